This design comes from an exercise in tuning for small area, a short achievable clock period and few clock cycles on the open sky130 flow, not from production work.
RTL that was checked went through simulation tests only; none was proved equivalent to the original.
Order is by start time. A run may have started before the one above it ended, and the first run may already hold edits.
Some runs may be left out. An edit can pass the tests and still lose a function that they never use.
For runs 3 to 5, 12 and 13, only the layout was checked, not whether the RTL still works.

<file path="flow/run.sh">
#!/bin/bash
# synth_recipe.tcl (not shown) runs the flow's synth.tcl, then flattens the netlist and writes it again
# the make line also repeats each setting of config.mk as NAME=value (left out here)
make -C /OpenROAD-flow-scripts/flow DESIGN_CONFIG=/design/flow/config.mk WORK_HOME=/design/flow/orfs CLKGATE_MAP_FILE= SYNTH_SCRIPT=/design/flow/synth_recipe.tcl finish
</file>
<file path="flow/config.mk">
export PLATFORM = sky130hd
export DESIGN_NAME = xoodoo
export DESIGN_NICKNAME = xoodoo
export VERILOG_FILES = /design/flow/design.v
export SDC_FILE = /design/flow/constraint.sdc
export NUM_CORES = 4
export LEC_CHECK = 0
export CAP_MARGIN = 20
export CORE_MARGIN = 2
export CORE_UTILIZATION = 35
export SLEW_MARGIN = 20
</file>
<file path="flow/constraint.sdc">
create_clock -name core_clock -period 6.5 [get_ports {clk_i}]
set_input_delay 1.3000 -clock core_clock [delete_from_list [all_inputs] [get_ports {clk_i}]]
set_output_delay 1.3000 -clock core_clock [all_outputs]
set_load 0.01 [all_outputs]
</file>
<file path="flow/design.v">
module xoodoo_rc(
    state_in,
    state_out,
    rc
);
    input  [5:0] state_in;
    output [5:0] state_out;
    output [31:0] rc;
    wire [2:0] si;
    wire [3:0] temp_new_si;
    wire [2:0] new_si;
    wire [2:0] qi;
    wire [2:0] new_qi;
    wire [3:0] qi_plus_t3;
    assign si = state_in[2:0];
    assign temp_new_si = {1'b0, si} + {si[1:0], si[2]};
    assign new_si = temp_new_si[2:0] + {2'b0, temp_new_si[3]};
    assign state_out[2:0] = new_si;
    assign qi = state_in[5:3];
    assign new_qi[0] = qi[2];
    assign new_qi[1] = qi[0] ^ qi[2];
    assign new_qi[2] = qi[1];
    assign state_out[5:3] = new_qi;
    assign qi_plus_t3 = {1'b1, qi};
    assign rc[31:10] = 22'h0;
    assign rc[9:0] = (si == 3'b001) ? {5'b0, qi_plus_t3[3], qi_plus_t3[2], qi_plus_t3[1], qi_plus_t3[0], 1'b0} :
                     (si == 3'b010) ? {4'b0, qi_plus_t3[3], qi_plus_t3[2], qi_plus_t3[1], qi_plus_t3[0], 2'b0} :
                     (si == 3'b011) ? {3'b0, qi_plus_t3[3], qi_plus_t3[2], qi_plus_t3[1], qi_plus_t3[0], 3'b0} :
                     (si == 3'b100) ? {2'b0, qi_plus_t3[3], qi_plus_t3[2], qi_plus_t3[1], qi_plus_t3[0], 4'b0} :
                     (si == 3'b101) ? {1'b0, qi_plus_t3[3], qi_plus_t3[2], qi_plus_t3[1], qi_plus_t3[0], 5'b0} :
                     (si == 3'b110) ? {qi_plus_t3[3], qi_plus_t3[2], qi_plus_t3[1], qi_plus_t3[0], 6'b0} :
                     10'b0;
endmodule
module xoodoo_round(
    state_in,
    rc,
    state_out
);
    input  [383:0] state_in;
    input  [31:0]  rc;
    output [383:0] state_out;
    reg  [31:0] state_array [0:2][0:3];
    reg  [31:0] theta_out [0:2][0:3];
    reg  [31:0] rho_w_out [0:2][0:3];
    reg  [31:0] iota_out [0:2][0:3];
    reg  [31:0] chi_out [0:2][0:3];
    reg  [31:0] rho_e_out [0:2][0:3];
    reg  [31:0] P [0:3];
    reg  [31:0] E [0:3];
    integer x, y;
    always @(*) begin
        for (y = 0; y < 3; y = y + 1)
            for (x = 0; x < 4; x = x + 1)
                state_array[y][x] = state_in[128*y + 32*x +: 32];
    end
    always @(*) begin
        for (x = 0; x < 4; x = x + 1)
            P[x] = state_array[0][x] ^ state_array[1][x] ^ state_array[2][x];
    end
    function [31:0] rotl32;
        input [31:0] val;
        input [4:0]  shift;
        begin
            rotl32 = (val << shift) | (val >> (32 - shift));
        end
    endfunction
    always @(*) begin
        for (x = 0; x < 4; x = x + 1) begin
            E[x] = rotl32(P[(x+3) % 4], 5) ^ rotl32(P[(x+3) % 4], 14);
        end
    end
    always @(*) begin
            for (y = 0; y < 3; y = y + 1)
            for (x = 0; x < 4; x = x + 1)
                theta_out[y][x] = state_array[y][x] ^ E[x];
    end
    always @(*) begin
            for (x = 0; x < 4; x = x + 1) begin
            rho_w_out[0][x] = theta_out[0][x];
            rho_w_out[1][x] = theta_out[1][(x+3) % 4];
            rho_w_out[2][x] = rotl32(theta_out[2][x], 11);
        end
    end
    always @(*) begin
        for (y = 0; y < 3; y = y + 1)
            for (x = 0; x < 4; x = x + 1)
                if (y == 0 && x == 0)
                    iota_out[y][x] = rho_w_out[y][x] ^ rc;
                else
                    iota_out[y][x] = rho_w_out[y][x];
    end
    reg [31:0] B0, B1, B2;
    always @(*) begin
        for (x = 0; x < 4; x = x + 1) begin
            B0 = (~iota_out[1][x]) & iota_out[2][x];
            B1 = (~iota_out[2][x]) & iota_out[0][x];
            B2 = (~iota_out[0][x]) & iota_out[1][x];
            chi_out[0][x] = iota_out[0][x] ^ B0;
            chi_out[1][x] = iota_out[1][x] ^ B1;
            chi_out[2][x] = iota_out[2][x] ^ B2;
        end
    end
    always @(*) begin
        for (x = 0; x < 4; x = x + 1) begin
            rho_e_out[0][x] = chi_out[0][x];
            rho_e_out[1][x] = rotl32(chi_out[1][x], 1);
            rho_e_out[2][x] = rotl32(chi_out[2][(x+2) % 4], 8);
        end
    end
    reg [383:0] state_out_reg;
    always @(*) begin
        for (y = 0; y < 3; y = y + 1)
            for (x = 0; x < 4; x = x + 1)
                state_out_reg[128*y + 32*x +: 32] = rho_e_out[y][x];
    end
    assign state_out = state_out_reg;
endmodule
module xoodoo_n_rounds(
    state_in,
    state_out,
    rc_state_in,
    rc_state_out
);
    parameter roundPerCycle = 2;
    input  [383:0] state_in;
    output [383:0] state_out;
    input  [5:0]   rc_state_in;
    output [5:0]   rc_state_out;
    wire [383:0] round_outputs [0:roundPerCycle-1];
    wire [31:0]  round_rc_values [0:roundPerCycle-1];
    wire [5:0]   round_rc_outputs [0:roundPerCycle-1];
    genvar r;
    generate
        for (r = 0; r < roundPerCycle; r = r + 1) begin : gen_rounds
            xoodoo_rc rc_inst(
                .state_in(r == 0 ? rc_state_in : round_rc_outputs[r-1]),
                .state_out(round_rc_outputs[r]),
                .rc(round_rc_values[r])
            );
            xoodoo_round round_inst(
                .state_in(r == 0 ? state_in : round_outputs[r-1]),
                .rc(round_rc_values[r]),
                .state_out(round_outputs[r])
            );
        end
    endgenerate
    assign state_out = round_outputs[roundPerCycle-1];
    assign rc_state_out = round_rc_outputs[roundPerCycle-1];
endmodule
module xoodoo(
    clk_i,
    rst_i,
    start_i,
    state_valid_o,
    init_reg,
    word_in,
    word_index_in,
    word_enable_in,
    domain_i,
    domain_enable_i,
    word_out
);
    input               clk_i;
    input               rst_i;
    input               start_i;
    output              state_valid_o;
    input               init_reg;
    input      [31:0]   word_in;
    input      [3:0]    word_index_in;   
    input               word_enable_in;
    input      [31:0]   domain_i;
    input               domain_enable_i;
    output     [31:0]   word_out;
    parameter roundPerCycle = 2;
    parameter active_rst = 1'b1;
    reg  [383:0] reg_value;
    wire [383:0] round_in_state;
    wire [383:0] round_out_state;
    reg  [5:0]  rc_state_in;
    wire [5:0]  rc_state_out;
    reg         done;
    reg         running;
    xoodoo_n_rounds #(.roundPerCycle(roundPerCycle)) rounds_inst(
        .state_in(reg_value),
        .state_out(round_out_state),
        .rc_state_in(rc_state_in),
        .rc_state_out(rc_state_out)
    );
    always @(posedge clk_i) begin
        if (rst_i == active_rst) begin
            reg_value <= 384'h0;
        end else begin
            if (init_reg == 1'b1) begin
                reg_value <= 384'h0;
            end else if (running == 1'b1 || start_i == 1'b1) begin
                reg_value <= round_out_state;
            end else begin
                if (domain_enable_i == 1'b1) begin
                    reg_value[383:352] <= reg_value[383:352] ^ domain_i;
                end
                if (word_enable_in == 1'b1) begin
                    reg_value[word_index_in*32 +: 32] <= 
                        reg_value[word_index_in*32 +: 32] ^ word_in;
                end
            end
        end
    end
    assign word_out = (word_index_in < 4'd12) ? reg_value[word_index_in*32 +: 32] : 32'h0;
    always @(posedge clk_i) begin
        if (rst_i == active_rst) begin
            done <= 1'b0;
            running <= 1'b0;
            rc_state_in <= 6'b011011;   
        end else begin
            if (start_i == 1'b1) begin
                done <= 1'b0;
                running <= 1'b1;
                rc_state_in <= rc_state_out;
            end else if (running == 1'b1) begin
                done <= 1'b0;
                running <= 1'b1;
                rc_state_in <= rc_state_out;
            end
            if (rc_state_out == 6'b010011) begin
                done <= 1'b1;
                running <= 1'b0;
                rc_state_in <= 6'b011011;   
            end
        end
    end
    assign state_valid_o = done;
endmodule
</file>
==> results.py, run 1 <==
metrics = {
    "outcome": {
        "outcome": "finished clean",
    },
    "synthesis": {
        "synth_edf_count": 0,
        "yosys.area_share.simple": 0.111,
        "ys.flop_type": "dfxtp_1",
        "synthXorXnorAreaFrac": 0.558,
        "synth_top_family_by_area": "XOR/XNOR gates",
        "yosysWarnings": 11,
        "synthCells": 4980,
        "syn-cell-area_um2": 50400,
        "ys_types": 57,
        "async_flop_share": 0,
        "yosysTopAreaCell": "xnor3_1",
        "synthAdderAreaFrac": 0.00338,
        "netlist.area_leader.share": 0.222,
        "synth_mux_area_frac": 0.0608,
        "synth-seq-cells": 392,
        "yosys-top-cells-area": "xnor3_1 (22%), dfxtp_1 (16%), xnor2_1 (14%)",
        "synth_area_per_cell_um2": 10.1,
        "yosysSeqAreaShare": 0.156,
        "synth_compound_area_frac": 0.0923,
    },
    "route": {
        "route.antenna.remaining_nets": 0,
        "routed_wl_um": 376000,
        "drt_pass1_iterations": 6,
        "wl_per_cell_um": 51.8,
        "route.detailed.drc": 0,
        "via_per_inst": 6.32,
        "vias": 45900,
        "detailedRoute.firstIterationViolations": 8547,
    },
    "cts": {
        "cts_tree": "built",
        "numCtsBuffers": 60,
        "clk_pin_slew_ns": 0.06,
        "insertion_delay_ns": 0.75,
        "post-cts-setup-buffer-count": 0,
        "cts.path.max_buffers": 3,
        "cts_resized": 0,
        "h-tree-depth": 2,
        "cts_root_buf": "clkbuf_16",
        "hold_buffers": 0,
        "cts.sinks": 392,
    },
    "floorplanning": {
        "die_y_um": 383,
        "die_w_um": 383,
        "fp-row-count": 139,
        "ios": 107,
        "dieArea_um2": 147000,
        "core-area_um2": 143000,
        "start_util": 0.352,
    },
    "cells_and_area": {
        "layout_common_cells": "xnor2_1 (818), nor2_1 (554), xnor3_1 (497), xor2_1 (461), dfxtp_1 (392)",
        "area_growth_pct": 15.8,
        "final_common_cell": "xnor2_1",
        "nets": 5381,
        "multi_input_area_um2": 41800,
        "utilization": 0.407,
        "regArea_um2": 7850,
        "layout-drive-gt1-share": 0.153,
        "final_cells": 7256,
        "fill_cells": 14200,
    },
    "sta": {
        "worst_slack_ns": 0.431,
        "fin_crit_sh": 0.934,
        "hold_violations": 0,
        "tns_ns": 0,
        "finalSetupViolCount": 0,
        "fin_skew_ns": 0.0493,
        "rsz0062_at_grt": "false",
        "relSlewSlack": 0.101,
        "min_period_ns": 6.07,
        "tightest_slew_ns": 1.34,
        "clock.fmax_mhz": 165,
        "drv_slew": 0,
    },
    "critical_path": {
        "critPathSlowestCell": "o21ai_0",
        "worstSetupPathType": "in2out",
        "cp.required_ns": 5.20,
        "crit_buf_inv": 5,
        "slowest_delay_ns": 0.75,
        "critPathCaptureType": "primary output",
        "cp_top_family": "buffers and inverters",
        "cp_max_fo": 13,
        "cp_cell_sequence": "clkdlybuf4s50_1 > inv_2 > buf_4 > mux2i_1 > o21ai_0 > buf_4 > clkdlybuf4s50_1",
        "startpoint_type": "input pin",
        "arrival_ns": 4.77,
    },
    "global_routing": {
        "grt.total_usage": 0.499,
        "antenna_found_initial": 23,
        "grt_pass1_vias": 40200,
        "grt_max_degree": 137,
        "overflow": 0,
        "grt_pass1_wl_um": 463000,
    },
    "place": {
        "numPortBuffers": 106,
        "gp_congestion": 1.17,
        "post-place-ws_ns": 0.667,
        "hpwl_um": 313000,
        "dp.cells": 7134,
    },
    "worst_hold_path": {
        "hold_class": "reg2reg",
    },
    "flow_run": {
        "max_cap_violations": 0,
    },
}
## final timing paths
check | to | start | slack, ns | cells past startpoint
setup reg to reg | reg_value[374] | reg_value[219] | 0.59 | 11
hold reg to reg | done | done | 0.50 | 2
hold / removal | done | done | 0.50 | 2
setup / recovery | word_out[25] | word_index_in[3] | 0.43 | 7
## cells in the mapped netlist (5+ instances only)
cell	count
xor3_1	78
buf_1	19
inv_1	13
nor2_1	555
a22oi_1	6
xnor2_1	831
nand3b_1	5
o22ai_1	345
clkbuf_1	223
xnor3_1	497
o21ai_0	99
nand2_1	362
nor2b_1	181
xor2_1	462
dfxtp_1	392
o21ai_1	7
xnor3_2	48
a21o_1	6
a21oi_1	353
nand3_1	12
mux2i_1	79
mux2_2	10
ha_1	12
xnor2_2	72
nand2b_1	111
and2_1	7
xor2_2	6
xor3_2	50
mux4_2	96
## stage by stage
step	instance area, um^2	hold slack (ns)
after floorplan	50400	0.460
after global placement	56100	0.474
after detailed placement	56200	0.484
after CTS	58300	0.504
after global routing	58300	0.554
final	58300	0.501
## cell families (layout without fill, tap and decap cells)
kind of cell	after synthesis	in the layout
other	0	9
multiplexers	185	185
AND/OR/NAND/NOR	1256	1256
flip-flops	392	392
buffers and inverters	259	623
AO/OA/AOI/OAI	829	829
adder cells (fa/ha/maj)	13	13
XOR/XNOR	2046	2046
## registers in the layout (all words and copies together), names as in the netlist
register	cells
running	1
reg_value	384
done	1
rc_state_in	6
## routing by layer
layer | share of wire | vias to the layer above | track usage
met5 | 0.00018 | - | 0
met4 | 0.099 | 8 | 0.392
met3 | 0.14 | 969 | 0.201
met2 | 0.38 | 3974 | 0.664
met1 | 0.38 | 23100 | 0.634
li1 | - | 17800 | -
## tightest hold or removal path: cells and delay by family, from the launching register on
kind | cells | cell delay, ns
flip-flops | 1 | 0.33
AND/OR/NAND/NOR | 1 | 0.07
AO/OA/AOI/OAI | 1 | 0.06
## cell type report
class / count / area share
Inverter: 13 / 0.000837
Antenna cell: 9 / 0.000386
Multi-Input combinational cell: 4329 / 0.716
Tap cell: 1903 / 0.0408
Clock buffer: 84 / 0.0301
Clock inverter: 28 / 0.00641
Sequential cell: 392 / 0.135
Timing Repair Buffer: 498 / 0.0707
Testbench counts, summed over its fixed seeds: cycles 15,110.
Power of run 1 is left out: the tool's default activity adds up to more than one toggle a clock period on the data nets, which glitch-free logic cannot reach.
==> run 2, diff against run 1 <==
==> flow/design.v (replaced) <==
module xoodoo_rc(
    round_i,
    rc
);
    input  [3:0] round_i;
    output reg [9:0] rc;
    always @(*) begin
        case (round_i)
            4'd0:  rc = 10'h058;
            4'd1:  rc = 10'h038;
            4'd2:  rc = 10'h3C0;
            4'd3:  rc = 10'h0D0;
            4'd4:  rc = 10'h120;
            4'd5:  rc = 10'h014;
            4'd6:  rc = 10'h060;
            4'd7:  rc = 10'h02C;
            4'd8:  rc = 10'h380;
            4'd9:  rc = 10'h0F0;
            4'd10: rc = 10'h1A0;
            4'd11: rc = 10'h012;
            default: rc = 10'h000;
        endcase
    end
endmodule
module xoodoo_xor2(a, b, y);
    input a, b;
    output y;
    assign y = a ^ b;
endmodule
module xoodoo_xnor2(a, b, y);
    input a, b;
    output y;
    assign y = ~(a ^ b);
endmodule
module xoodoo_ornb(a, b, y);
    input a, b;
    output y;
    assign y = a | ~b;
endmodule
module xoodoo_chi(b0, b1, b2, y);
    input b0, b1, b2;
    output y;
    wire n;
    xoodoo_ornb u_n(.a(b1), .b(b2), .y(n));
    xoodoo_xnor2 u_x(.a(b0), .b(n), .y(y));
endmodule
module xoodoo_round(
    state_in,
    rc,
    state_out
);
    parameter [9:0] RC_MASK = 10'h3FF;
    input  [383:0] state_in;
    input  [9:0]   rc;
    output [383:0] state_out;
    function integer rot;    
        input integer z;
        input integer n;
        begin
            rot = (z + 32 - n) % 32;
        end
    endfunction
    wire [31:0] a  [0:2][0:3];
    wire [31:0] p1 [0:3];
    wire [31:0] p  [0:3];
    wire [31:0] e  [0:3];
    wire [31:0] t  [0:2][0:3];
    wire [31:0] b  [0:2][0:3];
    wire [31:0] c  [0:2][0:3];
    genvar x, y, z;
    generate
        for (y = 0; y < 3; y = y + 1) begin : g_unpack
            for (x = 0; x < 4; x = x + 1) begin : g_x
                assign a[y][x] = state_in[128*y + 32*x +: 32];
            end
        end
        for (x = 0; x < 4; x = x + 1) begin : g_theta
            for (z = 0; z < 32; z = z + 1) begin : g_z
                xoodoo_xor2 u_p1(.a(a[0][x][z]), .b(a[1][x][z]), .y(p1[x][z]));
                xoodoo_xor2 u_p (.a(p1[x][z]),   .b(a[2][x][z]), .y(p[x][z]));
                xoodoo_xor2 u_e (.a(p[(x+3)%4][rot(z,5)]), .b(p[(x+3)%4][rot(z,14)]), .y(e[x][z]));
                xoodoo_xor2 u_t0(.a(a[0][x][z]), .b(e[x][z]), .y(t[0][x][z]));
                xoodoo_xor2 u_t1(.a(a[1][x][z]), .b(e[x][z]), .y(t[1][x][z]));
                xoodoo_xor2 u_t2(.a(a[2][x][z]), .b(e[x][z]), .y(t[2][x][z]));
            end
        end
        for (x = 0; x < 4; x = x + 1) begin : g_rhow
            for (z = 0; z < 32; z = z + 1) begin : g_z
                if (x == 0 && z < 10 && RC_MASK[z]) begin : g_iota
                    xoodoo_xor2 u_i(.a(t[0][0][z]), .b(rc[z]), .y(b[0][0][z]));
                end else begin : g_noiota
                    assign b[0][x][z] = t[0][x][z];
                end
                assign b[1][x][z] = t[1][(x+3)%4][z];
                assign b[2][x][z] = t[2][x][rot(z,11)];
            end
        end
        for (x = 0; x < 4; x = x + 1) begin : g_chi
            for (z = 0; z < 32; z = z + 1) begin : g_z
                xoodoo_chi u_c0(.b0(b[0][x][z]), .b1(b[1][x][z]), .b2(b[2][x][z]), .y(c[0][x][z]));
                xoodoo_chi u_c1(.b0(b[1][x][z]), .b1(b[2][x][z]), .b2(b[0][x][z]), .y(c[1][x][z]));
                xoodoo_chi u_c2(.b0(b[2][x][z]), .b1(b[0][x][z]), .b2(b[1][x][z]), .y(c[2][x][z]));
            end
        end
        for (x = 0; x < 4; x = x + 1) begin : g_rhoe
            for (z = 0; z < 32; z = z + 1) begin : g_z
                assign state_out[  0 + 32*x + z] = c[0][x][z];
                assign state_out[128 + 32*x + z] = c[1][x][rot(z,1)];
                assign state_out[256 + 32*x + z] = c[2][(x+2)%4][rot(z,8)];
            end
        end
    endgenerate
endmodule
module xoodoo_n_rounds(
    state_in,
    state_out,
    step_i
);
    parameter roundPerCycle = 2;
    input  [383:0] state_in;
    output [383:0] state_out;
    input  [3:0]   step_i;
    function [9:0] rc_mask;
        input integer slot;
        integer k;
        reg [9:0] m;
        begin
            m = 10'h0;
            for (k = slot; k < 12; k = k + roundPerCycle)
                case (k)
                    0: m = m | 10'h058;  1: m = m | 10'h038;  2: m = m | 10'h3C0;
                    3: m = m | 10'h0D0;  4: m = m | 10'h120;  5: m = m | 10'h014;
                    6: m = m | 10'h060;  7: m = m | 10'h02C;  8: m = m | 10'h380;
                    9: m = m | 10'h0F0; 10: m = m | 10'h1A0; 11: m = m | 10'h012;
                    default: m = m;
                endcase
            rc_mask = m;
        end
    endfunction
    wire [383:0] st [0:roundPerCycle];
    assign st[0] = state_in;
    genvar r;
    generate
        for (r = 0; r < roundPerCycle; r = r + 1) begin : gen_rounds
            wire [9:0] rc;
            wire [3:0] idx = step_i * roundPerCycle + r;
            xoodoo_rc rc_inst(
                .round_i(idx),
                .rc(rc)
            );
            xoodoo_round #(.RC_MASK(rc_mask(r))) round_inst(
                .state_in(st[r]),
                .rc(rc),
                .state_out(st[r+1])
            );
        end
    endgenerate
    assign state_out = st[roundPerCycle];
endmodule
module xoodoo_aoi222(a1, a2, b1, b2, c1, c2, y);
    input a1, a2, b1, b2, c1, c2;
    output y;
    assign y = ~((a1 & a2) | (b1 & b2) | (c1 & c2));
endmodule
module xoodoo_nand4(a, b, c, d, y);
    input a, b, c, d;
    output y;
    assign y = ~(a & b & c & d);
endmodule
module xoodoo_rd(sel, v, y);
    input [11:0] sel;
    input [11:0] v;
    output y;
    wire [3:0] g;
    genvar j;
    generate
        for (j = 0; j < 4; j = j + 1) begin : g_g
            xoodoo_aoi222 u_g(.a1(sel[3*j]),   .a2(v[3*j]),
                              .b1(sel[3*j+1]), .b2(v[3*j+1]),
                              .c1(sel[3*j+2]), .c2(v[3*j+2]), .y(g[j]));
        end
    endgenerate
    xoodoo_nand4 u_o(.a(g[0]), .b(g[1]), .c(g[2]), .d(g[3]), .y(y));
endmodule
module xoodoo(
    clk_i,
    rst_i,
    start_i,
    state_valid_o,
    init_reg,
    word_in,
    word_index_in,
    word_enable_in,
    domain_i,
    domain_enable_i,
    word_out
);
    input               clk_i;
    input               rst_i;
    input               start_i;
    output              state_valid_o;
    input               init_reg;
    input      [31:0]   word_in;
    input      [3:0]    word_index_in;   
    input               word_enable_in;
    input      [31:0]   domain_i;
    input               domain_enable_i;
    output     [31:0]   word_out;
    parameter roundPerCycle = 2;
    localparam STEPS = 12 / roundPerCycle;
    reg  [383:0] state_n;        
    wire [383:0] state = ~state_n;
    wire [383:0] round_out_state;
    reg  [3:0]  step;
    reg         running;
    reg         done;
    wire        perm = running | start_i;
    wire        clr  = rst_i | init_reg;
    xoodoo_n_rounds #(.roundPerCycle(roundPerCycle)) rounds_inst(
        .state_in(state),
        .state_out(round_out_state),
        .step_i(running ? step : 4'd0)
    );
    wire [11:0] sel;
    wire [11:0] ps, pn;
    wire        pr = perm & ~clr;
    genvar i, k;
    generate
        for (i = 0; i < 12; i = i + 1) begin : g_sel
            assign sel[i] = (word_index_in == i);
            assign pn[i]  = ~perm & ~clr & word_enable_in & sel[i];
            assign ps[i]  = ~perm & ~clr & ~(word_enable_in & sel[i]);
        end
    endgenerate
    wire [31:0] new_word = word_out ^ word_in;
    wire [31:0] dom = domain_enable_i ? domain_i : 32'h0;
    generate
        for (k = 0; k < 32; k = k + 1) begin : g_rd
            wire [11:0] v;
            for (i = 0; i < 12; i = i + 1) begin : g_v
                assign v[i] = state[32*i + k];
            end
            xoodoo_rd u_rd(.sel(sel), .v(v), .y(word_out[k]));
        end
    endgenerate
    wire [383:0] d;
    generate
        for (i = 0; i < 12; i = i + 1) begin : g_w
            for (k = 0; k < 32; k = k + 1) begin : g_b
                wire nv, hv;
                if (i == 11) begin : g_dom
                    assign nv = new_word[k] ^ dom[k];
                    assign hv = state[32*i + k] ^ dom[k];
                end else begin : g_plain
                    assign nv = new_word[k];
                    assign hv = state[32*i + k];
                end
                xoodoo_aoi222 u_upd(.a1(pr), .a2(round_out_state[32*i + k]),
                                    .b1(pn[i]), .b2(nv), .c1(ps[i]), .c2(hv),
                                    .y(d[32*i + k]));
            end
        end
    endgenerate
    always @(posedge clk_i)
        state_n <= d;
    wire last = running ? (step == STEPS - 1) : (STEPS == 1);
    always @(posedge clk_i) begin
        if (rst_i) begin
            done    <= 1'b0;
            running <= 1'b0;
            step    <= 4'd0;
        end else if (perm) begin
            if (last) begin
                done    <= 1'b1;
                running <= 1'b0;
                step    <= 4'd0;
            end else begin
                done    <= 1'b0;
                running <= 1'b1;
                step    <= (running ? step : 4'd0) + 4'd1;
            end
        end
    end
    assign state_valid_o = done;
endmodule
--- a/flow/config.mk
+++ b/flow/config.mk
@@ -9,3 +9,4 @@
 export CORE_MARGIN = 2
 export CORE_UTILIZATION = 35
 export SLEW_MARGIN = 20
+export SYNTH_HIERARCHICAL = 1
==> run 2 against run 1 <==
Compared with the run above: global-route usage grew 1.0 points; critical path depth stayed put; register-to-register slack better by 0.04 ns; design area is 8.7% lower; synthesized cell count fell by 5.8%; via count shrank 3.2%; setup slack gained 0.095 ns; fmax increased by 1.6%; flip-flop and latch count down 2; first-iteration DRC count is 26% higher; non-clock buffer count increased by 431.
==> results.py, run 2 <==
metrics = {
    "worst_hold_path": {
        "min_from": "step[3]",
        "hold_class": "reg2reg",
        "worstHoldEndpoint": "step[3]",
        "min_path_cells": 2,
    },
    "floorplanning": {
        "die_w_um": 349,
        "ios": 107,
        "dieArea_um2": 122000,
        "fp-row-count": 126,
        "die_y_um": 349,
        "core-area_um2": 118000,
        "start_util": 0.353,
    },
    "cells_and_area": {
        "layout-drive-gt1-share": 0.168,
        "layout_common_cells": "xor2_1 (1581), xnor2_1 (832), buf_4 (806), nand2b_1 (773), a222oi_1 (512)",
        "regMostFlops": "state_n",
        "final_common_cell": "xor2_1",
        "fill_cells": 12000,
        "area_growth_pct": 28.0,
        "final_cells": 7256,
        "reg.largest.list": "state_n (384), step (4)",
        "utilization": 0.452,
        "regArea_um2": 7810,
        "largest_register_ffs": 384,
        "multi_input_area_um2": 32600,
        "nets": 5762,
    },
    "route": {
        "drt_pass1_iterations": 11,
        "via_per_inst": 6.12,
        "route.antenna.remaining_nets": 0,
        "vias": 44400,
        "detailedRoute.firstIterationViolations": 10800,
        "wl_per_cell_um": 44.2,
        "route.detailed.drc": 0,
        "routed_wl_um": 321000,
    },
    "sta": {
        "finalSetupViolCount": 0,
        "tightest_slew_ns": 1.19,
        "hold_ws_ns": 0.494,
        "rsz0062_at_grt": "false",
        "drv_slew": 0,
        "worst_slack_ns": 0.526,
        "fin_crit_sh": 0.919,
        "hold_violations": 0,
        "relSlewSlack": 0.209,
        "fin_skew_ns": 0.0269,
        "clock.fmax_mhz": 167,
        "min_period_ns": 5.97,
    },
    "place": {
        "hpwl_um": 262000,
        "numPortBuffers": 106,
        "post-place-ws_ns": 0.648,
        "gp_congestion": 1.13,
        "dp.cells": 7153,
    },
    "critical_path": {
        "cp.required_ns": 5.20,
        "ff2ff_path_depth": 19,
        "worstSetupPathType": "in2out",
        "critPathSlowestCell": "a222oi_1",
        "cp_cell_sequence": "clkdlybuf4s50_1 > nand2b_1 > nor2_4 > buf_12 > a222oi_1 > nand4_1 > clkdlybuf4s50_1",
        "cpMostUsedCell": "clkdlybuf4s50_1",
        "reg2reg_slack_ns": 0.63,
        "arrival_ns": 4.67,
        "r2r_end": "state_n[336]",
        "slowest_delay_ns": 0.78,
        "startpoint_type": "input pin",
        "r2r_start": "state_n[41]",
        "cp_max_fo": 32,
        "critPathCaptureType": "primary output",
    },
    "cts": {
        "post-cts-setup-buffer-count": 0,
        "clk_pin_slew_ns": 0.06,
        "cts.path.max_buffers": 3,
        "hold_buffers": 0,
        "cts.sinks": 390,
        "numCtsBuffers": 54,
        "h-tree-depth": 2,
        "cts_resized": 0,
        "insertion_delay_ns": 0.68,
        "cts_tree": "built",
        "cts_root_buf": "clkbuf_16",
    },
    "flow_run": {
        "max_cap_violations": 0,
    },
    "synthesis": {
        "yosysWarnings": 11,
        "synth_area_per_cell_um2": 8.86,
        "synthCells": 4692,
        "syn-cell-area_um2": 41600,
    },
    "global_routing": {
        "grt_pass1_wl_um": 405000,
        "grt.total_usage": 0.509,
        "grt_pass1_vias": 40600,
        "overflow": 0,
        "grt_max_degree": 174,
        "antenna_found_initial": 6,
    },
    "outcome": {
        "outcome": "finished clean",
    },
}
[run 2: final cells by class]
cell class / count / share of cell area
Antenna cell: 2 / 0.0000940
Inverter: 398 / 0.0281
Timing Repair Buffer: 929 / 0.140
Multi-Input combinational cell: 3900 / 0.612
Sequential cell: 390 / 0.147
Clock buffer: 75 / 0.0299
Clock inverter: 26 / 0.00756
Tap cell: 1536 / 0.0361
[run 2: how the worst max path moves through the flow]
stage / from / to / slack [ns] / depth (start not counted)
2_1_floorplan: rst_i / state_n[0] / -1.94 / 3
3_3_place_gp: word_index_in[1] / word_out[27] / 0.66 / 7
3_5_place_dp: word_index_in[1] / word_out[27] / 0.65 / 7
4_1_cts: word_index_in[1] / word_out[27] / 0.65 / 7
5_1_grt: word_index_in[1] / word_out[27] / 0.51 / 7
6_report: word_index_in[1] / word_out[27] / 0.53 / 7
[run 2: critical path, delay by kind of cell]
kind,cells,cell delay (ns)
simple gates,3,0.97
compound gates,1,0.78
buf+inv,3,1.57
[run 2: metal layers]
layer,vias to the layer above,GRT usage,wire length (um)
met5,-,0,29
met4,4,0.388,30600
met3,905,0.144,41000
met2,3628,0.723,127000
met1,22000,0.647,122000
li1,17900,-,-
[run 2: through the flow]
step / TNS (ns) / area [um^2]
6_report: 0 / 53300
5_1_grt: 0 / 53300
4_1_cts: 0 / 53300
3_5_place_dp: 0 / 51300
3_3_place_gp: 0 / 51200
2_1_floorplan: -743.55 / 41600
Testbench counts for the RTL of run 2, summed over its fixed seeds: cycles 15,110.
Power of run 2 is left out for the same reason.
==> run 3, diff against run 2 <==
--- a/flow/design.v
+++ b/flow/design.v
@@ -116,7 +116,7 @@
     state_out,
     step_i
 );
-    parameter roundPerCycle = 2;
+    parameter roundPerCycle = 1;
     input  [383:0] state_in;
     output [383:0] state_out;
     input  [3:0]   step_i;
@@ -206,7 +206,7 @@
     input      [31:0]   domain_i;
     input               domain_enable_i;
     output     [31:0]   word_out;
-    parameter roundPerCycle = 2;
+    parameter roundPerCycle = 1;
     localparam STEPS = 12 / roundPerCycle;
     reg  [383:0] state_n;        
     wire [383:0] state = ~state_n;
--- a/flow/config.mk
+++ b/flow/config.mk
@@ -8,5 +8,6 @@
 export CAP_MARGIN = 20
 export CORE_MARGIN = 2
 export CORE_UTILIZATION = 35
+export SETUP_SLACK_MARGIN = 2.5
 export SLEW_MARGIN = 20
 export SYNTH_HIERARCHICAL = 1
==> run 3 against run 2 <==
Compared with the run above: clock skew decreased by 0.0059 ns; non-clock buffer count decreased by 672; design area decreased by 34%; still clean; critical endpoint is now word_out[21].
==> results.py, run 3 <==
metrics = {
    "outcome": {
        "outcome": "finished clean",
    },
    "critical_path": {
        "crit_buf_inv": 4,
        "cp.required_ns": 5.20,
        "arrival_ns": 2.88,
        "cpMostUsedCell": "buf_12",
        "slowest_delay_ns": 0.36,
        "cp_cell_sequence": "buf_12 > or2_4 > nor3_4 > buf_12 > buf_16 > a222oi_1 > nand4_1 > buf_2",
        "cp_top_family": "buffers and inverters",
        "reg2reg_slack_ns": 2.68,
        "startpoint_type": "input pin",
        "worstSetupPathType": "in2out",
        "cp_max_fo": 8,
        "critPathCaptureType": "primary output",
        "critPathSlowestCell": "a222oi_1",
    },
    "place": {
        "dpl_cell_area_um2": 32300,
        "gp_congestion": 1.07,
        "hpwl_um": 113000,
        "numPortBuffers": 106,
    },
    "cts": {
        "cts.path.max_buffers": 3,
        "cts.sinks": 390,
        "clk_pin_slew_ns": 0.05,
        "cts_tree": "built",
        "hold_buffers": 0,
        "h-tree-depth": 2,
        "numCtsBuffers": 50,
        "cts_root_buf": "clkbuf_16",
        "insertion_delay_ns": 0.63,
    },
    "cells_and_area": {
        "nets": 3501,
        "regMostFlops": "state_n",
        "area_growth_pct": 21.1,
        "layout-drive-gt1-share": 0.0920,
        "reg.largest.list": "state_n (384), step (4)",
        "fin_area_um2": 34900,
        "final_common_cell": "xor2_1",
        "layout_common_cells": "xor2_1 (810), a222oi_1 (512), xnor2_1 (448), inv_1 (391), dfxtp_1 (390)",
        "largest_register_ffs": 384,
        "utilization": 0.427,
    },
    "floorplanning": {
        "dieArea_um2": 84700,
        "fp-row-count": 105,
        "die_y_um": 291,
        "start_util": 0.352,
        "core-area_um2": 81800,
        "ios": 107,
        "die_w_um": 291,
    },
    "route": {
        "via_per_inst": 6.39,
        "route.antenna.remaining_nets": 0,
        "routed_wl_um": 157000,
        "detailedRoute.firstIterationViolations": 7279,
        "wl_per_cell_um": 34.6,
        "drt_pass1_iterations": 15,
        "route.detailed.drc": 0,
        "vias": 28900,
    },
    "global_routing": {
        "overflow": 0,
        "grt_max_degree": 189,
        "antenna_found_initial": 6,
        "grt_pass1_vias": 26000,
        "grt.total_usage": 0.351,
        "grt_pass1_wl_um": 211000,
    },
    "flow_run": {
        "max_cap_violations": 0,
    },
    "sta": {
        "relSlewSlack": 0.186,
        "hold_violations": 0,
        "rsz0062_at_grt": "true",
        "fin_skew_ns": 0.0211,
        "clock.fmax_mhz": 239,
        "min_period_ns": 4.18,
        "tightest_slew_ns": 1.22,
        "drv_slew": 0,
        "fin_crit_sh": 0.644,
        "tns_ns": 0,
        "finalSetupViolCount": 0,
    },
    "worst_hold_path": {
        "hold_class": "reg2reg",
    },
    "synthesis": {
        "syn-cell-area_um2": 28900,
        "synthCells": 3121,
        "synth_area_per_cell_um2": 9.24,
        "yosysWarnings": 10,
    },
}
run 3: layer usage:
metal / track usage / up-vias / wire [um]
met5: 0 / - / 65
met4: 0.241 / 10 / 13300
met3: 0.0914 / 590 / 21900
met2: 0.507 / 2472 / 63300
met1: 0.456 / 14000 / 58200
li1: - / 11800 / -
run 3: worst register-to-register path: cells and delay by family (launching register included):
kind	cells	cell delay, ns
AND/OR/NAND/NOR	1	0.11
flip-flops	1	0.30
XOR/XNOR	5	2.83
AO/OA/AOI/OAI	1	0.25
buffers and inverters	1	0.15
run 3: what timing repair did:
item,in CTS,in global routing
pin swaps,93,57
endpoints found under the setup margin,130,65
resized for setup,232,5
hold endpoints to repair,0,0
gates cloned,4,2
buffers inserted,52,9
run 3: final cells by class:
type	instances	area (um^2)
diodes	1	2.50
clock inverters	19	248
flip-flops and latches	390	7810
well taps	1070	1340
multi-input cells	2329	19900
repair buffers	257	2670
inverters	391	1470
clock buffers	72	1490
fillers	8139	46900
run 3: worst paths after layout:
kind | to | cells after the start | from
setup reg to reg | state_n[331] | 8 | state_n[94]
setup / recovery | word_out[21] | 8 | word_index_in[0]
hold reg to reg | done | 2 | done
hold / removal | done | 2 | done
run 3: metrics by stage:
stage,setup slack [ns],hold WS [ns],std cells
6_report,2.32,0.475,4529
5_1_grt,2.29,0.510,4528
4_1_cts,2.38,0.478,4517
3_5_place_dp,0.654,0.460,4370
3_3_place_gp,0.693,0.465,4369
2_1_floorplan,-1.94,0.461,3121
Power of run 3 is not shown: the default activity estimate is doubtful for this run.
==> run 4, diff against run 3 <==
--- a/flow/config.mk
+++ b/flow/config.mk
@@ -7,7 +7,8 @@
 export LEC_CHECK = 0
 export CAP_MARGIN = 20
 export CORE_MARGIN = 2
-export CORE_UTILIZATION = 35
+export CORE_UTILIZATION = 50
+export GPL_TIMING_DRIVEN = 0
 export SETUP_SLACK_MARGIN = 2.5
 export SLEW_MARGIN = 20
 export SYNTH_HIERARCHICAL = 1
==> run 4 against run 3 <==
Compared with the run above: flip-flop and latch count did not move; wire length rose by 3.8%; worst hold slack got worse by 0.014 ns; fmax fell by 5.5%; synthesized cell count did not move; count of clock-buffer cells in the layout fell by 8; clock skew rose by 0.0070 ns.
==> results.py, run 4 <==
metrics = {
    "outcome": {
        "outcome": "finished clean",
    },
    "worst_hold_path": {
        "hold_class": "reg2reg",
        "min_path_cells": 2,
    },
    "cells_and_area": {
        "largest_register_ffs": 384,
        "nets": 3580,
        "multi_input_area_um2": 20100,
        "layout-drive-gt1-share": 0.119,
        "utilization": 0.634,
        "regArea_um2": 7810,
        "reg.largest.list": "state_n (384), step (4)",
        "fill_cells": 4809,
        "area_growth_pct": 26.1,
        "final_common_cell": "xor2_1",
        "regMostFlops": "state_n",
        "layout_common_cells": "xor2_1 (782), a222oi_1 (512), xnor2_1 (447), inv_1 (391), dfxtp_1 (390)",
    },
    "sta": {
        "hold_violations": 0,
        "finalSetupViolCount": 0,
        "hold_ws_ns": 0.461,
        "fin_crit_sh": 0.681,
        "rsz0062_at_grt": "true",
        "tns_ns": 0,
        "drv_slew": 0,
        "tightest_slew_ns": 1.25,
        "relSlewSlack": 0.162,
        "clock.fmax_mhz": 226,
        "min_period_ns": 4.43,
        "fin_skew_ns": 0.0281,
    },
    "critical_path": {
        "arrival_ns": 3.13,
        "cp_cell_sequence": "clkbuf_16 > or2_4 > clkbuf_16 > nor3_4 > buf_16 > buf_12 > buf_8 > a222oi_1 > nand4_1 > buf_2",
        "cp_max_fo": 6,
        "worst-path-stages": 10,
        "slowest_delay_ns": 0.34,
        "cp_top_family": "buffers and inverters",
        "startpoint_type": "input pin",
        "critPathSlowestCell": "nand4_1",
        "critPathCaptureType": "primary output",
        "cp.required_ns": 5.20,
        "worstSetupPathType": "in2out",
        "ff2ff_path_depth": 8,
        "crit_buf_inv": 6,
        "cpMostUsedCell": "clkbuf_16",
    },
    "cts": {
        "numCtsBuffers": 47,
        "h-tree-depth": 2,
        "clk_pin_slew_ns": 0.07,
        "cts.path.max_buffers": 3,
        "insertion_delay_ns": 0.62,
        "cts_tree": "built",
        "cts.sinks": 390,
        "cts_root_buf": "clkbuf_16",
    },
    "flow_run": {
        "max_cap_violations": 0,
    },
    "global_routing": {
        "grt.total_usage": 0.523,
        "grt_pass1_vias": 28500,
        "overflow": 0,
        "grt_pass1_wl_um": 219000,
        "antenna_found_initial": 1,
        "grt_max_degree": 22,
    },
    "synthesis": {
        "synthCells": 3121,
        "syn-cell-area_um2": 28900,
        "yosysWarnings": 10,
        "synth_area_per_cell_um2": 9.24,
    },
    "floorplanning": {
        "die_w_um": 244,
        "fp-row-count": 88,
        "ios": 107,
        "start_util": 0.503,
        "die_y_um": 244,
        "core-area_um2": 57400,
        "dieArea_um2": 59600,
    },
    "route": {
        "via_per_inst": 7.10,
        "vias": 30500,
        "detailedRoute.firstIterationViolations": 7678,
        "drt_pass1_iterations": 15,
        "routed_wl_um": 163000,
        "route.antenna.remaining_nets": 0,
        "route.detailed.drc": 0,
        "wl_per_cell_um": 37.9,
    },
    "place": {
        "hpwl_um": 122000,
        "numPortBuffers": 103,
        "gp_congestion": 1.06,
    },
}
-- run 4: changes by cell type in the layout (fill, tap and decap cells not counted), sizes merged --
cell / before / now
buf: 186 / 258
clkdlybuf4s15: 0 / 2
bufbuf: 0 / 1
bufinv: 6 / 5
clkinvlp: 1 / 0
diode: 1 / 2
nor2: 32 / 31
-- run 4: path summary, 6_finish.rpt --
kind	start	to	slack [ns]
setup / recovery	word_index_in[0]	word_out[2]	2.07
hold / removal	done	done	0.46
setup reg to reg	state_n[172]	state_n[313]	2.53
hold reg to reg	done	done	0.46
-- run 4: tightest hold or removal path: cells and delay by family (launching register included) --
| family | cells | cell delay (ns) |
|---|---|---|
| AO/OA/AOI/OAI | 1 | 0.05 |
| flip-flops | 1 | 0.31 |
| AND/OR/NAND/NOR | 1 | 0.05 |
-- run 4: what timing repair did --
| item | 4_1_cts | 5_1_grt |
|---|---|---|
| pin swaps | 76 | 35 |
| endpoints found under the setup margin | 360 | 33 |
| gates cloned | 2 | 1 |
| hold buffers | 0 | 0 |
| resized for setup | 184 | 8 |
| buffers inserted | 89 | 21 |
-- run 4: area by class of cell --
| type | instances | share of cell area |
|---|---|---|
| Multi-Input combinational cell | 2328 | 0.553 |
| Sequential cell | 390 | 0.215 |
| Timing Repair Buffer | 328 | 0.119 |
| Inverter | 391 | 0.0403 |
| Clock buffer | 64 | 0.0366 |
| Tap cell | 765 | 0.0263 |
| Clock inverter | 17 | 0.00598 |
| Buffer | 12 | 0.00368 |
| Antenna cell | 2 | 0.000138 |
-- run 4: routing by layer --
| metal | GRT usage | vias up | routed length [um] |
|---|---|---|---|
| met5 | 0 | - | 13 |
| met3 | 0.197 | 864 | 26600 |
| met2 | 0.743 | 3015 | 64400 |
| met4 | 0.408 | 2 | 16100 |
| li1 | - | 12000 | - |
| met1 | 0.633 | 14600 | 55600 |
-- run 4: per-stage QoR --
stage	setup WS (ns)	cell area [um^2]	cells
detailed placement	0.660	33700	4101
floorplan	-1.94	29000	3121
CTS	2.21	36100	4273
global route	2.06	36400	4295
global placement	-7.81	31000	3989
finish	2.07	36400	4297
Power of run 4 is not shown: the default activity estimate is doubtful for this run.
==> run 5, diff against run 4 <==
--- a/flow/design.v
+++ b/flow/design.v
@@ -249,7 +249,7 @@
             for (k = 0; k < 32; k = k + 1) begin : g_b
                 wire nv, hv;
                 if (i == 11) begin : g_dom
-                    assign nv = new_word[k] ^ dom[k];
+                    assign nv = new_word[k];
                     assign hv = state[32*i + k] ^ dom[k];
                 end else begin : g_plain
                     assign nv = new_word[k];
==> flow/flow/run.sh (new file) <==
#!/bin/bash
# Standard ORFS layout (standard.sh) with plain buffers on the ports
# instead of the delay cells buffer_ports picks by default.
set -euo pipefail
export BUFFER_PORTS_ARGS="-buffer_cell sky130_fd_sc_hd__buf_1"
bash standard.sh > orfs_flow.log 2>&1
==> flow/standard.sh (new file) <==
#!/bin/bash
# synth_recipe.tcl (not shown) runs the flow's synth.tcl, then flattens the netlist and writes it again
# the make line also repeats each setting of config.mk as NAME=value (left out here)
make -C /OpenROAD-flow-scripts/flow DESIGN_CONFIG=/design/flow/config.mk WORK_HOME=/design/flow/orfs CLKGATE_MAP_FILE= SYNTH_SCRIPT=/design/flow/synth_recipe.tcl "${@:-finish}"
--- a/flow/config.mk
+++ b/flow/config.mk
@@ -7,8 +7,8 @@
 export LEC_CHECK = 0
 export CAP_MARGIN = 20
 export CORE_MARGIN = 2
-export CORE_UTILIZATION = 50
-export GPL_TIMING_DRIVEN = 0
+export CORE_UTILIZATION = 35
+export CTS_BUF_LIST = sky130_fd_sc_hd__clkbuf_4 sky130_fd_sc_hd__clkbuf_8
 export SETUP_SLACK_MARGIN = 2.5
 export SLEW_MARGIN = 20
 export SYNTH_HIERARCHICAL = 1
removed: flow/run.sh
==> run 5 against run 4 <==
Compared with the run above: wire length down 2.7%; clock skew grew 0.023 ns; highest routed layer is now met4; fmax rose by 4.4%; flip-flop and latch count unchanged; first-iteration DRC count rose by 3.1%; global-route usage fell by 16 points; worst hold slack about the same; cell count up 5.9%; register-to-register slack got worse by 0.11 ns; die area increased by 41%; via count shrank 4.8%.
==> results.py, run 5 <==
metrics = {
    "outcome": {
        "outcome": "finished clean",
    },
    "synthesis": {
        "synth_area_per_cell_um2": 9.25,
        "yosysWarnings": 10,
        "syn-cell-area_um2": 28600,
        "synthCells": 3089,
    },
    "critical_path": {
        "arrival_ns": 2.94,
        "cp_max_fo": 16,
        "startpoint_type": "input pin",
        "cp_cell_sequence": "buf_12 > nand2b_4 > buf_4 > nor2_4 > clkbuf_16 > a222oi_1 > nand4_1 > buf_4 > buf_1",
        "worstSetupPathType": "in2out",
        "cp.required_ns": 5.20,
        "slowest_delay_ns": 0.33,
        "startpoint": "word_index_in[1]",
        "critPathSlowestCell": "nor2_4",
        "reg2reg_slack_ns": 2.42,
        "cpMostUsedCell": "buf_4",
        "critPathCaptureType": "primary output",
        "r2r_start": "state_n[247]",
    },
    "floorplanning": {
        "fp-row-count": 104,
        "ios": 107,
        "dieArea_um2": 83900,
        "die_w_um": 290,
        "die_y_um": 290,
        "core-area_um2": 80700,
        "start_util": 0.354,
    },
    "cells_and_area": {
        "layout_common_cells": "xor2_1 (807), a222oi_1 (512), xnor2_1 (416), inv_1 (391), dfxtp_1 (390)",
        "area_growth_pct": 19.6,
        "nets": 3508,
        "largest_register_ffs": 384,
        "final_common_cell": "xor2_1",
        "regMostFlops": "state_n",
        "layout-drive-gt1-share": 0.109,
        "reg.largest.list": "state_n (384), step (4)",
    },
    "global_routing": {
        "grt_pass1_vias": 26700,
        "grt_max_degree": 192,
        "grt_pass1_wl_um": 211000,
        "antenna_found_initial": 7,
        "grt.total_usage": 0.358,
        "overflow": 0,
    },
    "sta": {
        "drv_slew": 0,
        "fin_crit_sh": 0.653,
        "hold_violations": 0,
        "rsz0062_at_grt": "true",
        "finalSetupViolCount": 0,
        "relSlewSlack": 0.0607,
        "tightest_slew_ns": 1.40,
        "tns_ns": 0,
        "min_period_ns": 4.24,
        "clock.fmax_mhz": 236,
        "fin_skew_ns": 0.0507,
    },
    "route": {
        "wl_per_cell_um": 34.8,
        "drt_pass1_iterations": 15,
        "vias": 29000,
        "route.antenna.remaining_nets": 0,
        "routed_wl_um": 158000,
        "detailedRoute.firstIterationViolations": 7919,
        "via_per_inst": 6.37,
        "route.detailed.drc": 0,
    },
    "worst_hold_path": {
        "min_from": "done",
        "hold_class": "reg2reg",
    },
    "place": {
        "hpwl_um": 111000,
        "gp_congestion": 1.07,
        "numPortBuffers": 106,
    },
    "cts": {
        "insertion_delay_ns": 0.73,
        "cts_root_buf": "clkbuf_8",
        "cts_tree": "built",
        "cts.sinks": 390,
        "h-tree-depth": 3,
        "clk_pin_slew_ns": 0.05,
        "numCtsBuffers": 76,
        "cts.path.max_buffers": 3,
        "hold_buffers": 0,
    },
    "flow_run": {
        "max_cap_violations": 0,
    },
}
run 5: metrics by stage:
stage / cell area (um^2) / setup WS (ns) / util / cells / hold slack [ns]
final: 34200 / 2.26 / 0.424 / 4552 / 0.462
after global routing: 34200 / 2.29 / 0.423 / 4547 / 0.493
after CTS: 33700 / 2.37 / 0.418 / 4523 / 0.470
after detailed placement: 31300 / 1.22 / 0.387 / 4320 / 0.456
after global placement: 31300 / 1.25 / 0.387 / 4320 / 0.451
after floorplan: 28700 / -1.94 / - / 3089 / 0.461
run 5: worst paths after layout:
| kind | cells past startpoint | to |
|---|---|---|
| worst min register to register | 2 | done |
| worst max-delay path | 9 | word_out[12] |
| worst min-delay path | 2 | done |
| worst max register to register | 8 | state_n[365] |
run 5: per-layer routing:
metal,vias to the layer above,track usage,part of all wire
met5,-,0,0
met2,2544,0.524,0.40
li1,11800,-,-
met1,14000,0.458,0.36
met3,619,0.109,0.15
met4,0,0.224,0.084
run 5: cell type report:
cell class              count  area, um^2
diodes                      6        15.0
clock buffers             115        1480
clock inverters            23         153
fillers                  8154       46500
inverters                 391        1470
multi-input cells        2297       19700
flip-flops and latches    390        7810
well taps                1060        1330
repair buffers            270        2250
run 5: worst max-delay path, delay by kind of cell:
kind	cells	cell delay [ns]
buffers and inverters	5	0.91
AND/OR/NAND/NOR	3	0.60
AO/OA/AOI/OAI	1	0.11
run 5: what timing repair did:
action,in CTS,in global routing
buffers inserted,63,14
gates resized for setup,69,31
endpoints found under the setup margin,32,44
pin swaps,63,29
cloned,2,9
Power of run 5 is not shown: the default activity estimate is doubtful for this run.
==> run 6, diff against run 5 <==
--- a/flow/design.v
+++ b/flow/design.v
@@ -162,25 +162,30 @@
     output y;
     assign y = ~((a1 & a2) | (b1 & b2) | (c1 & c2));
 endmodule
-module xoodoo_nand4(a, b, c, d, y);
-    input a, b, c, d;
-    output y;
-    assign y = ~(a & b & c & d);
-endmodule
-module xoodoo_rd(sel, v, y);
-    input [11:0] sel;
+module xoodoo_mux4(s, d, y);
+    input [1:0] s;
+    input [3:0] d;
+    output y;
+    assign y = d[s];
+endmodule
+module xoodoo_sel3(s, a, b, c, y);
+    input [1:0] s;
+    input a, b, c;
+    output y;
+    assign y = s[1] ? (~s[0] & c) : (s[0] ? b : a);
+endmodule
+module xoodoo_rd(idx, v, y);
+    input [3:0] idx;
     input [11:0] v;
     output y;
-    wire [3:0] g;
+    wire [2:0] m;
     genvar j;
     generate
-        for (j = 0; j < 4; j = j + 1) begin : g_g
-            xoodoo_aoi222 u_g(.a1(sel[3*j]),   .a2(v[3*j]),
-                              .b1(sel[3*j+1]), .b2(v[3*j+1]),
-                              .c1(sel[3*j+2]), .c2(v[3*j+2]), .y(g[j]));
-        end
-    endgenerate
-    xoodoo_nand4 u_o(.a(g[0]), .b(g[1]), .c(g[2]), .d(g[3]), .y(y));
+        for (j = 0; j < 3; j = j + 1) begin : g_m
+            xoodoo_mux4 u_m(.s(idx[1:0]), .d(v[4*j +: 4]), .y(m[j]));
+        end
+    endgenerate
+    xoodoo_sel3 u_o(.s(idx[3:2]), .a(m[0]), .b(m[1]), .c(m[2]), .y(y));
 endmodule
 module xoodoo(
     clk_i,
@@ -240,7 +245,7 @@
             for (i = 0; i < 12; i = i + 1) begin : g_v
                 assign v[i] = state[32*i + k];
             end
-            xoodoo_rd u_rd(.sel(sel), .v(v), .y(word_out[k]));
+            xoodoo_rd u_rd(.idx(word_index_in), .v(v), .y(word_out[k]));
         end
     endgenerate
     wire [383:0] d;
==> run 6 against run 5 <==
Compared with the run above: largest cell class unchanged; highest routed layer is now met5; fmax up 5.1%; critical endpoint is now word_out[5]; cell count up 0.35%; design area is 1.8% higher; wire length decreased by 5.1%; count of clock-buffer cells in the layout increased by 10.
==> results.py, run 6 <==
metrics = {
    "outcome": {
        "outcome": "finished clean",
    },
    "cells_and_area": {
        "reg.largest.list": "state_n (384), step (4)",
        "layout_common_cells": "xor2_1 (801), xnor2_1 (416), inv_1 (390), dfxtp_1 (390), nand2b_1 (385)",
        "area_growth_pct": 16.7,
        "final_cells": 4568,
        "regMostFlops": "state_n",
        "fill_cells": 8584,
        "fin_area_um2": 34800,
        "final_common_cell": "xor2_1",
        "nets": 3442,
        "layout-drive-gt1-share": 0.115,
        "largest_register_ffs": 384,
    },
    "cts": {
        "numCtsBuffers": 78,
        "cts_root_buf": "clkbuf_8",
        "cts.path.max_buffers": 3,
        "cts_tree": "built",
        "cts.sinks": 390,
        "clk_pin_slew_ns": 0.06,
        "insertion_delay_ns": 0.70,
        "h-tree-depth": 3,
    },
    "place": {
        "post-place-ws_ns": 1.61,
        "dp.cells": 4405,
        "hpwl_um": 108000,
        "dpl_cell_area_um2": 32400,
        "gp_congestion": 1.06,
        "numPortBuffers": 106,
    },
    "global_routing": {
        "grt_pass1_wl_um": 203000,
        "grt_max_degree": 213,
        "grt_pass1_vias": 25700,
        "antenna_found_initial": 5,
        "grt.total_usage": 0.333,
        "overflow": 0,
    },
    "floorplanning": {
        "start_util": 0.351,
        "core-area_um2": 84900,
        "die_y_um": 296,
        "ios": 107,
        "die_w_um": 296,
        "dieArea_um2": 87600,
        "fp-row-count": 107,
    },
    "route": {
        "route.detailed.drc": 0,
        "vias": 28100,
        "routed_wl_um": 150000,
        "detailedRoute.firstIterationViolations": 6490,
        "via_per_inst": 6.14,
        "wl_per_cell_um": 32.9,
        "drt_pass1_iterations": 12,
        "route.antenna.remaining_nets": 0,
    },
    "sta": {
        "fin_skew_ns": 0.0303,
        "hold_violations": 0,
        "hold_ws_ns": 0.462,
        "finalSetupViolCount": 0,
        "worst_slack_ns": 2.46,
        "relSlewSlack": 0.137,
        "min_period_ns": 4.04,
        "rsz0062_at_grt": "true",
        "drv_slew": 0,
        "fin_crit_sh": 0.621,
        "clock.fmax_mhz": 248,
        "tightest_slew_ns": 1.29,
    },
    "critical_path": {
        "cp_cell_sequence": "clkbuf_8 > buf_12 > mux2i_1 > o22ai_2 > buf_1",
        "cp_max_fo": 30,
        "cp.required_ns": 5.20,
        "worstSetupPathType": "in2out",
        "critPathSlowestCell": "o22ai_2",
        "critPathCaptureType": "primary output",
        "startpoint_type": "input pin",
        "arrival_ns": 2.74,
        "slowest_delay_ns": 0.36,
    },
    "synthesis": {
        "synthCells": 3104,
        "syn-cell-area_um2": 29800,
        "synth_area_per_cell_um2": 9.61,
        "yosysWarnings": 10,
    },
    "worst_hold_path": {
        "hold_class": "reg2reg",
    },
    "flow_run": {
        "max_cap_violations": 0,
    },
}
-- run 6: final cells by class --
cell class | count | area [um^2] | share of cell area
well taps | 1144 | 1430 | 0.0411
repair buffers | 184 | 1410 | 0.0404
diodes | 2 | 5.00 | 0.000144
clock inverters | 17 | 151 | 0.00435
flip-flops and latches | 390 | 7810 | 0.224
inverters | 390 | 1460 | 0.0421
multi-input cells | 2316 | 21000 | 0.602
clock buffers | 125 | 1570 | 0.0451
-- run 6: critical path, delay by kind of cell --
family | cells | cell delay [ns]
buf+inv | 3 | 0.82
compound gates | 1 | 0.36
mux | 1 | 0.18
-- run 6: routing by layer --
metal / vias up / track usage / part of all wire
met3: 530 / 0.0953 / 0.15
li1: 11500 / - / -
met2: 2313 / 0.485 / 0.41
met5: - / 0 / 0.00014
met1: 13700 / 0.430 / 0.37
met4: 6 / 0.211 / 0.077
-- run 6: path summary, 6_finish.rpt --
check | startpoint | to | slack [ns] | cells past startpoint
worst max-delay path | word_index_in[3] | word_out[5] | 2.46 | 5
worst max register to register | state_n[224] | state_n[333] | 2.83 | 9
worst min register to register | done | done | 0.46 | 2
worst min-delay path | done | done | 0.46 | 2
-- run 6: timing repair --
| item | in CTS | in global routing |
|---|---|---|
| gates resized for setup | 40 | 29 |
| hold buffers | 0 | 0 |
| cloned | 9 | 1 |
| setup endpoints to repair | 61 | 28 |
| setup buffers | 4 | 4 |
| pin swaps | 0 | 3 |
-- run 6: metrics by stage --
stage	TNS, ns	utilization
after global routing	0	0.410
after detailed placement	0	0.382
final	0	0.410
after CTS	0	0.407
after floorplan	-751.67	-
after global placement	0	0.382
Testbench counts for the RTL of run 6, summed over its fixed seeds: cycles 22,310.
Power of run 6 is not shown: the default activity estimate is doubtful for this run.
==> run 7, diff against run 6 <==
--- a/flow/config.mk
+++ b/flow/config.mk
@@ -9,6 +9,6 @@
 export CORE_MARGIN = 2
 export CORE_UTILIZATION = 35
 export CTS_BUF_LIST = sky130_fd_sc_hd__clkbuf_4 sky130_fd_sc_hd__clkbuf_8
-export SETUP_SLACK_MARGIN = 2.5
+export SETUP_SLACK_MARGIN = 2.8
 export SLEW_MARGIN = 20
 export SYNTH_HIERARCHICAL = 1
==> run 7 against run 6 <==
Compared with the run above: still clean; clock skew barely moved; wire length rose by 1.0%; count of clock-buffer cells in the layout did not move; sequential share of layout area fell by 0.23 points; cell count rose by 0.44%; first-iteration DRC count fell by 0.80%; setup slack improved by 0.037 ns; via count rose by 1.1%; design area rose by 1.0%; critical path depth rose by 1; non-clock buffer count rose by 19; highest routed layer unchanged.
==> results.py, run 7 <==
metrics = {
    "outcome": {
        "outcome": "finished clean",
    },
    "critical_path": {
        "critPathCapture": "word_out[29]",
        "critPathSlowestCell": "mux4_2",
        "r2r_start": "state_n[224]",
        "cp_cell_sequence": "clkbuf_16 > clkbuf_16 > mux4_2 > mux2i_1 > o22ai_2 > clkbuf_2",
        "cp_max_fo": 7,
        "startpoint": "word_index_in[0]",
        "ff2ff_path_depth": 9,
        "startpoint_type": "input pin",
        "critPathCaptureType": "primary output",
        "slowest_delay_ns": 0.50,
        "reg2reg_slack_ns": 2.83,
        "r2r_end": "state_n[333]",
        "arrival_ns": 2.70,
        "cp.required_ns": 5.20,
        "cpMostUsedCell": "clkbuf_16",
        "worstSetupPathType": "in2out",
    },
    "global_routing": {
        "grt.total_usage": 0.334,
        "overflow": 0,
        "grt_pass1_wl_um": 204000,
        "grt_max_degree": 213,
        "grt_pass1_vias": 25800,
        "antenna_found_initial": 5,
    },
    "route": {
        "wl_met1_um": 56300,
        "via_per_inst": 6.18,
        "drt_pass1_iterations": 11,
        "top_layer_used": "met5",
        "route.detailed.drc": 0,
        "dr_wl_met3_um": 21800,
        "wl_per_cell_um": 33.1,
        "route.antenna.remaining_nets": 0,
        "wl_met2_um": 62300,
        "routed_wl_um": 152000,
        "vias": 28400,
        "detailedRoute.firstIterationViolations": 6438,
    },
    "sta": {
        "hold_violations": 0,
        "relSlewSlack": 0.160,
        "drv_slew": 0,
        "tightest_slew_ns": 1.26,
        "rsz0062_at_grt": "true",
        "finalSetupViolCount": 0,
        "fin_skew_ns": 0.0302,
        "clock.fmax_mhz": 250,
        "fin_crit_sh": 0.616,
        "min_period_ns": 4.00,
    },
    "cts": {
        "numCtsBuffers": 78,
        "cts_root_buf": "clkbuf_8",
        "h-tree-depth": 3,
        "cts.path.max_buffers": 3,
        "cts.sinks": 390,
        "cts_tree": "built",
        "insertion_delay_ns": 0.71,
        "clk_pin_slew_ns": 0.06,
    },
    "cells_and_area": {
        "final_common_cell": "xor2_1",
        "regMostFlops": "state_n",
        "utilization": 0.414,
        "layout_common_cells": "xor2_1 (801), xnor2_1 (416), inv_1 (390), dfxtp_1 (390), nand2b_1 (385)",
        "nets": 3461,
        "largest_register_ffs": 384,
        "layout-drive-gt1-share": 0.126,
        "area_growth_pct": 17.9,
        "fill_cells": 8555,
        "reg.largest.list": "state_n (384), step (4)",
    },
    "worst_hold_path": {
        "hold_class": "reg2reg",
    },
    "place": {
        "numPortBuffers": 106,
        "hpwl_um": 108000,
        "gp_congestion": 1.06,
    },
    "floorplanning": {
        "dieArea_um2": 87600,
        "fp-row-count": 107,
        "ios": 107,
        "core-area_um2": 84900,
        "start_util": 0.351,
        "die_w_um": 296,
        "die_y_um": 296,
    },
    "synthesis": {
        "synth_area_per_cell_um2": 9.61,
        "synthCells": 3104,
        "yosysWarnings": 10,
        "syn-cell-area_um2": 29800,
    },
    "flow_run": {
        "max_cap_violations": 0,
    },
}
==> run 7: layout make-up <==
type	instances	area, um^2	share of cell area
diodes	3	7.51	0.000213
clock buffers	125	1570	0.0447
clock inverters	17	151	0.00431
inverters	390	1460	0.0416
multi-input cells	2316	21000	0.597
flip-flops and latches	390	7810	0.222
well taps	1144	1430	0.0407
repair buffers	203	1730	0.0492
==> run 7: stage by stage <==
| stage | setup TNS (ns) | setup slack (ns) | hold WS [ns] | std cells | area, um^2 |
|---|---|---|---|---|---|
| finish | 0 | 2.50 | 0.461 | 4588 | 35200 |
| global route | 0 | 2.46 | 0.483 | 4586 | 35200 |
| CTS | 0 | 2.49 | 0.464 | 4565 | 34700 |
| detailed placement | 0 | 1.61 | 0.454 | 4405 | 32400 |
| global placement | 0 | 1.63 | 0.449 | 4404 | 32400 |
| floorplan | -751.67 | -1.96 | 0.462 | 3104 | 29900 |
==> run 7: repair_timing <==
| action | in CTS | in global routing |
|---|---|---|
| pin swaps | 2 | 8 |
| hold buffers | 0 | 0 |
| buffers inserted | 7 | 15 |
| resized for setup | 49 | 57 |
| setup endpoints to repair | 212 | 60 |
| gates cloned | 11 | 4 |
==> run 7: worst min-delay path by stage <==
stage | slack [ns] | from | depth (start not counted) | to
6_report | 0.46 | done | 2 | done
5_1_grt | 0.48 | done | 2 | done
3_5_place_dp | 0.45 | done | 2 | done
3_3_place_gp | 0.45 | done | 2 | done
2_1_floorplan | 0.46 | step[1] | 2 | step[1]
4_1_cts | 0.46 | done | 2 | done
==> run 7: worst max-delay path, delay by kind of cell <==
| family | cells | cell delay [ns] |
|---|---|---|
| compound gates | 1 | 0.14 |
| buf+inv | 3 | 0.56 |
| mux | 2 | 0.68 |
==> run 7: metal layers <==
metal | vias to the layer above | global-route usage
met5 | - | 0
met1 | 13900 | 0.436
met3 | 527 | 0.0880
met4 | 4 | 0.205
li1 | 11500 | -
met2 | 2356 | 0.489
Power of run 7 is not shown: the default activity estimate is doubtful for this run.
==> run 8, diff against run 7 <==
==> flow/flow/run.sh (replaced) <==
#!/bin/bash
# Standard ORFS layout (standard.sh) with two changes:
# - plain buffers on the ports instead of the delay cells buffer_ports
#   picks by default;
# - the word_index_in and word_out pins grouped on one edge (flow/io.tcl).
set -euo pipefail
export BUFFER_PORTS_ARGS="-buffer_cell sky130_fd_sc_hd__buf_1"
export IO_CONSTRAINTS="$PWD/flow/io.tcl"
bash standard.sh > orfs_flow.log 2>&1
==> flow/flow/io.tcl (new file) <==
# Keep the read path's ports together: word_out is combinational from
# word_index_in, so their pins sit side by side on one edge.
set_io_pin_constraint -group -order -region bottom:* -pin_names {word_out[0] word_out[1] word_out[2] word_out[3] word_out[4] word_out[5] word_out[6] word_out[7] word_out[8] word_out[9] word_out[10] word_out[11] word_out[12] word_out[13] word_out[14] word_out[15] word_index_in[0] word_index_in[1] word_index_in[2] word_index_in[3] word_out[16] word_out[17] word_out[18] word_out[19] word_out[20] word_out[21] word_out[22] word_out[23] word_out[24] word_out[25] word_out[26] word_out[27] word_out[28] word_out[29] word_out[30] word_out[31]}
--- a/flow/config.mk
+++ b/flow/config.mk
@@ -9,6 +9,6 @@
 export CORE_MARGIN = 2
 export CORE_UTILIZATION = 35
 export CTS_BUF_LIST = sky130_fd_sc_hd__clkbuf_4 sky130_fd_sc_hd__clkbuf_8
-export SETUP_SLACK_MARGIN = 2.8
+export SETUP_SLACK_MARGIN = 2.5
 export SLEW_MARGIN = 20
 export SYNTH_HIERARCHICAL = 1
==> run 8 against run 7 <==
Compared with the run above: still clean on timing, DRC and antenna; worst hold slack improved by 0.00081 ns; via count increased by 0.63%; critical path depth increased by 1; flip-flop and latch count unchanged; largest cell class unchanged.
==> results.py, run 8 <==
metrics = {
    "cts": {
        "cts.sinks": 390,
        "cts_tree": "built",
        "h-tree-depth": 3,
        "numCtsBuffers": 76,
        "insertion_delay_ns": 0.70,
        "clk_pin_slew_ns": 0.06,
        "cts_root_buf": "clkbuf_8",
        "cts.path.max_buffers": 3,
    },
    "cells_and_area": {
        "fin_area_um2": 35100,
        "layout-drive-gt1-share": 0.124,
        "regMostFlops": "state_n",
        "final_common_cell": "xor2_1",
        "utilization": 0.414,
        "nets": 3456,
        "area_growth_pct": 17.7,
        "reg.largest.list": "state_n (384), step (4)",
        "layout_common_cells": "xor2_1 (800), xnor2_1 (416), inv_1 (390), dfxtp_1 (390), nand2b_1 (385)",
        "largest_register_ffs": 384,
        "fill_cells": 8624,
    },
    "synthesis": {
        "syn-cell-area_um2": 29800,
        "synth_area_per_cell_um2": 9.61,
        "yosysWarnings": 10,
        "synthCells": 3104,
    },
    "floorplanning": {
        "ios": 107,
        "die_w_um": 296,
        "core-area_um2": 84900,
        "die_y_um": 296,
        "dieArea_um2": 87600,
        "fp-row-count": 107,
        "start_util": 0.351,
    },
    "critical_path": {
        "ff2ff_path_depth": 8,
        "crit_buf_inv": 4,
        "r2r_end": "state_n[319]",
        "critPathSlowestCell": "mux4_2",
        "cp_max_fo": 5,
        "startpoint_type": "input pin",
        "cp_top_family": "multiplexers",
        "cp.required_ns": 5.20,
        "r2r_start": "state_n[201]",
        "worstSetupPathType": "in2out",
        "arrival_ns": 2.82,
        "cp_cell_sequence": "clkbuf_16 > buf_12 > buf_12 > mux4_2 > mux2i_2 > o22ai_4 > buf_1",
        "reg2reg_slack_ns": 2.85,
        "critPathCaptureType": "primary output",
        "slowest_delay_ns": 0.50,
        "cpMostUsedCell": "buf_12",
    },
    "route": {
        "route.antenna.remaining_nets": 0,
        "drt_pass1_iterations": 14,
        "detailedRoute.firstIterationViolations": 7610,
        "routed_wl_um": 156000,
        "vias": 28500,
        "route.detailed.drc": 0,
        "wl_per_cell_um": 34.1,
        "via_per_inst": 6.23,
    },
    "worst_hold_path": {
        "min_path_cells": 2,
        "hold_class": "reg2reg",
        "worstHoldEndpoint": "done",
        "min_from": "done",
    },
    "outcome": {
        "outcome": "finished clean",
    },
    "global_routing": {
        "grt_max_degree": 209,
        "grt.total_usage": 0.342,
        "antenna_found_initial": 7,
        "grt_pass1_vias": 25600,
        "overflow": 0,
        "grt_pass1_wl_um": 207000,
    },
    "sta": {
        "tightest_slew_ns": 1.25,
        "hold_ws_ns": 0.462,
        "fin_crit_sh": 0.633,
        "finalSetupViolCount": 0,
        "min_period_ns": 4.12,
        "relSlewSlack": 0.165,
        "clock.fmax_mhz": 243,
        "fin_skew_ns": 0.0355,
        "tns_ns": 0,
        "drv_slew": 0,
        "hold_violations": 0,
        "rsz0062_at_grt": "true",
    },
    "place": {
        "hpwl_um": 112000,
        "dpl_cell_area_um2": 32400,
        "gp_congestion": 1.04,
        "numPortBuffers": 106,
    },
    "flow_run": {
        "max_cap_violations": 0,
    },
}
## run 8: worst max-delay path by stage
stage	from	endpoint	slack (ns)	depth (start not counted)
2_1_floorplan	rst_i	state_n[0]	-1.96	3
3_3_place_gp	word_index_in[1]	word_out[0]	1.66	6
3_5_place_dp	word_index_in[1]	word_out[13]	1.65	6
4_1_cts	word_index_in[1]	word_out[7]	2.39	6
5_1_grt	word_index_in[0]	word_out[3]	2.39	7
6_report	word_index_in[0]	word_out[3]	2.38	7
## run 8: repair_timing
action,4_1_cts,5_1_grt
endpoints found under the setup margin,32,29
pin swaps,4,13
hold buffers,0,0
cloned,6,6
hold endpoints to repair,0,0
resized for setup,79,36
buffers inserted,12,13
## run 8: metrics by stage
step,setup slack (ns),cells
floorplan,-1.96,3104
global placement,1.66,4403
detailed placement,1.65,4403
CTS,2.39,4555
global route,2.39,4575
finish,2.38,4580
## run 8: worst reg2reg max path: cells and delay by family (launching register included)
kind,cells,cell delay (ns)
DFF,1,0.29
xor gates and xnor gates,5,2.53
AOI/OAI and AO/OA,1,0.22
and+or+nand+nor,1,0.23
buffers and inverters,1,0.17
## run 8: layer usage
metal | vias to the layer above | wire length (um) | GRT usage | share of wire
li1 | 11500 | - | - | -
met5 | - | 23 | 0 | 0.00015
met2 | 2495 | 63400 | 0.495 | 0.41
met3 | 588 | 23500 | 0.105 | 0.15
met4 | 4 | 12600 | 0.221 | 0.081
met1 | 13900 | 56500 | 0.439 | 0.36
## run 8: area by class of cell
type	instances	area [um^2]	share of cell area
diodes	6	15.0	0.000428
clock buffers	121	1550	0.0442
clock inverters	13	165	0.00470
inverters	390	1460	0.0417
multi-input cells	2316	21100	0.601
flip-flops and latches	390	7810	0.222
well taps	1144	1430	0.0408
repair buffers	200	1580	0.0449
Power of run 8 is not shown: the default activity estimate is doubtful for this run.
==> run 9, diff against run 8 <==
--- a/flow/design.v
+++ b/flow/design.v
@@ -45,12 +45,12 @@
     xoodoo_xnor2 u_x(.a(b0), .b(n), .y(y));
 endmodule
 module xoodoo_round(
-    state_in,
+    state_n_in,
     rc,
     state_out
 );
     parameter [9:0] RC_MASK = 10'h3FF;
-    input  [383:0] state_in;
+    input  [383:0] state_n_in;
     input  [9:0]   rc;
     output [383:0] state_out;
     function integer rot;    
@@ -60,9 +60,10 @@
             rot = (z + 32 - n) % 32;
         end
     endfunction
-    wire [31:0] a  [0:2][0:3];
+    wire [31:0] an [0:2][0:3];    
+    wire [31:0] ai [0:2][0:3];    
     wire [31:0] p1 [0:3];
-    wire [31:0] p  [0:3];
+    wire [31:0] p  [0:3];         
     wire [31:0] e  [0:3];
     wire [31:0] t  [0:2][0:3];
     wire [31:0] b  [0:2][0:3];
@@ -71,26 +72,29 @@
     generate
         for (y = 0; y < 3; y = y + 1) begin : g_unpack
             for (x = 0; x < 4; x = x + 1) begin : g_x
-                assign a[y][x] = state_in[128*y + 32*x +: 32];
+                assign an[y][x] = state_n_in[128*y + 32*x +: 32];
+                for (z = 0; z < 32; z = z + 1) begin : g_z
+                    if (y == 0 && x == 0 && z < 10 && RC_MASK[z]) begin : g_iota
+                        xoodoo_xor2 u_i(.a(an[0][0][z]), .b(rc[z]), .y(ai[0][0][z]));
+                    end else begin : g_noiota
+                        assign ai[y][x][z] = an[y][x][z];
+                    end
+                end
             end
         end
         for (x = 0; x < 4; x = x + 1) begin : g_theta
             for (z = 0; z < 32; z = z + 1) begin : g_z
-                xoodoo_xor2 u_p1(.a(a[0][x][z]), .b(a[1][x][z]), .y(p1[x][z]));
-                xoodoo_xor2 u_p (.a(p1[x][z]),   .b(a[2][x][z]), .y(p[x][z]));
+                xoodoo_xor2 u_p1(.a(an[0][x][z]), .b(an[1][x][z]), .y(p1[x][z]));
+                xoodoo_xor2 u_p (.a(p1[x][z]),    .b(an[2][x][z]), .y(p[x][z]));
                 xoodoo_xor2 u_e (.a(p[(x+3)%4][rot(z,5)]), .b(p[(x+3)%4][rot(z,14)]), .y(e[x][z]));
-                xoodoo_xor2 u_t0(.a(a[0][x][z]), .b(e[x][z]), .y(t[0][x][z]));
-                xoodoo_xor2 u_t1(.a(a[1][x][z]), .b(e[x][z]), .y(t[1][x][z]));
-                xoodoo_xor2 u_t2(.a(a[2][x][z]), .b(e[x][z]), .y(t[2][x][z]));
+                xoodoo_xnor2 u_t0(.a(ai[0][x][z]), .b(e[x][z]), .y(t[0][x][z]));
+                xoodoo_xnor2 u_t1(.a(ai[1][x][z]), .b(e[x][z]), .y(t[1][x][z]));
+                xoodoo_xnor2 u_t2(.a(ai[2][x][z]), .b(e[x][z]), .y(t[2][x][z]));
             end
         end
         for (x = 0; x < 4; x = x + 1) begin : g_rhow
             for (z = 0; z < 32; z = z + 1) begin : g_z
-                if (x == 0 && z < 10 && RC_MASK[z]) begin : g_iota
-                    xoodoo_xor2 u_i(.a(t[0][0][z]), .b(rc[z]), .y(b[0][0][z]));
-                end else begin : g_noiota
-                    assign b[0][x][z] = t[0][x][z];
-                end
+                assign b[0][x][z] = t[0][x][z];
                 assign b[1][x][z] = t[1][(x+3)%4][z];
                 assign b[2][x][z] = t[2][x][rot(z,11)];
             end
@@ -112,12 +116,12 @@
     endgenerate
 endmodule
 module xoodoo_n_rounds(
-    state_in,
+    state_n_in,
     state_out,
     step_i
 );
     parameter roundPerCycle = 1;
-    input  [383:0] state_in;
+    input  [383:0] state_n_in;     
     output [383:0] state_out;
     input  [3:0]   step_i;
     function [9:0] rc_mask;
@@ -138,7 +142,7 @@
         end
     endfunction
     wire [383:0] st [0:roundPerCycle];
-    assign st[0] = state_in;
+    assign st[0] = ~state_n_in;
     genvar r;
     generate
         for (r = 0; r < roundPerCycle; r = r + 1) begin : gen_rounds
@@ -149,7 +153,7 @@
                 .rc(rc)
             );
             xoodoo_round #(.RC_MASK(rc_mask(r))) round_inst(
-                .state_in(st[r]),
+                .state_n_in(r == 0 ? state_n_in : ~st[r]),
                 .rc(rc),
                 .state_out(st[r+1])
             );
@@ -222,7 +226,7 @@
     wire        perm = running | start_i;
     wire        clr  = rst_i | init_reg;
     xoodoo_n_rounds #(.roundPerCycle(roundPerCycle)) rounds_inst(
-        .state_in(state),
+        .state_n_in(state_n),
         .state_out(round_out_state),
         .step_i(running ? step : 4'd0)
     );
==> flow/flow/run.sh (replaced) <==
#!/bin/bash
# Standard ORFS layout (standard.sh) with two changes:
# - plain buffers on the ports instead of the delay cells buffer_ports
#   picks by default;
# - clock tree: larger sink clusters and no dummy load cells.
set -euo pipefail
export BUFFER_PORTS_ARGS="-buffer_cell sky130_fd_sc_hd__buf_1"
export CTS_ARGS="-sink_clustering_enable -repair_clock_nets -dont_use_dummy_load -sink_clustering_size 24 -sink_clustering_max_diameter 80 -buf_list {sky130_fd_sc_hd__clkbuf_8 sky130_fd_sc_hd__clkbuf_16}"
bash standard.sh > orfs_flow.log 2>&1
==> flow/config.mk (replaced) <==
export PLATFORM = sky130hd
export DESIGN_NAME = xoodoo
export DESIGN_NICKNAME = xoodoo
export VERILOG_FILES = /design/flow/design.v
export SDC_FILE = /design/flow/constraint.sdc
export NUM_CORES = 4
export LEC_CHECK = 0
export CAP_MARGIN = 5
export CORE_MARGIN = 2
export CORE_UTILIZATION = 35
export SETUP_SLACK_MARGIN = 2.5
export SLEW_MARGIN = 5
export SYNTH_HIERARCHICAL = 1
removed: flow/flow/io.tcl
==> run 9 against run 8 <==
Compared with the run above: critical path depth stayed put; cell count is 2.9% lower; synthesized cell count stayed put; still clean on timing, DRC and antenna; largest cell class unchanged; via count is 2.4% lower; clock skew is 0.049 ns higher; sequential share of layout area is 1.0 points higher; wire length is 2.1% lower; die area stayed put.
==> results.py, run 9 <==
metrics = {
    "critical_path": {
        "critPathCaptureType": "primary output",
        "startpoint_type": "input pin",
        "arrival_ns": 2.81,
        "ff2ff_path_depth": 7,
        "worstSetupPathType": "in2out",
        "cp.required_ns": 5.20,
        "r2r_start": "state_n[192]",
        "critPathCapture": "word_out[10]",
        "cp_max_fo": 8,
        "r2r_end": "state_n[310]",
        "startpoint": "word_index_in[0]",
        "reg2reg_slack_ns": 2.66,
    },
    "route": {
        "route.antenna.remaining_nets": 0,
        "via_per_inst": 6.27,
        "vias": 27900,
        "route.detailed.drc": 0,
        "routed_wl_um": 153000,
        "wl_per_cell_um": 34.3,
        "drt_pass1_iterations": 15,
        "detailedRoute.firstIterationViolations": 6077,
    },
    "sta": {
        "fin_skew_ns": 0.0841,
        "rsz0062_at_grt": "true",
        "hold_ws_ns": 0.470,
        "clock.fmax_mhz": 244,
        "min_period_ns": 4.11,
        "tightest_slew_ns": 1.32,
        "hold_violations": 0,
        "relSlewSlack": 0.120,
        "drv_slew": 0,
        "finalSetupViolCount": 0,
        "fin_crit_sh": 0.632,
    },
    "cts": {
        "cts_tree": "built",
        "insertion_delay_ns": 0.68,
        "cts_root_buf": "clkbuf_16",
        "numCtsBuffers": 30,
        "cts.sinks": 390,
        "cts.path.max_buffers": 3,
        "clk_pin_slew_ns": 0.06,
        "h-tree-depth": 1,
    },
    "cells_and_area": {
        "layout_common_cells": "xnor2_1 (800), xor2_1 (426), inv_1 (390), dfxtp_1 (390), nand2b_1 (385)",
        "final_common_cell": "xnor2_1",
        "reg.largest.list": "state_n (384), step (4)",
        "utilization": 0.396,
        "regArea_um2": 7810,
        "regMostFlops": "state_n",
        "largest_register_ffs": 384,
        "fill_cells": 8725,
        "multi_input_area_um2": 20900,
        "fin_area_um2": 33600,
        "nets": 3382,
        "layout-drive-gt1-share": 0.0785,
        "area_growth_pct": 12.6,
    },
    "synthesis": {
        "yosysWarnings": 10,
        "synthCells": 3104,
        "synth_area_per_cell_um2": 9.61,
        "syn-cell-area_um2": 29800,
    },
    "place": {
        "numPortBuffers": 106,
        "gp_congestion": 1.06,
        "hpwl_um": 111000,
        "dpl_cell_area_um2": 32300,
    },
    "floorplanning": {
        "start_util": 0.351,
        "die_w_um": 296,
        "core-area_um2": 84900,
        "fp-row-count": 107,
        "ios": 107,
        "die_y_um": 296,
        "dieArea_um2": 87600,
    },
    "global_routing": {
        "grt.total_usage": 0.338,
        "grt_pass1_vias": 25800,
        "grt_pass1_wl_um": 207000,
        "overflow": 0,
        "antenna_found_initial": 6,
        "grt_max_degree": 162,
    },
    "outcome": {
        "outcome": "finished clean",
    },
    "worst_hold_path": {
        "hold_class": "reg2reg",
    },
    "flow_run": {
        "max_cap_violations": 0,
    },
}
[run 9: worst max-delay path, cell delays in order]
cell       delay (ns)
clkbuf_16        0.19
buf_12           0.15
buf_16           0.14
mux4_2           0.51
mux2i_2          0.17
o22ai_2          0.13
buf_1            0.16
[run 9: timing repair]
action	CTS	global route
hold buffers	0	0
setup endpoints to repair	186	30
pin swaps	3	3
buffers inserted	7	2
gates resized for setup	52	9
gates cloned	6	0
[run 9: worst min-delay path by stage]
| stage | start | to | slack, ns | cells past startpoint |
|---|---|---|---|---|
| finish | done | done | 0.47 | 2 |
| global route | done | done | 0.51 | 2 |
| CTS | done | done | 0.47 | 2 |
| detailed placement | done | done | 0.46 | 2 |
| global placement | done | done | 0.45 | 2 |
| floorplan | step[1] | step[1] | 0.46 | 2 |
[run 9: per-stage QoR]
step	worst slack (ns)	cells	setup TNS, ns
floorplan	-1.96	3104	-751.67
global placement	1.48	4396	0
detailed placement	1.45	4396	0
CTS	2.41	4439	0
global route	2.35	4442	0
finish	2.39	4445	0
[run 9: layout make-up]
type,instances,area share
inverter,390,0.0436
multi-input combinational,2316,0.621
timing repair buffer,172,0.0377
tap,1144,0.0426
antenna,3,0.000223
clock buffer,30,0.0223
sequential,390,0.232
[run 9: metal layers]
layer	global-route usage	up-vias	wire, um
li1	-	11400	-
met1	0.430	13700	55900
met2	0.500	2282	63500
met3	0.0914	492	20800
met4	0.227	6	12500
met5	0	-	36
Testbench counts for the RTL of run 9, summed over its fixed seeds: cycles 22,310.
Power of run 9 is not shown: the default activity estimate is doubtful for this run.
==> run 10, diff against run 9 <==
--- a/flow/config.mk
+++ b/flow/config.mk
@@ -5,9 +5,9 @@
 export SDC_FILE = /design/flow/constraint.sdc
 export NUM_CORES = 4
 export LEC_CHECK = 0
-export CAP_MARGIN = 5
+export CAP_MARGIN = 20
 export CORE_MARGIN = 2
 export CORE_UTILIZATION = 35
 export SETUP_SLACK_MARGIN = 2.5
-export SLEW_MARGIN = 5
+export SLEW_MARGIN = 20
 export SYNTH_HIERARCHICAL = 1
==> run 10 against run 9 <==
Compared with the run above: clock skew is 0.025 ns lower; die area is the same; critical path depth unchanged; wire length increased by 0.66%; count of clock-buffer cells in the layout is the same; setup slack improved by 0.020 ns; sequential share of layout area down 0.24 points; utilization up 0.42 points; register-to-register slack improved by 0.05 ns; cell count rose by 0.38%; critical path type unchanged; highest routed layer unchanged.
==> results.py, run 10 <==
metrics = {
    "route": {
        "detailedRoute.firstIterationViolations": 6015,
        "route.antenna.remaining_nets": 0,
        "routed_wl_um": 154000,
        "route.detailed.drc": 0,
        "via_per_inst": 6.29,
        "drt_pass1_iterations": 13,
        "wl_per_cell_um": 34.4,
        "vias": 28100,
    },
    "worst_hold_path": {
        "min_from": "done",
        "worstHoldEndpoint": "done",
        "min_path_cells": 2,
        "hold_class": "reg2reg",
    },
    "sta": {
        "drv_slew": 0,
        "rsz0062_at_grt": "true",
        "hold_violations": 0,
        "fin_crit_sh": 0.628,
        "min_period_ns": 4.09,
        "finalSetupViolCount": 0,
        "tns_ns": 0,
        "relSlewSlack": 0.140,
        "tightest_slew_ns": 1.29,
        "clock.fmax_mhz": 245,
        "fin_skew_ns": 0.0590,
    },
    "place": {
        "hpwl_um": 112000,
        "dp.cells": 4398,
        "gp_congestion": 1.06,
        "numPortBuffers": 106,
    },
    "cts": {
        "cts_tree": "built",
        "cts_root_buf": "clkbuf_16",
        "cts.sinks": 390,
        "hold_buffers": 0,
        "insertion_delay_ns": 0.65,
        "cts.path.max_buffers": 3,
        "numCtsBuffers": 30,
        "clk_pin_slew_ns": 0.06,
        "h-tree-depth": 1,
    },
    "floorplanning": {
        "dieArea_um2": 87600,
        "die_w_um": 296,
        "ios": 107,
        "fp-row-count": 107,
        "core-area_um2": 84900,
        "die_y_um": 296,
        "start_util": 0.351,
    },
    "critical_path": {
        "r2r_start": "state_n[192]",
        "arrival_ns": 2.79,
        "critPathCaptureType": "primary output",
        "startpoint_type": "input pin",
        "cp.required_ns": 5.20,
        "reg2reg_slack_ns": 2.71,
        "ff2ff_path_depth": 7,
        "cp_max_fo": 5,
        "worstSetupPathType": "in2out",
        "r2r_end": "state_n[310]",
    },
    "flow_run": {
        "max_cap_violations": 0,
    },
    "cells_and_area": {
        "final_cells": 4462,
        "layout_common_cells": "xnor2_1 (800), xor2_1 (419), inv_1 (390), dfxtp_1 (390), nand2b_1 (385)",
        "multi_input_area_um2": 21000,
        "reg.largest.list": "state_n (384), step (4)",
        "final_common_cell": "xnor2_1",
        "largest_register_ffs": 384,
        "area_growth_pct": 13.8,
        "fill_cells": 8657,
        "regMostFlops": "state_n",
        "regArea_um2": 7810,
        "layout-drive-gt1-share": 0.0911,
        "nets": 3399,
    },
    "global_routing": {
        "grt_max_degree": 162,
        "antenna_found_initial": 5,
        "grt_pass1_vias": 25600,
        "overflow": 0,
        "grt.total_usage": 0.339,
        "grt_pass1_wl_um": 207000,
    },
    "synthesis": {
        "yosysWarnings": 10,
        "synth_area_per_cell_um2": 9.61,
        "syn-cell-area_um2": 29800,
        "synthCells": 3104,
    },
    "outcome": {
        "outcome": "finished clean",
    },
}
-- run 10: cell count changes in the layout (fill, tap and decap cells not counted), sizes merged --
| cell | before | now |
|---|---|---|
| bufbuf | 0 | 1 |
| clkbuf | 41 | 48 |
| buf | 161 | 170 |
-- run 10: per-layer routing --
metal  vias to the layer above  global-route usage  share of wire
met2                      2354               0.501           0.41
met5                         -                   0       0.000085
met4                         2               0.227          0.086
li1                      11400                   -              -
met3                       529              0.0854           0.14
met1                     13800               0.435           0.36
-- run 10: final cells by class --
class,instances,share of cell area
Clock buffer,30,0.0221
Timing Repair Buffer,189,0.0445
Sequential cell,390,0.230
Multi-Input combinational cell,2316,0.618
Tap cell,1144,0.0422
Inverter,390,0.0431
Antenna cell,3,0.000221
-- run 10: worst max-delay path by stage --
| stage | startpoint | to | depth (start not counted) |
|---|---|---|---|
| finish | word_index_in[0] | word_out[9] | 7 |
| global route | word_index_in[0] | word_out[11] | 7 |
| CTS | word_index_in[0] | word_out[28] | 7 |
| detailed placement | word_index_in[0] | word_out[3] | 6 |
| floorplan | rst_i | state_n[0] | 3 |
| global placement | word_index_in[0] | word_out[3] | 6 |
-- run 10: stage by stage --
stage / instance area (um^2) / hold slack [ns] / worst slack (ns) / util
after global routing: 33900 / 0.506 / 2.38 / 0.400
after global placement: 32300 / 0.448 / 1.48 / 0.381
after detailed placement: 32400 / 0.462 / 1.46 / 0.381
after floorplan: 29900 / 0.462 / -1.96 / -
final: 33900 / 0.473 / 2.41 / 0.400
after CTS: 33700 / 0.471 / 2.42 / 0.397
-- run 10: what timing repair did --
item / 4_1_cts / 5_1_grt
gates cloned: 8 / 0
resized for setup: 55 / 40
endpoints found under the setup margin: 184 / 33
pin swaps: 3 / 6
setup buffers: 15 / 8
-- run 10: worst max-delay path, cell delays in order --
cell and delay, ns:
clkbuf_16 0.18, buf_12 0.13, bufbuf_16 0.28, mux4_2 0.53, nand2_1 0.09, o22ai_2 0.09, buf_2 0.16
Power of run 10 is not shown: the default activity estimate is doubtful for this run.
==> run 11, diff against run 10 <==
--- a/flow/config.mk
+++ b/flow/config.mk
@@ -5,9 +5,10 @@
 export SDC_FILE = /design/flow/constraint.sdc
 export NUM_CORES = 4
 export LEC_CHECK = 0
-export CAP_MARGIN = 20
+export CAP_MARGIN = 5
 export CORE_MARGIN = 2
 export CORE_UTILIZATION = 35
+export PLACE_DENSITY = 0.75
 export SETUP_SLACK_MARGIN = 2.5
-export SLEW_MARGIN = 20
+export SLEW_MARGIN = 5
 export SYNTH_HIERARCHICAL = 1
==> run 11 against run 10 <==
Compared with the run above: still clean; clock skew rose by 0.012 ns; design area shrank 0.72%; utilization down 0.29 points; global-route usage shrank 1.3 points; first-iteration DRC count is 11% higher; cell count fell by 0.43%; fmax is 0.21% higher; register-to-register slack got worse by 0.06 ns; area after synthesis unchanged; highest routed layer is now met4.
==> results.py, run 11 <==
metrics = {
    "route": {
        "routed_wl_um": 149000,
        "vias": 28300,
        "drt_pass1_iterations": 15,
        "detailedRoute.firstIterationViolations": 6677,
        "route.antenna.remaining_nets": 0,
        "via_per_inst": 6.38,
        "wl_per_cell_um": 33.6,
        "route.detailed.drc": 0,
    },
    "cells_and_area": {
        "fin_area_um2": 33700,
        "fill_cells": 8493,
        "final_common_cell": "xnor2_1",
        "nets": 3381,
        "reg.largest.list": "state_n (384), step (4)",
        "largest_register_ffs": 384,
        "regMostFlops": "state_n",
        "layout_common_cells": "xnor2_1 (800), xor2_1 (425), inv_1 (390), dfxtp_1 (390), nand2b_1 (385)",
        "area_growth_pct": 13.0,
        "layout-drive-gt1-share": 0.0798,
    },
    "sta": {
        "finalSetupViolCount": 0,
        "fin_skew_ns": 0.0713,
        "tightest_slew_ns": 1.31,
        "hold_violations": 0,
        "rsz0062_at_grt": "true",
        "clock.fmax_mhz": 245,
        "min_period_ns": 4.08,
        "relSlewSlack": 0.125,
        "tns_ns": 0,
        "fin_crit_sh": 0.627,
        "drv_slew": 0,
    },
    "global_routing": {
        "grt_max_degree": 207,
        "grt.total_usage": 0.326,
        "overflow": 0,
        "grt_pass1_vias": 26100,
        "grt_pass1_wl_um": 201000,
        "antenna_found_initial": 4,
    },
    "floorplanning": {
        "ios": 107,
        "core-area_um2": 84900,
        "dieArea_um2": 87600,
        "fp-row-count": 107,
        "die_y_um": 296,
        "start_util": 0.351,
        "die_w_um": 296,
    },
    "place": {
        "gp_congestion": 1.12,
        "numPortBuffers": 106,
        "dpl_cell_area_um2": 32200,
        "hpwl_um": 109000,
    },
    "cts": {
        "cts_tree": "built",
        "cts.path.max_buffers": 3,
        "cts_root_buf": "clkbuf_16",
        "cts.sinks": 390,
        "hold_buffers": 0,
        "clk_pin_slew_ns": 0.07,
        "numCtsBuffers": 27,
        "insertion_delay_ns": 0.64,
        "h-tree-depth": 1,
    },
    "critical_path": {
        "cp_max_fo": 6,
        "critPathCaptureType": "primary output",
        "cp.required_ns": 5.20,
        "arrival_ns": 2.78,
        "startpoint_type": "input pin",
        "worstSetupPathType": "in2out",
    },
    "outcome": {
        "outcome": "finished clean",
    },
    "synthesis": {
        "yosysWarnings": 10,
        "synthCells": 3104,
        "synth_area_per_cell_um2": 9.61,
        "syn-cell-area_um2": 29800,
    },
    "flow_run": {
        "max_cap_violations": 0,
    },
    "worst_hold_path": {
        "hold_class": "reg2reg",
    },
}
[run 11: worst paths after layout]
path / start / endpoint / slack [ns] / cells past startpoint
setup / recovery: word_index_in[0] / word_out[26] / 2.42 / 6
hold / removal: done / done / 0.47 / 2
setup reg to reg: state_n[160] / state_n[269] / 2.65 / 7
hold reg to reg: done / done / 0.47 / 2
[run 11: per-layer routing]
metal,wire [um],vias to the layer above,global-route usage,share of wire
li1,-,11400,-,-
met1,51000,13600,0.408,0.34
met2,59500,2720,0.477,0.40
met3,23500,680,0.0908,0.16
met4,15300,0,0.238,0.10
met5,0,-,0,0
[run 11: metrics by stage]
stage / utilization / std cells / hold WS, ns / worst slack (ns)
finish: 0.397 / 4443 / 0.475 / 2.42
detailed placement: 0.380 / 4389 / 0.472 / 1.87
CTS: 0.392 / 4426 / 0.482 / 2.42
global route: 0.397 / 4441 / 0.506 / 2.41
global placement: 0.380 / 4389 / 0.461 / 1.90
floorplan: - / 3104 / 0.462 / -1.96
[run 11: area by class of cell]
type | count | area [um^2] | share of cell area
tap | 1144 | 1430 | 0.0425
sequential | 390 | 7810 | 0.232
timing repair buffer | 174 | 1430 | 0.0424
inverter | 390 | 1460 | 0.0434
multi-input combinational | 2316 | 20900 | 0.620
clock buffer | 27 | 676 | 0.0200
antenna | 2 | 5.00 | 0.000148
[run 11: worst max-delay path: stages]
cell and delay [ns]:
clkbuf_16 0.19, buf_16 0.18, mux4_2 0.50, mux2i_1 0.23
o22ai_1 0.14, buf_2 0.20
[run 11: timing repair]
action | in CTS | in global routing
gates cloned | 7 | 11
pin swaps | 1 | 2
setup endpoints to repair | 32 | 31
gates resized for setup | 33 | 34
buffers inserted | 3 | 4
Power of run 11 is not shown: the default activity estimate is doubtful for this run.
==> run 12, diff against run 11 <==
--- a/flow/design.v
+++ b/flow/design.v
@@ -166,30 +166,41 @@
     output y;
     assign y = ~((a1 & a2) | (b1 & b2) | (c1 & c2));
 endmodule
-module xoodoo_mux4(s, d, y);
-    input [1:0] s;
-    input [3:0] d;
+module xoodoo_nand4(a, b, c, d, y);
+    input a, b, c, d;
     output y;
-    assign y = d[s];
+    assign y = ~(a & b & c & d);
 endmodule
-module xoodoo_sel3(s, a, b, c, y);
-    input [1:0] s;
+module xoodoo_nand2(a, b, y);
+    input a, b;
+    output y;
+    assign y = ~(a & b);
+endmodule
+module xoodoo_nand3(a, b, c, y);
     input a, b, c;
     output y;
-    assign y = s[1] ? (~s[0] & c) : (s[0] ? b : a);
+    assign y = ~(a & b & c);
 endmodule
-module xoodoo_rd(idx, v, y);
-    input [3:0] idx;
+module xoodoo_rd(lo, hi, v, y);
+    input [3:0] lo;
+    input [2:0] hi;
     input [11:0] v;
     output y;
-    wire [2:0] m;
+    wire [2:0] z;
     genvar j;
     generate
         for (j = 0; j < 3; j = j + 1) begin : g_m
-            xoodoo_mux4 u_m(.s(idx[1:0]), .d(v[4*j +: 4]), .y(m[j]));
+            wire [3:0] g;
+            wire m;
+            genvar k;
+            for (k = 0; k < 4; k = k + 1) begin : g_g
+                xoodoo_nand2 u_g(.a(lo[k]), .b(v[4*j+k]), .y(g[k]));
+            end
+            xoodoo_nand4 u_m(.a(g[0]), .b(g[1]), .c(g[2]), .d(g[3]), .y(m));
+            xoodoo_nand2 u_z(.a(hi[j]), .b(m), .y(z[j]));
         end
     endgenerate
-    xoodoo_sel3 u_o(.s(idx[3:2]), .a(m[0]), .b(m[1]), .c(m[2]), .y(y));
+    xoodoo_nand3 u_o(.a(z[0]), .b(z[1]), .c(z[2]), .y(y));
 endmodule
 module xoodoo(
     clk_i,
@@ -230,13 +241,21 @@
         .state_out(round_out_state),
         .step_i(running ? step : 4'd0)
     );
+    wire [3:0]  lo;
+    wire [2:0]  hi;
     wire [11:0] sel;
     wire [11:0] ps, pn;
     wire        pr = perm & ~clr;
     genvar i, k;
     generate
+        for (i = 0; i < 4; i = i + 1) begin : g_lo
+            assign lo[i] = (word_index_in[1:0] == i);
+        end
+        for (i = 0; i < 3; i = i + 1) begin : g_hi
+            assign hi[i] = (word_index_in[3:2] == i);
+        end
         for (i = 0; i < 12; i = i + 1) begin : g_sel
-            assign sel[i] = (word_index_in == i);
+            assign sel[i] = hi[i/4] & lo[i%4];
             assign pn[i]  = ~perm & ~clr & word_enable_in & sel[i];
             assign ps[i]  = ~perm & ~clr & ~(word_enable_in & sel[i]);
         end
@@ -249,7 +268,7 @@
             for (i = 0; i < 12; i = i + 1) begin : g_v
                 assign v[i] = state[32*i + k];
             end
-            xoodoo_rd u_rd(.idx(word_index_in), .v(v), .y(word_out[k]));
+            xoodoo_rd u_rd(.lo(lo), .hi(hi), .v(v), .y(word_out[k]));
         end
     endgenerate
     wire [383:0] d;
--- a/flow/config.mk
+++ b/flow/config.mk
@@ -8,7 +8,6 @@
 export CAP_MARGIN = 5
 export CORE_MARGIN = 2
 export CORE_UTILIZATION = 35
-export PLACE_DENSITY = 0.75
 export SETUP_SLACK_MARGIN = 2.5
 export SLEW_MARGIN = 5
 export SYNTH_HIERARCHICAL = 1
==> run 12 against run 11 <==
Compared with the run above: cell count grew 9.9%; register-to-register slack lost 0.16 ns; design area grew 0.69%; still clean; clock skew shrank 0.025 ns; critical path depth grew 4; fmax shrank 0.45%; non-clock buffer count grew 22.
==> results.py, run 12 <==
metrics = {
    "floorplanning": {
        "fp-row-count": 106,
        "die_y_um": 295,
        "core-area_um2": 83700,
        "dieArea_um2": 87000,
        "die_w_um": 295,
        "ios": 107,
        "start_util": 0.354,
    },
    "route": {
        "detailedRoute.firstIterationViolations": 6508,
        "routed_wl_um": 169000,
        "via_per_inst": 6.23,
        "route.detailed.drc": 0,
        "wl_per_cell_um": 34.6,
        "drt_pass1_iterations": 14,
        "vias": 30400,
        "route.antenna.remaining_nets": 0,
    },
    "cts": {
        "hold_buffers": 0,
        "cts.path.max_buffers": 3,
        "numCtsBuffers": 29,
        "clk_pin_slew_ns": 0.08,
        "insertion_delay_ns": 0.64,
        "h-tree-depth": 1,
        "cts.sinks": 390,
        "cts_root_buf": "clkbuf_16",
        "cts_tree": "built",
    },
    "critical_path": {
        "cp_max_fo": 6,
        "startpoint_type": "input pin",
        "worstSetupPathType": "in2out",
        "cp.required_ns": 5.20,
        "critPathCaptureType": "primary output",
        "arrival_ns": 2.80,
        "reg2reg_slack_ns": 2.49,
    },
    "global_routing": {
        "grt_pass1_wl_um": 222000,
        "grt_busiest_layer": "met2",
        "use_met2": 0.528,
        "grt.total_usage": 0.365,
        "grt_pass1_vias": 27800,
        "overflow": 0,
        "grt_max_degree": 156,
        "use_met1": 0.454,
        "use_met3": 0.100,
        "antenna_found_initial": 8,
    },
    "cells_and_area": {
        "largest_register_ffs": 384,
        "reg.largest.list": "state_n (384), step (4)",
        "nets": 3830,
        "regArea_um2": 7810,
        "layout_common_cells": "xnor2_1 (800), nand2_1 (521), xor2_1 (426), inv_1 (390), dfxtp_1 (390)",
        "final_common_cell": "xnor2_1",
        "regMostFlops": "state_n",
        "multi_input_area_um2": 20700,
        "area_growth_pct": 14.5,
        "layout-drive-gt1-share": 0.0547,
        "fill_cells": 8715,
    },
    "sta": {
        "tightest_slew_ns": 1.36,
        "clock.fmax_mhz": 244,
        "relSlewSlack": 0.0929,
        "min_period_ns": 4.10,
        "hold_violations": 0,
        "fin_skew_ns": 0.0467,
        "finalSetupViolCount": 0,
        "drv_slew": 0,
        "fin_crit_sh": 0.630,
        "worst_slack_ns": 2.40,
        "rsz0062_at_grt": "true",
    },
    "place": {
        "hpwl_um": 114000,
        "gp_congestion": 1.09,
        "post-place-ws_ns": 1.63,
        "numPortBuffers": 106,
    },
    "worst_hold_path": {
        "hold_class": "reg2reg",
    },
    "flow_run": {
        "max_cap_violations": 0,
    },
    "outcome": {
        "outcome": "finished clean",
    },
    "synthesis": {
        "yosysWarnings": 10,
        "synth_area_per_cell_um2": 8.39,
        "syn-cell-area_um2": 29600,
        "synthCells": 3530,
    },
}
==> run 12: changes by cell type in the layout (fill, tap and decap cells not counted), moves of 12 or more <==
cell | previous run | this run
nand3_2 | 0 | 21
mux2i_1 | 27 | 3
nand2_1 | 75 | 521
o22ai_1 | 16 | 2
mux4_2 | 96 | 0
nand4_1 | 0 | 96
o22ai_2 | 17 | 0
nand3_1 | 1 | 13
==> run 12: path summary, 6_finish.rpt <==
| check | from | end | depth (start not counted) |
|---|---|---|---|
| worst max-delay path | word_index_in[0] | word_out[7] | 10 |
| worst min-delay path | done | done | 2 |
| worst max register to register | state_n[226] | state_n[346] | 6 |
| worst min register to register | done | done | 2 |
==> run 12: layer usage <==
metal  wire length, um  vias to the layer above
li1                  -                    12500
met1             59600                    14700
met2             67600                     2541
met3             24900                      617
met4             16800                        6
met5                36                        -
==> run 12: cell type report <==
cell class | count | area share
well taps | 1134 | 0.0418
diodes | 4 | 0.000295
multi-input cells | 2741 | 0.610
inverters | 390 | 0.0431
repair buffers | 196 | 0.0531
flip-flops and latches | 390 | 0.230
clock buffers | 29 | 0.0214
==> run 12: what timing repair did <==
item,4_1_cts,5_1_grt
setup buffers,6,10
pin swaps,2,9
setup endpoints to repair,32,32
cloned,12,13
resized for setup,43,40
==> run 12: critical path, stage by stage <==
cell and delay (ns):
buf_16 0.11, nor2b_4 0.13, buf_6 0.14, clkbuf_16 0.19, buf_16 0.17, nand2_2 0.06, nand4_1 0.23, nand2_1 0.17
nand3_2 0.12, buf_6 0.15
==> run 12: metrics by stage <==
stage / hold slack [ns] / util / setup TNS, ns / cells / cell area [um^2]
after CTS: 0.482 / 0.399 / 0 / 4857 / 33400
after floorplan: 0.461 / - / -744.91 / 3530 / 29700
after detailed placement: 0.462 / 0.385 / 0 / 4810 / 32200
final: 0.480 / 0.406 / 0 / 4884 / 33900
after global placement: 0.448 / 0.385 / 0 / 4810 / 32200
after global routing: 0.513 / 0.405 / 0 / 4880 / 33900
Power of run 12 is not shown: the default activity estimate is doubtful for this run.
==> run 13, diff against run 12 <==
--- a/flow/design.v
+++ b/flow/design.v
@@ -187,12 +187,11 @@
     input [11:0] v;
     output y;
     wire [2:0] z;
-    genvar j;
+    genvar j, k;
     generate
         for (j = 0; j < 3; j = j + 1) begin : g_m
             wire [3:0] g;
             wire m;
-            genvar k;
             for (k = 0; k < 4; k = k + 1) begin : g_g
                 xoodoo_nand2 u_g(.a(lo[k]), .b(v[4*j+k]), .y(g[k]));
             end
@@ -202,6 +201,25 @@
     endgenerate
     xoodoo_nand3 u_o(.a(z[0]), .b(z[1]), .c(z[2]), .y(y));
 endmodule
+module xoodoo_rd8(idx, v, y);
+    input  [3:0]  idx;
+    input  [95:0] v;      
+    output [7:0]  y;
+    wire [3:0] lo;
+    wire [2:0] hi;
+    genvar i, b;
+    generate
+        for (i = 0; i < 4; i = i + 1) begin : g_lo
+            assign lo[i] = (idx[1:0] == i);
+        end
+        for (i = 0; i < 3; i = i + 1) begin : g_hi
+            assign hi[i] = (idx[3:2] == i);
+        end
+        for (b = 0; b < 8; b = b + 1) begin : g_b
+            xoodoo_rd u_rd(.lo(lo), .hi(hi), .v(v[12*b +: 12]), .y(y[b]));
+        end
+    endgenerate
+endmodule
 module xoodoo(
     clk_i,
     rst_i,
@@ -263,12 +281,15 @@
     wire [31:0] new_word = word_out ^ word_in;
     wire [31:0] dom = domain_enable_i ? domain_i : 32'h0;
     generate
-        for (k = 0; k < 32; k = k + 1) begin : g_rd
-            wire [11:0] v;
-            for (i = 0; i < 12; i = i + 1) begin : g_v
-                assign v[i] = state[32*i + k];
+        for (k = 0; k < 4; k = k + 1) begin : g_rd
+            wire [95:0] v;
+            genvar b;
+            for (b = 0; b < 8; b = b + 1) begin : g_v
+                for (i = 0; i < 12; i = i + 1) begin : g_w
+                    assign v[12*b + i] = state[32*i + 8*k + b];
+                end
             end
-            xoodoo_rd u_rd(.lo(lo), .hi(hi), .v(v), .y(word_out[k]));
+            xoodoo_rd8 u_rd8(.idx(word_index_in), .v(v), .y(word_out[8*k +: 8]));
         end
     endgenerate
     wire [383:0] d;
==> run 13 against run 12 <==
Compared with the run above: fmax rose by 0.72%; sequential share of layout area about the same; count of clock-buffer cells in the layout rose by 2; flip-flop and latch count is the same.
==> results.py, run 13 <==
metrics = {
    "place": {
        "numPortBuffers": 106,
        "dpl_cell_area_um2": 32400,
        "gp_congestion": 1.09,
        "hpwl_um": 123000,
    },
    "cts": {
        "cts_root_buf": "clkbuf_16",
        "cts.sinks": 390,
        "cts_tree": "built",
        "h-tree-depth": 1,
        "clk_pin_slew_ns": 0.09,
        "numCtsBuffers": 31,
        "insertion_delay_ns": 0.68,
        "cts.path.max_buffers": 3,
    },
    "critical_path": {
        "arrival_ns": 4.49,
        "startpoint": "state_n[213]",
        "worstSetupPathType": "reg2reg",
        "critPathSlowestCell": "xor2_1",
        "r2r_start": "state_n[213]",
        "r2r_end": "state_n[299]",
        "reg2reg_slack_ns": 2.43,
        "ff2ff_path_depth": 7,
        "cp_cell_sequence": "xor2_1 > xor2_1 > xor2_1 > xnor2_1 > nand2b_1 > xnor2_1 > a222oi_1",
        "cpMostUsedCell": "xor2_1",
        "cp_max_fo": 3,
        "cp.required_ns": 6.92,
        "startpoint_type": "register",
        "critPathCaptureType": "register",
        "slowest_delay_ns": 1.00,
    },
    "floorplanning": {
        "die_w_um": 296,
        "fp-row-count": 106,
        "dieArea_um2": 87400,
        "start_util": 0.354,
        "die_y_um": 296,
        "core-area_um2": 84000,
        "ios": 107,
    },
    "cells_and_area": {
        "fin_area_um2": 34000,
        "nets": 3868,
        "utilization": 0.405,
        "reg.largest.list": "state_n (384), step (4)",
        "area_growth_pct": 14.2,
        "largest_register_ffs": 384,
        "regMostFlops": "state_n",
        "layout-drive-gt1-share": 0.0563,
        "layout_common_cells": "xnor2_1 (800), nand2_1 (523), xor2_1 (424), inv_1 (390), dfxtp_1 (390)",
        "fill_cells": 8727,
        "final_common_cell": "xnor2_1",
    },
    "global_routing": {
        "grt.total_usage": 0.368,
        "use_met3": 0.109,
        "grt_max_degree": 192,
        "antenna_found_initial": 4,
        "grt_pass1_vias": 28100,
        "overflow": 0,
        "grt_pass1_wl_um": 223000,
        "use_met2": 0.523,
        "use_met1": 0.462,
        "grt_busiest_layer": "met2",
    },
    "synthesis": {
        "synthCells": 3547,
        "synth_area_per_cell_um2": 8.39,
        "yosysWarnings": 10,
        "syn-cell-area_um2": 29800,
    },
    "route": {
        "route.antenna.remaining_nets": 0,
        "wl_per_cell_um": 34.2,
        "detailedRoute.firstIterationViolations": 6851,
        "vias": 30800,
        "drt_pass1_iterations": 14,
        "via_per_inst": 6.26,
        "route.detailed.drc": 0,
        "routed_wl_um": 168000,
    },
    "sta": {
        "fin_skew_ns": 0.0951,
        "clock.fmax_mhz": 246,
        "tightest_slew_ns": 1.37,
        "drv_slew": 0,
        "min_period_ns": 4.07,
        "finalSetupViolCount": 0,
        "relSlewSlack": 0.0866,
        "hold_violations": 0,
        "rsz0062_at_grt": "false",
        "fin_crit_sh": 0.626,
    },
    "outcome": {
        "outcome": "finished clean",
    },
    "worst_hold_path": {
        "worstHoldEndpoint": "done",
        "min_path_cells": 2,
        "hold_class": "reg2reg",
        "min_from": "done",
    },
    "flow_run": {
        "max_cap_violations": 0,
    },
}
[run 13: cell types whose count changed in the layout (fill, tap and decap cells not counted), moves of 8 or more]
cell	previous run	this run
clkbuf_2	16	1
nand3_1	13	27
and2b_4	0	8
nor2b_1	0	8
buf_1	82	96
nand3_2	21	7
buf_4	49	70
buf_12	10	21
buf_16	15	3
[run 13: metal layers]
layer,vias to the layer above,part of all wire
met5,-,0.000077
met4,2,0.10
met3,653,0.15
met2,2624,0.39
met1,14900,0.36
li1,12600,-
[run 13: worst max-delay path by stage]
stage	slack, ns	cells past startpoint	to
floorplan	-1.94	3	state_n[0]
global placement	1.65	8	word_out[29]
detailed placement	1.65	8	word_out[29]
CTS	2.49	8	word_out[0]
global route	2.52	7	word_out[5]
finish	2.43	7	state_n[299]
[run 13: cell type report]
class	instances	area, um^2	share of cell area
inverter	390	1460	0.0431
multi-input combinational	2765	20900	0.614
tap	1134	1420	0.0417
sequential	390	7810	0.230
timing repair buffer	208	1630	0.0480
clock buffer	31	776	0.0228
antenna	5	12.5	0.000368
[run 13: critical path: cells and delay by family, from the launching register on]
| family | cells | cell delay (ns) |
|---|---|---|
| XOR/XNOR | 5 | 2.95 |
| AO/OA/AOI/OAI | 1 | 0.25 |
| flip-flops | 1 | 0.44 |
| AND/OR/NAND/NOR | 1 | 0.23 |
[run 13: what timing repair did]
item                       4_1_cts  5_1_grt
setup buffers                   16        7
cloned                           8        6
pin swaps                        6        8
resized for setup               62       16
hold buffers                     0        0
setup endpoints to repair       32       46
[run 13: metrics by stage]
stage | worst slack [ns] | instances | hold WS, ns | TNS (ns)
6_report | 2.43 | 4923 | 0.469 | 0
5_1_grt | 2.52 | 4918 | 0.507 | 0
4_1_cts | 2.49 | 4905 | 0.479 | 0
3_5_place_dp | 1.65 | 4850 | 0.464 | 0
3_3_place_gp | 1.65 | 4850 | 0.446 | 0
2_1_floorplan | -1.94 | 3547 | 0.475 | -745.40
Power of run 13 is not shown: the default activity estimate is doubtful for this run.
==> run 14, diff against run 13 <==
--- a/flow/design.v
+++ b/flow/design.v
@@ -201,10 +201,10 @@
     endgenerate
     xoodoo_nand3 u_o(.a(z[0]), .b(z[1]), .c(z[2]), .y(y));
 endmodule
-module xoodoo_rd8(idx, v, y);
+module xoodoo_rd4(idx, v, y);
     input  [3:0]  idx;
-    input  [95:0] v;      
-    output [7:0]  y;
+    input  [47:0] v;      
+    output [3:0]  y;
     wire [3:0] lo;
     wire [2:0] hi;
     genvar i, b;
@@ -215,7 +215,7 @@
         for (i = 0; i < 3; i = i + 1) begin : g_hi
             assign hi[i] = (idx[3:2] == i);
         end
-        for (b = 0; b < 8; b = b + 1) begin : g_b
+        for (b = 0; b < 4; b = b + 1) begin : g_b
             xoodoo_rd u_rd(.lo(lo), .hi(hi), .v(v[12*b +: 12]), .y(y[b]));
         end
     endgenerate
@@ -281,15 +281,15 @@
     wire [31:0] new_word = word_out ^ word_in;
     wire [31:0] dom = domain_enable_i ? domain_i : 32'h0;
     generate
-        for (k = 0; k < 4; k = k + 1) begin : g_rd
-            wire [95:0] v;
+        for (k = 0; k < 8; k = k + 1) begin : g_rd
+            wire [47:0] v;
             genvar b;
-            for (b = 0; b < 8; b = b + 1) begin : g_v
+            for (b = 0; b < 4; b = b + 1) begin : g_v
                 for (i = 0; i < 12; i = i + 1) begin : g_w
-                    assign v[12*b + i] = state[32*i + 8*k + b];
+                    assign v[12*b + i] = state[32*i + 4*k + b];
                 end
             end
-            xoodoo_rd8 u_rd8(.idx(word_index_in), .v(v), .y(word_out[8*k +: 8]));
+            xoodoo_rd4 u_rd4(.idx(word_index_in), .v(v), .y(word_out[4*k +: 4]));
         end
     endgenerate
     wire [383:0] d;
==> run 14 against run 13 <==
Compared with the run above: register-to-register slack better by 0.33 ns; cell count down 0.12%; count of clock-buffer cells in the layout up 3; wire length down 6.4%; utilization down 1.0 points; synthesized cell count up 0.79%; clock skew down 0.047 ns; design area down 1.3%; via count down 2.3%; fmax up 1.2%; critical path depth down 2.
==> results.py, run 14 <==
metrics = {
    "route": {
        "detailedRoute.firstIterationViolations": 6419,
        "drt_pass1_iterations": 15,
        "route.antenna.remaining_nets": 0,
        "via_per_inst": 6.12,
        "routed_wl_um": 157000,
        "wl_per_cell_um": 32.0,
        "vias": 30100,
        "route.detailed.drc": 0,
    },
    "cts": {
        "numCtsBuffers": 34,
        "h-tree-depth": 2,
        "cts_tree": "built",
        "cts.sinks": 390,
        "cts.path.max_buffers": 3,
        "hold_buffers": 0,
        "insertion_delay_ns": 0.60,
        "cts_root_buf": "clkbuf_16",
        "clk_pin_slew_ns": 0.05,
    },
    "cells_and_area": {
        "area_growth_pct": 12.0,
        "final_common_cell": "xnor2_1",
        "nets": 3851,
        "layout_common_cells": "xnor2_1 (800), nand2_1 (524), xor2_1 (425), inv_1 (390), dfxtp_1 (390)",
        "reg.largest.list": "state_n (384), step (4)",
        "largest_register_ffs": 384,
        "utilization": 0.394,
        "layout-drive-gt1-share": 0.0443,
        "regMostFlops": "state_n",
        "fill_cells": 8830,
    },
    "worst_hold_path": {
        "worstHoldEndpoint": "done",
        "min_path_cells": 2,
        "min_from": "done",
        "hold_class": "reg2reg",
    },
    "floorplanning": {
        "fp-row-count": 107,
        "die_y_um": 296,
        "dieArea_um2": 87900,
        "start_util": 0.352,
        "ios": 107,
        "core-area_um2": 85000,
        "die_w_um": 296,
    },
    "sta": {
        "finalSetupViolCount": 0,
        "hold_violations": 0,
        "fin_crit_sh": 0.618,
        "fin_skew_ns": 0.0479,
        "rsz0062_at_grt": "true",
        "tightest_slew_ns": 1.29,
        "worst_slack_ns": 2.48,
        "drv_slew": 0,
        "min_period_ns": 4.02,
        "relSlewSlack": 0.140,
        "hold_ws_ns": 0.465,
        "clock.fmax_mhz": 249,
    },
    "global_routing": {
        "overflow": 0,
        "grt_max_degree": 179,
        "grt_pass1_vias": 27700,
        "grt.total_usage": 0.345,
        "antenna_found_initial": 10,
        "grt_pass1_wl_um": 213000,
    },
    "critical_path": {
        "startpoint": "word_index_in[2]",
        "critPathCaptureType": "primary output",
        "r2r_end": "state_n[318]",
        "startpoint_type": "input pin",
        "reg2reg_slack_ns": 2.76,
        "r2r_start": "state_n[209]",
        "cp.required_ns": 5.20,
        "arrival_ns": 2.72,
        "cp_max_fo": 27,
        "worstSetupPathType": "in2out",
        "ff2ff_path_depth": 7,
    },
    "synthesis": {
        "syn-cell-area_um2": 29900,
        "yosysWarnings": 10,
        "synthCells": 3575,
        "synth_area_per_cell_um2": 8.37,
    },
    "outcome": {
        "outcome": "finished clean",
    },
    "flow_run": {
        "max_cap_violations": 0,
    },
    "place": {
        "numPortBuffers": 106,
        "post-place-ws_ns": 1.72,
        "gp_congestion": 1.10,
        "hpwl_um": 119000,
    },
}
run 14: through the flow:
step / cells / TNS (ns) / cell area [um^2]
CTS: 4903 / 0 / 33400
finish: 4917 / 0 / 33500
global placement: 4869 / 0 / 32400
floorplan: 3575 / -745.40 / 30000
global route: 4911 / 0 / 33500
detailed placement: 4869 / 0 / 32400
run 14: worst max-delay path, cell delays in order:
cell      delay (ns)
clkbuf_4        0.48
nor2b_1         0.42
nand2_1         0.10
nand3_1         0.21
buf_1           0.18
run 14: worst max path at each step:
stage / slack [ns] / endpoint / cells after the start
CTS: 2.50 / word_out[15] / 8
global placement: 1.70 / word_out[4] / 7
finish: 2.48 / word_out[3] / 5
floorplan: -1.94 / state_n[0] / 3
detailed placement: 1.72 / word_out[24] / 8
global route: 2.48 / word_out[3] / 7
run 14: metal layers:
layer  wire length [um]  share of wire  GRT usage
met1              58600           0.37      0.442
met5                 52        0.00033          0
met2              64500           0.41      0.509
met4              12500          0.079      0.225
met3              21900           0.14     0.0944
run 14: cell type report:
class / count / area, um^2 / share of cell area
multi-input combinational: 2787 / 21000 / 0.626
sequential: 390 / 7810 / 0.233
inverter: 390 / 1460 / 0.0437
tap: 1144 / 1430 / 0.0427
timing repair buffer: 166 / 986 / 0.0294
clock buffer: 34 / 851 / 0.0254
antenna: 6 / 15.0 / 0.000448
run 14: what timing repair did:
action,in CTS,in global routing
cloned,0,3
buffers inserted,0,5
pin swaps,0,1
resized for setup,31,20
endpoints found under the setup margin,43,36
Testbench counts for the RTL of run 14, summed over its fixed seeds: cycles 22,310.
Power of run 14 is not shown: the default activity estimate is doubtful for this run.
==> run 15, diff against run 14 <==
--- a/flow/config.mk
+++ b/flow/config.mk
@@ -8,6 +8,7 @@
 export CAP_MARGIN = 5
 export CORE_MARGIN = 2
 export CORE_UTILIZATION = 35
-export SETUP_SLACK_MARGIN = 2.5
+export PLACE_DENSITY = 0.75
+export SETUP_SLACK_MARGIN = 2.7
 export SLEW_MARGIN = 5
 export SYNTH_HIERARCHICAL = 1
==> run 15 against run 14 <==
Compared with the run above: critical path depth rose by 1; non-clock buffer count rose by 25; cell count rose by 0.47%; utilization rose by 0.55 points; worst hold slack improved by 0.010 ns; fmax rose by 1.4%; count of clock-buffer cells in the layout fell by 5; synthesized cell count did not move; die area did not move.
==> results.py, run 15 <==
metrics = {
    "outcome": {
        "outcome": "finished clean",
    },
    "global_routing": {
        "grt_pass1_vias": 28600,
        "grt_max_degree": 166,
        "grt.total_usage": 0.343,
        "grt_pass1_wl_um": 213000,
        "overflow": 0,
        "antenna_found_initial": 5,
    },
    "sta": {
        "fin_crit_sh": 0.610,
        "clock.fmax_mhz": 252,
        "fin_skew_ns": 0.0646,
        "min_period_ns": 3.96,
        "tns_ns": 0,
        "hold_ws_ns": 0.475,
        "drv_slew": 0,
        "tightest_slew_ns": 1.35,
        "hold_violations": 0,
        "relSlewSlack": 0.0997,
        "rsz0062_at_grt": "true",
        "finalSetupViolCount": 0,
    },
    "cells_and_area": {
        "utilization": 0.400,
        "largest_register_ffs": 384,
        "multi_input_area_um2": 21200,
        "final_common_cell": "xnor2_1",
        "layout-drive-gt1-share": 0.0614,
        "reg.largest.list": "state_n (384), step (4)",
        "nets": 3876,
        "layout_common_cells": "xnor2_1 (800), nand2_1 (523), xor2_1 (425), inv_1 (390), dfxtp_1 (390)",
        "regArea_um2": 7810,
        "fill_cells": 8703,
        "area_growth_pct": 13.6,
        "regMostFlops": "state_n",
    },
    "critical_path": {
        "r2r_start": "state_n[214]",
        "critPathCaptureType": "register",
        "reg2reg_slack_ns": 2.70,
        "worstSetupPathType": "in2reg",
        "cp_max_fo": 20,
        "slowest_delay_ns": 1.22,
        "ff2ff_path_depth": 7,
        "critPathCapture": "state_n[22]",
        "arrival_ns": 4.38,
        "r2r_end": "state_n[291]",
        "cp_cell_sequence": "buf_1 > nor2_2 > nand2_1 > a21oi_4 > buf_4 > a222oi_1",
        "cp.required_ns": 6.91,
        "critPathSlowestCell": "a21oi_4",
        "startpoint_type": "input pin",
        "startpoint": "start_i",
    },
    "route": {
        "route.detailed.drc": 0,
        "route.antenna.remaining_nets": 0,
        "detailedRoute.firstIterationViolations": 6605,
        "wl_per_cell_um": 31.7,
        "vias": 30700,
        "drt_pass1_iterations": 14,
        "routed_wl_um": 157000,
        "via_per_inst": 6.21,
    },
    "synthesis": {
        "synth_area_per_cell_um2": 8.37,
        "syn-cell-area_um2": 29900,
        "synthCells": 3575,
        "yosysWarnings": 10,
    },
    "floorplanning": {
        "core-area_um2": 85000,
        "start_util": 0.352,
        "fp-row-count": 107,
        "dieArea_um2": 87900,
        "die_w_um": 296,
        "die_y_um": 296,
        "ios": 107,
    },
    "cts": {
        "cts.sinks": 390,
        "numCtsBuffers": 29,
        "insertion_delay_ns": 0.65,
        "h-tree-depth": 1,
        "hold_buffers": 0,
        "cts_root_buf": "clkbuf_16",
        "clk_pin_slew_ns": 0.06,
        "cts_tree": "built",
        "cts.path.max_buffers": 3,
    },
    "worst_hold_path": {
        "min_from": "done",
        "hold_class": "reg2reg",
    },
    "place": {
        "numPortBuffers": 106,
        "hpwl_um": 117000,
        "gp_congestion": 1.12,
    },
    "flow_run": {
        "max_cap_violations": 0,
    },
}
[run 15: critical path: cells and delay by family]
kind,cells,cell delay [ns]
AND/OR/NAND/NOR,2,1.00
AO/OA/AOI/OAI,2,1.38
buffers and inverters,2,0.67
[run 15: area by class of cell]
cell class	count	share of cell area
tap	1144	0.0421
clock buffer	29	0.0213
timing repair buffer	191	0.0410
multi-input combinational	2792	0.623
antenna	4	0.000294
sequential	390	0.230
inverter	390	0.0431
[run 15: worst min-delay path by stage]
stage	cells past startpoint	to	slack, ns
final	2	done	0.47
after detailed placement	2	done	0.46
after floorplan	2	step[3]	0.48
after CTS	2	done	0.47
after global routing	2	done	0.52
after global placement	2	done	0.45
[run 15: per-stage QoR]
| stage | setup WS, ns | cells | cell area [um^2] |
|---|---|---|---|
| after detailed placement | 1.62 | 4859 | 32300 |
| final | 2.54 | 4940 | 34000 |
| after CTS | 2.66 | 4917 | 33700 |
| after floorplan | -1.94 | 3575 | 30000 |
| after global placement | 1.59 | 4859 | 32300 |
| after global routing | 2.53 | 4936 | 34000 |
[run 15: what timing repair did]
item                                    CTS  global route
gates resized for setup                  86            51
buffers inserted                         21            14
pin swaps                                 7             7
cloned                                    8             5
endpoints found under the setup margin  269           129
[run 15: metal layers]
metal  track usage  vias up  part of all wire
met5             0        -           0.00015
met4         0.277        4             0.098
li1              -    12700                 -
met2         0.493     2603              0.40
met1         0.415    14700              0.35
met3         0.114      722              0.15
Power of run 15 is not shown: the default activity estimate is doubtful for this run.
==> run 16, diff against run 15 <==
--- a/flow/config.mk
+++ b/flow/config.mk
@@ -8,7 +8,6 @@
 export CAP_MARGIN = 5
 export CORE_MARGIN = 2
 export CORE_UTILIZATION = 35
-export PLACE_DENSITY = 0.75
-export SETUP_SLACK_MARGIN = 2.7
+export SETUP_SLACK_MARGIN = 2.9
 export SLEW_MARGIN = 5
 export SYNTH_HIERARCHICAL = 1
==> run 16 against run 15 <==
Compared with the run above: sequential share of layout area down 0.84 points; fmax up 6.0%; count of clock-buffer cells in the layout increased by 5; flip-flop and latch count is the same; critical endpoint is now word_out[0].
==> results.py, run 16 <==
metrics = {
    "outcome": {
        "outcome": "finished clean",
    },
    "floorplanning": {
        "core-area_um2": 85000,
        "fp-row-count": 107,
        "ios": 107,
        "die_w_um": 296,
        "dieArea_um2": 87900,
        "die_y_um": 296,
        "start_util": 0.352,
    },
    "route": {
        "vias": 31000,
        "via_per_inst": 6.19,
        "drt_pass1_iterations": 13,
        "route.antenna.remaining_nets": 0,
        "wl_per_cell_um": 32.7,
        "detailedRoute.firstIterationViolations": 6959,
        "route.detailed.drc": 0,
        "routed_wl_um": 164000,
    },
    "critical_path": {
        "ff2ff_path_depth": 7,
        "cp_max_fo": 8,
        "cp.required_ns": 5.20,
        "critPathCapture": "word_out[0]",
        "arrival_ns": 2.44,
        "reg2reg_slack_ns": 2.89,
        "critPathCaptureType": "primary output",
        "r2r_start": "state_n[113]",
        "r2r_end": "state_n[350]",
        "worstSetupPathType": "in2out",
        "startpoint_type": "input pin",
        "startpoint": "word_index_in[0]",
    },
    "global_routing": {
        "grt_pass1_vias": 28500,
        "grt.total_usage": 0.360,
        "grt_pass1_wl_um": 222000,
        "grt_max_degree": 179,
        "overflow": 0,
        "antenna_found_initial": 12,
    },
    "cells_and_area": {
        "fill_cells": 8653,
        "nets": 3939,
        "final_common_cell": "xnor2_1",
        "largest_register_ffs": 384,
        "layout-drive-gt1-share": 0.0957,
        "reg.largest.list": "state_n (384), step (4)",
        "layout_common_cells": "xnor2_1 (798), nand2_1 (488), xor2_1 (422), inv_1 (390), dfxtp_1 (390)",
        "regMostFlops": "state_n",
        "area_growth_pct": 17.9,
    },
    "synthesis": {
        "synth_area_per_cell_um2": 8.37,
        "syn-cell-area_um2": 29900,
        "yosysWarnings": 10,
        "synthCells": 3575,
    },
    "sta": {
        "clock.fmax_mhz": 267,
        "drv_slew": 0,
        "tightest_slew_ns": 1.31,
        "relSlewSlack": 0.122,
        "finalSetupViolCount": 0,
        "fin_crit_sh": 0.575,
        "min_period_ns": 3.74,
        "tns_ns": 0,
        "rsz0062_at_grt": "true",
        "hold_violations": 0,
        "fin_skew_ns": 0.0518,
    },
    "cts": {
        "h-tree-depth": 2,
        "cts.sinks": 390,
        "cts.path.max_buffers": 3,
        "cts_root_buf": "clkbuf_16",
        "cts_tree": "built",
        "numCtsBuffers": 34,
        "insertion_delay_ns": 0.61,
        "clk_pin_slew_ns": 0.05,
    },
    "place": {
        "numPortBuffers": 106,
        "gp_congestion": 1.10,
        "hpwl_um": 119000,
    },
    "flow_run": {
        "max_cap_violations": 0,
    },
    "worst_hold_path": {
        "hold_class": "reg2reg",
    },
}
run 16: routing by layer:
metal	track usage	up-vias	part of all wire
li1	-	12800	-
met3	0.110	600	0.14
met5	0.00554	-	0.0011
met2	0.523	2566	0.41
met4	0.247	18	0.082
met1	0.454	15000	0.37
run 16: worst min path at each step:
stage / startpoint / endpoint / slack, ns / cells after the start
after floorplan: step[3] / step[3] / 0.48 / 2
after detailed placement: done / done / 0.46 / 2
after global routing: done / done / 0.49 / 2
after global placement: done / done / 0.45 / 2
final: done / done / 0.46 / 2
after CTS: done / done / 0.47 / 2
run 16: critical path, stage by stage:
cell       delay (ns)
clkbuf_16        0.17
buf_12           0.16
and2b_2          0.27
nand2_1          0.09
nand4_1          0.07
nand2_1          0.12
nand3_4          0.12
buf_6            0.14
run 16: layout make-up:
cell class	count	area (um^2)	share of cell area
Antenna cell	4	10.0	0.000284
Multi-Input combinational cell	2801	21500	0.610
Inverter	390	1460	0.0415
Sequential cell	390	7810	0.221
Tap cell	1144	1430	0.0406
Clock buffer	34	851	0.0241
Timing Repair Buffer	240	2200	0.0624
run 16: repair_timing:
action | CTS | global route
pin swaps | 39 | 69
hold buffers | 0 | 0
endpoints found under the setup margin | 317 | 78
gates cloned | 27 | 6
setup buffers | 45 | 18
gates resized for setup | 186 | 85
run 16: metrics by stage:
step	utilization	hold WS, ns	cell area [um^2]	setup WS (ns)	instances
after floorplan	-	0.475	30000	-1.94	3575
after global placement	0.381	0.450	32400	1.70	4869
after detailed placement	0.381	0.459	32400	1.72	4869
after CTS	0.409	0.469	34700	2.75	4975
after global routing	0.415	0.493	35300	2.72	4999
final	0.415	0.465	35300	2.76	5003
Power of run 16 is not shown: the default activity estimate is doubtful for this run.
==> run 17, diff against run 16 <==
--- a/flow/config.mk
+++ b/flow/config.mk
@@ -8,6 +8,6 @@
 export CAP_MARGIN = 5
 export CORE_MARGIN = 2
 export CORE_UTILIZATION = 35
-export SETUP_SLACK_MARGIN = 2.9
+export SETUP_SLACK_MARGIN = 2.7
 export SLEW_MARGIN = 5
 export SYNTH_HIERARCHICAL = 1
==> run 17 against run 16 <==
Compared with the run above: global-route usage decreased by 0.85 points; cell count decreased by 0.96%; first-iteration DRC count fell by 4.3%; register-to-register slack worse by 0.14 ns; synthesized cell count stayed put; critical path depth is 1 lower; still clean on timing, DRC and antenna; wire length fell by 2.0%; design area is 3.4% lower; die area is the same; setup slack got worse by 0.11 ns; largest cell class unchanged; count of clock-buffer cells in the layout is the same; non-clock buffer count down 44.
==> results.py, run 17 <==
metrics = {
    "outcome": {
        "outcome": "finished clean",
    },
    "critical_path": {
        "slowest_delay_ns": 0.30,
        "startpoint_type": "input pin",
        "cp_max_fo": 23,
        "critPathCaptureType": "primary output",
        "crit_buf_inv": 2,
        "cpMostUsedCell": "nand2_1",
        "worstSetupPathType": "in2out",
        "arrival_ns": 2.55,
        "cp_top_family": "simple AND/OR/NAND/NOR gates",
        "cp.required_ns": 5.20,
        "critPathSlowestCell": "and2_4",
        "cp_cell_sequence": "clkbuf_16 > and2_4 > nand2_1 > nand4_1 > nand2_1 > nand3_1 > buf_1",
    },
    "global_routing": {
        "grt_max_degree": 179,
        "grt.total_usage": 0.351,
        "grt_pass1_vias": 27900,
        "antenna_found_initial": 7,
        "grt_pass1_wl_um": 216000,
        "overflow": 0,
    },
    "sta": {
        "fin_skew_ns": 0.0493,
        "min_period_ns": 3.85,
        "fin_crit_sh": 0.592,
        "relSlewSlack": 0.137,
        "drv_slew": 0,
        "hold_violations": 0,
        "rsz0062_at_grt": "true",
        "clock.fmax_mhz": 260,
        "tightest_slew_ns": 1.29,
        "worst_slack_ns": 2.65,
        "finalSetupViolCount": 0,
    },
    "route": {
        "wl_per_cell_um": 32.4,
        "vias": 30300,
        "route.detailed.drc": 0,
        "drt_pass1_iterations": 15,
        "detailedRoute.firstIterationViolations": 6658,
        "via_per_inst": 6.12,
        "route.antenna.remaining_nets": 0,
        "routed_wl_um": 160000,
    },
    "cells_and_area": {
        "regMostFlops": "state_n",
        "regArea_um2": 7810,
        "fill_cells": 8793,
        "area_growth_pct": 13.9,
        "reg.largest.list": "state_n (384), step (4)",
        "nets": 3891,
        "multi_input_area_um2": 21200,
        "largest_register_ffs": 384,
        "utilization": 0.401,
        "layout_common_cells": "xnor2_1 (800), nand2_1 (523), xor2_1 (425), inv_1 (390), dfxtp_1 (390)",
        "fin_area_um2": 34100,
        "final_common_cell": "xnor2_1",
        "layout-drive-gt1-share": 0.0607,
    },
    "cts": {
        "cts_tree": "built",
        "cts.sinks": 390,
        "insertion_delay_ns": 0.60,
        "cts.path.max_buffers": 3,
        "numCtsBuffers": 34,
        "cts_root_buf": "clkbuf_16",
        "clk_pin_slew_ns": 0.05,
        "h-tree-depth": 2,
    },
    "floorplanning": {
        "core-area_um2": 85000,
        "start_util": 0.352,
        "fp-row-count": 107,
        "ios": 107,
        "dieArea_um2": 87900,
        "die_y_um": 296,
        "die_w_um": 296,
    },
    "place": {
        "numPortBuffers": 106,
        "hpwl_um": 119000,
        "post-place-ws_ns": 1.72,
        "dpl_cell_area_um2": 32400,
        "gp_congestion": 1.10,
    },
    "synthesis": {
        "synth_area_per_cell_um2": 8.37,
        "synthCells": 3575,
        "yosysWarnings": 10,
        "syn-cell-area_um2": 29900,
    },
    "flow_run": {
        "max_cap_violations": 0,
    },
    "worst_hold_path": {
        "hold_class": "reg2reg",
    },
}
## run 17: cell count changes in the layout (fill, tap and decap cells not counted), sizes merged
cell / previous run / this run
and2b: 18 / 16
clkbuf: 49 / 47
buf: 225 / 183
nor2: 35 / 34
and2: 17 / 15
nor2b: 29 / 30
## run 17: metal layers
| layer | up-vias | routed length (um) | track usage |
|---|---|---|---|
| met5 | - | 71 | 0 |
| met4 | 6 | 13200 | 0.237 |
| met3 | 578 | 22900 | 0.102 |
| met2 | 2395 | 65400 | 0.512 |
| li1 | 12700 | - | - |
| met1 | 14600 | 58800 | 0.447 |
## run 17: layout make-up
cell class / instances / share of cell area
Tap cell: 1144 / 0.0420
Timing Repair Buffer: 196 / 0.0402
Sequential cell: 390 / 0.229
Antenna cell: 4 / 0.000294
Multi-Input combinational cell: 2797 / 0.621
Inverter: 390 / 0.0429
Clock buffer: 34 / 0.0250
## run 17: tightest hold or removal path, stage by stage (launching register included)
cell     delay (ns)
dfxtp_1        0.31
nand2_1        0.05
a21oi_1        0.05
## run 17: stage by stage
stage	hold WS, ns	setup TNS (ns)	std cells
after floorplan	0.475	-745.40	3575
after global placement	0.450	0	4869
after detailed placement	0.459	0	4869
after CTS	0.469	0	4925
after global routing	0.493	0	4951
final	0.465	0	4955
## run 17: path summary, 6_finish.rpt
check / start / slack, ns / end / cells after the start
max: word_index_in[0] / 2.65 / word_out[23] / 7
min: done / 0.46 / done / 2
max reg2reg: state_n[209] / 2.75 / state_n[318] / 7
min reg2reg: done / 0.46 / done / 2
## run 17: what timing repair did
item / CTS / global route
endpoints found under the setup margin: 205 / 102
gates cloned: 7 / 9
gates resized for setup: 63 / 38
hold buffers: 0 / 0
buffers inserted: 15 / 17
pin swaps: 2 / 5
Power of run 17 is not shown: the default activity estimate is doubtful for this run.
==> run 18, diff against run 17 <==
--- a/flow/config.mk
+++ b/flow/config.mk
@@ -8,6 +8,6 @@
 export CAP_MARGIN = 5
 export CORE_MARGIN = 2
 export CORE_UTILIZATION = 35
-export SETUP_SLACK_MARGIN = 2.7
+export SETUP_SLACK_MARGIN = 2.8
 export SLEW_MARGIN = 5
 export SYNTH_HIERARCHICAL = 1
==> run 18 against run 17 <==
Compared with the run above: area after synthesis unchanged; setup slack gained 0.056 ns; non-clock buffer count increased by 9; critical path depth shrank 2.
==> results.py, run 18 <==
metrics = {
    "critical_path": {
        "cp_max_fo": 27,
        "reg2reg_slack_ns": 2.74,
        "critPathSlowestCell": "nor2b_1",
        "cp.required_ns": 5.20,
        "crit_buf_inv": 2,
        "r2r_start": "state_n[209]",
        "r2r_end": "state_n[318]",
        "cp_top_family": "simple AND/OR/NAND/NOR gates",
        "ff2ff_path_depth": 7,
        "startpoint_type": "input pin",
        "arrival_ns": 2.49,
        "worstSetupPathType": "in2out",
        "critPathCaptureType": "primary output",
        "slowest_delay_ns": 0.37,
        "cp_cell_sequence": "clkbuf_8 > nor2b_1 > nand2_1 > nand3_1 > buf_1",
    },
    "worst_hold_path": {
        "min_path_cells": 2,
        "min_from": "done",
        "worstHoldEndpoint": "done",
        "hold_class": "reg2reg",
    },
    "route": {
        "route.antenna.remaining_nets": 0,
        "via_per_inst": 6.20,
        "vias": 30800,
        "routed_wl_um": 163000,
        "wl_per_cell_um": 32.8,
        "drt_pass1_iterations": 12,
        "route.detailed.drc": 0,
        "detailedRoute.firstIterationViolations": 6813,
    },
    "global_routing": {
        "use_met3": 0.103,
        "use_met2": 0.516,
        "grt.total_usage": 0.352,
        "grt_pass1_vias": 28000,
        "overflow": 0,
        "antenna_found_initial": 11,
        "use_met1": 0.448,
        "grt_pass1_wl_um": 217000,
        "grt_busiest_layer": "met2",
        "grt_max_degree": 179,
    },
    "cts": {
        "cts_tree": "built",
        "cts_root_buf": "clkbuf_16",
        "cts.sinks": 390,
        "clk_pin_slew_ns": 0.05,
        "h-tree-depth": 2,
        "hold_buffers": 0,
        "cts.path.max_buffers": 3,
        "insertion_delay_ns": 0.61,
        "numCtsBuffers": 34,
    },
    "floorplanning": {
        "die_w_um": 296,
        "start_util": 0.352,
        "ios": 107,
        "die_y_um": 296,
        "core-area_um2": 85000,
        "fp-row-count": 107,
        "dieArea_um2": 87900,
    },
    "cells_and_area": {
        "largest_register_ffs": 384,
        "regMostFlops": "state_n",
        "regArea_um2": 7810,
        "nets": 3905,
        "reg.largest.list": "state_n (384), step (4)",
        "final_common_cell": "xnor2_1",
        "area_growth_pct": 14.8,
        "layout_common_cells": "xnor2_1 (800), nand2_1 (514), xor2_1 (425), inv_1 (390), dfxtp_1 (390)",
        "utilization": 0.404,
        "multi_input_area_um2": 21300,
        "fill_cells": 8767,
        "layout-drive-gt1-share": 0.0725,
    },
    "synthesis": {
        "synthCells": 3575,
        "synth_area_per_cell_um2": 8.37,
        "syn-cell-area_um2": 29900,
        "yosysWarnings": 10,
    },
    "sta": {
        "fin_skew_ns": 0.0547,
        "worst_slack_ns": 2.71,
        "hold_violations": 0,
        "finalSetupViolCount": 0,
        "hold_ws_ns": 0.465,
        "clock.fmax_mhz": 264,
        "relSlewSlack": 0.126,
        "min_period_ns": 3.79,
        "tightest_slew_ns": 1.31,
        "drv_slew": 0,
        "rsz0062_at_grt": "true",
        "fin_crit_sh": 0.584,
    },
    "outcome": {
        "outcome": "finished clean",
    },
    "place": {
        "gp_congestion": 1.10,
        "post-place-ws_ns": 1.72,
        "numPortBuffers": 106,
        "hpwl_um": 119000,
    },
    "flow_run": {
        "max_cap_violations": 0,
    },
}
## run 18: cell count changes in the layout (fill, tap and decap cells not counted), sizes merged
cell    previous run  this run
clkbuf            47        49
nor2              34        35
buf              183       190
and2              15        18
and2b             16        17
## run 18: final cells by class
cell class,count,area share
Timing Repair Buffer,205,0.0434
Antenna cell,4,0.000291
Inverter,390,0.0426
Sequential cell,390,0.227
Multi-Input combinational cell,2802,0.620
Clock buffer,34,0.0248
Tap cell,1144,0.0417
## run 18: worst register-to-register path: stages, from the launching register on
cell	delay (ns)
dfxtp_1	0.39
xor2_1	0.38
xor2_1	0.51
xor2_1	0.96
xnor2_1	0.30
nand2b_1	0.23
xnor2_1	0.56
a222oi_1	0.23
## run 18: what timing repair did
| item | in CTS | in global routing |
|---|---|---|
| pin swaps | 7 | 23 |
| cloned | 8 | 17 |
| setup buffers | 28 | 9 |
| endpoints found under the setup margin | 300 | 63 |
| resized for setup | 79 | 74 |
## run 18: worst max-delay path by stage
stage	start	endpoint	slack, ns	depth (start not counted)
4_1_cts	word_index_in[0]	word_out[8]	2.67	7
3_3_place_gp	word_index_in[1]	word_out[4]	1.70	7
2_1_floorplan	rst_i	state_n[0]	-1.94	3
6_report	word_index_in[3]	word_out[21]	2.71	5
3_5_place_dp	word_index_in[0]	word_out[24]	1.72	8
5_1_grt	word_index_in[3]	word_out[9]	2.71	5
## run 18: per-layer routing
layer | vias to the layer above | part of all wire | wire length, um
li1 | 12700 | - | -
met1 | 14900 | 0.37 | 59500
met2 | 2528 | 0.40 | 65700
met3 | 625 | 0.15 | 23900
met4 | 6 | 0.085 | 13800
met5 | - | 0.00022 | 36
## run 18: per-stage QoR
stage                     TNS, ns  std cells  cell area (um^2)
final                           0       4969             34400
after global routing            0       4965             34400
after CTS                       0       4939             33900
after detailed placement        0       4869             32400
after global placement          0       4869             32400
after floorplan           -745.40       3575             30000
Power of run 18 is not shown: the default activity estimate is doubtful for this run.

-- static timing again, ports no longer ideal --
The results above use ideal ports. As a check the final layouts listed here were re-extracted and re-timed, cells and wires unchanged. Step 1 (the two cells are an assumption about what drives the block):
set clk [get_ports {clk_i}]
set_driving_cell -lib_cell sky130_fd_sc_hd__clkbuf_16 $clk
set_driving_cell -lib_cell sky130_fd_sc_hd__buf_2 [delete_from_list [all_inputs] $clk]
Step 2 also shifts input and output timing later by t, the mid clock arrival at the registers, as if the neighbouring blocks saw the same clock. Slacks: no drivers / after step 1 / after step 2; pairs: no drivers / after step 1.
run	t (ns)	slack for setup (ns)	worst setup path at the end	slew at the worst register clock pin (ns)	worst slew at a driven data input, ns
run 1	0.811	0.431 / 0.409 / 0.409	input to output	0.07 / 0.07	0.12
run 2	0.738	0.526 / 0.503 / 0.503	input to output	0.07 / 0.07	0.10
run 3	0.680	2.316 / 2.217 / 1.718	input to register	0.07 / 0.07	0.10
run 4	0.669	2.073 / 2.003 / 1.884	input to register	0.07 / 0.07	0.07
run 5	0.772	2.257 / 2.192 / 1.706	input to register	0.07 / 0.07	0.09
run 6	0.752	2.461 / 2.111 / 1.854	input to register	0.07 / 0.07	0.37
run 7	0.758	2.499 / 2.112 / 2.112	input to output	0.07 / 0.07	0.39
run 8	0.744	2.382 / 2.074 / 1.894	input to register	0.07 / 0.07	0.30
run 9	0.705	2.394 / 2.107 / 1.873	input to register	0.10 / 0.10	0.28
run 10	0.693	2.415 / 2.091 / 1.833	input to register	0.10 / 0.10	0.33
run 11	0.676	2.423 / 2.105 / 2.007	input to register	0.11 / 0.11	0.32
run 12	0.693	2.405 / 2.311 / 1.980	input to register	0.11 / 0.11	0.14
run 13	0.699	2.434 / 2.399 / 1.959	input to register	0.11 / 0.11	0.18
run 14	0.643	2.482 / 2.305 / 1.924	input to register	0.11 / 0.11	0.25
run 15	0.686	2.536 / 2.409 / 1.881	input to register	0.10 / 0.10	0.34
run 16	0.643	2.760 / 2.209 / 2.088	input to register	0.11 / 0.11	0.67
run 17	0.641	2.650 / 2.366 / 2.116	input to register	0.11 / 0.11	0.30
run 18	0.647	2.706 / 2.358 / 2.155	input to register	0.11 / 0.11	0.43
After both steps setup and hold are still met in every run listed. The setup slack of run 16, which loses most, moves by -0.551 ns with the drivers and by -0.672 ns with both steps.
